This design comes from an exercise in tuning for small area, a short achievable clock period and few clock cycles on the open sky130 flow, not from production work. At most, simulation tests tie the RTL to the original design; equivalence was not proved. Order is by start time. A run may have started before the one above it ended, and the first run may already hold edits. Not every run is shown, and edits may drop behaviour that the tests do not exercise. Function not checked in runs 1, 2, 7 to 9, 11, 15 to 17, 20, 25 and 26: the RTL went through the layout flow alone. Power is estimated from default activity; no workload was simulated.

`flow/run.sh`:
```
#!/bin/bash
# synth_recipe.tcl (not shown) runs the flow's synth.tcl, then flattens the netlist and writes it again
# the make line also repeats each setting of config.mk as NAME=value (left out here)
make -C /OpenROAD-flow-scripts/flow DESIGN_CONFIG=/design/flow/config.mk WORK_HOME=/design/flow/orfs CLKGATE_MAP_FILE= SYNTH_SCRIPT=/design/flow/synth_recipe.tcl finish
```
`flow/config.mk`:
```
export PLATFORM = sky130hd
export DESIGN_NAME = CPU
export DESIGN_NICKNAME = CPU
export VERILOG_FILES = /design/flow/design.v
export SDC_FILE = /design/flow/constraint.sdc
export NUM_CORES = 4
export LEC_CHECK = 0
export CAP_MARGIN = 20
export CORE_MARGIN = 2
export CORE_UTILIZATION = 40
export SLEW_MARGIN = 20
```
`flow/constraint.sdc`:
```
create_clock -name core_clock -period 8.0 [get_ports {clk}]
set_input_delay 1.6000 -clock core_clock [delete_from_list [all_inputs] [get_ports {clk}]]
set_output_delay 1.6000 -clock core_clock [all_outputs]
set_load 0.01 [all_outputs]
```
`flow/design.v`:
```
module CPU(clk, rst, data_out, data_in, address, memwt, reg0);
input clk;
input rst;
input [15:0] data_in;
output [15:0] data_out;
output [11:0] address;
output [15:0] reg0;
output memwt;
reg [15:0] regbank [7:0];
reg [11:0] addr;       
reg [11:0] pc;         
reg        zeroflag;
reg [15:0] opa, opb;   
reg [15:0] sdata;      
reg ex_alu, ex_ldi, ex_ld, ex_st, ex_mem;
reg [7:0] ex_we;       
reg [2:0] ex_rd;
reg s_sum, s_and, s_or, s_xor, cin;
assign memwt = ex_st;
assign data_out = sdata;
assign address = addr;
assign reg0 = regbank[0];
wire [15:0] g = opa & opb;
wire [15:0] p = opa ^ opb;
wire [15:0] o = opa | opb;
wire [15:0] g0 = {g[15:1], g[0] | (p[0] & cin)};
wire [15:0] p0 = p;
wire [15:0] g1, p1, g2, p2, g3, p3, g4, p4;
genvar i;
generate
    for (i = 0; i < 16; i = i + 1) begin : pfx
        if (i & 1) begin
            assign g1[i] = g0[i] | (p0[i] & g0[i - 1]);
            assign p1[i] = p0[i] & p0[i - 1];
        end else begin
            assign g1[i] = g0[i];
            assign p1[i] = p0[i];
        end
        if (i & 2) begin
            assign g2[i] = g1[i] | (p1[i] & g1[(i & ~3) + 1]);
            assign p2[i] = p1[i] & p1[(i & ~3) + 1];
        end else begin
            assign g2[i] = g1[i];
            assign p2[i] = p1[i];
        end
        if (i & 4) begin
            assign g3[i] = g2[i] | (p2[i] & g2[(i & ~7) + 3]);
            assign p3[i] = p2[i] & p2[(i & ~7) + 3];
        end else begin
            assign g3[i] = g2[i];
            assign p3[i] = p2[i];
        end
        if (i & 8) begin
            assign g4[i] = g3[i] | (p3[i] & g3[7]);
            assign p4[i] = p3[i] & p3[7];
        end else begin
            assign g4[i] = g3[i];
            assign p4[i] = p3[i];
        end
    end
endgenerate
wire [15:0] carry = {g4[14:0], cin};      
wire [15:0] sum = p ^ carry;
wire [15:0] result = ({16{s_sum}} & sum) | ({16{s_and}} & g) |
                     ({16{s_or}} & o) | ({16{s_xor}} & p);
wire z_sum = ~|(p ^ {o[14:0], cin});
wire z_next = (s_sum & z_sum) | (s_and & ~|g) | (s_or & ~|o) | (s_xor & ~|p) |
              ~(s_sum | s_and | s_or | s_xor);
wire [3:0] op = data_in[15:12];
wire [2:0] f = data_in[11:9];
wire [2:0] u = data_in[8:6];
wire [2:0] sa = data_in[8:6];
wire [2:0] sb = data_in[5:3];
wire fetch = ~ex_mem;
wire [11:0] seq = addr + 12'd1;
wire [15:0] ra = (ex_alu && ex_rd == sa) ? result : regbank[sa];
wire [15:0] rb = (ex_alu && ex_rd == sb) ? result : regbank[sb];
wire is_alu = (op == 4'h7);
wire un = is_alu & (f == 3'h7);                  
wire zf_now = ex_alu ? z_next : zeroflag;
wire take = (op == 4'h5) | ((op == 4'h4) & zf_now);
always @(posedge clk) begin
    opa <= un ? {16{u == 3'h3}} : ra;
    opb <= rb ^ {16{is_alu & ((f == 3'h1) | (un & (u == 3'h1)))}};
    sdata <= ra;
    cin <= (f == 3'h1) | (un & (u == 3'h2));
    s_sum <= (f == 3'h0) | (f == 3'h1) | (un & ~u[2]);
    s_and <= (f == 3'h2);
    s_or  <= (f == 3'h3);
    s_xor <= (f == 3'h4);
    ex_rd <= data_in[2:0];
    if (ex_alu)
        regbank[ex_rd] <= result;
    else if (ex_ldi | ex_ld)
        regbank[ex_rd] <= data_in;
    if (fetch)
        pc <= seq;
    if (rst) begin
        addr <= 12'd0;
        zeroflag <= 1'b0;
        {ex_alu, ex_ldi, ex_ld, ex_st, ex_mem} <= 5'b0;
    end else begin
        zeroflag <= zf_now;
        if (fetch) begin
            ex_alu <= is_alu;
            ex_ldi <= (op == 4'h1);
            ex_ld  <= (op == 4'h2);
            ex_st  <= (op == 4'h3);
            ex_mem <= (op == 4'h1) | (op == 4'h2) | (op == 4'h3);
            if ((op == 4'h2) | (op == 4'h3))
                addr <= rb[11:0];
            else if (take)
                addr <= seq + data_in[11:0];
            else
                addr <= seq;
        end else begin
            {ex_alu, ex_ldi, ex_ld, ex_st, ex_mem} <= 5'b0;
            addr <= ex_ldi ? seq : pc;
        end
    end
end
endmodule
```
==> results of run 1 <==
[power by group]
| group | leakage, uW | internal, uW | switching (uW) |
|---|---|---|---|
| registers | 0.00192 | 1250 | 32.9 |
| logic | 0.00263 | 214 | 304 |
| clock network | 0.000438 | 752 | 459 |
| total | 0.00499 | 2220 | 796 |
[per-stage QoR]
step           std cells  worst slack (ns)  utilization [%]
3_3_place_gp        1345             3.460            43.78
3_5_place_dp        1345             3.436            43.78
6_report            1389             3.773            46.90
5_1_grt             1389             3.588            46.90
4_1_cts             1389             3.904            46.90
2_1_floorplan        941             4.212                -
[cell usage in the layout, fill, tap and decap left out, types with 5 or more instances in the layout]
cell	netlist	final
mux4_2	64	64
a31oi_1	8	8
dfxtp_1	74	74
a32o_1	10	10
nor3b_1	5	5
mux2i_1	41	41
clkdlybuf4s50_1	0	58
a31o_2	5	5
mux2_2	15	15
nor3_1	10	8
a22oi_1	6	6
xnor2_1	46	46
nand4_1	11	11
ha_1	44	44
clkbuf_16	0	28
xor2_1	16	16
nor4_1	11	11
o22ai_1	6	6
a21o_1	6	6
nand2b_1	5	5
a211oi_1	7	7
a21oi_1	45	45
edfxtp_1	140	140
inv_1	50	50
a21bo_2	7	7
nand3_1	14	14
or2_2	5	5
o21ai_0	42	42
nor2_1	65	65
fa_1	6	6
buf_4	0	20
nand2_1	66	66
[flip-flops by register name (all words and copies together), names as in the netlist, 3 cells and up]
| name | cells |
|---|---|
| opa | 16 |
| pc | 12 |
| addr | 12 |
| regbank | 128 |
| sdata | 16 |
| opb | 16 |
| ex_rd | 3 |
[cell families (layout without fill, tap and decap cells)]
logic type | count (synthesis) | count (layout) | synth area share (%)
compound gates | 174 | 174 | 10.11
buf+inv | 113 | 177 | 3.893
xor+xnor | 62 | 62 | 4.720
simple gates | 208 | 208 | 8.461
mux | 120 | 120 | 17.56
fa+ha+maj | 50 | 50 | 5.829
flops | 214 | 214 | 49.42
[layer usage]
layer	vias to the layer above	track usage (%)
li1	3609	-
met1	3992	29.16
met2	260	34.57
met3	43	2.675
met4	0	6.583
met5	-	0
[area by class of cell]
| cell class | count | share of cell area (%) |
|---|---|---|
| clock buffers | 33 | 5.551 |
| clock inverters | 11 | 1.103 |
| inverters | 51 | 1.430 |
| multi-input cells | 614 | 40.25 |
| flip-flops and latches | 214 | 42.47 |
| well taps | 384 | 3.589 |
| repair buffers | 82 | 5.607 |
[final timing paths]
kind,startpoint,end,slack [ns],cells past startpoint
setup / recovery,opa[0],addr[8],3.77,14
hold reg to reg,zeroflag,zeroflag,0.54,2
hold / removal,zeroflag,zeroflag,0.54,2
setup reg to reg,opa[0],addr[8],3.77,14
[worst register-to-register path, stage by stage (launching register included)]
cell and delay [ns]:
dfxtp_1 0.34, inv_1 0.08, fa_1 0.44, fa_1 0.44, nand3b_1 0.21, a211oi_1 0.55, nor3_1 0.12, fa_1 0.50
inv_1 0.04, a22oi_1 0.23, nand2_1 0.15, o21ai_0 0.61, a21oi_1 0.18, o21ai_0 0.12, o21ai_0 0.10
==> summary.md, run 1 <==
| Metric | Value |
|---|---|
| Initial drt markers | `747` |
| CTS clk-pin slew, worst paths | `roughly 0.06 ns` |
| Vias in the first global route | `between 7000 and 8000` |
| DRT met1 WL | `~14000 um` |
| Clk buf depth | `3` |
| Power Total | `~3000 uW` |
| Max VDD drop | `roughly 0.16 mV` |
| Worst stage delay on the critical path | `just over 0.6 ns` |
| Crit Path Class | `flop to flop` |
| Period utilization | `approximately 53%` |
| DR WL met3 | `approximately 1900 um` |
| Grt total ovfl | `0` |
| Vias per inst | `about 5.7` |
| Min-Delay Path Class | `flop to flop` |
| Synth top cells by count | `edfxtp_1, dfxtp_1, nand2_1` |
| Placed instance area | `roughly 12000 um^2` |
| Hold_ws | `~0.54 ns` |
| Die X | `between 150 and 200 um` |
| Area contributors post-synth | `edfxtp_1, dfxtp_1, mux4_2` |
| Gpl congestion | `0.9331` |
| Clock Skews | `between 0.015 and 0.02 ns` |
| Top layer in use | `met4` |
| Mapped cell area | `11500 um^2` |
| Count of input and output buffers | `62` |
| Insertion delay to the later sink of the worst-skew pair | `~0.53 ns` |
| CTS Sinks | `approximately 210` |
| Yosys cell types | `60` |
| Die Span Y | `173.6 um` |
| Total track usage | `21.01%` |
| Cell chain of the critical path | `inv_1 -> fa_1 -> fa_1 -> nand3b_1 -> a211oi_1 -> nor3_1 -> fa_1 -> inv_1 -> a22oi_1 -> nand2_1 -> o21ai_0 -> a21oi_1 -> o21ai_0 -> o21ai_0` |
| Wirelength per Cell | `22.83 um` |
| Slew headroom | `36.41%` |
| CP Buf/Inv Count | `2` |
| Syn Area/Cell | `~12 um^2` |
| Status | `timing/DRC/antenna clean` |
| Post-synthesis cell count | `941` |
| Hold_buf cts | `0` |
| Leak | `about 0.005 uW` |
| Multi-input logic area | `5389 um^2` |
| First-pass GRT wire length | `between 40000 and 50000 um` |
| Setup Fix Bufs, Post-CTS | `0` |
| Routed wire length | `~32000 um` |
| Num CTS Buffers | `24` |
| Seq/Total Area, Yosys | `49.42%` |
| Fill count | `approximately 2600` |
| Synth Flop Type | `edfxtp_1` |
| CP max FO | `4` |
| Post-synth EDFFs | `140` |
| Io pins | `63` |
| Async set or reset register ratio after synthesis | `0%` |
| Root buffer cell | `clkbuf_16` |
| Most frequent cell after synthesis | `edfxtp_1` |
| Max Cap Viol | `0` |
| Yosys warns | `1` |
| Drt first pass iters | `5` |
| Startpoint Class | `flop` |
| H-tree Lvls | `1` |
| Core Region | `28550 um^2` |
| F_max | `between 200 and 250 MHz` |
| Final nets | `between 1000 and 1500` |
| PD cells | `approximately 230 nW/um^2` |
| Slew Viols, Final | `0` |
| P&R area growth vs syn | `16.37%` |
| Least-Margin Pin Slew | `between 0.9 and 1 ns` |
| PostCTS Resize Cnt | `0` |
| Initial antenna violation count | `1` |
| Setup TNS | `0 ns` |
| Largest net degree at the start of global routing | `between 40 and 50` |
| Final setup fails | `0` |
| Post-route antenna net violation count | `0` |
| Share of final-layout standard cells stronger than drive strength 1 | `17.11%` |
| Vias post-DR | `between 7000 and 8000` |
| CTS tree | `built` |
| Min cycle time layout | `~4.2 ns` |
| WP data required | `8.40 ns` |
| Sequential cell area | `around 5700 um^2` |
| Met2 routed WL | `15050 um` |
| # rows | `between 60 and 70` |
| Largest delay share family, worst path | `compound AO/OA/AOI/OAI gates` |
| Initial Utilization | `around 40%` |
| Remaining DRCs | `0` |
| Synth Net Count | `1009` |
| Area leader, netlist | `edfxtp_1` |
| Final Hold Viols | `0` |
| RSZ-0062 raised after global routing | `no` |
| Worst setup EP type | `flop` |
| Dpl hpwl | `22480 um` |
| Yosys top cell area share | `~37%` |
| Diodes inserted | `0` |
| Crit path DAT | `4.63 ns` |
| Synthesized flop and latch total | `~210` |
| Die ar. | `about 30000 um^2` |
| Design Area, Final | `around 13000 um^2` |
| Critical path's slowest cell | `o21ai_0` |
==> run 2: changes to the inputs <==
--- a/flow/config.mk
+++ b/flow/config.mk
@@ -5,7 +5,9 @@
 export SDC_FILE = /design/flow/constraint.sdc
 export NUM_CORES = 4
 export LEC_CHECK = 0
+export ABC_CLOCK_PERIOD_IN_PS = 3000
 export CAP_MARGIN = 20
 export CORE_MARGIN = 2
 export CORE_UTILIZATION = 40
+export SETUP_SLACK_MARGIN = 5.0
 export SLEW_MARGIN = 20
==> summary.md, run 2 <==
| Metric | Value |
|---|---|
| Min cycle time layout | `3.319 ns (was 4.228 ns)` |
| Clock Skews | `0.02197 ns (was 0.01931 ns)` |
| Seq/Total Area, Yosys | `49.42% (unchanged)` |
| Pint | `2270 uW (was 2218 uW)` |
| F_max | `301.3 MHz (was 236.5 MHz)` |
| Die ar. | `30140 um^2 (unchanged)` |
| Seq pwr share | `41.0% (was 42.6%)` |
| Root buffer cell | `clkbuf_16 (unchanged)` |
| Largest net degree at the start of global routing | `48 (unchanged)` |
| Switch Pwr | `867.8 uW (was 796.2 uW)` |
| Leak | `0.005622 uW (was 0.004990 uW)` |
| Crit path DAT | `3.74 ns (was 4.63 ns)` |
| Worst R2R Setup Slack | `4.68 ns (was 3.77 ns)` |
| Die Span Y | `173.6 um (unchanged)` |
| Max VDD drop | `0.1332 mV (was 0.1556 mV)` |
| Dpl hpwl | `22270 um (was 22480 um)` |
| Startpoint Class | `flop (unchanged)` |
| Clk buf depth | `3 (unchanged)` |
| RSZ-0062 raised after global routing | `yes (was no)` |
| Most frequent cell after synthesis | `edfxtp_1 (unchanged)` |
| Routed wire length | `34300 um (was 31710 um)` |
| Most flops, register | `regbank (unchanged)` |
| CP max FO | `4 (unchanged)` |
| Syn Area/Cell | `12.23 um^2 (unchanged)` |
| Place WS | `3.704 ns (was 3.436 ns)` |
| Synthesized flop and latch total | `214 (unchanged)` |
| Synth Flop Type | `edfxtp_1 (unchanged)` |
| Initial drt markers | `741 (was 747)` |
| Min-Delay Path Class | `flop to flop (unchanged)` |
| Wirelength per Cell | `23.58 um (was 22.83 um)` |
| Yosys top cell area share | `36.54% (unchanged)` |
| Slew headroom | `38.73% (was 36.41%)` |
| Insertion delay to the later sink of the worst-skew pair | `0.54 ns (was 0.53 ns)` |
| Gpl congestion | `0.9096 (was 0.9331)` |
| Slew Viols, Final | `0 (unchanged)` |
| Crit Path Class | `flop to flop (unchanged)` |
| Remaining DRCs | `0 (unchanged)` |
| Placed instance area | `12560 um^2 (was 12500 um^2)` |
| Design Area, Final | `14720 um^2 (was 13390 um^2)` |
| PD cells | `213.2 nW/um^2 (was 225.2 nW/um^2)` |
| Grt total ovfl | `0 (unchanged)` |
| Total track usage | `22.40% (was 21.01%)` |
| H-tree Lvls | `1 (unchanged)` |
| CTS clk-pin slew, worst paths | `0.06 ns (about the same)` |
| Setup TNS | `0 ns (unchanged)` |
| Least-Margin Pin Slew | `0.9178 ns (was 0.9495 ns)` |
| Reg2reg start | `opb[0] (was opa[0])` |
| Clock Power Share | `37.7% (was 40.2%)` |
| Final setup fails | `0 (unchanged)` |
| P&R area growth vs syn | `27.93% (was 16.37%)` |
| Die X | `173.6 um (unchanged)` |
| Yosys cell types | `60 (unchanged)` |
| Worst setup margin | `4.681 ns (was 3.773 ns)` |
| Vias post-DR | `8342 (was 7904)` |
| Diodes inserted | `0 (unchanged)` |
| Async set or reset register ratio after synthesis | `0% (unchanged)` |
| WP data required | `8.42 ns (was 8.40 ns)` |
| Fill count | `2489 (was 2645)` |
| Area contributors post-synth | `edfxtp_1, dfxtp_1, mux4_2 (unchanged)` |
| Drt first pass iters | `5 (unchanged)` |
| Synth Net Count | `1009 (unchanged)` |
| Initial Utilization | `40.30% (unchanged)` |
| Initial antenna violation count | `1 (unchanged)` |
| Final Hold Viols | `0 (unchanged)` |
| Commonest non-fill, non-tap cell in the layout | `edfxtp_1 (unchanged)` |
| Vias in the first global route | `8344 (was 7941)` |
| Min-Delay Startpoint | `pc[8] (was zeroflag)` |
| Final nets | `1119 (was 1055)` |
| Most frequent cells in the layout | `edfxtp_1, dfxtp_1, mux4_2 (was edfxtp_1, dfxtp_1, nand2_1)` |
| # rows | `62 (unchanged)` |
| First-pass GRT wire length | `51160 um (was 48630 um)` |
| Mapped cell area | `11500 um^2 (unchanged)` |
| Max reg flops | `128 (unchanged)` |
| Area leader, netlist | `edfxtp_1 (unchanged)` |
| Status | `timing/DRC/antenna clean (unchanged)` |
| Max Cap Viol | `0 (unchanged)` |
| Worst setup EP type | `flop (unchanged)` |
| Count of input and output buffers | `62 (unchanged)` |
| Sw frac | `27.65% (was 26.41%)` |
| Yosys warns | `1 (unchanged)` |
| Synth top cells by count | `edfxtp_1, dfxtp_1, nand2_1 (unchanged)` |
| CTS Sinks | `214 (unchanged)` |
| Critical path startpoint | `opb[0] (was opa[0])` |
| Post-route antenna net violation count | `0 (unchanged)` |
| Io pins | `63 (unchanged)` |
| Share of final-layout standard cells stronger than drive strength 1 | `30.91% (was 17.11%)` |
| Num CTS Buffers | `26 (was 24)` |
| Period utilization | `41.48% (was 52.84%)` |
| Post-synth EDFFs | `140 (unchanged)` |
| Post-synthesis cell count | `941 (unchanged)` |
| Vias per inst | `5.733 (was 5.690)` |
| Hold_buf cts | `0 (unchanged)` |
| Core Region | `28550 um^2 (unchanged)` |
| Combinational share of power | `21.3% (was 17.2%)` |
| Power Total | `3138 uW (was 3015 uW)` |
| CTS tree | `built (unchanged)` |
-- run 2: cell counts after synthesis --
Identical to the previous run, type by type.
-- run 2: cell families after synthesis --
family	count (synthesis)	share of synthesized area [%]
DFF	214	49.42
xor gates and xnor gates	62	4.720
muxes	120	17.56
AOI/OAI and AO/OA	174	10.11
and+or+nand+nor	208	8.461
adders and majority gates	50	5.829
buffers and inverters	113	3.893
-- run 2: critical path: stages (launching register included) --
cell and delay (ns):
dfxtp_2 0.34, inv_2 0.05, fa_2 0.39, fa_2 0.36
nand3b_1 0.24, a211oi_4 0.34, buf_4 0.17, nor2_2 0.05
a21oi_2 0.20, xor2_2 0.11, a221oi_4 0.35, o21ai_1 0.23
a221o_1 0.38
-- run 2: layer usage --
layer	wire length, um	vias up	track usage [%]	part of all wire, %
li1	-	3756	-	-
met4	1519	0	8.999	4.4
met2	16470	291	37.23	48
met3	2113	89	3.246	6.2
met5	0	-	0	0
met1	14200	4206	29.66	41
-- run 2: path summary, 6_finish.rpt --
kind,end,cells past startpoint
max,addr[10],12
max reg2reg,addr[10],12
min,addr[8],2
min reg2reg,addr[8],2
-- run 2: layout make-up --
cell class	instances	area (um^2)	area share, %
inverter	51	193.9	1.318
sequential	214	5693	38.68
multi-input combinational	615	6015	40.87
clock inverter	15	157.7	1.071
tap	384	480.5	3.264
timing repair buffer	143	1480	10.06
clock buffer	33	698.2	4.744
-- run 2: through the flow --
stage	cells	util (%)	hold WS, ns
2_1_floorplan	941	-	0.4816
3_3_place_gp	1344	43.98	0.5092
3_5_place_dp	1344	43.98	0.5139
4_1_cts	1438	50.26	0.5252
5_1_grt	1455	51.56	0.5586
6_report	1455	51.56	0.5268
-- run 2: power by group through the flow --
stage | clock (uW) | sequential, uW | combinational, uW
finish | 1180 | 1290 | 669
global route | 1230 | 1290 | 720
CTS | 1190 | 1280 | 619
detailed placement | 0 | 1310 | 524
global placement | 0 | 1310 | 522
floorplan | 0 | 1300 | 366
-- run 2: timing repair --
action / CTS / global route
setup buffers: 42 / 16
pin swaps: 41 / 37
setup endpoints to repair: 177 / 150
gates resized for setup: 163 / 65
hold endpoints to repair: 0 / 0
cloned: 4 / 1
==> run 3: changes to the inputs <==
--- a/flow/design.v
+++ b/flow/design.v
@@ -8,16 +8,15 @@
 output memwt;
 reg [15:0] regbank [7:0];
 reg [11:0] addr;       
-reg [11:0] pc;         
 reg        zeroflag;
-reg [15:0] opa, opb;   
-reg [15:0] sdata;      
+reg [15:0] opa;        
+reg [15:0] opb;        
 reg ex_alu, ex_ldi, ex_ld, ex_st, ex_mem;
 reg [7:0] ex_we;       
 reg [2:0] ex_rd;
 reg s_sum, s_and, s_or, s_xor, cin;
 assign memwt = ex_st;
-assign data_out = sdata;
+assign data_out = opa;
 assign address = addr;
 assign reg0 = regbank[0];
 wire [15:0] g = opa & opb;
@@ -78,11 +77,12 @@
 wire is_alu = (op == 4'h7);
 wire un = is_alu & (f == 3'h7);                  
 wire zf_now = ex_alu ? z_next : zeroflag;
+wire ldst = (op == 4'h2) | (op == 4'h3);
+wire hazard = ex_alu & (ex_rd == sb);
 wire take = (op == 4'h5) | ((op == 4'h4) & zf_now);
 always @(posedge clk) begin
     opa <= un ? {16{u == 3'h3}} : ra;
-    opb <= rb ^ {16{is_alu & ((f == 3'h1) | (un & (u == 3'h1)))}};
-    sdata <= ra;
+    opb <= ldst ? {4'h0, seq} : rb ^ {16{is_alu & ((f == 3'h1) | (un & (u == 3'h1)))}};
     cin <= (f == 3'h1) | (un & (u == 3'h2));
     s_sum <= (f == 3'h0) | (f == 3'h1) | (un & ~u[2]);
     s_and <= (f == 3'h2);
@@ -93,29 +93,29 @@
         regbank[ex_rd] <= result;
     else if (ex_ldi | ex_ld)
         regbank[ex_rd] <= data_in;
-    if (fetch)
-        pc <= seq;
     if (rst) begin
         addr <= 12'd0;
         zeroflag <= 1'b0;
         {ex_alu, ex_ldi, ex_ld, ex_st, ex_mem} <= 5'b0;
     end else begin
         zeroflag <= zf_now;
-        if (fetch) begin
+        if (fetch & ldst & hazard) begin
+            {ex_alu, ex_ldi, ex_ld, ex_st, ex_mem} <= 5'b0;
+        end else if (fetch) begin
             ex_alu <= is_alu;
             ex_ldi <= (op == 4'h1);
             ex_ld  <= (op == 4'h2);
             ex_st  <= (op == 4'h3);
-            ex_mem <= (op == 4'h1) | (op == 4'h2) | (op == 4'h3);
-            if ((op == 4'h2) | (op == 4'h3))
-                addr <= rb[11:0];
+            ex_mem <= (op == 4'h1) | ldst;
+            if (ldst)
+                addr <= regbank[sb][11:0];
             else if (take)
                 addr <= seq + data_in[11:0];
             else
                 addr <= seq;
         end else begin
             {ex_alu, ex_ldi, ex_ld, ex_st, ex_mem} <= 5'b0;
-            addr <= ex_ldi ? seq : pc;
+            addr <= ex_ldi ? seq : opb[11:0];
         end
     end
 end
==> flow/config.mk (replaced) <==
export PLATFORM = sky130hd
export DESIGN_NAME = CPU
export DESIGN_NICKNAME = CPU
export VERILOG_FILES = /design/flow/design.v
export SDC_FILE = /design/flow/constraint.sdc
export NUM_CORES = 4
export LEC_CHECK = 0
export ABC_CLOCK_PERIOD_IN_PS = 2000
export CAP_MARGIN = 20
export CORE_MARGIN = 2
export CORE_UTILIZATION = 60
export SETUP_SLACK_MARGIN = 5.0
export SLEW_MARGIN = 20
==> summary.md, run 3 <==
| Metric | Value |
|---|---|
| Die X | `139.5 um (was 173.6 um)` |
| Regs by FF count | `regbank (128), opa (16), opb (16)` |
| Remaining DRCs | `0 (unchanged)` |
| Io pins | `63 (unchanged)` |
| Routing usage on met1 | `51.21% (was 29.66%)` |
| Placed instance area | `11960 um^2 (was 12560 um^2)` |
| Final Hold Viols | `0 (unchanged)` |
| Wirelength per Cell | `30.04 um (was 23.58 um)` |
| Yosys top cell area share | `34.92% (was 36.54%)` |
| Min cycle time layout | `3.351 ns (was 3.319 ns)` |
| Worst stage delay on the critical path | `0.63 ns (was 0.39 ns)` |
| Commonest non-fill, non-tap cell in the layout | `edfxtp_1 (unchanged)` |
| Synth Net Count | `1015 (was 1009)` |
| H-tree Lvls | `4 (was 1)` |
| Worst reg2reg endpoint | `regbank[7][7] (was addr[10])` |
| Critical path startpoint | `opa[0] (was opb[0])` |
| Dpl hpwl | `23600 um (was 22270 um)` |
| FF-to-FF path depth | `10 (was 12)` |
| Yosys cell types | `68 (was 60)` |
| Drt first pass iters | `9 (was 5)` |
| Diodes inserted | `0 (unchanged)` |
| CTS clk-pin slew, worst paths | `0.07 ns (was 0.06 ns)` |
| Synth Flop Type | `edfxtp_1 (unchanged)` |
| Die Span Y | `139.5 um (was 173.6 um)` |
| Startpoint Class | `flop (unchanged)` |
| Routed wire length | `39170 um (was 34300 um)` |
| Worst setup EP type | `flop (unchanged)` |
| Insertion delay to the later sink of the worst-skew pair | `0.45 ns (was 0.54 ns)` |
| Most frequent cell after synthesis | `edfxtp_1 (unchanged)` |
| # rows | `49 (was 62)` |
| Setup TNS | `0 ns (unchanged)` |
| Period utilization | `41.89% (was 41.48%)` |
| Status | `timing/DRC/antenna clean (unchanged)` |
| Crit Path Class | `flop to flop (unchanged)` |
| Max reg flops | `128 (unchanged)` |
| Count of input and output buffers | `62 (unchanged)` |
| F_max | `298.4 MHz (was 301.3 MHz)` |
| Core Region | `17960 um^2 (was 28550 um^2)` |
| CP max FO | `8 (was 4)` |
| Design Area, Final | `14240 um^2 (was 14720 um^2)` |
| First-pass GRT wire length | `56840 um (was 51160 um)` |
| Max VDD drop | `0.1927 mV (was 0.1332 mV)` |
| Min-Delay Endpoint | `opb[0] (was addr[8])` |
| M3 GR Usage | `9.257% (was 3.246%)` |
| Largest delay share family, worst path | `compound AO/OA/AOI/OAI gates (unchanged)` |
| Min-Delay Startpoint | `addr[0] (was pc[8])` |
| Post-route antenna net violation count | `0 (unchanged)` |
| Final nets | `1131 (was 1119)` |
| CTS tree | `built (unchanged)` |
| Area contributors post-synth | `edfxtp_1, mux4_2, dfxtp_1 (was edfxtp_1, dfxtp_1, mux4_2)` |
| Critical path's slowest cell | `a221oi_2 (was fa_2)` |
| Grt met2 use | `62.31% (was 37.23%)` |
| Num CTS Buffers | `17 (was 26)` |
| Worst Hold Depth | `1 (was 2)` |
| Fill count | `996 (was 2489)` |
| WP data required | `8.07 ns (was 8.42 ns)` |
| CP Buf/Inv Count | `2 (unchanged)` |
| Root buffer cell | `clkbuf_16 (unchanged)` |
| Slew headroom | `32.04% (was 38.73%)` |
| Power Total | `2749 uW (was 3138 uW)` |
| Post-synth EDFFs | `128 (was 140)` |
| Total track usage | `39.25% (was 22.40%)` |
| Initial drt markers | `1434 (was 741)` |
| Die ar. | `19450 um^2 (was 30140 um^2)` |
| Synthesized flop and latch total | `186 (was 214)` |
| Clock Skews | `0.02335 ns (was 0.02197 ns)` |
| Largest net degree at the start of global routing | `39 (was 48)` |
| Sequential cell area | `5049 um^2 (was 5693 um^2)` |
| Reg2reg start | `opa[0] (was opb[0])` |
| Max Cap Viol | `0 (unchanged)` |
| Vias post-DR | `9390 (was 8342)` |
| Leak | `0.005387 uW (was 0.005622 uW)` |
| CTS Sinks | `186 (was 214)` |
| Async set or reset register ratio after synthesis | `0% (unchanged)` |
| Most flops, register | `regbank (unchanged)` |
| P&R area growth vs syn | `29.35% (was 27.93%)` |
| Slew Viols, Final | `0 (unchanged)` |
| Clk buf depth | `2 (was 3)` |
| Multi-input logic area | `6495 um^2 (was 6015 um^2)` |
| Post-synthesis cell count | `947 (was 941)` |
| Vias in the first global route | `9052 (was 8344)` |
| Yosys warns | `1 (unchanged)` |
| Worst R2R Setup Slack | `4.65 ns (was 4.68 ns)` |
| Area leader, netlist | `edfxtp_1 (unchanged)` |
| Gpl congestion | `0.9331 (was 0.9096)` |
| Most used cell, CP | `fa_2 (unchanged)` |
| Crit path DAT | `3.43 ns (was 3.74 ns)` |
| RSZ-0062 raised after global routing | `yes (unchanged)` |
| Grt total ovfl | `0 (unchanged)` |
| Syn Area/Cell | `11.62 um^2 (was 12.23 um^2)` |
| Least-Margin Pin Slew | `1.018 ns (was 0.9178 ns)` |
| Seq/Total Area, Yosys | `45.46% (was 49.42%)` |
| Most frequent cells in the layout | `edfxtp_1, mux4_2, buf_4 (was edfxtp_1, dfxtp_1, mux4_2)` |
| Mapped cell area | `11010 um^2 (was 11500 um^2)` |
| Synth top cells by count | `edfxtp_1, nor2_1, mux4_2, nand2_1, dfxtp_1 (was edfxtp_1, dfxtp_1, nand2_1)` |
| Cell chain of the critical path | `inv_4 -> fa_2 -> fa_2 -> nor2b_4 -> o31a_1 -> buf_4 -> o21ai_0 -> xnor2_1 -> a221oi_2 -> a21oi_1 (was inv_2 -> fa_2 -> fa_2 -> nand3b_1 -> a211oi_4 -> buf_4 -> nor2_2 -> a21oi_2 -> xor2_2 -> a221oi_4 -> o21ai_1 -> a221o_1)` |
| Vias per inst | `7.201 (was 5.733)` |
| Initial Utilization | `61.28% (was 40.30%)` |
| Min-Delay Path Class | `flop to flop (unchanged)` |
| PD cells | `193.1 nW/um^2 (was 213.2 nW/um^2)` |
| Final setup fails | `0 (unchanged)` |
| Share of final-layout standard cells stronger than drive strength 1 | `34.79% (was 30.91%)` |
| Busiest layer in global routing | `met2 (unchanged)` |
| Initial antenna violation count | `0 (was 1)` |
==> run 3: logic make-up after synthesis <==
kind of cell	count (synthesis)	share of synthesized area (%)
DFF	186	45.46
buffers and inverters	104	3.853
adders and majority gates	50	6.092
xor gates and xnor gates	58	4.615
and+or+nand+nor	225	9.877
muxes	117	18.10
AOI/OAI and AO/OA	207	12.00
==> run 3: routing by layer <==
| layer | routed length [um] | share of wire [%] | vias up |
|---|---|---|---|
| met4 | 2471 | 6.3 | 0 |
| met5 | 0 | 0 | - |
| met1 | 13790 | 35 | 4600 |
| li1 | - | - | 3826 |
| met3 | 4394 | 11 | 192 |
| met2 | 18520 | 47 | 772 |
==> run 3: layout make-up <==
class	instances	area share, %
Tap cell	229	2.012
Multi-Input combinational cell	659	45.61
Timing Repair Buffer	154	11.44
Sequential cell	186	35.46
Clock buffer	17	2.988
Inverter	45	1.230
Clock inverter	14	1.257
==> run 3: worst max-delay path by stage <==
stage,slack [ns],depth (start not counted),end
finish,4.65,10,regbank[7][7]
global route,4.57,15,opb[9]
CTS,4.67,15,opb[9]
detailed placement,3.53,7,opb[13]
global placement,3.63,7,opb[7]
floorplan,4.69,9,addr[6]
==> run 3: power by group <==
group | internal [uW] | switching [uW] | leakage [uW]
Sequential | 1090 | 47.7 | 0.00166
Combinational | 320 | 404 | 0.00344
Clock | 474 | 413 | 0.000293
Total | 1880 | 865 | 0.00539
==> run 3: per-stage QoR <==
step,setup slack [ns],hold WS [ns],instances,utilization [%]
6_report,4.649,0.5878,1304,79.26
5_1_grt,4.574,0.5812,1304,79.26
4_1_cts,4.667,0.5684,1280,76.14
3_5_place_dp,3.532,0.5949,1195,66.60
3_3_place_gp,3.631,0.5869,1195,66.60
2_1_floorplan,4.687,0.5370,947,-
==> run 3: timing repair <==
| action | CTS | global route |
|---|---|---|
| hold buffers | 0 | 0 |
| gates resized for setup | 184 | 104 |
| buffers inserted | 47 | 23 |
| pin swaps | 35 | 49 |
| cloned | 7 | 1 |
| endpoints found under the setup margin | 186 | 139 |
| endpoints found under the hold margin | 0 | 0 |
Testbench counts for the RTL of run 3, summed over its fixed seeds: cycles 36,768.
==> run 4: changes to the inputs <==
==> flow/flow/run.sh (new file) <==
#!/bin/bash
# The standard layout, except that synthesis leaves adders to abc instead of
# mapping them to the library's full and half adder cells first.
set -euo pipefail
bash standard.sh ADDER_MAP_FILE= finish > standard.log 2>&1
==> flow/standard.sh (new file) <==
#!/bin/bash
# synth_recipe.tcl (not shown) runs the flow's synth.tcl, then flattens the netlist and writes it again
# the make line also repeats each setting of config.mk as NAME=value (left out here)
make -C /OpenROAD-flow-scripts/flow DESIGN_CONFIG=/design/flow/config.mk WORK_HOME=/design/flow/orfs CLKGATE_MAP_FILE= SYNTH_SCRIPT=/design/flow/synth_recipe.tcl "${@:-finish}"
==> flow/config.mk (replaced) <==
export PLATFORM = sky130hd
export DESIGN_NAME = CPU
export DESIGN_NICKNAME = CPU
export VERILOG_FILES = /design/flow/design.v
export SDC_FILE = /design/flow/constraint.sdc
export NUM_CORES = 4
export LEC_CHECK = 0
export ABC_CLOCK_PERIOD_IN_PS = 3000
export CAP_MARGIN = 20
export CORE_MARGIN = 2
export CORE_UTILIZATION = 40
export SETUP_SLACK_MARGIN = 5.0
export SLEW_MARGIN = 20
removed: flow/run.sh
==> summary.md, run 4 <==
| Metric | Value |
|---|---|
| Status | `timing/DRC/antenna clean (unchanged)` |
| # rows | `61 (was 49)` |
| Setup TNS | `0 ns (unchanged)` |
| Vias in the first global route | `8388 (was 9052)` |
| WP data required | `8.31 ns (was 8.07 ns)` |
| Yosys warns | `1 (unchanged)` |
| Die ar. | `29260 um^2 (was 19450 um^2)` |
| Max reg flops | `128 (unchanged)` |
| Final setup fails | `0 (unchanged)` |
| CP max FO | `5 (was 8)` |
| Max Cap Viol | `0 (unchanged)` |
| Largest net degree at the start of global routing | `47 (was 39)` |
| Startpoint Class | `input port (was flop)` |
| Die Span Y | `171.0 um (was 139.5 um)` |
| Total track usage | `23.18% (was 39.25%)` |
| Most frequent cells in the layout | `edfxtp_1, nor2_1, a21oi_1 (was edfxtp_1, mux4_2, buf_4)` |
| Gpl congestion | `0.9394 (was 0.9331)` |
| Post-synthesis mux area share | `17.55% (was 18.10%)` |
| P&R area growth vs syn | `26.24% (was 29.35%)` |
| Most frequent cell after synthesis | `edfxtp_1 (unchanged)` |
| Critical path's slowest cell | `or4_4 (was a221oi_2)` |
| Max VDD drop | `0.1317 mV (was 0.1927 mV)` |
| Root buffer cell | `clkbuf_16 (unchanged)` |
| CTS tree | `built (unchanged)` |
| CTS clk-pin slew, worst paths | `0.08 ns (was 0.07 ns)` |
| Clk buf depth | `2 (unchanged)` |
| Post-synthesis cell count | `1023 (was 947)` |
| Remaining DRCs | `0 (unchanged)` |
| Most flops, register | `regbank (unchanged)` |
| Initial Utilization | `40.40% (was 61.28%)` |
| Period utilization | `45.33% (was 41.89%)` |
| Hold_ws | `0.5432 ns (was 0.5878 ns)` |
| Crit Path Class | `input port to flop (was flop to flop)` |
| Compound-cell area share of the yosys netlist | `14.53% (was 12.00%)` |
| Insertion delay to the later sink of the worst-skew pair | `0.43 ns (was 0.45 ns)` |
| Initial antenna violation count | `1 (was 0)` |
| Regs by FF count | `regbank (128), opa (16), opb (16) (unchanged)` |
| Synth Net Count | `1041 (was 1015)` |
| Io pins | `63 (unchanged)` |
| Slew headroom | `44.69% (was 32.04%)` |
| Area leader, netlist | `edfxtp_1 (unchanged)` |
| Least-Margin Pin Slew | `0.8285 ns (was 1.018 ns)` |
| Routed wire length | `34570 um (was 39170 um)` |
| Yosys top cell area share | `34.44% (was 34.92%)` |
| Vias post-DR | `8922 (was 9390)` |
| Dpl hpwl | `22170 um (was 23600 um)` |
| Synth Flop Type | `edfxtp_1 (unchanged)` |
| Min-Delay Path Class | `flop to flop (unchanged)` |
| F_max | `275.8 MHz (was 298.4 MHz)` |
| CTS Sinks | `186 (unchanged)` |
| H-tree Lvls | `4 (unchanged)` |
| Worst setup EP type | `flop (unchanged)` |
| Final nets | `1115 (was 1131)` |
| Min cycle time layout | `3.626 ns (was 3.351 ns)` |
| Adder-Cell Fraction of Synth Area | `0.7847% (was 6.092%)` |
| Area contributors post-synth | `edfxtp_1, mux4_2, dfxtp_1 (unchanged)` |
| Slew Viols, Final | `0 (unchanged)` |
| Core Region | `27630 um^2 (was 17960 um^2)` |
| Wirelength per Cell | `23.26 um (was 30.04 um)` |
| PD cells | `189.9 nW/um^2 (was 193.1 nW/um^2)` |
| Post-synthesis simple-gate area fraction | `11.21% (was 9.877%)` |
| Fill count | `2460 (was 996)` |
| Count of input and output buffers | `62 (unchanged)` |
| Worst stage delay on the critical path | `0.60 ns (was 0.63 ns)` |
| Vias per inst | `6.004 (was 7.201)` |
| Share of final-layout standard cells stronger than drive strength 1 | `33.48% (was 34.79%)` |
| RSZ-0062 raised after global routing | `yes (unchanged)` |
| Num CTS Buffers | `17 (unchanged)` |
| First-pass GRT wire length | `50340 um (was 56840 um)` |
| Cell chain of the critical path | `buf_12 -> a21oi_4 -> a211oi_4 -> a31oi_1 -> or4_4 -> a31oi_4 -> o2111ai_2 -> o211ai_1 -> xnor2_1 -> or3_1 -> a21oi_2 -> o22ai_1 (was inv_4 -> fa_2 -> fa_2 -> nor2b_4 -> o31a_1 -> buf_4 -> o21ai_0 -> xnor2_1 -> a221oi_2 -> a21oi_1)` |
| Yosys cell types | `76 (was 68)` |
| Async set or reset register ratio after synthesis | `0% (unchanged)` |
| Synthesized flop and latch total | `186 (unchanged)` |
| Diodes inserted | `0 (unchanged)` |
| Main combinational cell family by area after synthesis | `multiplexers (unchanged)` |
| Grt total ovfl | `0 (unchanged)` |
| Drt first pass iters | `6 (was 9)` |
| Synth top cells by count | `edfxtp_1, a21oi_1, nor2_1 (was edfxtp_1, nor2_1, mux4_2, nand2_1, dfxtp_1)` |
| Syn Area/Cell | `10.91 um^2 (was 11.62 um^2)` |
| Die X | `171.0 um (was 139.5 um)` |
| Commonest non-fill, non-tap cell in the layout | `edfxtp_1 (unchanged)` |
| Clock Skews | `0.01626 ns (was 0.02335 ns)` |
| Seq/Total Area, Yosys | `44.84% (was 45.46%)` |
| Hold_buf cts | `0 (unchanged)` |
| Synth Area in XOR/XNOR | `6.401% (was 4.615%)` |
| Leak | `0.005021 uW (was 0.005387 uW)` |
| Mapped cell area | `11160 um^2 (was 11010 um^2)` |
| Crit path DAT | `3.94 ns (was 3.43 ns)` |
| Final Hold Viols | `0 (unchanged)` |
| Post-synth EDFFs | `128 (unchanged)` |
| Initial drt markers | `928 (was 1434)` |
| Post-route antenna net violation count | `0 (unchanged)` |
## run 4: final cells by class
type,instances,area (um^2),area share (%)
Timing Repair Buffer,152,1590,11.29
Multi-Input combinational cell,729,6280,44.57
Sequential cell,186,5117,36.32
Inverter,11,45.04,0.3197
Clock inverter,13,160.2,1.137
Clock buffer,17,425.4,3.019
Tap cell,378,473.0,3.356
## run 4: report_power, final
part	switching [uW]	internal, uW
Combinational	350	291
Sequential	79.9	1100
Clock	388	468
Total	818	1860
## run 4: metal layers
metal	wire length (um)	global-route usage, %	share of wire (%)
met2	16750	37.85	48
met3	2397	3.794	6.9
met4	1142	9.727	3.3
met1	14270	30.66	41
met5	0	0	0
## run 4: through the flow
step | utilization [%] | instances | setup slack [ns] | power [uW] | area [um^2]
after floorplan | - | 1023 | 4.199 | 1550 | 11380
after global placement | 43.30 | 1386 | 3.250 | 1694 | 11960
after detailed placement | 43.30 | 1386 | 3.143 | 1696 | 11960
after CTS | 48.65 | 1452 | 4.406 | 2622 | 13440
after global routing | 51.00 | 1486 | 4.255 | 2778 | 14090
final | 51.00 | 1486 | 4.374 | 2676 | 14090
## run 4: critical path, delay by kind of cell
family / cells / cell delay, ns
AND/OR/NAND/NOR: 2 / 0.92
buffers and inverters: 1 / 0.09
XOR/XNOR: 1 / 0.09
AO/OA/AOI/OAI: 8 / 1.24
## run 4: timing repair
| item | CTS | global route |
|---|---|---|
| cloned | 3 | 3 |
| buffers inserted | 33 | 31 |
| setup endpoints to repair | 148 | 136 |
| pin swaps | 28 | 40 |
| gates resized for setup | 211 | 85 |
## run 4: cell families after synthesis
logic type | after synthesis
muxes | 113
and+or+nand+nor | 269
AOI/OAI and AO/OA | 260
buffers and inverters | 108
DFF | 186
adders and majority gates | 8
xor gates and xnor gates | 79
## run 4: path summary, 6_finish.rpt
| path | start | cells past startpoint | endpoint | slack [ns] |
|---|---|---|---|---|
| worst max-delay path | data_in[2] | 12 | addr[8] | 4.37 |
| worst min-delay path | addr[2] | 2 | addr[2] | 0.54 |
| worst max register to register | opa[0] | 12 | opb[14] | 4.81 |
| worst min register to register | addr[2] | 2 | addr[2] | 0.54 |
==> run 5: changes to the inputs <==
==> flow/run.sh (new file) <==
#!/bin/bash
# synth_recipe.tcl (not shown) runs the flow's synth.tcl, then flattens the netlist and writes it again
# the make line also repeats each setting of config.mk as NAME=value (left out here)
make -C /OpenROAD-flow-scripts/flow DESIGN_CONFIG=/design/flow/config.mk WORK_HOME=/design/flow/orfs CLKGATE_MAP_FILE= SYNTH_SCRIPT=/design/flow/synth_recipe.tcl finish
removed: flow/flow/run.sh
removed: flow/standard.sh
==> summary.md, run 5 <==
| Metric | Value |
|---|---|
| Remaining DRCs | `0 (unchanged)` |
| Regs by FF count | `regbank (128), opa (16), opb (16) (unchanged)` |
| Drt first pass iters | `6 (unchanged)` |
| Leak | `0.005514 uW (was 0.005021 uW)` |
| Insertion delay to the later sink of the worst-skew pair | `0.44 ns (was 0.43 ns)` |
| Worst reg2reg endpoint | `regbank[6][7] (was opb[14])` |
| Compound-cell area share of the yosys netlist | `12.00% (was 14.53%)` |
| Worst R2R Setup Slack | `4.74 ns (was 4.81 ns)` |
| First-pass GRT wire length | `51410 um (was 50340 um)` |
| Power Total | `2718 uW (was 2676 uW)` |
| Post-synthesis simple-gate area fraction | `9.877% (was 11.21%)` |
| Initial drt markers | `922 (was 928)` |
| Syn Area/Cell | `11.62 um^2 (was 10.91 um^2)` |
| Vias per inst | `6.036 (was 6.004)` |
| Seq pwr share | `41.8% (was 44.0%)` |
| Yosys top cell area share | `34.92% (was 34.44%)` |
| Startpoint Class | `flop (was input port)` |
| Initial Utilization | `40.84% (was 40.40%)` |
| Diodes inserted | `0 (unchanged)` |
| Die X | `169.9 um (was 171.0 um)` |
| Synthesized flop and latch total | `186 (unchanged)` |
| Max Cap Viol | `0 (unchanged)` |
| Least-Margin Pin Slew | `1.090 ns (was 0.8285 ns)` |
| PD cells | `187.3 nW/um^2 (was 189.9 nW/um^2)` |
| Period utilization | `40.75% (was 45.33%)` |
| Worst setup EP type | `flop (unchanged)` |
| Most frequent cells in the layout | `edfxtp_1, buf_4, mux4_2 (was edfxtp_1, nor2_1, a21oi_1)` |
| Hold_buf cts | `0 (unchanged)` |
| WP data required | `8.10 ns (was 8.31 ns)` |
| Clock Power Share | `32.0% (about the same)` |
| # rows | `60 (was 61)` |
| Yosys warns | `1 (unchanged)` |
| Final Hold Viols | `0 (unchanged)` |
| Status | `timing/DRC/antenna clean (unchanged)` |
| Io pins | `63 (unchanged)` |
| Min-Delay Endpoint | `opb[0] (was addr[2])` |
| Share of final-layout standard cells stronger than drive strength 1 | `35.45% (was 33.48%)` |
| Adder-Cell Fraction of Synth Area | `6.092% (was 0.7847%)` |
| Vias in the first global route | `8308 (was 8388)` |
| Switch Pwr | `850.5 uW (was 818.1 uW)` |
| Vias post-DR | `8613 (was 8922)` |
| Most flops, register | `regbank (unchanged)` |
| Grt total ovfl | `0 (unchanged)` |
| Synth top cells by count | `edfxtp_1, nor2_1, mux4_2, nand2_1, dfxtp_1 (was edfxtp_1, a21oi_1, nor2_1)` |
| Post-route antenna net violation count | `0 (unchanged)` |
| Final setup fails | `0 (unchanged)` |
| Area contributors post-synth | `edfxtp_1, mux4_2, dfxtp_1 (unchanged)` |
| F_max | `306.8 MHz (was 275.8 MHz)` |
| Pint | `1868 uW (was 1857 uW)` |
| Synth Area in XOR/XNOR | `4.615% (was 6.401%)` |
| Wirelength per Cell | `24.97 um (was 23.26 um)` |
| Root buffer cell | `clkbuf_16 (unchanged)` |
| Crit Path Class | `flop to flop (was input port to flop)` |
| Core Region | `26950 um^2 (was 27630 um^2)` |
| P&R area growth vs syn | `31.85% (was 26.24%)` |
| Worst Hold Depth | `1 (was 2)` |
| CTS clk-pin slew, worst paths | `0.08 ns (about the same)` |
| Num CTS Buffers | `17 (unchanged)` |
| Crit path DAT | `3.36 ns (was 3.94 ns)` |
| Clock Skews | `0.01839 ns (was 0.01626 ns)` |
| Synth Flop Type | `edfxtp_1 (unchanged)` |
| Count of input and output buffers | `62 (unchanged)` |
| Max VDD drop | `0.1268 mV (was 0.1317 mV)` |
| Async set or reset register ratio after synthesis | `0% (unchanged)` |
| Die Span Y | `169.9 um (was 171.0 um)` |
| Commonest non-fill, non-tap cell in the layout | `edfxtp_1 (unchanged)` |
| Placed instance area | `12120 um^2 (was 11960 um^2)` |
| Mapped cell area | `11010 um^2 (was 11160 um^2)` |
| Gpl congestion | `0.8899 (was 0.9394)` |
| Combinational share of power | `26.2% (was 24.0%)` |
| H-tree Lvls | `4 (unchanged)` |
| Post-synth EDFFs | `128 (unchanged)` |
| Clk buf depth | `2 (unchanged)` |
| Min-Delay Startpoint | `addr[0] (was addr[2])` |
| Dpl hpwl | `22680 um (was 22170 um)` |
| Area leader, netlist | `edfxtp_1 (unchanged)` |
| Initial antenna violation count | `0 (was 1)` |
| RSZ-0062 raised after global routing | `yes (unchanged)` |
| Sw frac | `31.29% (was 30.58%)` |
| CP max FO | `8 (was 5)` |
| Reg2reg start | `cin (was opa[0])` |
| Design Area, Final | `14510 um^2 (was 14090 um^2)` |
| Post-synthesis cell count | `947 (was 1023)` |
| Slew headroom | `27.25% (was 44.69%)` |
| Die ar. | `28860 um^2 (was 29260 um^2)` |
| Total track usage | `24.14% (was 23.18%)` |
| FF-to-FF path depth | `10 (was 12)` |
| Min cycle time layout | `3.260 ns (was 3.626 ns)` |
| Slew Viols, Final | `0 (unchanged)` |
| Largest net degree at the start of global routing | `39 (was 47)` |
| Max reg flops | `128 (unchanged)` |
| CTS tree | `built (unchanged)` |
| Seq/Total Area, Yosys | `45.46% (was 44.84%)` |
| Routed wire length | `35630 um (was 34570 um)` |
| Setup TNS | `0 ns (unchanged)` |
| Main combinational cell family by area after synthesis | `multiplexers (unchanged)` |
| Hold_ws | `0.5241 ns (was 0.5432 ns)` |
| Yosys cell types | `68 (was 76)` |
| Synth Net Count | `1015 (was 1041)` |
| Post-synthesis mux area share | `18.10% (was 17.55%)` |
| CTS Sinks | `186 (unchanged)` |
| Final nets | `1141 (was 1115)` |
| Min-Delay Path Class | `flop to flop (unchanged)` |
| Most frequent cell after synthesis | `edfxtp_1 (unchanged)` |
==> run 5: cell types whose count changed after synthesis, sizes merged, moves of 15 or more <==
| cell | before | now |
|---|---|---|
| xor2 | 34 | 17 |
| ha | 0 | 44 |
| a21oi | 111 | 53 |
| buf | 45 | 22 |
| o21ai | 52 | 70 |
| inv | 11 | 45 |
| clkbuf | 52 | 37 |
| nor2 | 101 | 68 |
==> run 5: how the worst max path moves through the flow <==
| stage | startpoint | end | slack [ns] |
|---|---|---|---|
| 2_1_floorplan | data_in[0] | addr[6] | 4.69 |
| 3_3_place_gp | data_in[12] | opb[13] | 3.68 |
| 3_5_place_dp | data_in[12] | opb[13] | 3.61 |
| 4_1_cts | cin | opb[9] | 4.69 |
| 5_1_grt | cin | regbank[6][7] | 4.65 |
| 6_report | cin | regbank[6][7] | 4.74 |
==> run 5: power by group through the flow <==
stage               combinational, uW  sequential [uW]  clock (uW)
floorplan                         385             1140           0
global placement                  545             1150           0
detailed placement                548             1150           0
CTS                               643             1130         879
global route                      761             1140         911
finish                            712             1140         869
==> run 5: stage by stage <==
| step | instances | utilization [%] | worst slack, ns |
|---|---|---|---|
| 2_1_floorplan | 947 | - | 4.687 |
| 3_3_place_gp | 1309 | 44.99 | 3.685 |
| 4_1_cts | 1389 | 51.22 | 4.692 |
| 5_1_grt | 1427 | 53.85 | 4.646 |
| 3_5_place_dp | 1309 | 44.99 | 3.613 |
| 6_report | 1427 | 53.85 | 4.740 |
==> run 5: cell families after synthesis <==
logic type | after synthesis
adder cells (fa/ha/maj) | 50
buffers and inverters | 104
AO/OA/AOI/OAI | 207
AND/OR/NAND/NOR | 225
multiplexers | 117
flip-flops | 186
XOR/XNOR | 58
==> run 5: what timing repair did <==
| action | in CTS | in global routing |
|---|---|---|
| pin swaps | 31 | 41 |
| gates cloned | 6 | 2 |
| endpoints found under the setup margin | 183 | 157 |
| hold endpoints to repair | 0 | 0 |
| resized for setup | 177 | 99 |
| buffers inserted | 42 | 36 |
==> run 5: worst max-delay path, stage by stage, from the launching register on <==
cell      delay, ns
dfxtp_2        0.33
inv_2          0.04
fa_2           0.39
fa_2           0.41
nor2b_4        0.13
o31a_1         0.25
buf_4          0.16
o21ai_0        0.14
xnor2_1        0.17
a221oi_2       0.56
a21oi_1        0.35
==> run 5: layout make-up <==
class,count,area (um^2)
fillers,2214,12440
flip-flops and latches,186,5052
clock buffers,17,425.4
well taps,341,426.7
multi-input cells,658,6466
clock inverters,15,180.2
repair buffers,165,1790
inverters,45,172.7
==> run 5: routing by layer <==
metal	part of all wire (%)	GRT usage (%)	routed length, um
met1	42	33.06	14810
met4	3.3	9.588	1174
met5	0	0	0
met3	7.1	3.349	2526
met2	48	38.97	17120
==> run 6: changes to the inputs <==
--- a/flow/config.mk
+++ b/flow/config.mk
@@ -9,5 +9,8 @@
 export CAP_MARGIN = 20
 export CORE_MARGIN = 2
 export CORE_UTILIZATION = 40
+export CTS_BUF_LIST = sky130_fd_sc_hd__clkbuf_8
+export CTS_CLUSTER_DIAMETER = 120
+export CTS_CLUSTER_SIZE = 40
 export SETUP_SLACK_MARGIN = 5.0
 export SLEW_MARGIN = 20
==> summary.md, run 6 <==
| Metric | Value |
|---|---|
| Crit path DAT | `3.52 ns (was 3.36 ns)` |
| Final nets | `1137 (was 1141)` |
| Critical path's slowest cell | `fa_2 (was a221oi_2)` |
| Worst setup EP type | `flop (unchanged)` |
| Area contributors post-synth | `edfxtp_1, mux4_2, dfxtp_1 (unchanged)` |
| FF-to-FF path depth | `13 (was 10)` |
| Worst reg2reg endpoint | `regbank[5][9] (was regbank[6][7])` |
| Seq/Total Area, Yosys | `45.46% (unchanged)` |
| Main combinational cell family by area after synthesis | `multiplexers (unchanged)` |
| Post-synthesis simple-gate area fraction | `9.877% (unchanged)` |
| Adder-Cell Fraction of Synth Area | `6.092% (unchanged)` |
| Post-route antenna net violation count | `0 (unchanged)` |
| Regs by FF count | `regbank (128), opa (16), opb (16) (unchanged)` |
| Io pins | `63 (unchanged)` |
| Most flops, register | `regbank (unchanged)` |
| Startpoint Class | `flop (unchanged)` |
| Reg2reg start | `opa[0] (was cin)` |
| Max VDD drop | `0.09004 mV (was 0.1268 mV)` |
| Yosys top cell area share | `34.92% (unchanged)` |
| Vias in the first global route | `8220 (was 8308)` |
| CP max FO | `8 (unchanged)` |
| Cell chain of the critical path | `inv_4 -> fa_2 -> fa_2 -> nor2b_4 -> o31a_1 -> o211a_1 -> nor2_2 -> fa_2 -> xnor2_2 -> a221oi_4 -> buf_6 -> buf_4 -> a21oi_4 (was inv_2 -> fa_2 -> fa_2 -> nor2b_4 -> o31a_1 -> buf_4 -> o21ai_0 -> xnor2_1 -> a221oi_2 -> a21oi_1)` |
| CTS clk-pin slew, worst paths | `0.12 ns (was 0.08 ns)` |
| PD cells | `176.8 nW/um^2 (was 187.3 nW/um^2)` |
| Insertion delay to the later sink of the worst-skew pair | `0.48 ns (was 0.44 ns)` |
| Status | `timing/DRC/antenna clean (unchanged)` |
| Min-Delay Path Class | `flop to flop (unchanged)` |
| Max Cap Viol | `0 (unchanged)` |
| Compound-cell area share of the yosys netlist | `12.00% (unchanged)` |
| Share of final-layout standard cells stronger than drive strength 1 | `34.94% (was 35.45%)` |
| Commonest non-fill, non-tap cell in the layout | `edfxtp_1 (unchanged)` |
| Initial drt markers | `845 (was 922)` |
| Period utilization | `40.50% (was 40.75%)` |
| Mapped cell area | `11010 um^2 (unchanged)` |
| Slew Viols, Final | `0 (unchanged)` |
| Dpl hpwl | `22680 um (unchanged)` |
| Crit Path Class | `flop to flop (unchanged)` |
| Remaining DRCs | `0 (unchanged)` |
| Synth Area in XOR/XNOR | `4.615% (unchanged)` |
| Worst stage delay on the critical path | `0.41 ns (was 0.56 ns)` |
| Slew headroom | `22.52% (was 27.25%)` |
| CTS tree | `built (unchanged)` |
| RSZ-0062 raised after global routing | `yes (unchanged)` |
| Initial antenna violation count | `0 (unchanged)` |
| Die X | `169.9 um (unchanged)` |
| Post-synthesis mux area share | `18.10% (unchanged)` |
| Placed instance area | `12120 um^2 (unchanged)` |
| Leak | `0.005301 uW (was 0.005514 uW)` |
| Grt total ovfl | `0 (unchanged)` |
| Drt first pass iters | `5 (was 6)` |
| Least-Margin Pin Slew | `1.161 ns (was 1.090 ns)` |
| Most frequent cells in the layout | `edfxtp_1, buf_4, mux4_2 (unchanged)` |
| Final Hold Viols | `0 (unchanged)` |
| Root buffer cell | `clkbuf_8 (was clkbuf_16)` |
| Most used cell, CP | `fa_2 (unchanged)` |
| Min cycle time layout | `3.240 ns (was 3.260 ns)` |
| Critical path startpoint | `opa[0] (was cin)` |
| Yosys cell types | `68 (unchanged)` |
| Hold_ws | `0.5094 ns (was 0.5241 ns)` |
| Synth top cells by count | `edfxtp_1, nor2_1, mux4_2, nand2_1, dfxtp_1 (unchanged)` |
| Area leader, netlist | `edfxtp_1 (unchanged)` |
| Synth Net Count | `1015 (unchanged)` |
| Wirelength per Cell | `24.41 um (was 24.97 um)` |
| H-tree Lvls | `4 (unchanged)` |
| Synthesized flop and latch total | `186 (unchanged)` |
| Routed wire length | `34740 um (was 35630 um)` |
| First-pass GRT wire length | `50400 um (was 51410 um)` |
| Clk buf depth | `2 (unchanged)` |
| Final setup fails | `0 (unchanged)` |
| WP data required | `8.28 ns (was 8.10 ns)` |
| Core Region | `26950 um^2 (unchanged)` |
| Syn Area/Cell | `11.62 um^2 (unchanged)` |
| Gpl congestion | `0.8899 (unchanged)` |
| Num CTS Buffers | `17 (unchanged)` |
| Min-Delay Startpoint | `addr[0] (unchanged)` |
| Largest net degree at the start of global routing | `39 (unchanged)` |
| Clock Skews | `0.02699 ns (was 0.01839 ns)` |
| Max reg flops | `128 (unchanged)` |
| Vias post-DR | `8481 (was 8613)` |
| Worst R2R Setup Slack | `4.76 ns (was 4.74 ns)` |
| Synth Flop Type | `edfxtp_1 (unchanged)` |
| Final Util | `52.43% (was 53.85%)` |
| Design Area, Final | `14130 um^2 (was 14510 um^2)` |
| Die ar. | `28860 um^2 (unchanged)` |
| Die Span Y | `169.9 um (unchanged)` |
| Count of input and output buffers | `62 (unchanged)` |
| P&R area growth vs syn | `28.36% (was 31.85%)` |
| Total track usage | `23.68% (was 24.14%)` |
| Setup TNS | `0 ns (unchanged)` |
| Async set or reset register ratio after synthesis | `0% (unchanged)` |
| Yosys warns | `1 (unchanged)` |
| Vias per inst | `5.960 (was 6.036)` |
| Most frequent cell after synthesis | `edfxtp_1 (unchanged)` |
| Post-synthesis cell count | `947 (unchanged)` |
| Worst Hold Depth | `1 (unchanged)` |
| Initial Utilization | `40.84% (unchanged)` |
| Post-synth EDFFs | `128 (unchanged)` |
| CTS Sinks | `186 (unchanged)` |
| F_max | `308.6 MHz (was 306.8 MHz)` |
| Min-Delay Endpoint | `opb[0] (unchanged)` |
| Diodes inserted | `0 (unchanged)` |
| # rows | `60 (unchanged)` |
| Hold_buf cts | `0 (unchanged)` |
## run 6: changes by cell type in the layout (fill, tap and decap cells not counted), sizes merged
cell,delta
buf,-5
bufbuf,-1
clkbuf,-1
clkdlybuf4s15,+3
clkdlybuf4s50,-18
dlygate4sd2,+30
dlymetal6s2s,-12
## run 6: what timing repair did
item,CTS,global route
gates resized for setup,188,96
setup buffers,51,25
pin swaps,27,35
endpoints found under the setup margin,197,154
cloned,5,1
## run 6: worst max-delay path: cells and delay by family, from the launching register on
kind | cells | cell delay, ns
AND/OR/NAND/NOR | 2 | 0.18
adder cells (fa/ha/maj) | 3 | 1.15
AO/OA/AOI/OAI | 4 | 0.74
XOR/XNOR | 1 | 0.21
flip-flops | 1 | 0.38
buffers and inverters | 3 | 0.38
## run 6: logic make-up (layout without fill, tap and decap cells)
group | after synthesis | after routing
adder cells (fa/ha/maj) | 50 | 50
flip-flops | 186 | 186
AND/OR/NAND/NOR | 225 | 226
AO/OA/AOI/OAI | 207 | 207
multiplexers | 117 | 117
buffers and inverters | 104 | 238
XOR/XNOR | 58 | 58
## run 6: cell type report
| type | instances | area, um^2 |
|---|---|---|
| clock inverter | 15 | 180.2 |
| fill | 2289 | 12820 |
| inverter | 45 | 175.2 |
| sequential | 186 | 5060 |
| tap | 341 | 426.7 |
| multi-input combinational | 658 | 6470 |
| clock buffer | 17 | 234.0 |
| timing repair buffer | 161 | 1584 |
## run 6: through the flow
step                      std cells  power [uW]  setup WS [ns]
after global routing           1423        2597          4.653
after detailed placement       1309        1701          3.613
final                          1423        2498          4.760
after global placement         1309        1698          3.685
after floorplan                 947        1522          4.687
after CTS                      1397        2429          4.696
## run 6: worst max path at each step
stage                    end  slack, ns  depth (start not counted)
6_report       regbank[5][9]       4.76                         13
5_1_grt               opb[9]       4.65                         15
2_1_floorplan        addr[6]       4.69                          9
4_1_cts               opb[9]       4.70                         15
3_5_place_dp         opb[13]       3.61                          7
3_3_place_gp         opb[13]       3.68                          7
## run 6: routing by layer
layer	up-vias	routed length (um)	track usage, %
met1	4282	14750	32.58
met3	64	2215	3.581
met2	300	16630	38.21
met4	0	1135	8.584
li1	3835	-	-
met5	-	0	0
## run 6: power breakdown
| group | switching (uW) | leakage, uW | internal, uW |
|---|---|---|---|
| registers | 45.9 | 0.00166 | 1090 |
| logic | 383 | 0.00344 | 319 |
| clock network | 394 | 0.000202 | 265 |
==> run 7: changes to the inputs <==
--- a/flow/design.v
+++ b/flow/design.v
@@ -8,13 +8,13 @@
 output memwt;
 reg [15:0] regbank [7:0];
 reg [11:0] addr;       
+reg [11:0] pc;         
 reg        zeroflag;
 reg [15:0] opa;        
 reg [15:0] opb;        
 reg ex_alu, ex_ldi, ex_ld, ex_st, ex_mem;
-reg [7:0] ex_we;       
 reg [2:0] ex_rd;
-reg s_sum, s_and, s_or, s_xor, cin;
+reg s_sum, s_and, s_or, s_xor, s_inv;
 assign memwt = ex_st;
 assign data_out = opa;
 assign address = addr;
@@ -22,18 +22,16 @@
 wire [15:0] g = opa & opb;
 wire [15:0] p = opa ^ opb;
 wire [15:0] o = opa | opb;
-wire [15:0] g0 = {g[15:1], g[0] | (p[0] & cin)};
-wire [15:0] p0 = p;
-wire [15:0] g1, p1, g2, p2, g3, p3, g4, p4;
+wire [15:0] g1, p1, g2, p2, g3, p3, g4;
 genvar i;
 generate
     for (i = 0; i < 16; i = i + 1) begin : pfx
         if (i & 1) begin
-            assign g1[i] = g0[i] | (p0[i] & g0[i - 1]);
-            assign p1[i] = p0[i] & p0[i - 1];
+            assign g1[i] = g[i] | (p[i] & g[i - 1]);
+            assign p1[i] = p[i] & p[i - 1];
         end else begin
-            assign g1[i] = g0[i];
-            assign p1[i] = p0[i];
+            assign g1[i] = g[i];
+            assign p1[i] = p[i];
         end
         if (i & 2) begin
             assign g2[i] = g1[i] | (p1[i] & g1[(i & ~3) + 1]);
@@ -49,20 +47,18 @@
             assign g3[i] = g2[i];
             assign p3[i] = p2[i];
         end
-        if (i & 8) begin
+        if (i & 8)
             assign g4[i] = g3[i] | (p3[i] & g3[7]);
-            assign p4[i] = p3[i] & p3[7];
-        end else begin
+        else
             assign g4[i] = g3[i];
-            assign p4[i] = p3[i];
-        end
     end
 endgenerate
-wire [15:0] carry = {g4[14:0], cin};      
-wire [15:0] sum = p ^ carry;
+wire [15:0] carry = {g4[14:0], 1'b0};     
+wire [15:0] sum = (p ^ {16{s_inv}}) ^ carry;
 wire [15:0] result = ({16{s_sum}} & sum) | ({16{s_and}} & g) |
                      ({16{s_or}} & o) | ({16{s_xor}} & p);
-wire z_sum = ~|(p ^ {o[14:0], cin});
+wire z_add = ~|(p ^ {o[14:0], 1'b0});
+wire z_sum = s_inv ? &p : z_add;
 wire z_next = (s_sum & z_sum) | (s_and & ~|g) | (s_or & ~|o) | (s_xor & ~|p) |
               ~(s_sum | s_and | s_or | s_xor);
 wire [3:0] op = data_in[15:12];
@@ -76,14 +72,15 @@
 wire [15:0] rb = (ex_alu && ex_rd == sb) ? result : regbank[sb];
 wire is_alu = (op == 4'h7);
 wire un = is_alu & (f == 3'h7);                  
+wire sub = is_alu & (f == 3'h1);
 wire zf_now = ex_alu ? z_next : zeroflag;
 wire ldst = (op == 4'h2) | (op == 4'h3);
 wire hazard = ex_alu & (ex_rd == sb);
 wire take = (op == 4'h5) | ((op == 4'h4) & zf_now);
 always @(posedge clk) begin
-    opa <= un ? {16{u == 3'h3}} : ra;
-    opb <= ldst ? {4'h0, seq} : rb ^ {16{is_alu & ((f == 3'h1) | (un & (u == 3'h1)))}};
-    cin <= (f == 3'h1) | (un & (u == 3'h2));
+    opa <= un ? {{15{u == 3'h3}}, (u == 3'h2) | (u == 3'h3)} : ra ^ {16{sub}};
+    opb <= rb ^ {16{un & (u == 3'h1)}};
+    s_inv <= (f == 3'h1);
     s_sum <= (f == 3'h0) | (f == 3'h1) | (un & ~u[2]);
     s_and <= (f == 3'h2);
     s_or  <= (f == 3'h3);
@@ -93,6 +90,8 @@
         regbank[ex_rd] <= result;
     else if (ex_ldi | ex_ld)
         regbank[ex_rd] <= data_in;
+    if (fetch)
+        pc <= seq;
     if (rst) begin
         addr <= 12'd0;
         zeroflag <= 1'b0;
@@ -115,7 +114,7 @@
                 addr <= seq;
         end else begin
             {ex_alu, ex_ldi, ex_ld, ex_st, ex_mem} <= 5'b0;
-            addr <= ex_ldi ? seq : opb[11:0];
+            addr <= ex_ldi ? seq : pc;
         end
     end
 end
--- a/flow/config.mk
+++ b/flow/config.mk
@@ -10,7 +10,7 @@
 export CORE_MARGIN = 2
 export CORE_UTILIZATION = 40
 export CTS_BUF_LIST = sky130_fd_sc_hd__clkbuf_8
-export CTS_CLUSTER_DIAMETER = 120
-export CTS_CLUSTER_SIZE = 40
+export CTS_CLUSTER_DIAMETER = 100
+export CTS_CLUSTER_SIZE = 30
 export SETUP_SLACK_MARGIN = 5.0
 export SLEW_MARGIN = 20
==> summary.md, run 7 <==
| Metric | Value |
|---|---|
| Core Region | `28630 um^2 (was 26950 um^2)` |
| Period utilization | `41.83% (was 40.50%)` |
| Worst setup EP type | `flop (unchanged)` |
| Insertion delay to the later sink of the worst-skew pair | `0.48 ns (about the same)` |
| H-tree Lvls | `4 (unchanged)` |
| Slew headroom | `28.31% (was 22.52%)` |
| Diodes inserted | `0 (unchanged)` |
| Final setup fails | `0 (unchanged)` |
| Status | `timing/DRC/antenna clean (unchanged)` |
| Crit path DAT | `3.74 ns (was 3.52 ns)` |
| Count of input and output buffers | `62 (unchanged)` |
| F_max | `298.8 MHz (was 308.6 MHz)` |
| Total track usage | `22.40% (was 23.68%)` |
| Die Span Y | `174.3 um (was 169.9 um)` |
| Synth top cells by count | `edfxtp_1, nand2_1, mux4_2 (was edfxtp_1, nor2_1, mux4_2, nand2_1, dfxtp_1)` |
| First-pass GRT wire length | `51820 um (was 50400 um)` |
| Max VDD drop | `0.08786 mV (was 0.09004 mV)` |
| Min-Delay Path Class | `flop to flop (unchanged)` |
| Gpl congestion | `0.8891 (was 0.8899)` |
| Worst setup margin | `4.653 ns (was 4.760 ns)` |
| Die X | `174.3 um (was 169.9 um)` |
| Synth Flop Type | `edfxtp_1 (unchanged)` |
| Startpoint Class | `input port (was flop)` |
| Die ar. | `30370 um^2 (was 28860 um^2)` |
| Fill count | `2487 (was 2289)` |
| Worst Hold Depth | `2 (was 1)` |
| Routed wire length | `34950 um (was 34740 um)` |
| Regs by FF count | `regbank (128), opa (16), opb (16) (unchanged)` |
| Hold_buf cts | `0 (unchanged)` |
| Crit Path Class | `input port to flop (was flop to flop)` |
| Post-synth EDFFs | `140 (was 128)` |
| Clock Skews | `0.02395 ns (was 0.02699 ns)` |
| Most flops, register | `regbank (unchanged)` |
| Initial Utilization | `40.51% (was 40.84%)` |
| Yosys cell types | `66 (was 68)` |
| WP data required | `8.39 ns (was 8.28 ns)` |
| CP max FO | `3 (was 8)` |
| FF-to-FF path depth | `14 (was 13)` |
| Yosys warns | `1 (unchanged)` |
| Io pins | `63 (unchanged)` |
| Setup TNS | `0 ns (unchanged)` |
| Share of final-layout standard cells stronger than drive strength 1 | `30.74% (was 34.94%)` |
| Commonest non-fill, non-tap cell in the layout | `edfxtp_1 (unchanged)` |
| Largest net degree at the start of global routing | `40 (was 39)` |
| Post-synthesis cell count | `1014 (was 947)` |
| Dpl hpwl | `22870 um (was 22680 um)` |
| Max Cap Viol | `0 (unchanged)` |
| Vias in the first global route | `8465 (was 8220)` |
| Synth Net Count | `1077 (was 1015)` |
| Initial drt markers | `914 (was 845)` |
| Least-Margin Pin Slew | `1.075 ns (was 1.161 ns)` |
| Post-route antenna net violation count | `0 (unchanged)` |
| Place WS | `3.380 ns (was 3.613 ns)` |
| Num CTS Buffers | `17 (unchanged)` |
| Initial antenna violation count | `0 (unchanged)` |
| Synthesized flop and latch total | `198 (was 186)` |
| Slew Viols, Final | `0 (unchanged)` |
| Seq/Total Area, Yosys | `46.27% (was 45.46%)` |
| RSZ-0062 raised after global routing | `yes (unchanged)` |
| Worst R2R Setup Slack | `5.00 ns (was 4.76 ns)` |
| Final Hold Viols | `0 (unchanged)` |
| Most frequent cell after synthesis | `edfxtp_1 (unchanged)` |
| Leak | `0.005571 uW (was 0.005301 uW)` |
| Yosys top cell area share | `36.25% (was 34.92%)` |
| CTS clk-pin slew, worst paths | `0.12 ns (about the same)` |
| Grt total ovfl | `0 (unchanged)` |
| Mapped cell area | `11600 um^2 (was 11010 um^2)` |
| Reg2reg start | `addr[0] (was opa[0])` |
| Final nets | `1182 (was 1137)` |
| Wirelength per Cell | `23.05 um (was 24.41 um)` |
| Syn Area/Cell | `11.44 um^2 (was 11.62 um^2)` |
| Remaining DRCs | `0 (unchanged)` |
| Cell chain of the critical path | `buf_8 -> ha_4 -> fa_2 -> a21o_1 -> a21oi_2 -> o21bai_2 -> a2111oi_4 -> o21ai_1 -> and3b_1 -> o21a_1 -> o221a_2 (was inv_4 -> fa_2 -> fa_2 -> nor2b_4 -> o31a_1 -> o211a_1 -> nor2_2 -> fa_2 -> xnor2_2 -> a221oi_4 -> buf_6 -> buf_4 -> a21oi_4)` |
| Clk buf depth | `2 (unchanged)` |
| Vias per inst | `5.833 (was 5.960)` |
| Root buffer cell | `clkbuf_8 (unchanged)` |
| Worst reg2reg endpoint | `addr[11] (was regbank[5][9])` |
| PD cells | `172.4 nW/um^2 (was 176.8 nW/um^2)` |
| Worst stage delay on the critical path | `0.39 ns (was 0.41 ns)` |
| Drt first pass iters | `6 (was 5)` |
| Min cycle time layout | `3.347 ns (was 3.240 ns)` |
| CTS tree | `built (unchanged)` |
| # rows | `62 (was 60)` |
| Most frequent cells in the layout | `edfxtp_1, nand2_1, buf_4 (was edfxtp_1, buf_4, mux4_2)` |
| Area contributors post-synth | `edfxtp_1, mux4_2, dfxtp_1 (unchanged)` |
| Min-Delay Endpoint | `zeroflag (was opb[0])` |
| Area leader, netlist | `edfxtp_1 (unchanged)` |
| CTS Sinks | `198 (was 186)` |
| Async set or reset register ratio after synthesis | `0% (unchanged)` |
| Vias post-DR | `8843 (was 8481)` |
| Min-Delay Startpoint | `zeroflag (was addr[0])` |
| Max reg flops | `128 (unchanged)` |
| P&R area growth vs syn | `25.16% (was 28.36%)` |
| Critical path's slowest cell | `a2111oi_4 (was fa_2)` |
## run 7: cell types whose count changed in the layout (fill, tap and decap cells not counted), moves of 13 or more
cell     change
nand2_1     +27
xnor2_1     +13
xor2_1      +30
nand3_1     +13
## run 7: per-layer routing
layer	track usage, %	share of wire, %
met1	31.40	43
met2	36.61	48
met3	2.953	6.1
met4	6.197	2.5
met5	0	0
## run 7: power breakdown
part	total, uW	switching [uW]	internal (uW)
Clock	625	395	230
Sequential	1200	32.5	1170
Combinational	680	376	304
Total	2500	803	1700
## run 7: kinds of logic after synthesis
kind of cell               after synthesis  share of synthesized area, %
buffers and inverters                  128                         4.586
adders and majority gates               45                         4.920
DFF                                    198                         46.27
muxes                                  101                         15.74
xor gates and xnor gates                93                         7.024
and+or+nand+nor                        276                         11.87
AOI/OAI and AO/OA                      173                         9.592
## run 7: worst max path at each step
stage               cells after the start        from       to  slack (ns)
detailed placement                      7  data_in[3]   opb[8]        3.38
finish                                 11  data_in[0]  addr[8]        4.65
floorplan                              10  data_in[0]  addr[8]        4.34
global route                           11  data_in[0]  addr[8]        4.60
global placement                        7  data_in[3]   opb[8]        3.45
CTS                                    11  data_in[0]  addr[8]        4.64
## run 7: area by class of cell
cell class | instances | area [um^2] | area share [%]
multi-input combinational | 689 | 6419 | 44.22
sequential | 198 | 5419 | 37.34
timing repair buffer | 159 | 1620 | 11.16
tap | 384 | 480.5 | 3.310
clock buffer | 17 | 234.0 | 1.612
inverter | 54 | 205.2 | 1.414
clock inverter | 15 | 136.4 | 0.9397
## run 7: critical path: cells and delay by family
| kind | cells | cell delay, ns |
|---|---|---|
| AND/OR/NAND/NOR | 1 | 0.16 |
| AO/OA/AOI/OAI | 7 | 1.37 |
| adder cells (fa/ha/maj) | 2 | 0.50 |
| buffers and inverters | 1 | 0.10 |
## run 7: per-stage QoR
step / hold slack (ns) / util [%] / instances / total power (uW) / area (um^2)
2_1_floorplan: 0.4559 / - / 1014 / 1599 / 11890
3_3_place_gp: 0.4795 / 44.14 / 1406 / 1756 / 12640
3_5_place_dp: 0.4829 / 44.14 / 1406 / 1759 / 12640
4_1_cts: 0.5035 / 47.87 / 1479 / 2420 / 13700
5_1_grt: 0.5611 / 50.70 / 1516 / 2606 / 14510
6_report: 0.5241 / 50.70 / 1516 / 2502 / 14510
## run 7: what timing repair did
action | in CTS | in global routing
pin swaps | 23 | 26
buffers inserted | 38 | 33
gates resized for setup | 172 | 102
cloned | 3 | 4
hold endpoints to repair | 0 | 0
setup endpoints to repair | 173 | 115
==> run 8: changes to the inputs <==
--- a/flow/config.mk
+++ b/flow/config.mk
@@ -8,7 +8,7 @@
 export ABC_CLOCK_PERIOD_IN_PS = 3000
 export CAP_MARGIN = 20
 export CORE_MARGIN = 2
-export CORE_UTILIZATION = 40
+export CORE_UTILIZATION = 50
 export CTS_BUF_LIST = sky130_fd_sc_hd__clkbuf_8
 export CTS_CLUSTER_DIAMETER = 100
 export CTS_CLUSTER_SIZE = 30
==> summary.md, run 8 <==
| Metric | Value |
|---|---|
| Status | `timing/DRC/antenna clean (unchanged)` |
| F_max | `298.4 MHz (was 298.8 MHz)` |
| Most flops, register | `regbank (unchanged)` |
| Max Cap Viol | `0 (unchanged)` |
| Largest net degree at the start of global routing | `40 (unchanged)` |
| Insertion delay to the later sink of the worst-skew pair | `0.49 ns (was 0.48 ns)` |
| FF-to-FF path depth | `12 (was 14)` |
| Yosys warns | `1 (unchanged)` |
| Startpoint Class | `input port (unchanged)` |
| CTS tree | `built (unchanged)` |
| CP Buf/Inv Count | `1 (unchanged)` |
| Worst setup EP type | `flop (unchanged)` |
| Slew headroom | `41.05% (was 28.31%)` |
| WP data required | `8.39 ns (about the same)` |
| DP Cell Count | `1309 (was 1406)` |
| Largest delay share family, worst path | `compound AO/OA/AOI/OAI gates (unchanged)` |
| Async set or reset register ratio after synthesis | `0% (unchanged)` |
| Dpl hpwl | `21830 um (was 22870 um)` |
| Least-Margin Pin Slew | `0.8843 ns (was 1.075 ns)` |
| Period utilization | `41.89% (was 41.83%)` |
| CTS clk-pin slew, worst paths | `0.11 ns (was 0.12 ns)` |
| Worst R2R Setup Slack | `5.06 ns (was 5.00 ns)` |
| Final nets | `1159 (was 1182)` |
| Post-route antenna net violation count | `0 (unchanged)` |
| Crit Path Class | `input port to flop (unchanged)` |
| Setup TNS | `0 ns (unchanged)` |
| Min cycle time layout | `3.351 ns (was 3.347 ns)` |
| Drt first pass iters | `7 (was 6)` |
| Remaining DRCs | `0 (unchanged)` |
| Slew Viols, Final | `0 (unchanged)` |
| Vias in the first global route | `8244 (was 8465)` |
| H-tree Lvls | `4 (unchanged)` |
| Die ar. | `24430 um^2 (was 30370 um^2)` |
| Synth Flop Type | `edfxtp_1 (unchanged)` |
| Mapped cell area | `11600 um^2 (unchanged)` |
| Routed wire length | `33090 um (was 34950 um)` |
| Synth top cells by count | `edfxtp_1, nand2_1, mux4_2 (unchanged)` |
| Initial antenna violation count | `0 (unchanged)` |
| Worst Hold Depth | `2 (unchanged)` |
| Die X | `156.3 um (was 174.3 um)` |
| Regs by FF count | `regbank (128), opa (16), opb (16) (unchanged)` |
| Total track usage | `27.25% (was 22.40%)` |
| Io pins | `63 (unchanged)` |
| Critical path's slowest cell | `fa_2 (was a2111oi_4)` |
| Root buffer cell | `clkbuf_8 (unchanged)` |
| P&R area growth vs syn | `20.90% (was 25.16%)` |
| Synthesized flop and latch total | `198 (unchanged)` |
| Placed instance area | `12530 um^2 (was 12640 um^2)` |
| Vias per inst | `6.194 (was 5.833)` |
| Crit path depth | `11 (unchanged)` |
| Synth Net Count | `1077 (unchanged)` |
| Vias post-DR | `8628 (was 8843)` |
| Yosys cell types | `66 (unchanged)` |
| Most frequent cell after synthesis | `edfxtp_1 (unchanged)` |
| # rows | `55 (was 62)` |
| Most frequent cells in the layout | `edfxtp_1, nand2_1, mux4_2 (was edfxtp_1, nand2_1, buf_4)` |
| Grt total ovfl | `0 (unchanged)` |
| Core Region | `22710 um^2 (was 28630 um^2)` |
| Yosys top cell area share | `36.25% (unchanged)` |
| Count of input and output buffers | `62 (unchanged)` |
| Clk buf depth | `2 (unchanged)` |
| Wirelength per Cell | `23.76 um (was 23.05 um)` |
| Crit path DAT | `3.74 ns (about the same)` |
| Max reg flops | `128 (unchanged)` |
| Share of final-layout standard cells stronger than drive strength 1 | `28.52% (was 30.74%)` |
| Worst stage delay on the critical path | `0.36 ns (was 0.39 ns)` |
| CP max FO | `2 (was 3)` |
| Post-synth EDFFs | `140 (unchanged)` |
| Cell chain of the critical path | `buf_8 -> ha_4 -> fa_2 -> a21o_1 -> a21oi_2 -> o21bai_2 -> a2111oi_4 -> o21ai_1 -> and3b_1 -> o21a_1 -> o221a_2 (unchanged)` |
| Gpl congestion | `0.8769 (was 0.8891)` |
| PD cells | `174.8 nW/um^2 (was 172.4 nW/um^2)` |
| Final Hold Viols | `0 (unchanged)` |
| Leak | `0.005394 uW (was 0.005571 uW)` |
| Post-synthesis cell count | `1014 (unchanged)` |
| RSZ-0062 raised after global routing | `yes (unchanged)` |
| Design Area, Final | `14020 um^2 (was 14510 um^2)` |
| Commonest non-fill, non-tap cell in the layout | `edfxtp_1 (unchanged)` |
| Seq/Total Area, Yosys | `46.27% (unchanged)` |
| Area leader, netlist | `edfxtp_1 (unchanged)` |
| Area contributors post-synth | `edfxtp_1, mux4_2, dfxtp_1 (unchanged)` |
| Max VDD drop | `0.1041 mV (was 0.08786 mV)` |
| Diodes inserted | `0 (unchanged)` |
| Min-Delay Path Class | `flop to flop (unchanged)` |
| Num CTS Buffers | `17 (unchanged)` |
| Initial Utilization | `51.06% (was 40.51%)` |
| First-pass GRT wire length | `49250 um (was 51820 um)` |
| Post-route insts no fill | `1393 (was 1516)` |
| CTS Sinks | `198 (unchanged)` |
| Die Span Y | `156.3 um (was 174.3 um)` |
| Initial drt markers | `861 (was 914)` |
| Clock Skews | `0.01514 ns (was 0.02395 ns)` |
| Final setup fails | `0 (unchanged)` |
| Syn Area/Cell | `11.44 um^2 (unchanged)` |
-- run 8: through the flow --
step           utilization (%)  power [uW]  hold WS (ns)  worst slack, ns
6_report                 61.74        2450        0.5234            4.649
5_1_grt                  61.74        2545        0.5626            4.596
4_1_cts                  59.92        2407        0.5042            4.665
3_5_place_dp             55.16        1755        0.4847            3.578
3_3_place_gp             55.16        1753        0.4798            3.609
2_1_floorplan                -        1599        0.4559            4.336
-- run 8: kinds of logic after synthesis --
family | Yosys count | synth area share [%]
AND/OR/NAND/NOR | 276 | 11.87
flip-flops | 198 | 46.27
AO/OA/AOI/OAI | 173 | 9.592
buffers and inverters | 128 | 4.586
multiplexers | 101 | 15.74
XOR/XNOR | 93 | 7.024
adder cells (fa/ha/maj) | 45 | 4.920
-- run 8: what timing repair did --
item                       CTS  global route
hold endpoints to repair     0             0
gates resized for setup    174            70
pin swaps                   26            19
setup endpoints to repair  173           101
hold buffers                 0             0
buffers inserted            34            14
cloned                       3             2
-- run 8: final timing paths --
check / end / from
setup / recovery: addr[8] / data_in[0]
hold / removal: addr[1] / addr[1]
setup reg to reg: addr[8] / addr[0]
hold reg to reg: addr[1] / addr[1]
-- run 8: routing by layer --
metal / track usage (%) / part of all wire (%) / up-vias
met3: 4.016 / 5.5 / 59
met4: 8.126 / 2.4 / 0
met5: 0 / 0 / -
met1: 39.38 / 45 / 4345
met2: 42.98 / 47 / 295
li1: - / - / 3929
-- run 8: worst reg2reg max path, delay by kind of cell, from the launching register on --
kind / cells / cell delay [ns]
XOR/XNOR: 1 / 0.27
buffers and inverters: 1 / 0.14
AND/OR/NAND/NOR: 1 / 0.17
AO/OA/AOI/OAI: 7 / 1.37
flip-flops: 1 / 0.37
adder cells (fa/ha/maj): 2 / 0.53
-- run 8: final cells by class --
type	instances	area (um^2)
fillers	1846	8690
multi-input cells	688	6275
flip-flops and latches	198	5403
repair buffers	137	1420
well taps	285	356.6
clock buffers	17	234.0
inverters	54	205.2
clock inverters	14	126.4
-- run 8: power breakdown --
group / internal (uW) / switching, uW
logic: 285 / 358
clock network: 223 / 389
registers: 1160 / 30.8
==> run 9: changes to the inputs <==
--- a/flow/design.v
+++ b/flow/design.v
@@ -54,9 +54,17 @@
     end
 endgenerate
 wire [15:0] carry = {g4[14:0], 1'b0};     
-wire [15:0] sum = (p ^ {16{s_inv}}) ^ carry;
-wire [15:0] result = ({16{s_sum}} & sum) | ({16{s_and}} & g) |
-                     ({16{s_or}} & o) | ({16{s_xor}} & p);
+wire s_zero = ~(s_sum | s_and | s_or | s_xor);
+function [15:0] res_x;
+    input en, m;
+    begin
+        res_x = ({16{en & s_sum}} & ((p ^ {16{s_inv ^ m}}) ^ carry)) |
+                ({16{en & s_and}} & (g ^ {16{m}})) |
+                ({16{en & s_or}} & (o ^ {16{m}})) |
+                ({16{en & s_xor}} & (p ^ {16{m}})) |
+                {16{en & s_zero & m}};
+    end
+endfunction
 wire z_add = ~|(p ^ {o[14:0], 1'b0});
 wire z_sum = s_inv ? &p : z_add;
 wire z_next = (s_sum & z_sum) | (s_and & ~|g) | (s_or & ~|o) | (s_xor & ~|p) |
@@ -68,8 +76,10 @@
 wire [2:0] sb = data_in[5:3];
 wire fetch = ~ex_mem;
 wire [11:0] seq = addr + 12'd1;
-wire [15:0] ra = (ex_alu && ex_rd == sa) ? result : regbank[sa];
-wire [15:0] rb = (ex_alu && ex_rd == sb) ? result : regbank[sb];
+wire [15:0] rb_bank = regbank[sb];
+wire [15:0] ra_bank = regbank[sa];
+wire fwd_a = ex_alu && ex_rd == sa;
+wire fwd_b = ex_alu && ex_rd == sb;
 wire is_alu = (op == 4'h7);
 wire un = is_alu & (f == 3'h7);                  
 wire sub = is_alu & (f == 3'h1);
@@ -77,23 +87,66 @@
 wire ldst = (op == 4'h2) | (op == 4'h3);
 wire hazard = ex_alu & (ex_rd == sb);
 wire take = (op == 4'h5) | ((op == 4'h4) & zf_now);
+wire [11:0] jx = seq;
+wire [11:0] jy = data_in[11:0];
+wire [11:0] jg = jx & jy;
+wire [11:0] jp = jx ^ jy;
+wire [11:0] jg1, jp1, jg2, jp2, jg3, jp3, jg4;
+generate
+    for (i = 0; i < 12; i = i + 1) begin : jpfx
+        if (i & 1) begin
+            assign jg1[i] = jg[i] | (jp[i] & jg[i - 1]);
+            assign jp1[i] = jp[i] & jp[i - 1];
+        end else begin
+            assign jg1[i] = jg[i];
+            assign jp1[i] = jp[i];
+        end
+        if (i & 2) begin
+            assign jg2[i] = jg1[i] | (jp1[i] & jg1[(i & ~3) + 1]);
+            assign jp2[i] = jp1[i] & jp1[(i & ~3) + 1];
+        end else begin
+            assign jg2[i] = jg1[i];
+            assign jp2[i] = jp1[i];
+        end
+        if (i & 4) begin
+            assign jg3[i] = jg2[i] | (jp2[i] & jg2[(i & ~7) + 3]);
+            assign jp3[i] = jp2[i] & jp2[(i & ~7) + 3];
+        end else begin
+            assign jg3[i] = jg2[i];
+            assign jp3[i] = jp2[i];
+        end
+        if (i & 8)
+            assign jg4[i] = jg3[i] | (jp3[i] & jg3[7]);
+        else
+            assign jg4[i] = jg3[i];
+    end
+endgenerate
+wire [11:0] target = jp ^ {jg4[10:0], 1'b0};
+wire n_rb   = ~rst & fetch & ldst & ~hazard;
+wire n_hold = ~rst & fetch & ldst & hazard;
+wire n_jmp  = ~rst & fetch & ~ldst & take;
+wire n_seq  = ~rst & ((fetch & ~ldst & ~take) | ex_ldi);
+wire n_pc   = ~rst & ~fetch & ~ex_ldi;
+wire [11:0] addr_next = ({12{n_rb}} & rb_bank[11:0]) | ({12{n_hold}} & addr) |
+                        ({12{n_jmp}} & target) | ({12{n_seq}} & seq) |
+                        ({12{n_pc}} & pc);
 always @(posedge clk) begin
-    opa <= un ? {{15{u == 3'h3}}, (u == 3'h2) | (u == 3'h3)} : ra ^ {16{sub}};
-    opb <= rb ^ {16{un & (u == 3'h1)}};
+    opa <= un ? {{15{u == 3'h3}}, (u == 3'h2) | (u == 3'h3)} :
+          res_x(fwd_a, sub) | ({16{~fwd_a}} & (ra_bank ^ {16{sub}}));
+    opb <= res_x(fwd_b, un & (u == 3'h1)) |
+          ({16{~fwd_b}} & (rb_bank ^ {16{un & (u == 3'h1)}}));
     s_inv <= (f == 3'h1);
     s_sum <= (f == 3'h0) | (f == 3'h1) | (un & ~u[2]);
     s_and <= (f == 3'h2);
     s_or  <= (f == 3'h3);
     s_xor <= (f == 3'h4);
     ex_rd <= data_in[2:0];
-    if (ex_alu)
-        regbank[ex_rd] <= result;
-    else if (ex_ldi | ex_ld)
-        regbank[ex_rd] <= data_in;
+    if (ex_alu | ex_ldi | ex_ld)
+        regbank[ex_rd] <= res_x(ex_alu, 1'b0) | ({16{~ex_alu}} & data_in);
     if (fetch)
         pc <= seq;
+    addr <= addr_next;
     if (rst) begin
-        addr <= 12'd0;
         zeroflag <= 1'b0;
         {ex_alu, ex_ldi, ex_ld, ex_st, ex_mem} <= 5'b0;
     end else begin
@@ -106,15 +159,8 @@
             ex_ld  <= (op == 4'h2);
             ex_st  <= (op == 4'h3);
             ex_mem <= (op == 4'h1) | ldst;
-            if (ldst)
-                addr <= regbank[sb][11:0];
-            else if (take)
-                addr <= seq + data_in[11:0];
-            else
-                addr <= seq;
         end else begin
             {ex_alu, ex_ldi, ex_ld, ex_st, ex_mem} <= 5'b0;
-            addr <= ex_ldi ? seq : pc;
         end
     end
 end
==> summary.md, run 9 <==
| Metric | Value |
|---|---|
| Most frequent cells in the layout | `edfxtp_1, buf_4, nand2_1 (was edfxtp_1, nand2_1, mux4_2)` |
| Worst setup EP type | `flop (unchanged)` |
| Wirelength per Cell | `28.62 um (was 23.76 um)` |
| Max reg flops | `128 (unchanged)` |
| Syn Area/Cell | `10.54 um^2 (was 11.44 um^2)` |
| H-tree Lvls | `4 (unchanged)` |
| Synthesized flop and latch total | `198 (unchanged)` |
| Worst setup margin | `4.705 ns (was 4.649 ns)` |
| Main combinational cell family by area after synthesis | `compound AO/OA/AOI/OAI gates (was multiplexers)` |
| Synth top cells by count | `edfxtp_1, nand2_1, xnor2_1 (was edfxtp_1, nand2_1, mux4_2)` |
| Io pins | `63 (unchanged)` |
| Remaining DRCs | `0 (unchanged)` |
| Grt total ovfl | `0 (unchanged)` |
| Root buffer cell | `clkbuf_8 (unchanged)` |
| Placed instance area | `13910 um^2 (was 12530 um^2)` |
| Vias in the first global route | `10680 (was 8244)` |
| Post-synthesis cell count | `1216 (was 1014)` |
| Design Area, Final | `17150 um^2 (was 14020 um^2)` |
| Setup TNS | `0 ns (unchanged)` |
| Share of final-layout standard cells stronger than drive strength 1 | `33.67% (was 28.52%)` |
| Status | `timing/DRC/antenna clean (unchanged)` |
| Most frequent cell after synthesis | `edfxtp_1 (unchanged)` |
| CTS tree | `built (unchanged)` |
| Max Cap Viol | `0 (unchanged)` |
| Async set or reset register ratio after synthesis | `0% (unchanged)` |
| Synth Net Count | `1281 (was 1077)` |
| F_max | `303.5 MHz (was 298.4 MHz)` |
| P&R area growth vs syn | `33.78% (was 20.90%)` |
| Mapped cell area | `12820 um^2 (was 11600 um^2)` |
| Die ar. | `26940 um^2 (was 24430 um^2)` |
| Post-synthesis mux area share | `13.83% (was 15.74%)` |
| CP max FO | `2 (unchanged)` |
| Dpl hpwl | `28590 um (was 21830 um)` |
| Most flops, register | `regbank (unchanged)` |
| Vias per inst | `6.742 (was 6.194)` |
| Largest net degree at the start of global routing | `34 (was 40)` |
| Final Hold Viols | `0 (unchanged)` |
| Area contributors post-synth | `edfxtp_1, mux4_2, dfxtp_1 (unchanged)` |
| # rows | `58 (was 55)` |
| Yosys cell types | `69 (was 66)` |
| Routed wire length | `48630 um (was 33090 um)` |
| Min-Delay Path Class | `flop to flop (unchanged)` |
| Final nets | `1422 (was 1159)` |
| Count of input and output buffers | `62 (unchanged)` |
| Period utilization | `41.18% (was 41.89%)` |
| Post-route antenna net violation count | `0 (unchanged)` |
| Num CTS Buffers | `17 (unchanged)` |
| Yosys top cell area share | `32.79% (was 36.25%)` |
| Total track usage | `35.52% (was 27.25%)` |
| Crit Path Class | `input port to flop (unchanged)` |
| Compound-cell area share of the yosys netlist | `15.24% (was 9.592%)` |
| Core Region | `25180 um^2 (was 22710 um^2)` |
| CTS clk-pin slew, worst paths | `0.12 ns (was 0.11 ns)` |
| Insertion delay to the later sink of the worst-skew pair | `0.49 ns (about the same)` |
| Hold_buf cts | `0 (unchanged)` |
| Initial antenna violation count | `0 (unchanged)` |
| Adder-Cell Fraction of Synth Area | `4.821% (was 4.920%)` |
| Crit path DAT | `3.68 ns (was 3.74 ns)` |
| Final setup fails | `0 (unchanged)` |
| Area leader, netlist | `edfxtp_1 (unchanged)` |
| WP data required | `8.39 ns (about the same)` |
| Post-synth EDFFs | `140 (unchanged)` |
| Leak | `0.006304 uW (was 0.005394 uW)` |
| Least-Margin Pin Slew | `0.8825 ns (was 0.8843 ns)` |
| Startpoint Class | `input port (unchanged)` |
| Max VDD drop | `0.1064 mV (was 0.1041 mV)` |
| Initial Utilization | `50.91% (was 51.06%)` |
| Post-synthesis simple-gate area fraction | `10.88% (was 11.87%)` |
| Die Span Y | `164.1 um (was 156.3 um)` |
| Regs by FF count | `regbank (128), opa (16), opb (16) (unchanged)` |
| CTS Sinks | `198 (unchanged)` |
| RSZ-0062 raised after global routing | `yes (unchanged)` |
| Place WS | `3.102 ns (was 3.578 ns)` |
| Yosys warns | `1 (unchanged)` |
| Clock Skews | `0.02493 ns (was 0.01514 ns)` |
| PD cells | `158.8 nW/um^2 (was 174.8 nW/um^2)` |
| First-pass GRT wire length | `69140 um (was 49250 um)` |
| Slew Viols, Final | `0 (unchanged)` |
| Synth Flop Type | `edfxtp_1 (unchanged)` |
| Min cycle time layout | `3.295 ns (was 3.351 ns)` |
| Gpl congestion | `0.9927 (was 0.8769)` |
| Clk buf depth | `2 (unchanged)` |
| Drt first pass iters | `11 (was 7)` |
| Die X | `164.1 um (was 156.3 um)` |
| Seq/Total Area, Yosys | `41.85% (was 46.27%)` |
| Commonest non-fill, non-tap cell in the layout | `edfxtp_1 (unchanged)` |
| Vias post-DR | `11450 (was 8628)` |
| Synth Area in XOR/XNOR | `8.334% (was 7.024%)` |
| Initial drt markers | `1676 (was 861)` |
| Slew headroom | `40.85% (was 41.05%)` |
| Diodes inserted | `0 (unchanged)` |
-- run 9: changes by cell type after synthesis, moves of 14 or more --
cell	change
a21oi_1	+19
a221o_1	+16
clkbuf_1	+17
nor2_1	+27
o21ai_0	+24
o22ai_1	+14
xnor2_1	+38
-- run 9: cells by family (layout without fill, tap and decap cells) --
kind of cell	Yosys count	count (layout)
fa+ha+maj	47	47
xor+xnor	122	122
flops	198	198
simple gates	299	299
buf+inv	161	314
mux	97	97
compound gates	292	292
-- run 9: final cells by class --
cell class                 instances  area (um^2)
timing repair buffer             218         2527
inverter                          65        246.5
clock buffer                      17        234.0
multi-input combinational        857         8162
tap                              330        412.9
clock inverter                    14        177.7
sequential                       198         5391
fill                            1868         8030
-- run 9: final timing paths --
check / startpoint / end / slack (ns) / cells after the start
min reg2reg: pc[4] / addr[4] / 0.57 / 3
min: pc[4] / addr[4] / 0.57 / 3
max reg2reg: addr[0] / addr[11] / 4.96 / 11
max: data_in[0] / addr[9] / 4.71 / 12
-- run 9: through the flow --
stage	power, uW	hold WS (ns)	utilization, %	std cells
final	2723	0.5667	68.11	1699
after global routing	2811	0.6164	68.11	1699
after floorplan	1656	0.5154	-	1216
after global placement	1839	0.5326	55.24	1541
after CTS	2636	0.5680	63.80	1650
after detailed placement	1840	0.5415	55.24	1541
-- run 9: worst max-delay path, cell delays in order --
cell	delay (ns)
buf_8	0.08
ha_4	0.12
inv_4	0.03
fa_2	0.38
nor2b_2	0.16
o2111ai_2	0.13
nand3_2	0.12
o41ai_4	0.08
buf_4	0.16
fa_1	0.38
xnor2_1	0.14
a221o_1	0.29
-- run 9: layer usage --
layer | global-route usage [%] | vias to the layer above | part of all wire, %
met4 | 18.26 | 0 | 6.4
met5 | 0 | - | 0
met3 | 6.364 | 199 | 11
met2 | 54.53 | 817 | 44
li1 | - | 4865 | -
met1 | 48.40 | 5573 | 38
-- run 9: repair_timing --
item,in CTS,in global routing
setup buffers,66,45
pin swaps,40,53
endpoints found under the setup margin,194,124
endpoints found under the hold margin,0,0
gates cloned,12,4
resized for setup,287,131
-- run 9: power breakdown --
part	switching [uW]	internal (uW)	leakage (uW)
clock network	432	268	0.000206
registers	29.1	1140	0.00178
logic	483	373	0.00432
total	944	1780	0.00630
==> run 10: changes to the inputs <==
--- a/flow/design.v
+++ b/flow/design.v
@@ -54,17 +54,9 @@
     end
 endgenerate
 wire [15:0] carry = {g4[14:0], 1'b0};     
-wire s_zero = ~(s_sum | s_and | s_or | s_xor);
-function [15:0] res_x;
-    input en, m;
-    begin
-        res_x = ({16{en & s_sum}} & ((p ^ {16{s_inv ^ m}}) ^ carry)) |
-                ({16{en & s_and}} & (g ^ {16{m}})) |
-                ({16{en & s_or}} & (o ^ {16{m}})) |
-                ({16{en & s_xor}} & (p ^ {16{m}})) |
-                {16{en & s_zero & m}};
-    end
-endfunction
+wire [15:0] sum = (p ^ {16{s_inv}}) ^ carry;
+wire [15:0] result = ({16{s_sum}} & sum) | ({16{s_and}} & g) |
+                     ({16{s_or}} & o) | ({16{s_xor}} & p);
 wire z_add = ~|(p ^ {o[14:0], 1'b0});
 wire z_sum = s_inv ? &p : z_add;
 wire z_next = (s_sum & z_sum) | (s_and & ~|g) | (s_or & ~|o) | (s_xor & ~|p) |
@@ -77,9 +69,8 @@
 wire fetch = ~ex_mem;
 wire [11:0] seq = addr + 12'd1;
 wire [15:0] rb_bank = regbank[sb];
-wire [15:0] ra_bank = regbank[sa];
-wire fwd_a = ex_alu && ex_rd == sa;
-wire fwd_b = ex_alu && ex_rd == sb;
+wire [15:0] ra = (ex_alu && ex_rd == sa) ? result : regbank[sa];
+wire [15:0] rb = (ex_alu && ex_rd == sb) ? result : rb_bank;
 wire is_alu = (op == 4'h7);
 wire un = is_alu & (f == 3'h7);                  
 wire sub = is_alu & (f == 3'h1);
@@ -131,18 +122,18 @@
                         ({12{n_jmp}} & target) | ({12{n_seq}} & seq) |
                         ({12{n_pc}} & pc);
 always @(posedge clk) begin
-    opa <= un ? {{15{u == 3'h3}}, (u == 3'h2) | (u == 3'h3)} :
-          res_x(fwd_a, sub) | ({16{~fwd_a}} & (ra_bank ^ {16{sub}}));
-    opb <= res_x(fwd_b, un & (u == 3'h1)) |
-          ({16{~fwd_b}} & (rb_bank ^ {16{un & (u == 3'h1)}}));
+    opa <= un ? {{15{u == 3'h3}}, (u == 3'h2) | (u == 3'h3)} : ra ^ {16{sub}};
+    opb <= rb ^ {16{un & (u == 3'h1)}};
     s_inv <= (f == 3'h1);
     s_sum <= (f == 3'h0) | (f == 3'h1) | (un & ~u[2]);
     s_and <= (f == 3'h2);
     s_or  <= (f == 3'h3);
     s_xor <= (f == 3'h4);
     ex_rd <= data_in[2:0];
-    if (ex_alu | ex_ldi | ex_ld)
-        regbank[ex_rd] <= res_x(ex_alu, 1'b0) | ({16{~ex_alu}} & data_in);
+    if (ex_alu)
+        regbank[ex_rd] <= result;
+    else if (ex_ldi | ex_ld)
+        regbank[ex_rd] <= data_in;
     if (fetch)
         pc <= seq;
     addr <= addr_next;
--- a/flow/config.mk
+++ b/flow/config.mk
@@ -8,7 +8,7 @@
 export ABC_CLOCK_PERIOD_IN_PS = 3000
 export CAP_MARGIN = 20
 export CORE_MARGIN = 2
-export CORE_UTILIZATION = 50
+export CORE_UTILIZATION = 40
 export CTS_BUF_LIST = sky130_fd_sc_hd__clkbuf_8
 export CTS_CLUSTER_DIAMETER = 100
 export CTS_CLUSTER_SIZE = 30
==> summary.md, run 10 <==
| Metric | Value |
|---|---|
| Status | `timing/DRC/antenna clean (unchanged)` |
| Crit Path Class | `input port to flop (unchanged)` |
| Slew headroom | `39.65% (was 40.85%)` |
| CP Buf/Inv Count | `4 (was 3)` |
| Slew Viols, Final | `0 (unchanged)` |
| Max reg flops | `128 (unchanged)` |
| Final setup fails | `0 (unchanged)` |
| Clock Skews | `0.02048 ns (was 0.02493 ns)` |
| Min cycle time layout | `3.044 ns (was 3.295 ns)` |
| DP Cell Count | `1384 (was 1541)` |
| PD cells | `179.9 nW/um^2 (was 158.8 nW/um^2)` |
| Post-synth EDFFs | `140 (unchanged)` |
| RSZ-0062 raised after global routing | `yes (unchanged)` |
| Die X | `173.3 um (was 164.1 um)` |
| Leak | `0.005344 uW (was 0.006304 uW)` |
| Mapped cell area | `11460 um^2 (was 12820 um^2)` |
| Final nets | `1147 (was 1422)` |
| Io pins | `63 (unchanged)` |
| Power Total | `2552 uW (was 2723 uW)` |
| Setup TNS | `0 ns (unchanged)` |
| F_max | `328.5 MHz (was 303.5 MHz)` |
| Post-route antenna net violation count | `0 (unchanged)` |
| Worst setup margin | `4.956 ns (was 4.705 ns)` |
| Initial Utilization | `40.92% (was 50.91%)` |
| Synth Flop Type | `edfxtp_1 (unchanged)` |
| Vias per inst | `5.971 (was 6.742)` |
| Yosys cell types | `74 (was 69)` |
| Vias post-DR | `8795 (was 11450)` |
| Worst setup EP type | `flop (unchanged)` |
| Area contributors post-synth | `edfxtp_1, mux4_2, dfxtp_1 (unchanged)` |
| Worst stage delay on the critical path | `0.50 ns (was 0.38 ns)` |
| Yosys warns | `1 (unchanged)` |
| Most flops, register | `regbank (unchanged)` |
| Min-Delay Path Class | `flop to flop (unchanged)` |
| Placed instance area | `12550 um^2 (was 13910 um^2)` |
| Core Region | `28010 um^2 (was 25180 um^2)` |
| Least-Margin Pin Slew | `0.9052 ns (was 0.8825 ns)` |
| Synth Net Count | `1058 (was 1281)` |
| Regs by FF count | `regbank (128), opa (16), opb (16) (unchanged)` |
| Async set or reset register ratio after synthesis | `0% (unchanged)` |
| Max Cap Viol | `0 (unchanged)` |
| Crit path DAT | `3.41 ns (was 3.68 ns)` |
| CP max FO | `6 (was 2)` |
| Period utilization | `38.05% (was 41.18%)` |
| Seq/Total Area, Yosys | `46.81% (was 41.85%)` |
| Most used cell, CP | `buf_12` |
| First-pass GRT wire length | `52130 um (was 69140 um)` |
| Max VDD drop | `0.09938 mV (was 0.1064 mV)` |
| Post-route insts no fill | `1473 (was 1699)` |
| Initial antenna violation count | `0 (unchanged)` |
| Total track usage | `22.94% (was 35.52%)` |
| Wirelength per Cell | `23.82 um (was 28.62 um)` |
| Share of final-layout standard cells stronger than drive strength 1 | `28.86% (was 33.67%)` |
| Place WS | `3.485 ns (was 3.102 ns)` |
| H-tree Lvls | `4 (unchanged)` |
| Largest delay share family, worst path | `multiplexers (was adder cells)` |
| Hold_buf cts | `0 (unchanged)` |
| Yosys top cell area share | `36.68% (was 32.79%)` |
| Vias in the first global route | `8385 (was 10680)` |
| Drt first pass iters | `5 (was 11)` |
| Startpoint Class | `input port (unchanged)` |
| Die Span Y | `173.3 um (was 164.1 um)` |
| Commonest non-fill, non-tap cell in the layout | `edfxtp_1 (unchanged)` |
| Insertion delay to the later sink of the worst-skew pair | `0.48 ns (was 0.49 ns)` |
| Largest net degree at the start of global routing | `41 (was 34)` |
| Critical path's slowest cell | `mux4_2 (was fa_2)` |
| Remaining DRCs | `0 (unchanged)` |
| Routed wire length | `35090 um (was 48630 um)` |
| Diodes inserted | `0 (unchanged)` |
| CTS Sinks | `198 (unchanged)` |
| Num CTS Buffers | `17 (unchanged)` |
| Most frequent cells in the layout | `edfxtp_1, nand2_1, mux4_2 (was edfxtp_1, buf_4, nand2_1)` |
| CTS tree | `built (unchanged)` |
| Gpl congestion | `0.8932 (was 0.9927)` |
| Area leader, netlist | `edfxtp_1 (unchanged)` |
| Count of input and output buffers | `62 (unchanged)` |
| Most frequent cell after synthesis | `edfxtp_1 (unchanged)` |
| Synth top cells by count | `edfxtp_1, nand2_1, mux4_2 (was edfxtp_1, nand2_1, xnor2_1)` |
| Fill count | `2437 (was 1868)` |
| Die ar. | `30030 um^2 (was 26940 um^2)` |
| Final Hold Viols | `0 (unchanged)` |
| Grt total ovfl | `0 (unchanged)` |
| Design Area, Final | `14180 um^2 (was 17150 um^2)` |
| Initial drt markers | `1243 (was 1676)` |
| Dpl hpwl | `23370 um (was 28590 um)` |
| Root buffer cell | `clkbuf_8 (unchanged)` |
| # rows | `61 (was 58)` |
| Cell chain of the critical path | `buf_8 -> buf_12 -> buf_12 -> buf_12 -> mux4_2 -> mux2i_1 -> nand2_1 -> o211ai_1 -> o2111ai_1 (was buf_8 -> ha_4 -> inv_4 -> fa_2 -> nor2b_2 -> o2111ai_2 -> nand3_2 -> o41ai_4 -> buf_4 -> fa_1 -> xnor2_1 -> a221o_1)` |
| P&R area growth vs syn | `23.75% (was 33.78%)` |
| Synthesized flop and latch total | `198 (unchanged)` |
| CTS clk-pin slew, worst paths | `0.11 ns (was 0.12 ns)` |
| Clk buf depth | `2 (unchanged)` |
| Post-synthesis cell count | `993 (was 1216)` |
| Syn Area/Cell | `11.54 um^2 (was 10.54 um^2)` |
| WP data required | `8.36 ns (was 8.39 ns)` |
run 10: cell type report:
class | instances | area, um^2 | share of cell area (%)
clock buffers | 17 | 234.0 | 1.649
clock inverters | 15 | 187.7 | 1.323
inverters | 53 | 201.4 | 1.420
multi-input cells | 675 | 6310 | 44.48
flip-flops and latches | 198 | 5404 | 38.10
well taps | 378 | 473.0 | 3.334
repair buffers | 137 | 1375 | 9.694
run 10: worst paths after layout:
| check | endpoint | slack, ns | cells after the start | start |
|---|---|---|---|---|
| worst max-delay path | addr[9] | 4.96 | 9 | data_in[3] |
| worst min-delay path | addr[8] | 0.48 | 2 | pc[8] |
| worst max register to register | regbank[4][14] | 5.09 | 10 | opb[9] |
| worst min register to register | addr[8] | 0.48 | 2 | pc[8] |
run 10: per-stage QoR:
stage | util, % | hold WS, ns
finish | 50.64 | 0.4766
global route | 50.64 | 0.4838
CTS | 48.99 | 0.4791
detailed placement | 44.81 | 0.4501
global placement | 44.81 | 0.4438
floorplan | - | 0.4334
run 10: worst register-to-register path, cell delays in order (launching register included):
cell and delay, ns:
dfxtp_1 0.41, inv_1 0.07, ha_2 0.35, and4_4 0.22, and2_0 0.13, a22o_1 0.23
o41a_1 0.42, and2_0 0.16, o31a_1 0.32, nor3_2 0.20, a21oi_4 0.13
run 10: layer usage:
metal / global-route usage, % / part of all wire, % / vias up
met3: 4.079 / 6.8 / 52
met1: 32.59 / 44 / 4427
met2: 35.40 / 47 / 405
met4: 8.157 / 2.9 / 0
met5: 0 / 0 / -
li1: - / - / 3911
run 10: cells by family after synthesis:
kind of cell	count (synthesis)	synth area share (%)
AO/OA/AOI/OAI	187	10.89
AND/OR/NAND/NOR	269	11.60
buffers and inverters	122	4.344
flip-flops	198	46.81
adder cells (fa/ha/maj)	47	5.392
XOR/XNOR	83	6.342
multiplexers	87	14.62
run 10: timing repair:
action | CTS | global route
endpoints found under the setup margin | 155 | 83
gates cloned | 5 | 4
setup buffers | 33 | 15
pin swaps | 26 | 16
endpoints found under the hold margin | 0 | 0
resized for setup | 174 | 54
run 10: report_power, final:
part           total (uW)  internal, uW  switching, uW
clock network         705           319            387
registers            1210          1170           37.8
logic                 637           267            370
Testbench counts for the RTL of run 10, summed over its fixed seeds: cycles 36,768.
==> run 11: changes to the inputs <==
--- a/flow/design.v
+++ b/flow/design.v
@@ -8,7 +8,6 @@
 output memwt;
 reg [15:0] regbank [7:0];
 reg [11:0] addr;       
-reg [11:0] pc;         
 reg        zeroflag;
 reg [15:0] opa;        
 reg [15:0] opb;        
@@ -120,10 +119,10 @@
 wire n_pc   = ~rst & ~fetch & ~ex_ldi;
 wire [11:0] addr_next = ({12{n_rb}} & rb_bank[11:0]) | ({12{n_hold}} & addr) |
                         ({12{n_jmp}} & target) | ({12{n_seq}} & seq) |
-                        ({12{n_pc}} & pc);
+                        ({12{n_pc}} & opb[11:0]);
 always @(posedge clk) begin
     opa <= un ? {{15{u == 3'h3}}, (u == 3'h2) | (u == 3'h3)} : ra ^ {16{sub}};
-    opb <= rb ^ {16{un & (u == 3'h1)}};
+    opb <= ldst ? {4'h0, seq} : rb ^ {16{un & (u == 3'h1)}};
     s_inv <= (f == 3'h1);
     s_sum <= (f == 3'h0) | (f == 3'h1) | (un & ~u[2]);
     s_and <= (f == 3'h2);
@@ -134,8 +133,6 @@
         regbank[ex_rd] <= result;
     else if (ex_ldi | ex_ld)
         regbank[ex_rd] <= data_in;
-    if (fetch)
-        pc <= seq;
     addr <= addr_next;
     if (rst) begin
         zeroflag <= 1'b0;
==> summary.md, run 11 <==
| Metric | Value |
|---|---|
| Yosys top cell area share | `33.77% (was 36.68%)` |
| Min-Delay Path Class | `flop to flop (unchanged)` |
| Post-route antenna net violation count | `0 (unchanged)` |
| Slew Viols, Final | `0 (unchanged)` |
| Insertion delay to the later sink of the worst-skew pair | `0.48 ns (about the same)` |
| F_max | `313.4 MHz (was 328.5 MHz)` |
| Largest net degree at the start of global routing | `40 (was 41)` |
| Dpl hpwl | `24130 um (was 23370 um)` |
| Setup TNS | `0 ns (unchanged)` |
| CTS clk-pin slew, worst paths | `0.12 ns (was 0.11 ns)` |
| Root buffer cell | `clkbuf_8 (unchanged)` |
| Commonest non-fill, non-tap cell in the layout | `edfxtp_1 (unchanged)` |
| Reg2reg start | `addr[0] (was opb[9])` |
| Min cycle time layout | `3.190 ns (was 3.044 ns)` |
| Initial antenna violation count | `1 (was 0)` |
| Final nets | `1180 (was 1147)` |
| Diodes inserted | `0 (unchanged)` |
| Crit path DAT | `3.54 ns (was 3.41 ns)` |
| Routed wire length | `36020 um (was 35090 um)` |
| Die Span Y | `172.7 um (was 173.3 um)` |
| Vias in the first global route | `8557 (was 8385)` |
| First-pass GRT wire length | `53050 um (was 52130 um)` |
| Area leader, netlist | `edfxtp_1 (unchanged)` |
| Worst R2R Setup Slack | `5.00 ns (was 5.09 ns)` |
| Max reg flops | `128 (unchanged)` |
| Die X | `172.7 um (was 173.3 um)` |
| Min-Delay Startpoint | `zeroflag (was pc[8])` |
| Worst reg2reg endpoint | `addr[11] (was regbank[4][14])` |
| P&R area growth vs syn | `23.99% (was 23.75%)` |
| Period utilization | `39.88% (was 38.05%)` |
| Vias per inst | `5.832 (was 5.971)` |
| Most frequent cells in the layout | `edfxtp_1, nand2_1, nor2_1 (was edfxtp_1, nand2_1, mux4_2)` |
| # rows | `61 (unchanged)` |
| Initial Utilization | `40.75% (was 40.92%)` |
| Count of input and output buffers | `62 (unchanged)` |
| Seq/Total Area, Yosys | `43.97% (was 46.81%)` |
| Post-route insts no fill | `1506 (was 1473)` |
| Yosys cell types | `77 (was 74)` |
| Leak | `0.005421 uW (was 0.005344 uW)` |
| Syn Area/Cell | `11.24 um^2 (was 11.54 um^2)` |
| Routing usage on met1 | `31.55% (was 32.59%)` |
| Num CTS Buffers | `17 (unchanged)` |
| Initial drt markers | `1010 (was 1243)` |
| Remaining DRCs | `0 (unchanged)` |
| Crit Path Class | `input port to flop (unchanged)` |
| Regs by FF count | `regbank (128), opa (16), opb (16) (unchanged)` |
| Critical path's slowest cell | `fa_2 (was mux4_2)` |
| Async set or reset register ratio after synthesis | `0% (unchanged)` |
| Die ar. | `29820 um^2 (was 30030 um^2)` |
| Cell chain of the critical path | `buf_8 -> ha_4 -> inv_2 -> fa_2 -> nor2b_4 -> o31ai_4 -> a211oi_2 -> o31ai_2 -> and3_1 -> o21a_1 -> xor2_1 -> o221ai_1 (was buf_8 -> buf_12 -> buf_12 -> buf_12 -> mux4_2 -> mux2i_1 -> nand2_1 -> o211ai_1 -> o2111ai_1)` |
| RSZ-0062 raised after global routing | `yes (unchanged)` |
| Core Region | `27930 um^2 (was 28010 um^2)` |
| Min-Delay Endpoint | `zeroflag (was addr[8])` |
| Worst stage delay on the critical path | `0.36 ns (was 0.50 ns)` |
| PD cells | `174.8 nW/um^2 (was 179.9 nW/um^2)` |
| Multi-input logic area | `6386 um^2 (was 6310 um^2)` |
| Worst setup EP type | `flop (unchanged)` |
| Drt first pass iters | `6 (was 5)` |
| Mapped cell area | `11380 um^2 (was 11460 um^2)` |
| Busiest layer in global routing | `met2 (unchanged)` |
| Clk buf depth | `2 (unchanged)` |
| Share of final-layout standard cells stronger than drive strength 1 | `29.96% (was 28.86%)` |
| Worst Hold Depth | `2 (unchanged)` |
| Synth Flop Type | `edfxtp_1 (unchanged)` |
| DP Cell Count | `1406 (was 1384)` |
| Most frequent cell after synthesis | `edfxtp_1 (unchanged)` |
| Post-synth EDFFs | `128 (was 140)` |
| Max VDD drop | `0.1019 mV (was 0.09938 mV)` |
| Gpl congestion | `0.9078 (was 0.8932)` |
| WP data required | `8.35 ns (was 8.36 ns)` |
| Vias post-DR | `8783 (was 8795)` |
| Final Hold Viols | `0 (unchanged)` |
| H-tree Lvls | `4 (unchanged)` |
| FF-to-FF path depth | `13 (was 10)` |
| Fill count | `2497 (was 2437)` |
| Final setup fails | `0 (unchanged)` |
| Wirelength per Cell | `23.92 um (was 23.82 um)` |
| Sequential cell area | `5044 um^2 (was 5404 um^2)` |
| Synth Net Count | `1078 (was 1058)` |
| Most flops, register | `regbank (unchanged)` |
| Least-Margin Pin Slew | `0.9912 ns (was 0.9052 ns)` |
| Max Cap Viol | `0 (unchanged)` |
| Status | `timing/DRC/antenna clean (unchanged)` |
| Grt met2 use | `38.47% (was 35.40%)` |
| CTS tree | `built (unchanged)` |
| Clock Skews | `0.01986 ns (was 0.02048 ns)` |
| Slew headroom | `33.92% (was 39.65%)` |
| CTS Sinks | `186 (was 198)` |
| Total track usage | `23.47% (was 22.94%)` |
| Synthesized flop and latch total | `186 (was 198)` |
| Grt total ovfl | `0 (unchanged)` |
| Yosys warns | `1 (unchanged)` |
| CP max FO | `3 (was 6)` |
| M3 GR Usage | `3.980% (was 4.079%)` |
| Synth top cells by count | `edfxtp_1, nand2_1, nor2_1 (was edfxtp_1, nand2_1, mux4_2)` |
| Area contributors post-synth | `edfxtp_1, mux4_2, dfxtp_1 (unchanged)` |
| Startpoint Class | `input port (unchanged)` |
| Io pins | `63 (unchanged)` |
| Post-synthesis cell count | `1013 (was 993)` |
run 11: changes by cell type in the layout (fill, tap and decap cells not counted), sizes merged, moves of 12 or more:
cell,previous run,this run
dlygate4sd2,49,36
xor2,43,29
a21oi,42,56
nand2,83,102
xnor2,40,54
nor2b,14,2
a211oi,16,4
nor2,59,79
edfxtp,140,128
mux2i,20,38
buf,76,93
run 11: how the worst max path moves through the flow:
| stage | startpoint | endpoint | depth (start not counted) | slack (ns) |
|---|---|---|---|---|
| global route | data_in[0] | addr[11] | 12 | 4.70 |
| global placement | data_in[5] | addr[6] | 8 | 3.26 |
| finish | data_in[0] | addr[11] | 12 | 4.81 |
| CTS | data_in[0] | addr[11] | 12 | 4.80 |
| detailed placement | data_in[5] | addr[7] | 8 | 3.20 |
| floorplan | data_in[0] | addr[9] | 10 | 4.52 |
run 11: logic make-up after synthesis:
| kind of cell | count (synthesis) | share of synthesized area [%] |
|---|---|---|
| multiplexers | 105 | 16.30 |
| XOR/XNOR | 83 | 6.386 |
| AO/OA/AOI/OAI | 172 | 10.35 |
| flip-flops | 186 | 43.97 |
| AND/OR/NAND/NOR | 306 | 13.13 |
| adder cells (fa/ha/maj) | 47 | 5.430 |
| buffers and inverters | 114 | 4.429 |
run 11: routing by layer:
layer,vias up,wire length [um]
met5,-,12
met2,361,17310
met1,4378,15490
met3,70,2153
li1,3972,-
met4,2,1044
run 11: report_power, final:
| part | internal, uW | total [uW] | switching, uW |
|---|---|---|---|
| Combinational | 285 | 683 | 397 |
| Sequential | 1090 | 1140 | 40.5 |
| Clock | 239 | 649 | 410 |
run 11: through the flow:
| step | hold slack, ns | setup WS, ns | area [um^2] | util, % | power, uW |
|---|---|---|---|---|---|
| 2_1_floorplan | 0.4559 | 4.523 | 11640 | - | 1562 |
| 3_3_place_gp | 0.4837 | 3.264 | 12400 | 44.37 | 1739 |
| 3_5_place_dp | 0.4849 | 3.198 | 12400 | 44.37 | 1743 |
| 4_1_cts | 0.5092 | 4.803 | 13550 | 48.50 | 2431 |
| 5_1_grt | 0.5816 | 4.702 | 14110 | 50.53 | 2558 |
| 6_report | 0.5179 | 4.810 | 14110 | 50.53 | 2467 |
run 11: cell type report:
type	instances	area share [%]
sequential	186	35.73
tap	378	3.351
inverter	45	1.214
multi-input combinational	713	45.24
clock inverter	15	1.170
timing repair buffer	152	11.63
clock buffer	17	1.658
run 11: critical path, delay by kind of cell:
family	cells	cell delay [ns]
adder cells (fa/ha/maj)	2	0.47
AO/OA/AOI/OAI	5	0.86
AND/OR/NAND/NOR	2	0.33
XOR/XNOR	1	0.15
buffers and inverters	2	0.12
run 11: what timing repair did:
item	4_1_cts	5_1_grt
setup endpoints to repair	162	84
resized for setup	183	65
pin swaps	18	22
hold buffers	0	0
buffers inserted	35	25
cloned	5	3
==> run 12: changes to the inputs <==
--- a/flow/design.v
+++ b/flow/design.v
@@ -8,6 +8,7 @@
 output memwt;
 reg [15:0] regbank [7:0];
 reg [11:0] addr;       
+reg [11:0] pc;         
 reg        zeroflag;
 reg [15:0] opa;        
 reg [15:0] opb;        
@@ -119,10 +120,10 @@
 wire n_pc   = ~rst & ~fetch & ~ex_ldi;
 wire [11:0] addr_next = ({12{n_rb}} & rb_bank[11:0]) | ({12{n_hold}} & addr) |
                         ({12{n_jmp}} & target) | ({12{n_seq}} & seq) |
-                        ({12{n_pc}} & opb[11:0]);
+                        ({12{n_pc}} & pc);
 always @(posedge clk) begin
     opa <= un ? {{15{u == 3'h3}}, (u == 3'h2) | (u == 3'h3)} : ra ^ {16{sub}};
-    opb <= ldst ? {4'h0, seq} : rb ^ {16{un & (u == 3'h1)}};
+    opb <= rb ^ {16{un & (u == 3'h1)}};
     s_inv <= (f == 3'h1);
     s_sum <= (f == 3'h0) | (f == 3'h1) | (un & ~u[2]);
     s_and <= (f == 3'h2);
@@ -133,6 +134,8 @@
         regbank[ex_rd] <= result;
     else if (ex_ldi | ex_ld)
         regbank[ex_rd] <= data_in;
+    if (fetch)
+        pc <= seq;
     addr <= addr_next;
     if (rst) begin
         zeroflag <= 1'b0;
==> flow/flow/run.sh (new file) <==
#!/bin/bash
# The standard layout (standard.sh), except that the port buffers are
# plain buf_1 cells (the default choice is a delay cell, slower and larger),
# and synthesis leaves the adders to abc instead of first mapping them to the
# library's full and half adder cells.
set -euo pipefail
bash standard.sh "BUFFER_PORTS_ARGS=-buffer_cell sky130_fd_sc_hd__buf_1" ADDER_MAP_FILE= finish > standard.log 2>&1
==> flow/standard.sh (new file) <==
#!/bin/bash
# synth_recipe.tcl (not shown) runs the flow's synth.tcl, then flattens the netlist and writes it again
# the make line also repeats each setting of config.mk as NAME=value (left out here)
make -C /OpenROAD-flow-scripts/flow DESIGN_CONFIG=/design/flow/config.mk WORK_HOME=/design/flow/orfs CLKGATE_MAP_FILE= SYNTH_SCRIPT=/design/flow/synth_recipe.tcl "${@:-finish}"
removed: flow/run.sh
==> summary.md, run 12 <==
| Metric | Value |
|---|---|
| Adder-Cell Fraction of Synth Area | `0.4773% (was 5.430%)` |
| PD cells | `191.2 nW/um^2 (was 174.8 nW/um^2)` |
| Least-Margin Pin Slew | `0.9136 ns (was 0.9912 ns)` |
| Critical path startpoint | `data_in[1] (was data_in[0])` |
| Max VDD drop | `0.1149 mV (was 0.1019 mV)` |
| Final Util | `47.87% (was 50.53%)` |
| F_max | `283.8 MHz (was 313.4 MHz)` |
| Insertion delay to the later sink of the worst-skew pair | `0.49 ns (was 0.48 ns)` |
| Yosys warns | `1 (unchanged)` |
| Max reg flops | `128 (unchanged)` |
| H-tree Lvls | `4 (unchanged)` |
| Reg2reg start | `addr[1] (was addr[0])` |
| Worst setup EP type | `flop (unchanged)` |
| Async set or reset register ratio after synthesis | `0% (unchanged)` |
| Post-synth EDFFs | `140 (was 128)` |
| Worst reg2reg endpoint | `addr[11] (unchanged)` |
| Die ar. | `30210 um^2 (was 29820 um^2)` |
| Power Total | `2613 uW (was 2467 uW)` |
| Worst stage delay on the critical path | `0.34 ns (was 0.36 ns)` |
| Status | `timing/DRC/antenna clean (unchanged)` |
| Count of input and output buffers | `62 (unchanged)` |
| Final Hold Viols | `0 (unchanged)` |
| Share of final-layout standard cells stronger than drive strength 1 | `28.21% (was 29.96%)` |
| Post-synthesis simple-gate area fraction | `10.96% (was 13.13%)` |
| Cell chain of the critical path | `buf_12 -> o22ai_4 -> a21boi_2 -> and4bb_2 -> o2bb2ai_4 -> a211o_1 -> a21o_1 -> a311oi_2 -> nor4_4 -> a211o_1 -> a41oi_2 -> a21boi_2 (was buf_8 -> ha_4 -> inv_2 -> fa_2 -> nor2b_4 -> o31ai_4 -> a211oi_2 -> o31ai_2 -> and3_1 -> o21a_1 -> xor2_1 -> o221ai_1)` |
| WP data required | `8.44 ns (was 8.35 ns)` |
| Io pins | `63 (unchanged)` |
| Initial antenna violation count | `0 (was 1)` |
| Gpl congestion | `0.9527 (was 0.9078)` |
| First-pass GRT wire length | `50450 um (was 53050 um)` |
| Syn Area/Cell | `11.14 um^2 (was 11.24 um^2)` |
| Remaining DRCs | `0 (unchanged)` |
| # rows | `62 (was 61)` |
| CTS clk-pin slew, worst paths | `0.12 ns (about the same)` |
| Min-Delay Path Class | `flop to flop (unchanged)` |
| Root buffer cell | `clkbuf_8 (unchanged)` |
| CTS tree | `built (unchanged)` |
| RSZ-0062 raised after global routing | `yes (unchanged)` |
| Drt first pass iters | `5 (was 6)` |
| Vias post-DR | `8929 (was 8783)` |
| Initial drt markers | `1049 (was 1010)` |
| Total track usage | `21.73% (was 23.47%)` |
| Commonest non-fill, non-tap cell in the layout | `edfxtp_1 (unchanged)` |
| Place WS | `3.158 ns (was 3.198 ns)` |
| Synth Area in XOR/XNOR | `8.797% (was 6.386%)` |
| Area leader, netlist | `edfxtp_1 (unchanged)` |
| Compound-cell area share of the yosys netlist | `14.12% (was 10.35%)` |
| Wirelength per Cell | `22.41 um (was 23.92 um)` |
| Slew headroom | `38.87% (was 33.92%)` |
| Crit Path Class | `input port to flop (unchanged)` |
| Post-route antenna net violation count | `0 (unchanged)` |
| Post-synthesis cell count | `1035 (was 1013)` |
| Synthesized flop and latch total | `198 (was 186)` |
| Seq/Total Area, Yosys | `46.51% (was 43.97%)` |
| Mapped cell area | `11530 um^2 (was 11380 um^2)` |
| Min-Delay Endpoint | `addr[0] (was zeroflag)` |
| Main combinational cell family by area after synthesis | `multiplexers (unchanged)` |
| Most flops, register | `regbank (unchanged)` |
| Num CTS Buffers | `17 (unchanged)` |
| P&R area growth vs syn | `18.48% (was 23.99%)` |
| Min cycle time layout | `3.524 ns (was 3.190 ns)` |
| Leak | `0.004632 uW (was 0.005421 uW)` |
| Most frequent cell after synthesis | `edfxtp_1 (unchanged)` |
| Die Span Y | `173.8 um (was 172.7 um)` |
| Most frequent cells in the layout | `edfxtp_1, a21oi_1, xnor2_1 (was edfxtp_1, nand2_1, nor2_1)` |
| Area contributors post-synth | `edfxtp_1, mux4_2, dfxtp_1 (unchanged)` |
| Initial Utilization | `40.41% (was 40.75%)` |
| Core Region | `28550 um^2 (was 27930 um^2)` |
| Vias in the first global route | `8328 (was 8557)` |
| Min-Delay Startpoint | `pc[0] (was zeroflag)` |
| Startpoint Class | `input port (unchanged)` |
| Fill count | `2646 (was 2497)` |
| Dpl hpwl | `22020 um (was 24130 um)` |
| Clock Skews | `0.02828 ns (was 0.01986 ns)` |
| Clk buf depth | `2 (unchanged)` |
| Die X | `173.8 um (was 172.7 um)` |
| Synth Flop Type | `edfxtp_1 (unchanged)` |
| CTS Sinks | `198 (was 186)` |
| Diodes inserted | `0 (unchanged)` |
| Yosys cell types | `71 (was 77)` |
| Critical path's slowest cell | `and4bb_2 (was fa_2)` |
| Crit path DAT | `3.96 ns (was 3.54 ns)` |
| Routed wire length | `33390 um (was 36020 um)` |
| Post-synthesis mux area share | `15.27% (was 16.30%)` |
| CP max FO | `5 (was 3)` |
| Hold_buf cts | `0 (unchanged)` |
| Worst R2R Setup Slack | `4.80 ns (was 5.00 ns)` |
| Period utilization | `44.05% (was 39.88%)` |
| Setup TNS | `0 ns (unchanged)` |
| Final nets | `1111 (was 1180)` |
| Slew Viols, Final | `0 (unchanged)` |
| Synth Net Count | `1053 (was 1078)` |
| Vias per inst | `5.993 (was 5.832)` |
| FF-to-FF path depth | `11 (was 13)` |
| Yosys top cell area share | `36.45% (was 33.77%)` |
| Largest net degree at the start of global routing | `43 (was 40)` |
| Max Cap Viol | `0 (unchanged)` |
| Grt total ovfl | `0 (unchanged)` |
| Worst Hold Depth | `2 (unchanged)` |
| Worst setup margin | `4.476 ns (was 4.810 ns)` |
| Synth top cells by count | `edfxtp_1, a21oi_1, xnor2_1 (was edfxtp_1, nand2_1, nor2_1)` |
| Final setup fails | `0 (unchanged)` |
| Regs by FF count | `regbank (128), opa (16), opb (16) (unchanged)` |
-- run 12: stage by stage --
stage	area (um^2)	hold WS [ns]	std cells
6_report	13670	0.4758	1490
4_1_cts	13160	0.4771	1467
3_3_place_gp	12180	0.4439	1407
3_5_place_dp	12180	0.4449	1407
5_1_grt	13670	0.5171	1490
2_1_floorplan	11860	0.4251	1035
-- run 12: how the worst max path moves through the flow --
stage	end	slack (ns)	cells past startpoint
after detailed placement	addr[11]	3.16	11
final	addr[11]	4.48	12
after global placement	addr[11]	3.25	11
after floorplan	addr[11]	4.37	11
after global routing	addr[11]	4.42	12
after CTS	addr[11]	4.56	12
-- run 12: kinds of logic after synthesis --
logic type,Yosys count
AO/OA/AOI/OAI,262
AND/OR/NAND/NOR,253
flip-flops,198
XOR/XNOR,115
buffers and inverters,108
multiplexers,94
adder cells (fa/ha/maj),5
-- run 12: worst max-delay path: cells and delay by family --
kind / cells / cell delay (ns)
AOI/OAI and AO/OA: 9 / 1.81
buffers and inverters: 1 / 0.11
and+or+nand+nor: 2 / 0.43
-- run 12: report_power, final --
group / switching [uW] / internal, uW / total, uW
registers: 91.6 / 1180 / 1280
clock network: 384 / 286 / 670
logic: 369 / 298 / 667
-- run 12: final cells by class --
class	count	area, um^2	area share, %
Clock buffer	17	234.0	1.712
Clock inverter	15	166.4	1.218
Tap cell	384	480.5	3.516
Timing Repair Buffer	134	1011	7.397
Sequential cell	198	5420	39.66
Inverter	11	41.29	0.3021
Multi-Input combinational cell	731	6314	46.20
-- run 12: metal layers --
metal	track usage, %	wire (um)	up-vias
met2	34.36	15850	362
met3	2.873	2071	56
met5	0	0	-
met1	30.82	14510	4475
met4	7.668	952	0
li1	-	-	4036
-- run 12: timing repair --
item	CTS	global route
pin swaps	27	21
endpoints found under the setup margin	118	105
gates resized for setup	90	66
buffers inserted	26	20
endpoints found under the hold margin	0	0
cloned	2	3
Testbench counts for the RTL of run 12, summed over its fixed seeds: cycles 36,768.
==> run 13: changes to the inputs <==
==> flow/flow/run.sh (replaced) <==
#!/bin/bash
# The standard layout (standard.sh), except that the port buffers are
# plain buf_1 cells: the default choice is a delay cell, slower and larger.
set -euo pipefail
bash standard.sh "BUFFER_PORTS_ARGS=-buffer_cell sky130_fd_sc_hd__buf_1" finish > standard.log 2>&1
==> summary.md, run 13 <==
| Metric | Value |
|---|---|
| Period utilization | `37.44% (was 44.05%)` |
| Final Hold Viols | `0 (unchanged)` |
| CTS Sinks | `198 (unchanged)` |
| Met2 routed WL | `16700 um (was 15850 um)` |
| Max VDD drop | `0.08608 mV (was 0.1149 mV)` |
| Insertion delay to the later sink of the worst-skew pair | `0.48 ns (was 0.49 ns)` |
| Setup TNS | `0 ns (unchanged)` |
| Most frequent cells in the layout | `edfxtp_1, nand2_1, mux4_2 (was edfxtp_1, a21oi_1, xnor2_1)` |
| Gpl congestion | `0.8863 (was 0.9527)` |
| Fill count | `2472 (was 2646)` |
| Initial antenna violation count | `0 (unchanged)` |
| Regs by FF count | `regbank (128), opa (16), opb (16) (unchanged)` |
| F_max | `333.8 MHz (was 283.8 MHz)` |
| DP Cell Count | `1384 (was 1407)` |
| Final setup fails | `0 (unchanged)` |
| Post-route insts no fill | `1466 (was 1490)` |
| CTS clk-pin slew, worst paths | `0.11 ns (was 0.12 ns)` |
| Final Util | `48.85% (was 47.87%)` |
| Synthesized flop and latch total | `198 (unchanged)` |
| Synth Net Count | `1058 (was 1053)` |
| WP data required | `8.36 ns (was 8.44 ns)` |
| Dpl hpwl | `22940 um (was 22020 um)` |
| Grt total ovfl | `0 (unchanged)` |
| First-pass GRT wire length | `51330 um (was 50450 um)` |
| Most frequent cell after synthesis | `edfxtp_1 (unchanged)` |
| Vias per inst | `5.993 (about the same)` |
| Slew Viols, Final | `0 (unchanged)` |
| Diodes inserted | `0 (unchanged)` |
| Placed instance area | `12200 um^2 (was 12180 um^2)` |
| Slew headroom | `30.96% (was 38.87%)` |
| Die Span Y | `173.3 um (was 173.8 um)` |
| Yosys cell types | `74 (was 71)` |
| PD cells | `181.4 nW/um^2 (was 191.2 nW/um^2)` |
| Max reg flops | `128 (unchanged)` |
| Synth top cells by count | `edfxtp_1, nand2_1, mux4_2 (was edfxtp_1, a21oi_1, xnor2_1)` |
| Vias in the first global route | `8376 (was 8328)` |
| Syn Area/Cell | `11.54 um^2 (was 11.14 um^2)` |
| Least-Margin Pin Slew | `1.030 ns (was 0.9136 ns)` |
| Synth Flop Type | `edfxtp_1 (unchanged)` |
| Clock Skews | `0.02480 ns (was 0.02828 ns)` |
| Mapped cell area | `11460 um^2 (was 11530 um^2)` |
| Largest net degree at the start of global routing | `41 (was 43)` |
| Most flops, register | `regbank (unchanged)` |
| Routed wire length | `35040 um (was 33390 um)` |
| CP max FO | `19 (was 5)` |
| Yosys top cell area share | `36.68% (was 36.45%)` |
| Remaining DRCs | `0 (unchanged)` |
| Design Area, Final | `13680 um^2 (was 13670 um^2)` |
| Vias post-DR | `8786 (was 8929)` |
| Crit path DAT | `3.36 ns (was 3.96 ns)` |
| Drt first pass iters | `5 (unchanged)` |
| Count of input and output buffers | `62 (unchanged)` |
| Critical path startpoint | `data_in[8] (was data_in[1])` |
| FF-to-FF path depth | `10 (was 11)` |
| Yosys warns | `1 (unchanged)` |
| Seq/Total Area, Yosys | `46.81% (was 46.51%)` |
| Reg2reg start | `opa[5] (was addr[1])` |
| Worst reg2reg endpoint | `regbank[6][14] (was addr[11])` |
| Die X | `173.3 um (was 173.8 um)` |
| Initial drt markers | `1253 (was 1049)` |
| Worst R2R Setup Slack | `5.06 ns (was 4.80 ns)` |
| Clk buf depth | `2 (unchanged)` |
| Commonest non-fill, non-tap cell in the layout | `edfxtp_1 (unchanged)` |
| Min cycle time layout | `2.995 ns (was 3.524 ns)` |
| Place WS | `3.509 ns (was 3.158 ns)` |
| DR WL met3 | `2714 um (was 2071 um)` |
| Area leader, netlist | `edfxtp_1 (unchanged)` |
| Top layer in use | `met4 (unchanged)` |
| Async set or reset register ratio after synthesis | `0% (unchanged)` |
| Status | `timing/DRC/antenna clean (unchanged)` |
| Worst setup margin | `5.005 ns (was 4.476 ns)` |
| Startpoint Class | `input port (unchanged)` |
| Crit Path Class | `input port to flop (unchanged)` |
| # rows | `61 (was 62)` |
| CTS tree | `built (unchanged)` |
| Die ar. | `30030 um^2 (was 30210 um^2)` |
| DRT met1 WL | `14840 um (was 14510 um)` |
| Initial Utilization | `40.92% (was 40.41%)` |
| Post-synth EDFFs | `140 (unchanged)` |
| Num CTS Buffers | `17 (unchanged)` |
| Io pins | `63 (unchanged)` |
| Max Cap Viol | `0 (unchanged)` |
| Area contributors post-synth | `edfxtp_1, mux4_2, dfxtp_1 (unchanged)` |
| H-tree Lvls | `4 (unchanged)` |
| Min-Delay Path Class | `flop to flop (unchanged)` |
| Critical Path Sink | `opa[15] (was addr[11])` |
| RSZ-0062 raised after global routing | `yes (unchanged)` |
| Core Region | `28010 um^2 (was 28550 um^2)` |
| Final nets | `1140 (was 1111)` |
| Total track usage | `22.61% (was 21.73%)` |
| Leak | `0.004972 uW (was 0.004632 uW)` |
| Worst setup EP type | `flop (unchanged)` |
| Post-synthesis cell count | `993 (was 1035)` |
| Wirelength per Cell | `23.90 um (was 22.41 um)` |
| Post-route antenna net violation count | `0 (unchanged)` |
| P&R area growth vs syn | `19.39% (was 18.48%)` |
| Root buffer cell | `clkbuf_8 (unchanged)` |
| Share of final-layout standard cells stronger than drive strength 1 | `26.47% (was 28.21%)` |
-- run 13: how the worst min path moves through the flow --
stage / start / to / slack (ns) / cells past startpoint
after floorplan: pc[8] / addr[8] / 0.43 / 2
after global placement: pc[1] / addr[1] / 0.44 / 2
after detailed placement: pc[7] / addr[7] / 0.47 / 2
after CTS: pc[0] / addr[0] / 0.48 / 2
after global routing: pc[8] / addr[8] / 0.53 / 2
final: pc[1] / addr[1] / 0.49 / 2
-- run 13: cell families (layout without fill, tap and decap cells) --
family | count (synthesis) | count (layout) | share of synthesized area (%)
DFF | 198 | 198 | 46.81
buffers and inverters | 122 | 216 | 4.344
xor gates and xnor gates | 83 | 83 | 6.342
and+or+nand+nor | 269 | 270 | 11.60
muxes | 87 | 87 | 14.62
adders and majority gates | 47 | 47 | 5.392
AOI/OAI and AO/OA | 187 | 187 | 10.89
-- run 13: what timing repair did --
item,in CTS,in global routing
endpoints found under the hold margin,0,0
resized for setup,78,51
pin swaps,14,12
gates cloned,4,5
setup buffers,14,27
hold buffers,0,0
endpoints found under the setup margin,121,68
-- run 13: per-layer routing --
layer  track usage [%]  vias up
li1                  -     3902
met1             31.71     4405
met2             35.95      428
met3             3.553       51
met4             7.627        0
met5                 0        -
-- run 13: per-stage QoR --
step	total power, uW	hold slack [ns]
floorplan	1596	0.4334
global route	2577	0.5254
global placement	1734	0.4401
finish	2483	0.4907
CTS	2435	0.4846
detailed placement	1740	0.4669
-- run 13: critical path: stages --
cell,delay (ns)
buf_1,0.07
buf_4,0.23
inv_2,0.49
mux2i_4,0.36
a21oi_1,0.09
a31oi_1,0.18
mux2i_1,0.23
nand2_1,0.07
-- run 13: power by group --
group	total (uW)	leakage [uW]	internal [uW]	switching [uW]
Clock	665	0.000204	265	400
Combinational	610	0.00298	248	362
Sequential	1210	0.00179	1170	37.8
-- run 13: final cells by class --
type                            count  area (um^2)  area share (%)
Clock buffer                       17        234.0           1.710
Inverter                           53        198.9           1.454
Multi-Input combinational cell    674         6198           45.30
Tap cell                          378        473.0           3.456
Timing Repair Buffer              131         1020           7.452
Clock inverter                     15        178.9           1.307
Sequential cell                   198         5381           39.33
==> run 14: changes to the inputs <==
--- a/flow/config.mk
+++ b/flow/config.mk
@@ -8,9 +8,9 @@
 export ABC_CLOCK_PERIOD_IN_PS = 3000
 export CAP_MARGIN = 20
 export CORE_MARGIN = 2
-export CORE_UTILIZATION = 40
+export CORE_UTILIZATION = 50
 export CTS_BUF_LIST = sky130_fd_sc_hd__clkbuf_8
 export CTS_CLUSTER_DIAMETER = 100
-export CTS_CLUSTER_SIZE = 30
+export CTS_CLUSTER_SIZE = 24
 export SETUP_SLACK_MARGIN = 5.0
 export SLEW_MARGIN = 20
==> summary.md, run 14 <==
| Metric | Value |
|---|---|
| Count of input and output buffers | `62 (unchanged)` |
| Regs by FF count | `regbank (128), opa (16), opb (16) (unchanged)` |
| Min-Delay Path Class | `flop to flop (unchanged)` |
| # rows | `55 (was 61)` |
| Startpoint Class | `input port (unchanged)` |
| Vias in the first global route | `8100 (was 8376)` |
| Vias per inst | `6.290 (was 5.993)` |
| Pint | `1681 uW (was 1682 uW)` |
| Worst stage delay on the critical path | `0.42 ns (was 0.49 ns)` |
| Critical path's slowest cell | `fa_1 (was inv_2)` |
| Synthesized flop and latch total | `198 (unchanged)` |
| Slew Viols, Final | `0 (unchanged)` |
| Initial Utilization | `50.78% (was 40.92%)` |
| Yosys warns | `1 (unchanged)` |
| Io pins | `63 (unchanged)` |
| Area leader, netlist | `edfxtp_1 (unchanged)` |
| Post-synthesis cell count | `993 (unchanged)` |
| CP max FO | `3 (was 19)` |
| CTS Sinks | `198 (unchanged)` |
| Routing usage on met1 | `39.46% (was 31.71%)` |
| Die X | `155.4 um (was 173.3 um)` |
| Most frequent cell after synthesis | `edfxtp_1 (unchanged)` |
| Die ar. | `24150 um^2 (was 30030 um^2)` |
| Root buffer cell | `clkbuf_8 (unchanged)` |
| Crit path DAT | `3.43 ns (was 3.36 ns)` |
| Least-Margin Pin Slew | `1.034 ns (was 1.030 ns)` |
| Most frequent cells in the layout | `edfxtp_1, nand2_1, mux4_2 (unchanged)` |
| First-pass GRT wire length | `49440 um (was 51330 um)` |
| Commonest non-fill, non-tap cell in the layout | `edfxtp_1 (unchanged)` |
| Period utilization | `38.09% (was 37.44%)` |
| CTS clk-pin slew, worst paths | `0.11 ns (about the same)` |
| RSZ-0062 raised after global routing | `yes (unchanged)` |
| Remaining DRCs | `0 (unchanged)` |
| Synth Flop Type | `edfxtp_1 (unchanged)` |
| Final Hold Viols | `0 (unchanged)` |
| F_max | `328.1 MHz (was 333.8 MHz)` |
| WP data required | `8.39 ns (was 8.36 ns)` |
| Core Region | `22570 um^2 (was 28010 um^2)` |
| Yosys cell types | `74 (unchanged)` |
| Initial antenna violation count | `0 (unchanged)` |
| Insertion delay to the later sink of the worst-skew pair | `0.49 ns (was 0.48 ns)` |
| Min-Delay Startpoint | `pc[7] (was pc[1])` |
| Grt met2 use | `43.91% (was 35.95%)` |
| Placed instance area | `12110 um^2 (was 12200 um^2)` |
| Dpl hpwl | `22390 um (was 22940 um)` |
| Max Cap Viol | `0 (unchanged)` |
| Wirelength per Cell | `24.81 um (was 23.90 um)` |
| Initial drt markers | `856 (was 1253)` |
| CP Buf/Inv Count | `6 (was 3)` |
| Async set or reset register ratio after synthesis | `0% (unchanged)` |
| Synth top cells by count | `edfxtp_1, nand2_1, mux4_2 (unchanged)` |
| Fill count | `1868 (was 2472)` |
| Worst setup EP type | `flop (unchanged)` |
| PD cells | `184.0 nW/um^2 (was 181.4 nW/um^2)` |
| Grt total ovfl | `0 (unchanged)` |
| Largest delay share family, worst path | `adder cells (was buffers and inverters)` |
| Drt first pass iters | `5 (unchanged)` |
| Crit Path Class | `input port to flop (unchanged)` |
| CTS tree | `built (unchanged)` |
| Diodes inserted | `0 (unchanged)` |
| H-tree Lvls | `4 (unchanged)` |
| Most flops, register | `regbank (unchanged)` |
| Num CTS Buffers | `17 (unchanged)` |
| Yosys top cell area share | `36.68% (unchanged)` |
| Max reg flops | `128 (unchanged)` |
| Leak | `0.004917 uW (was 0.004972 uW)` |
| Cell chain of the critical path | `buf_8 -> ha_4 -> inv_2 -> fa_2 -> inv_2 -> buf_4 -> buf_4 -> buf_4 -> fa_1 -> xor2_1 -> a221o_1 (was buf_1 -> buf_4 -> inv_2 -> mux2i_4 -> a21oi_1 -> a31oi_1 -> mux2i_1 -> nand2_1)` |
| Total track usage | `27.73% (was 22.61%)` |
| Design Area, Final | `13480 um^2 (was 13680 um^2)` |
| Critical path startpoint | `data_in[0] (was data_in[8])` |
| Die Span Y | `155.4 um (was 173.3 um)` |
| Reg2reg start | `opa[6] (was opa[5])` |
| Seq pwr share | `48.7% (about the same)` |
| Gpl congestion | `0.8857 (was 0.8863)` |
| Routed wire length | `33840 um (was 35040 um)` |
| Final nets | `1131 (was 1140)` |
| Clk buf depth | `2 (unchanged)` |
| Share of final-layout standard cells stronger than drive strength 1 | `25.67% (was 26.47%)` |
| DP Cell Count | `1294 (was 1384)` |
| Post-route insts no fill | `1364 (was 1466)` |
| Combinational share of power | `24.7% (was 24.6%)` |
| Mapped cell area | `11460 um^2 (unchanged)` |
| Syn Area/Cell | `11.54 um^2 (unchanged)` |
| Worst Hold Depth | `2 (unchanged)` |
| Seq/Total Area, Yosys | `46.81% (unchanged)` |
| Switch Pwr | `799.1 uW (was 800.5 uW)` |
| FF-to-FF path depth | `10 (unchanged)` |
| Busiest layer in global routing | `met2 (unchanged)` |
| Area contributors post-synth | `edfxtp_1, mux4_2, dfxtp_1 (unchanged)` |
| Slew headroom | `31.06% (was 30.96%)` |
| Synth Net Count | `1058 (unchanged)` |
| Crit path depth | `11 (was 8)` |
| P&R area growth vs syn | `17.62% (was 19.39%)` |
| Final setup fails | `0 (unchanged)` |
| Setup TNS | `0 ns (unchanged)` |
| Clock Power Share | `26.6% (was 26.8%)` |
| M3 GR Usage | `3.928% (was 3.553%)` |
| Min cycle time layout | `3.047 ns (was 2.995 ns)` |
| Post-route antenna net violation count | `0 (unchanged)` |
| Sw frac | `32.22% (was 32.24%)` |
| Post-synth EDFFs | `140 (unchanged)` |
| Hold_buf cts | `0 (unchanged)` |
| Most used cell, CP | `buf_4` |
| Vias post-DR | `8580 (was 8786)` |
| Clock Skews | `0.02069 ns (was 0.02480 ns)` |
| Max VDD drop | `0.1076 mV (was 0.08608 mV)` |
| Largest net degree at the start of global routing | `41 (unchanged)` |
| Status | `timing/DRC/antenna clean (unchanged)` |
[run 14: metal layers]
layer  share of wire [%]  wire length [um]
met1                  43             14510
met2                  47             15930
met3                 7.2              2453
met4                 2.8               949
met5                   0                 0
[run 14: timing repair]
| item | CTS | global route |
|---|---|---|
| setup buffers | 10 | 22 |
| cloned | 3 | 3 |
| setup endpoints to repair | 91 | 85 |
| resized for setup | 69 | 59 |
| pin swaps | 9 | 19 |
[run 14: cell families after synthesis]
family | count (synthesis) | synth area share, %
and+or+nand+nor | 269 | 11.60
xor gates and xnor gates | 83 | 6.342
AOI/OAI and AO/OA | 187 | 10.89
muxes | 87 | 14.62
buffers and inverters | 122 | 4.344
adders and majority gates | 47 | 5.392
DFF | 198 | 46.81
[run 14: cell type report]
cell class                 instances  area (um^2)  area share [%]
multi-input combinational        673         6203           46.01
clock buffer                      17        234.0           1.735
sequential                       198         5379           39.90
tap                              285        356.6           2.645
inverter                          53        201.4           1.494
clock inverter                    15        165.2           1.225
timing repair buffer             123        942.2           6.988
[run 14: path summary, 6_finish.rpt]
kind | endpoint | slack, ns
max reg2reg | opa[14] | 5.05
min | addr[7] | 0.49
max | addr[3] | 4.95
min reg2reg | addr[7] | 0.49
[run 14: power by group through the flow]
stage / Clock [uW] / Combinational (uW) / Sequential [uW]
finish: 661 / 612 / 1210
global route: 705 / 659 / 1210
CTS: 669 / 555 / 1210
detailed placement: 0 / 514 / 1230
global placement: 0 / 512 / 1230
floorplan: 0 / 377 / 1220
[run 14: tightest hold or removal path, cell delays in order, from the launching register on]
cell and delay, ns:
edfxtp_1 0.34, nand2_1 0.05, o2111ai_1 0.07
[run 14: per-stage QoR]
stage               hold WS (ns)  utilization, %  worst slack, ns  power, uW
global route              0.5149           59.73            4.944       2575
finish                    0.4881           59.73            4.953       2480
detailed placement        0.4649           53.65            3.601       1743
CTS                       0.4920           57.42            4.972       2430
floorplan                 0.4334               -            4.759       1596
global placement          0.4557           53.58            3.490       1739
==> run 15: changes to the inputs <==
--- a/flow/design.v
+++ b/flow/design.v
@@ -123,8 +123,8 @@
                         ({12{n_pc}} & pc);
 always @(posedge clk) begin
     opa <= un ? {{15{u == 3'h3}}, (u == 3'h2) | (u == 3'h3)} : ra ^ {16{sub}};
-    opb <= rb ^ {16{un & (u == 3'h1)}};
-    s_inv <= (f == 3'h1);
+    opb <= rb;
+    s_inv <= (f == 3'h1) | ((f == 3'h7) & (u == 3'h1));
     s_sum <= (f == 3'h0) | (f == 3'h1) | (un & ~u[2]);
     s_and <= (f == 3'h2);
     s_or  <= (f == 3'h3);
==> summary.md, run 15 <==
| Metric | Value |
|---|---|
| Status | `timing/DRC/antenna clean (unchanged)` |
| Synthesized flop and latch total | `198 (unchanged)` |
| Die Span Y | `154.7 um (was 155.4 um)` |
| Largest delay share family, worst path | `adder cells (unchanged)` |
| Crit Path Class | `input port to flop (unchanged)` |
| Synth top cells by count | `edfxtp_1, nand2_1, mux4_2 (unchanged)` |
| Diodes inserted | `0 (unchanged)` |
| Most frequent cell after synthesis | `edfxtp_1 (unchanged)` |
| Post-synth EDFFs | `140 (unchanged)` |
| Yosys warns | `1 (unchanged)` |
| Initial Utilization | `50.61% (was 50.78%)` |
| Final Hold Viols | `0 (unchanged)` |
| Clk buf depth | `2 (unchanged)` |
| Initial antenna violation count | `0 (unchanged)` |
| Grt total ovfl | `0 (unchanged)` |
| CTS clk-pin slew, worst paths | `0.11 ns (about the same)` |
| Slew Viols, Final | `0 (unchanged)` |
| Seq/Total Area, Yosys | `47.25% (was 46.81%)` |
| Root buffer cell | `clkbuf_8 (unchanged)` |
| Max Cap Viol | `0 (unchanged)` |
| CTS tree | `built (unchanged)` |
| P&R area growth vs syn | `15.45% (was 17.62%)` |
| Regs by FF count | `regbank (128), opa (16), opb (16) (unchanged)` |
| Commonest non-fill, non-tap cell in the layout | `edfxtp_1 (unchanged)` |
| Yosys cell types | `72 (was 74)` |
| Remaining DRCs | `0 (unchanged)` |
| Wirelength per Cell | `24.56 um (was 24.81 um)` |
| Die ar. | `23930 um^2 (was 24150 um^2)` |
| First-pass GRT wire length | `48620 um (was 49440 um)` |
| Clock Skews | `0.01666 ns (was 0.02069 ns)` |
| Share of final-layout standard cells stronger than drive strength 1 | `24.19% (was 25.67%)` |
| Vias post-DR | `8451 (was 8580)` |
| Place WS | `3.506 ns (was 3.601 ns)` |
| CP Buf/Inv Count | `3 (was 6)` |
| PD cells | `186.5 nW/um^2 (was 184.0 nW/um^2)` |
| Least-Margin Pin Slew | `1.205 ns (was 1.034 ns)` |
| F_max | `300.6 MHz (was 328.1 MHz)` |
| Gpl congestion | `0.9334 (was 0.8857)` |
| Drt first pass iters | `6 (was 5)` |
| Leak | `0.004795 uW (was 0.004917 uW)` |
| WP data required | `8.39 ns (about the same)` |
| Area leader, netlist | `edfxtp_1 (unchanged)` |
| Total track usage | `27.26% (was 27.73%)` |
| Critical path's slowest cell | `fa_2 (was fa_1)` |
| Multi-input logic area | `5921 um^2 (was 6203 um^2)` |
| Yosys top cell area share | `37.02% (was 36.68%)` |
| Most frequent cells in the layout | `edfxtp_1, nand2_1, mux4_2 (unchanged)` |
| Insertion delay to the later sink of the worst-skew pair | `0.49 ns (about the same)` |
| Hold_ws | `0.4964 ns (was 0.4881 ns)` |
| Sequential cell area | `5368 um^2 (was 5379 um^2)` |
| Most flops, register | `regbank (unchanged)` |
| Mapped cell area | `11350 um^2 (was 11460 um^2)` |
| CTS Sinks | `198 (unchanged)` |
| Core Region | `22430 um^2 (was 22570 um^2)` |
| Area contributors post-synth | `edfxtp_1, mux4_2, dfxtp_1 (unchanged)` |
| Largest net degree at the start of global routing | `38 (was 41)` |
| Crit path DAT | `3.72 ns (was 3.43 ns)` |
| Dpl hpwl | `21970 um (was 22390 um)` |
| Vias in the first global route | `7994 (was 8100)` |
| Final setup fails | `0 (unchanged)` |
| RSZ-0062 raised after global routing | `yes (unchanged)` |
| Die X | `154.7 um (was 155.4 um)` |
| Setup TNS | `0 ns (unchanged)` |
| Min-Delay Path Class | `flop to flop (unchanged)` |
| CP max FO | `3 (unchanged)` |
| Count of input and output buffers | `62 (unchanged)` |
| Synth Net Count | `1039 (was 1058)` |
| Worst setup EP type | `flop (unchanged)` |
| Startpoint Class | `input port (unchanged)` |
| Initial drt markers | `870 (was 856)` |
| Fill count | `1862 (was 1868)` |
| Final nets | `1102 (was 1131)` |
| Final Util | `58.43% (was 59.73%)` |
| Worst setup margin | `4.673 ns (was 4.953 ns)` |
| Max VDD drop | `0.09647 mV (was 0.1076 mV)` |
| Cell chain of the critical path | `buf_8 -> ha_4 -> inv_2 -> fa_2 -> nor2b_4 -> o31ai_4 -> a211oi_2 -> a21oi_2 -> fa_2 -> inv_2 -> a221o_1 (was buf_8 -> ha_4 -> inv_2 -> fa_2 -> inv_2 -> buf_4 -> buf_4 -> buf_4 -> fa_1 -> xor2_1 -> a221o_1)` |
| # rows | `55 (unchanged)` |
| Vias per inst | `6.330 (was 6.290)` |
| DP Cell Count | `1274 (was 1294)` |
| Post-synthesis cell count | `974 (was 993)` |
| Min cycle time layout | `3.327 ns (was 3.047 ns)` |
| Worst stage delay on the critical path | `0.55 ns (was 0.42 ns)` |
| Routed wire length | `32790 um (was 33840 um)` |
| Io pins | `63 (unchanged)` |
| Max reg flops | `128 (unchanged)` |
| Syn Area/Cell | `11.66 um^2 (was 11.54 um^2)` |
| Async set or reset register ratio after synthesis | `0% (unchanged)` |
| H-tree Lvls | `4 (unchanged)` |
| Post-route insts no fill | `1335 (was 1364)` |
| Period utilization | `41.58% (was 38.09%)` |
| Synth Flop Type | `edfxtp_1 (unchanged)` |
| Num CTS Buffers | `17 (unchanged)` |
| Post-route antenna net violation count | `0 (unchanged)` |
| Slew headroom | `19.68% (was 31.06%)` |
[run 15: layer usage]
| layer | GRT usage, % | vias up | wire length [um] |
|---|---|---|---|
| met5 | 0 | - | 0 |
| met4 | 8.510 | 0 | 835 |
| met3 | 4.847 | 58 | 2192 |
| met2 | 43.56 | 357 | 15660 |
| met1 | 38.26 | 4249 | 14100 |
| li1 | - | 3787 | - |
[run 15: logic make-up (layout without fill, tap and decap cells)]
family / count (synthesis) / count (layout) / share of synthesized area (%)
simple gates: 245 / 245 / 10.63
compound gates: 214 / 214 / 12.44
flops: 198 / 198 / 47.25
buf+inv: 121 / 197 / 4.716
mux: 80 / 80 / 14.13
xor+xnor: 69 / 69 / 5.388
fa+ha+maj: 47 / 47 / 5.444
[run 15: area by class of cell]
type | instances | area share, %
clock buffer | 17 | 1.785
sequential | 198 | 40.95
multi-input combinational | 655 | 45.17
inverter | 52 | 1.508
timing repair buffer | 113 | 6.624
tap | 285 | 2.720
clock inverter | 15 | 1.250
[run 15: worst paths after layout]
| path | cells past startpoint | endpoint | slack [ns] | startpoint |
|---|---|---|---|---|
| min | 1 | zeroflag | 0.50 | zeroflag |
| min reg2reg | 1 | zeroflag | 0.50 | zeroflag |
| max | 11 | addr[8] | 4.67 | data_in[0] |
| max reg2reg | 11 | addr[8] | 4.95 | addr[0] |
[run 15: worst reg2reg max path, delay by kind of cell (launching register included)]
kind	cells	cell delay (ns)
XOR/XNOR	1	0.40
AND/OR/NAND/NOR	1	0.10
AO/OA/AOI/OAI	5	0.97
buffers and inverters	1	0.03
flip-flops	1	0.47
adder cells (fa/ha/maj)	3	0.98
[run 15: timing repair]
| action | in CTS | in global routing |
|---|---|---|
| pin swaps | 12 | 7 |
| gates resized for setup | 71 | 43 |
| hold buffers | 0 | 0 |
| setup endpoints to repair | 107 | 119 |
| buffers inserted | 17 | 8 |
| cloned | 2 | 2 |
[run 15: through the flow]
| stage | total power, uW | area [um^2] |
|---|---|---|
| 2_1_floorplan | 1604 | 11590 |
| 6_report | 2445 | 13110 |
| 3_3_place_gp | 1734 | 11910 |
| 3_5_place_dp | 1739 | 11910 |
| 5_1_grt | 2546 | 13110 |
| 4_1_cts | 2416 | 12820 |
[run 15: report_power, final]
| group | switching [uW] | internal, uW |
|---|---|---|
| registers | 35.9 | 1170 |
| logic | 347 | 237 |
| clock network | 395 | 261 |
==> run 16: changes to the inputs <==
==> flow/flow/run.sh (replaced) <==
#!/bin/bash
# The standard layout (standard.sh), except that the port buffers are
# plain buf_1 cells (the default choice is a delay cell, slower and larger)
# and clock tree synthesis adds no dummy loads to balance its buffers.
set -euo pipefail
bash standard.sh "BUFFER_PORTS_ARGS=-buffer_cell sky130_fd_sc_hd__buf_1" \
  "CTS_ARGS=-sink_clustering_enable -repair_clock_nets -dont_use_dummy_load -buf_list sky130_fd_sc_hd__clkbuf_8 -sink_clustering_size 24 -sink_clustering_max_diameter 100" \
  finish > standard.log 2>&1
==> summary.md, run 16 <==
| Metric | Value |
|---|---|
| Vias in the first global route | `7958 (was 7994)` |
| WP data required | `8.36 ns (was 8.39 ns)` |
| Initial antenna violation count | `0 (unchanged)` |
| Reg2reg start | `addr[0] (unchanged)` |
| Clk buf depth | `2 (unchanged)` |
| Remaining DRCs | `0 (unchanged)` |
| H-tree Lvls | `4 (unchanged)` |
| Min-Delay Path Class | `flop to flop (unchanged)` |
| Startpoint Class | `input port (unchanged)` |
| Critical Path Sink | `addr[9] (was addr[8])` |
| F_max | `298.6 MHz (was 300.6 MHz)` |
| Most frequent cells in the layout | `edfxtp_1, nand2_1, mux4_2 (unchanged)` |
| Commonest non-fill, non-tap cell in the layout | `edfxtp_1 (unchanged)` |
| Final Hold Viols | `0 (unchanged)` |
| Io pins | `63 (unchanged)` |
| Max Cap Viol | `0 (unchanged)` |
| Status | `timing/DRC/antenna clean (unchanged)` |
| Area leader, netlist | `edfxtp_1 (unchanged)` |
| Post-synth EDFFs | `140 (unchanged)` |
| Share of final-layout standard cells stronger than drive strength 1 | `24.31% (was 24.19%)` |
| Synth Flop Type | `edfxtp_1 (unchanged)` |
| Crit Path Class | `input port to flop (unchanged)` |
| Die ar. | `23930 um^2 (unchanged)` |
| Yosys cell types | `72 (unchanged)` |
| Synth top cells by count | `edfxtp_1, nand2_1, mux4_2 (unchanged)` |
| Num CTS Buffers | `17 (unchanged)` |
| CTS tree | `built (unchanged)` |
| CTS clk-pin slew, worst paths | `0.11 ns (about the same)` |
| Dpl hpwl | `21970 um (unchanged)` |
| Fill count | `1832 (was 1862)` |
| Slew Viols, Final | `0 (unchanged)` |
| Die Span Y | `154.7 um (unchanged)` |
| Min cycle time layout | `3.349 ns (was 3.327 ns)` |
| Worst setup margin | `4.651 ns (was 4.673 ns)` |
| Post-synthesis simple-gate area fraction | `10.63% (unchanged)` |
| Adder-Cell Fraction of Synth Area | `5.444% (unchanged)` |
| Largest net degree at the start of global routing | `38 (unchanged)` |
| CTS Sinks | `198 (unchanged)` |
| Compound-cell area share of the yosys netlist | `12.44% (unchanged)` |
| Main combinational cell family by area after synthesis | `multiplexers (unchanged)` |
| Clock Skews | `0.03985 ns (was 0.01666 ns)` |
| Total track usage | `27.18% (was 27.26%)` |
| Most frequent cell after synthesis | `edfxtp_1 (unchanged)` |
| Most flops, register | `regbank (unchanged)` |
| Root buffer cell | `clkbuf_8 (unchanged)` |
| Worst reg2reg endpoint | `addr[9] (was addr[8])` |
| Initial drt markers | `1019 (was 870)` |
| Placed instance area | `11910 um^2 (unchanged)` |
| Multi-input logic area | `5987 um^2 (was 5921 um^2)` |
| Insertion delay to the later sink of the worst-skew pair | `0.46 ns (was 0.49 ns)` |
| Diodes inserted | `0 (unchanged)` |
| Final nets | `1116 (was 1102)` |
| Sequential cell area | `5368 um^2 (unchanged)` |
| Vias per inst | `6.362 (was 6.330)` |
| Critical path startpoint | `data_in[0] (unchanged)` |
| Wirelength per Cell | `25.20 um (was 24.56 um)` |
| Synth Net Count | `1039 (unchanged)` |
| Post-route antenna net violation count | `0 (unchanged)` |
| Mapped cell area | `11350 um^2 (unchanged)` |
| FF-to-FF path depth | `11 (unchanged)` |
| RSZ-0062 raised after global routing | `yes (unchanged)` |
| Regs by FF count | `regbank (128), opa (16), opb (16) (unchanged)` |
| Post-synthesis cell count | `974 (unchanged)` |
| Vias post-DR | `8487 (was 8451)` |
| Core Region | `22430 um^2 (unchanged)` |
| Gpl congestion | `0.9334 (unchanged)` |
| Die X | `154.7 um (unchanged)` |
| Leak | `0.004843 uW (was 0.004795 uW)` |
| Crit path DAT | `3.71 ns (was 3.72 ns)` |
| Grt total ovfl | `0 (unchanged)` |
| Yosys top cell area share | `37.02% (unchanged)` |
| Drt first pass iters | `5 (was 6)` |
| Period utilization | `41.86% (was 41.58%)` |
| Final setup fails | `0 (unchanged)` |
| Slew headroom | `24.63% (was 19.68%)` |
| CP max FO | `3 (unchanged)` |
| Async set or reset register ratio after synthesis | `0% (unchanged)` |
| Max reg flops | `128 (unchanged)` |
| Seq/Total Area, Yosys | `47.25% (unchanged)` |
| First-pass GRT wire length | `48450 um (was 48620 um)` |
| Design Area, Final | `13220 um^2 (was 13110 um^2)` |
| P&R area growth vs syn | `16.39% (was 15.45%)` |
| Post-synthesis mux area share | `14.13% (unchanged)` |
| Count of input and output buffers | `62 (unchanged)` |
| Synth Area in XOR/XNOR | `5.388% (unchanged)` |
| Synthesized flop and latch total | `198 (unchanged)` |
| Least-Margin Pin Slew | `1.131 ns (was 1.205 ns)` |
| Routed wire length | `33610 um (was 32790 um)` |
| Yosys warns | `1 (unchanged)` |
| Area contributors post-synth | `edfxtp_1, mux4_2, dfxtp_1 (unchanged)` |
| Place WS | `3.506 ns (unchanged)` |
| Setup TNS | `0 ns (unchanged)` |
| PD cells | `174.4 nW/um^2 (was 186.5 nW/um^2)` |
| Max VDD drop | `0.09788 mV (was 0.09647 mV)` |
| Syn Area/Cell | `11.66 um^2 (unchanged)` |
| Hold_buf cts | `0 (unchanged)` |
| Worst setup EP type | `flop (unchanged)` |
| Initial Utilization | `50.61% (unchanged)` |
| Worst R2R Setup Slack | `4.96 ns (was 4.95 ns)` |
| # rows | `55 (unchanged)` |
run 16: cell counts after synthesis:
No cell type changed its count.
run 16: critical path: stages:
cell,delay (ns)
buf_8,0.08
ha_4,0.12
inv_2,0.03
fa_2,0.36
nor2b_4,0.15
o31ai_4,0.10
a211oi_2,0.31
a21oi_2,0.10
fa_1,0.40
xnor2_1,0.15
a221o_1,0.29
run 16: power breakdown:
group	leakage (uW)	total (uW)	switching (uW)	internal, uW
logic	0.00294	604	355	250
registers	0.00179	1200	36.1	1170
clock network	0.000122	496	307	189
total	0.00484	2310	698	1610
run 16: cells by family after synthesis:
| kind of cell | after synthesis |
|---|---|
| buffers and inverters | 121 |
| and+or+nand+nor | 245 |
| DFF | 198 |
| muxes | 80 |
| AOI/OAI and AO/OA | 214 |
| adders and majority gates | 47 |
| xor gates and xnor gates | 69 |
run 16: worst min-delay path by stage:
stage / startpoint / to / slack, ns / depth (start not counted)
after floorplan: ex_mem / ex_alu / 0.44 / 1
after global placement: zeroflag / zeroflag / 0.46 / 1
after detailed placement: zeroflag / zeroflag / 0.47 / 1
after CTS: zeroflag / zeroflag / 0.49 / 1
after global routing: zeroflag / zeroflag / 0.51 / 1
final: zeroflag / zeroflag / 0.49 / 1
run 16: timing repair:
action,CTS,global route
setup buffers,19,16
cloned,3,5
pin swaps,11,17
endpoints found under the setup margin,101,116
gates resized for setup,70,58
run 16: routing by layer:
metal | wire (um) | global-route usage [%] | share of wire, %
met5 | 0 | 0 | 0
met4 | 723 | 8.686 | 2.2
met3 | 2748 | 4.763 | 8.2
met2 | 16270 | 43.62 | 48
met1 | 13870 | 37.96 | 41
run 16: cell type report:
| type | count | area share [%] |
|---|---|---|
| Multi-Input combinational cell | 655 | 45.30 |
| Sequential cell | 198 | 40.62 |
| Timing Repair Buffer | 127 | 8.114 |
| Tap cell | 285 | 2.698 |
| Clock buffer | 17 | 1.770 |
| Inverter | 52 | 1.496 |
run 16: per-stage QoR:
step / power [uW] / util, % / hold WS (ns) / cells
finish: 2305 / 58.91 / 0.4898 / 1334
global route: 2405 / 58.91 / 0.5113 / 1334
CTS: 2263 / 56.72 / 0.4896 / 1313
detailed placement: 1739 / 53.11 / 0.4741 / 1274
global placement: 1734 / 53.11 / 0.4634 / 1274
floorplan: 1604 / - / 0.4436 / 974
==> run 17: changes to the inputs <==
==> flow/flow/run.sh (replaced) <==
#!/bin/bash
# The standard layout (standard.sh), except that the port buffers are
# plain buf_1 cells: the default choice is a delay cell, slower and larger.
set -euo pipefail
bash standard.sh "BUFFER_PORTS_ARGS=-buffer_cell sky130_fd_sc_hd__buf_1" finish > standard.log 2>&1
--- a/flow/config.mk
+++ b/flow/config.mk
@@ -14,3 +14,4 @@
 export CTS_CLUSTER_SIZE = 24
 export SETUP_SLACK_MARGIN = 5.0
 export SLEW_MARGIN = 20
+export TNS_END_PERCENT = 0
==> summary.md, run 17 <==
| Metric | Value |
|---|---|
| Status | `timing/DRC/antenna clean (unchanged)` |
| PD cells | `187.8 nW/um^2 (was 174.4 nW/um^2)` |
| Sequential cell area | `5365 um^2 (was 5368 um^2)` |
| Hold_buf cts | `0 (unchanged)` |
| Slew headroom | `30.26% (was 24.63%)` |
| Dpl hpwl | `22590 um (was 21970 um)` |
| Adder-Cell Fraction of Synth Area | `5.444% (unchanged)` |
| Die ar. | `23930 um^2 (unchanged)` |
| Crit Path Class | `input port to flop (unchanged)` |
| Crit path depth | `9 (was 11)` |
| Remaining DRCs | `0 (unchanged)` |
| CTS tree | `built (unchanged)` |
| Yosys top cell area share | `37.02% (unchanged)` |
| Cell chain of the critical path | `clkbuf_8 -> buf_12 -> buf_12 -> xnor2_1 -> and4_1 -> buf_4 -> a211oi_2 -> o21ai_0 -> a221o_1 (was buf_8 -> ha_4 -> inv_2 -> fa_2 -> nor2b_4 -> o31ai_4 -> a211oi_2 -> a21oi_2 -> fa_1 -> xnor2_1 -> a221o_1)` |
| Async set or reset register ratio after synthesis | `0% (unchanged)` |
| Wirelength per Cell | `24.37 um (was 25.20 um)` |
| Yosys warns | `1 (unchanged)` |
| First-pass GRT wire length | `49050 um (was 48450 um)` |
| Num CTS Buffers | `17 (unchanged)` |
| Largest net degree at the start of global routing | `38 (unchanged)` |
| Count of input and output buffers | `62 (unchanged)` |
| Most flops, register | `regbank (unchanged)` |
| Post-synthesis mux area share | `14.13% (unchanged)` |
| Startpoint Class | `input port (unchanged)` |
| Post-route insts no fill | `1320 (was 1334)` |
| Multi-input logic area | `5619 um^2 (was 5987 um^2)` |
| Post-synthesis cell count | `974 (unchanged)` |
| Min-Delay Path Class | `flop to flop (unchanged)` |
| Worst setup margin | `4.663 ns (was 4.651 ns)` |
| Post-synthesis simple-gate area fraction | `10.63% (unchanged)` |
| Commonest non-fill, non-tap cell in the layout | `edfxtp_1 (unchanged)` |
| CP Buf/Inv Count | `4 (was 2)` |
| Io pins | `63 (unchanged)` |
| Met2 routed WL | `15190 um (was 16270 um)` |
| Max VDD drop | `0.1085 mV (was 0.09788 mV)` |
| Critical path's slowest cell | `and4_1 (was fa_1)` |
| Least-Margin Pin Slew | `1.046 ns (was 1.131 ns)` |
| Total track usage | `27.43% (was 27.18%)` |
| Die X | `154.7 um (unchanged)` |
| Yosys cell types | `72 (unchanged)` |
| Synthesized flop and latch total | `198 (unchanged)` |
| Routed wire length | `32170 um (was 33610 um)` |
| H-tree Lvls | `4 (unchanged)` |
| Slew Viols, Final | `0 (unchanged)` |
| Min cycle time layout | `3.337 ns (was 3.349 ns)` |
| F_max | `299.6 MHz (was 298.6 MHz)` |
| Post-route antenna net violation count | `0 (unchanged)` |
| Max reg flops | `128 (unchanged)` |
| Vias per inst | `6.320 (was 6.362)` |
| Top layer in use | `met4 (unchanged)` |
| Initial drt markers | `883 (was 1019)` |
| Synth Area in XOR/XNOR | `5.388% (unchanged)` |
| Worst Hold Depth | `1 (unchanged)` |
| Area contributors post-synth | `edfxtp_1, mux4_2, dfxtp_1 (unchanged)` |
| Place WS | `3.335 ns (was 3.506 ns)` |
| Synth Flop Type | `edfxtp_1 (unchanged)` |
| Main combinational cell family by area after synthesis | `multiplexers (unchanged)` |
| Area leader, netlist | `edfxtp_1 (unchanged)` |
| Syn Area/Cell | `11.66 um^2 (unchanged)` |
| Compound-cell area share of the yosys netlist | `12.44% (unchanged)` |
| Seq/Total Area, Yosys | `47.25% (unchanged)` |
| Worst setup EP type | `flop (unchanged)` |
| Die Span Y | `154.7 um (unchanged)` |
| Most frequent cells in the layout | `edfxtp_1, nand2_1, mux4_2 (unchanged)` |
| Most used cell, CP | `buf_12` |
| RSZ-0062 raised after global routing | `yes (unchanged)` |
| FF-to-FF path depth | `10 (was 11)` |
| Hold_ws | `0.4973 ns (was 0.4898 ns)` |
| Power Total | `2365 uW (was 2305 uW)` |
| Grt total ovfl | `0 (unchanged)` |
| WP data required | `8.35 ns (was 8.36 ns)` |
| Post-synth EDFFs | `140 (unchanged)` |
| Crit path DAT | `3.69 ns (was 3.71 ns)` |
| Final nets | `1087 (was 1116)` |
| Leak | `0.004624 uW (was 0.004843 uW)` |
| DRT met1 WL | `14050 um (was 13870 um)` |
| CTS Sinks | `198 (unchanged)` |
| # rows | `55 (unchanged)` |
| Share of final-layout standard cells stronger than drive strength 1 | `18.07% (was 24.31%)` |
| Gpl congestion | `0.9279 (was 0.9334)` |
| Largest delay share family, worst path | `compound AO/OA/AOI/OAI gates (was adder cells)` |
| Regs by FF count | `regbank (128), opa (16), opb (16) (unchanged)` |
| Final setup fails | `0 (unchanged)` |
| Initial antenna violation count | `0 (unchanged)` |
| Setup TNS | `0 ns (unchanged)` |
| P&R area growth vs syn | `10.92% (was 16.39%)` |
| Clock Skews | `0.02117 ns (was 0.03985 ns)` |
| Core Region | `22430 um^2 (unchanged)` |
| Synth top cells by count | `edfxtp_1, nand2_1, mux4_2 (unchanged)` |
| DP Cell Count | `1273 (was 1274)` |
| Initial Utilization | `50.61% (unchanged)` |
| Max Cap Viol | `0 (unchanged)` |
| Period utilization | `41.72% (was 41.86%)` |
| Worst stage delay on the critical path | `0.39 ns (was 0.40 ns)` |
| Synth Net Count | `1039 (unchanged)` |
| Vias post-DR | `8342 (was 8487)` |
| Most frequent cell after synthesis | `edfxtp_1 (unchanged)` |
| DR WL met3 | `2188 um (was 2748 um)` |
| CTS clk-pin slew, worst paths | `0.12 ns (was 0.11 ns)` |
| Clk buf depth | `2 (unchanged)` |
| Root buffer cell | `clkbuf_8 (unchanged)` |
| Vias in the first global route | `7990 (was 7958)` |
| Fill count | `1891 (was 1832)` |
| Final Hold Viols | `0 (unchanged)` |
| CP max FO | `22 (was 3)` |
| Mapped cell area | `11350 um^2 (unchanged)` |
| Diodes inserted | `0 (unchanged)` |
| Insertion delay to the later sink of the worst-skew pair | `0.48 ns (was 0.46 ns)` |
| Drt first pass iters | `5 (unchanged)` |
==> run 17: cell counts after synthesis <==
Identical to the previous run, type by type.
==> run 17: what timing repair did <==
item	in CTS	in global routing
buffers inserted	13	0
setup endpoints to repair	135	139
gates resized for setup	42	1
gates cloned	2	0
pin swaps	8	0
==> run 17: kinds of logic after synthesis <==
kind of cell | count (synthesis)
AO/OA/AOI/OAI | 214
XOR/XNOR | 69
adder cells (fa/ha/maj) | 47
buffers and inverters | 121
flip-flops | 198
multiplexers | 80
AND/OR/NAND/NOR | 245
==> run 17: final timing paths <==
| check | from | endpoint | slack [ns] |
|---|---|---|---|
| setup / recovery | data_in[4] | addr[4] | 4.66 |
| hold / removal | ex_mem | ex_alu | 0.50 |
| setup reg to reg | opa[7] | regbank[0][13] | 4.75 |
| hold reg to reg | ex_mem | ex_alu | 0.50 |
==> run 17: stage by stage <==
stage                     cell area, um^2  utilization [%]
after floorplan                     11400                -
after global placement              11840            52.77
after detailed placement            11840            52.77
after CTS                           12590            56.12
after global routing                12590            56.14
final                               12590            56.14
==> run 17: where the power goes <==
| part | total, uW | switching, uW | internal, uW |
|---|---|---|---|
| clock network | 617 | 389 | 228 |
| registers | 1200 | 34.0 | 1170 |
| logic | 545 | 332 | 213 |
| total | 2370 | 756 | 1610 |
==> run 17: area by class of cell <==
cell class                      instances  share of cell area [%]
Clock buffer                           17                   1.858
Sequential cell                       198                   42.60
Inverter                               52                   1.550
Timing Repair Buffer                   98                   5.494
Multi-Input combinational cell        655                   44.62
Tap cell                              285                   2.831
Clock inverter                         15                   1.053
==> run 17: per-layer routing <==
metal / GRT usage (%) / vias up
met5: 0 / -
met4: 7.055 / 0
met3: 3.811 / 53
met2: 44.45 / 365
met1: 39.29 / 4164
li1: - / 3760
==> run 18: changes to the inputs <==
--- a/flow/design.v
+++ b/flow/design.v
@@ -19,41 +19,58 @@
 assign data_out = opa;
 assign address = addr;
 assign reg0 = regbank[0];
+function [15:0] carries;
+    input [15:0] x, y;
+    reg [15:0] g, p, g1, p1, g2, p2, g3, p3, c;
+    integer k;
+    begin
+        g = x & y;
+        p = x ^ y;
+        for (k = 0; k < 16; k = k + 1) begin
+            if (k & 1) begin
+                g1[k] = g[k] | (p[k] & g[k - 1]);
+                p1[k] = p[k] & p[k - 1];
+            end else begin
+                g1[k] = g[k];
+                p1[k] = p[k];
+            end
+        end
+        g1[1] = g[1] | ((p[1] & x[0]) & y[0]);
+        for (k = 0; k < 16; k = k + 1) begin
+            if (k & 2) begin
+                g2[k] = g1[k] | (p1[k] & g1[(k & ~3) + 1]);
+                p2[k] = p1[k] & p1[(k & ~3) + 1];
+            end else begin
+                g2[k] = g1[k];
+                p2[k] = p1[k];
+            end
+        end
+        for (k = 0; k < 16; k = k + 1) begin
+            if (k & 4) begin
+                g3[k] = g2[k] | (p2[k] & g2[(k & ~7) + 3]);
+                p3[k] = p2[k] & p2[(k & ~7) + 3];
+            end else begin
+                g3[k] = g2[k];
+                p3[k] = p2[k];
+            end
+        end
+        c[0] = 1'b0;
+        for (k = 0; k < 15; k = k + 1) begin
+            if (k & 8)
+                c[k + 1] = g3[k] | (p3[k] & g3[7]);
+            else
+                c[k + 1] = g3[k];
+        end
+        c[3] = (g[2] | (p[2] & g[1])) | ((p[2] & p[1]) & g[0]);
+        c[5] = (g[4] | (p[4] & g[3])) | ((p[4] & p[3]) & c[3]);
+        c[9] = (g[8] | (p[8] & g[7])) | ((p[8] & p[7]) & g3[6]);
+        carries = c;
+    end
+endfunction
 wire [15:0] g = opa & opb;
 wire [15:0] p = opa ^ opb;
 wire [15:0] o = opa | opb;
-wire [15:0] g1, p1, g2, p2, g3, p3, g4;
-genvar i;
-generate
-    for (i = 0; i < 16; i = i + 1) begin : pfx
-        if (i & 1) begin
-            assign g1[i] = g[i] | (p[i] & g[i - 1]);
-            assign p1[i] = p[i] & p[i - 1];
-        end else begin
-            assign g1[i] = g[i];
-            assign p1[i] = p[i];
-        end
-        if (i & 2) begin
-            assign g2[i] = g1[i] | (p1[i] & g1[(i & ~3) + 1]);
-            assign p2[i] = p1[i] & p1[(i & ~3) + 1];
-        end else begin
-            assign g2[i] = g1[i];
-            assign p2[i] = p1[i];
-        end
-        if (i & 4) begin
-            assign g3[i] = g2[i] | (p2[i] & g2[(i & ~7) + 3]);
-            assign p3[i] = p2[i] & p2[(i & ~7) + 3];
-        end else begin
-            assign g3[i] = g2[i];
-            assign p3[i] = p2[i];
-        end
-        if (i & 8)
-            assign g4[i] = g3[i] | (p3[i] & g3[7]);
-        else
-            assign g4[i] = g3[i];
-    end
-endgenerate
-wire [15:0] carry = {g4[14:0], 1'b0};     
+wire [15:0] carry = carries(opa, opb);     
 wire [15:0] sum = (p ^ {16{s_inv}}) ^ carry;
 wire [15:0] result = ({16{s_sum}} & sum) | ({16{s_and}} & g) |
                      ({16{s_or}} & o) | ({16{s_xor}} & p);
@@ -78,41 +95,8 @@
 wire ldst = (op == 4'h2) | (op == 4'h3);
 wire hazard = ex_alu & (ex_rd == sb);
 wire take = (op == 4'h5) | ((op == 4'h4) & zf_now);
-wire [11:0] jx = seq;
-wire [11:0] jy = data_in[11:0];
-wire [11:0] jg = jx & jy;
-wire [11:0] jp = jx ^ jy;
-wire [11:0] jg1, jp1, jg2, jp2, jg3, jp3, jg4;
-generate
-    for (i = 0; i < 12; i = i + 1) begin : jpfx
-        if (i & 1) begin
-            assign jg1[i] = jg[i] | (jp[i] & jg[i - 1]);
-            assign jp1[i] = jp[i] & jp[i - 1];
-        end else begin
-            assign jg1[i] = jg[i];
-            assign jp1[i] = jp[i];
-        end
-        if (i & 2) begin
-            assign jg2[i] = jg1[i] | (jp1[i] & jg1[(i & ~3) + 1]);
-            assign jp2[i] = jp1[i] & jp1[(i & ~3) + 1];
-        end else begin
-            assign jg2[i] = jg1[i];
-            assign jp2[i] = jp1[i];
-        end
-        if (i & 4) begin
-            assign jg3[i] = jg2[i] | (jp2[i] & jg2[(i & ~7) + 3]);
-            assign jp3[i] = jp2[i] & jp2[(i & ~7) + 3];
-        end else begin
-            assign jg3[i] = jg2[i];
-            assign jp3[i] = jp2[i];
-        end
-        if (i & 8)
-            assign jg4[i] = jg3[i] | (jp3[i] & jg3[7]);
-        else
-            assign jg4[i] = jg3[i];
-    end
-endgenerate
-wire [11:0] target = jp ^ {jg4[10:0], 1'b0};
+wire [15:0] jc = carries({4'h0, seq}, {4'h0, data_in[11:0]});
+wire [11:0] target = seq ^ data_in[11:0] ^ jc[11:0];
 wire n_rb   = ~rst & fetch & ldst & ~hazard;
 wire n_hold = ~rst & fetch & ldst & hazard;
 wire n_jmp  = ~rst & fetch & ~ldst & take;
==> summary.md, run 18 <==
| Metric | Value |
|---|---|
| Final setup fails | `0 (unchanged)` |
| Main combinational cell family by area after synthesis | `multiplexers (unchanged)` |
| Routed wire length | `32140 um (was 32170 um)` |
| Yosys cell types | `68 (was 72)` |
| Die Span Y | `155.0 um (was 154.7 um)` |
| Slew Viols, Final | `0 (unchanged)` |
| Die X | `155.0 um (was 154.7 um)` |
| Remaining DRCs | `0 (unchanged)` |
| Post-synthesis mux area share | `15.53% (was 14.13%)` |
| Max Cap Viol | `0 (unchanged)` |
| Gpl congestion | `0.9088 (was 0.9279)` |
| Sequential cell area | `5365 um^2 (unchanged)` |
| F_max | `321.0 MHz (was 299.6 MHz)` |
| Startpoint Class | `input port (unchanged)` |
| Sw frac | `32.59% (was 31.95%)` |
| # rows | `55 (unchanged)` |
| Max reg flops | `128 (unchanged)` |
| Final Hold Viols | `0 (unchanged)` |
| Clk buf depth | `2 (unchanged)` |
| Synth Net Count | `1045 (was 1039)` |
| Yosys warns | `1 (unchanged)` |
| CP max FO | `37 (was 22)` |
| Clock Skews | `0.01911 ns (was 0.02117 ns)` |
| Async set or reset register ratio after synthesis | `0% (unchanged)` |
| Worst stage delay on the critical path | `0.44 ns (was 0.39 ns)` |
| Worst setup margin | `4.884 ns (was 4.663 ns)` |
| Post-synthesis cell count | `983 (was 974)` |
| Max VDD drop | `0.1048 mV (was 0.1085 mV)` |
| Setup TNS | `0 ns (unchanged)` |
| Seq/Total Area, Yosys | `47.07% (was 47.25%)` |
| Share of final-layout standard cells stronger than drive strength 1 | `19.16% (was 18.07%)` |
| Final Util | `56.55% (was 56.14%)` |
| Total track usage | `26.89% (was 27.43%)` |
| Cell chain of the critical path | `clkbuf_2 -> clkbuf_8 -> xnor2_2 -> and4_2 -> and4_1 -> o211ai_1 -> o311ai_1 -> mux2i_1 -> nand2_1 (was clkbuf_8 -> buf_12 -> buf_12 -> xnor2_1 -> and4_1 -> buf_4 -> a211oi_2 -> o21ai_0 -> a221o_1)` |
| Wirelength per Cell | `24.09 um (was 24.37 um)` |
| Combinational share of power | `24.7% (was 23.1%)` |
| Min-Delay Path Class | `flop to flop (unchanged)` |
| Synth top cells by count | `edfxtp_1, nor2_1, mux4_2 (was edfxtp_1, nand2_1, mux4_2)` |
| Drt first pass iters | `5 (unchanged)` |
| P&R area growth vs syn | `11.64% (was 10.92%)` |
| Count of input and output buffers | `62 (unchanged)` |
| Io pins | `63 (unchanged)` |
| Seq pwr share | `49.9% (was 50.8%)` |
| Insertion delay to the later sink of the worst-skew pair | `0.48 ns (about the same)` |
| Switch Pwr | `793.9 uW (was 755.5 uW)` |
| Initial antenna violation count | `0 (unchanged)` |
| Place WS | `3.385 ns (was 3.335 ns)` |
| Clock Power Share | `25.4% (was 26.1%)` |
| Slew headroom | `19.09% (was 30.26%)` |
| Diodes inserted | `0 (unchanged)` |
| Num CTS Buffers | `17 (unchanged)` |
| Worst setup EP type | `flop (unchanged)` |
| CTS tree | `built (unchanged)` |
| Most frequent cell after synthesis | `edfxtp_1 (unchanged)` |
| Final nets | `1098 (was 1087)` |
| Commonest non-fill, non-tap cell in the layout | `edfxtp_1 (unchanged)` |
| Hold_ws | `0.4868 ns (was 0.4973 ns)` |
| H-tree Lvls | `4 (unchanged)` |
| CTS clk-pin slew, worst paths | `0.10 ns (was 0.12 ns)` |
| Synth Flop Type | `edfxtp_1 (unchanged)` |
| Post-route antenna net violation count | `0 (unchanged)` |
| Status | `timing/DRC/antenna clean (unchanged)` |
| Vias post-DR | `8356 (was 8342)` |
| Initial Utilization | `50.65% (was 50.61%)` |
| Crit path DAT | `3.47 ns (was 3.69 ns)` |
| PD cells | `191.5 nW/um^2 (was 187.8 nW/um^2)` |
| Synthesized flop and latch total | `198 (unchanged)` |
| Syn Area/Cell | `11.60 um^2 (was 11.66 um^2)` |
| Die ar. | `24020 um^2 (was 23930 um^2)` |
| Grt total ovfl | `0 (unchanged)` |
| Vias per inst | `6.264 (was 6.320)` |
| Largest net degree at the start of global routing | `39 (was 38)` |
| Core Region | `22500 um^2 (was 22430 um^2)` |
| Crit Path Class | `input port to flop (unchanged)` |
| Vias in the first global route | `7989 (was 7990)` |
| Period utilization | `38.95% (was 41.72%)` |
| Post-synthesis simple-gate area fraction | `11.02% (was 10.63%)` |
| Leak | `0.004682 uW (was 0.004624 uW)` |
| Post-synth EDFFs | `140 (unchanged)` |
| Yosys top cell area share | `36.88% (was 37.02%)` |
| Root buffer cell | `clkbuf_8 (unchanged)` |
| Most flops, register | `regbank (unchanged)` |
| Area contributors post-synth | `edfxtp_1, mux4_2, dfxtp_1 (unchanged)` |
| CTS Sinks | `198 (unchanged)` |
| Dpl hpwl | `22350 um (was 22590 um)` |
| Initial drt markers | `736 (was 883)` |
| Most frequent cells in the layout | `edfxtp_1, nor2_1, mux4_2 (was edfxtp_1, nand2_1, mux4_2)` |
| Mapped cell area | `11400 um^2 (was 11350 um^2)` |
| First-pass GRT wire length | `48270 um (was 49050 um)` |
| Fill count | `1943 (was 1891)` |
| Least-Margin Pin Slew | `1.214 ns (was 1.046 ns)` |
| Min cycle time layout | `3.116 ns (was 3.337 ns)` |
| Compound-cell area share of the yosys netlist | `12.23% (was 12.44%)` |
| Adder-Cell Fraction of Synth Area | `4.830% (was 5.444%)` |
| WP data required | `8.35 ns (about the same)` |
| Regs by FF count | `regbank (128), opa (16), opb (16) (unchanged)` |
| Area leader, netlist | `edfxtp_1 (unchanged)` |
| Synth Area in XOR/XNOR | `4.995% (was 5.388%)` |
| Critical path's slowest cell | `and4_2 (was and4_1)` |
| Pint | `1642 uW (was 1610 uW)` |
| Multi-input logic area | `5804 um^2 (was 5619 um^2)` |
| Power Total | `2436 uW (was 2365 uW)` |
| RSZ-0062 raised after global routing | `yes (unchanged)` |
run 18: layer usage:
layer  GRT usage (%)  share of wire [%]  vias up
met4           8.818                2.2        0
li1                -                  -     3833
met1           38.66                 44     4211
met2           42.48                 48      273
met3           3.733                5.7       39
met5               0                  0        -
run 18: power groups by stage:
stage / Clock (uW) / Sequential (uW) / Combinational, uW
2_1_floorplan: 0 / 1230 / 410
3_3_place_gp: 0 / 1240 / 562
3_5_place_dp: 0 / 1240 / 565
4_1_cts: 630 / 1210 / 577
5_1_grt: 669 / 1220 / 653
6_report: 618 / 1220 / 603
run 18: worst max-delay path: cells and delay by family:
| kind | cells | cell delay [ns] |
|---|---|---|
| and+or+nand+nor | 3 | 0.74 |
| buffers and inverters | 2 | 0.34 |
| xor gates and xnor gates | 1 | 0.30 |
| AOI/OAI and AO/OA | 2 | 0.23 |
| muxes | 1 | 0.22 |
run 18: what timing repair did:
item | 4_1_cts | 5_1_grt
endpoints found under the setup margin | 123 | 116
setup buffers | 5 | 13
gates cloned | 1 | 0
pin swaps | 2 | 4
hold endpoints to repair | 0 | 0
hold buffers | 0 | 0
gates resized for setup | 23 | 26
run 18: through the flow:
step,area [um^2],cells
final,12720,1334
after global routing,12720,1334
after CTS,12500,1320
after detailed placement,11980,1282
after global placement,11980,1282
after floorplan,11560,983
run 18: cell families (layout without fill, tap and decap cells):
logic type,after synthesis,in the layout
flops,198,198
buf+inv,125,190
compound gates,208,208
fa+ha+maj,44,44
simple gates,247,248
mux,96,96
xor+xnor,65,65
run 18: area by class of cell:
cell class / count / share of cell area, %
Timing Repair Buffer: 101 / 4.798
Sequential cell: 198 / 42.16
Inverter: 57 / 1.681
Multi-Input combinational cell: 661 / 45.61
Clock inverter: 15 / 1.101
Tap cell: 285 / 2.802
Clock buffer: 17 / 1.839
run 18: path summary, 6_finish.rpt:
check                           startpoint             end  slack, ns  depth (start not counted)
worst max-delay path            data_in[7]         opa[11]       4.88                          9
worst min-delay path              zeroflag        zeroflag       0.49                          2
worst max register to register      opa[3]  regbank[4][10]       4.93                          8
worst min register to register    zeroflag        zeroflag       0.49                          2
Testbench counts for the RTL of run 18, summed over its fixed seeds: cycles 36,768.
==> run 19: changes to the inputs <==
--- a/flow/config.mk
+++ b/flow/config.mk
@@ -14,4 +14,3 @@
 export CTS_CLUSTER_SIZE = 24
 export SETUP_SLACK_MARGIN = 5.0
 export SLEW_MARGIN = 20
-export TNS_END_PERCENT = 0
==> summary.md, run 19 <==
| Metric | Value |
|---|---|
| Max Cap Viol | `0 (unchanged)` |
| Mapped cell area | `11400 um^2 (unchanged)` |
| Initial Utilization | `50.65% (unchanged)` |
| Largest net degree at the start of global routing | `38 (was 39)` |
| Final Hold Viols | `0 (unchanged)` |
| Synth top cells by count | `edfxtp_1, nor2_1, mux4_2 (unchanged)` |
| Place WS | `3.446 ns (was 3.385 ns)` |
| Share of final-layout standard cells stronger than drive strength 1 | `24.02% (was 19.16%)` |
| PD cells | `188.1 nW/um^2 (was 191.5 nW/um^2)` |
| Fill count | `1881 (was 1943)` |
| Compound-cell area share of the yosys netlist | `12.23% (unchanged)` |
| Adder-Cell Fraction of Synth Area | `4.830% (unchanged)` |
| Slew Viols, Final | `0 (unchanged)` |
| Vias post-DR | `8454 (was 8356)` |
| Yosys warns | `1 (unchanged)` |
| CTS clk-pin slew, worst paths | `0.11 ns (was 0.10 ns)` |
| Post-synth EDFFs | `140 (unchanged)` |
| Commonest non-fill, non-tap cell in the layout | `edfxtp_1 (unchanged)` |
| Worst setup EP type | `flop (unchanged)` |
| Multi-input logic area | `6033 um^2 (was 5804 um^2)` |
| Post-synthesis cell count | `983 (unchanged)` |
| Leak | `0.004868 uW (was 0.004682 uW)` |
| Wirelength per Cell | `24.29 um (was 24.09 um)` |
| Most flops, register | `regbank (unchanged)` |
| Final nets | `1115 (was 1098)` |
| Synth Net Count | `1045 (unchanged)` |
| Die X | `155.0 um (unchanged)` |
| Yosys cell types | `68 (unchanged)` |
| Insertion delay to the later sink of the worst-skew pair | `0.49 ns (was 0.48 ns)` |
| First-pass GRT wire length | `48760 um (was 48270 um)` |
| Vias in the first global route | `7979 (was 7989)` |
| Status | `timing/DRC/antenna clean (unchanged)` |
| Slew headroom | `19.02% (was 19.09%)` |
| Cell chain of the critical path | `inv_1 -> ha_4 -> nand4_1 -> buf_4 -> a221oi_4 -> nor4_1 -> or4_1 -> a21o_1 -> mux2_4 (was clkbuf_2 -> clkbuf_8 -> xnor2_2 -> and4_2 -> and4_1 -> o211ai_1 -> o311ai_1 -> mux2i_1 -> nand2_1)` |
| Largest delay share family, worst path | `simple AND/OR/NAND/NOR gates (unchanged)` |
| Routed wire length | `32820 um (was 32140 um)` |
| Reg2reg start | `opa[5] (was opa[3])` |
| Worst setup margin | `5.058 ns (was 4.884 ns)` |
| Initial drt markers | `816 (was 736)` |
| Drt first pass iters | `5 (unchanged)` |
| Max reg flops | `128 (unchanged)` |
| Post-synthesis simple-gate area fraction | `11.02% (unchanged)` |
| Least-Margin Pin Slew | `1.215 ns (was 1.214 ns)` |
| Worst stage delay on the critical path | `0.49 ns (was 0.44 ns)` |
| Critical path's slowest cell | `or4_1 (was and4_2)` |
| Syn Area/Cell | `11.60 um^2 (unchanged)` |
| Synth Flop Type | `edfxtp_1 (unchanged)` |
| Crit Path Class | `flop to flop (was input port to flop)` |
| Num CTS Buffers | `17 (unchanged)` |
| Regs by FF count | `regbank (128), opa (16), opb (16) (unchanged)` |
| Count of input and output buffers | `62 (unchanged)` |
| Async set or reset register ratio after synthesis | `0% (unchanged)` |
| Final setup fails | `0 (unchanged)` |
| Vias per inst | `6.258 (was 6.264)` |
| Gpl congestion | `0.9066 (was 0.9088)` |
| Clk buf depth | `2 (unchanged)` |
| CTS Sinks | `198 (unchanged)` |
| Min-Delay Endpoint | `addr[3] (was zeroflag)` |
| Die Span Y | `155.0 um (unchanged)` |
| Synth Area in XOR/XNOR | `4.995% (unchanged)` |
| CP max FO | `8 (was 37)` |
| Worst Hold Depth | `2 (unchanged)` |
| Critical path startpoint | `opa[5] (was data_in[7])` |
| Io pins | `63 (unchanged)` |
| Core Region | `22500 um^2 (unchanged)` |
| Crit path DAT | `3.17 ns (was 3.47 ns)` |
| Area leader, netlist | `edfxtp_1 (unchanged)` |
| Dpl hpwl | `22420 um (was 22350 um)` |
| WP data required | `8.23 ns (was 8.35 ns)` |
| Worst reg2reg endpoint | `regbank[4][10] (unchanged)` |
| Sequential cell area | `5371 um^2 (was 5365 um^2)` |
| Remaining DRCs | `0 (unchanged)` |
| Final Util | `58.68% (was 56.55%)` |
| Root buffer cell | `clkbuf_8 (unchanged)` |
| Worst R2R Setup Slack | `5.06 ns (was 4.93 ns)` |
| Most frequent cell after synthesis | `edfxtp_1 (unchanged)` |
| P&R area growth vs syn | `15.85% (was 11.64%)` |
| Initial antenna violation count | `0 (unchanged)` |
| Period utilization | `36.77% (was 38.95%)` |
| # rows | `55 (unchanged)` |
| Yosys top cell area share | `36.88% (unchanged)` |
| Post-synthesis mux area share | `15.53% (unchanged)` |
| Grt total ovfl | `0 (unchanged)` |
| CP Buf/Inv Count | `2 (unchanged)` |
| Min-Delay Startpoint | `pc[3] (was zeroflag)` |
| Die ar. | `24020 um^2 (unchanged)` |
| Clock Skews | `0.01484 ns (was 0.01911 ns)` |
| Min cycle time layout | `2.942 ns (was 3.116 ns)` |
| FF-to-FF path depth | `9 (was 8)` |
| Main combinational cell family by area after synthesis | `multiplexers (unchanged)` |
| F_max | `339.9 MHz (was 321.0 MHz)` |
| Startpoint Class | `flop (was input port)` |
| Synthesized flop and latch total | `198 (unchanged)` |
| H-tree Lvls | `4 (unchanged)` |
| Area contributors post-synth | `edfxtp_1, mux4_2, dfxtp_1 (unchanged)` |
| Max VDD drop | `0.09513 mV (was 0.1048 mV)` |
| Diodes inserted | `0 (unchanged)` |
| Total track usage | `27.32% (was 26.89%)` |
| Min-Delay Path Class | `flop to flop (unchanged)` |
| Most frequent cells in the layout | `edfxtp_1, nor2_1, mux4_2 (unchanged)` |
| RSZ-0062 raised after global routing | `yes (unchanged)` |
| Seq/Total Area, Yosys | `47.07% (unchanged)` |
| Post-route antenna net violation count | `0 (unchanged)` |
| Setup TNS | `0 ns (unchanged)` |
| CTS tree | `built (unchanged)` |
[run 19: cell count changes in the layout (fill, tap and decap cells not counted), moves of 4 or more]
| cell | change |
|---|---|
| dfxtp_2 | +5 |
| nor2b_4 | +5 |
| buf_4 | +11 |
| ha_1 | -8 |
| mux2_2 | -4 |
| dfxtp_1 | -5 |
| mux2_4 | +4 |
| ha_2 | +4 |
| a21oi_1 | -4 |
| ha_4 | +4 |
| nor2b_1 | -5 |
| buf_12 | +5 |
[run 19: through the flow]
stage / area (um^2) / power, uW / hold slack (ns) / std cells
2_1_floorplan: 11770 / 1649 / 0.4365 / 983
3_3_place_gp: 12110 / 1810 / 0.4529 / 1284
3_5_place_dp: 12110 / 1811 / 0.4503 / 1284
4_1_cts: 12870 / 2441 / 0.4746 / 1334
5_1_grt: 13210 / 2581 / 0.5019 / 1351
6_report: 13210 / 2484 / 0.4803 / 1351
[run 19: worst register-to-register path, cell delays in order, from the launching register on]
cell and delay (ns):
dfxtp_1 0.43, inv_1 0.10, ha_4 0.33, nand4_1 0.12
buf_4 0.17, a221oi_4 0.25, nor4_1 0.09, or4_1 0.49
a21o_1 0.33, mux2_4 0.37
[run 19: how the worst max path moves through the flow]
stage	end	slack [ns]	cells after the start
finish	regbank[4][10]	5.06	9
global route	addr[8]	4.99	10
CTS	regbank[4][14]	4.92	9
detailed placement	addr[11]	3.45	10
global placement	addr[11]	3.50	10
floorplan	addr[11]	4.85	9
[run 19: cell type report]
| cell class | instances | area share (%) |
|---|---|---|
| well taps | 285 | 2.700 |
| repair buffers | 119 | 6.614 |
| clock inverters | 15 | 0.9286 |
| clock buffers | 17 | 1.772 |
| multi-input cells | 660 | 45.69 |
| inverters | 57 | 1.620 |
| flip-flops and latches | 198 | 40.68 |
[run 19: where the power goes]
group	total, uW	internal (uW)	switching [uW]
Combinational	654	272	382
Sequential	1220	1180	39.6
Clock	614	223	392
Total	2480	1670	813
[run 19: layer usage]
metal	wire length [um]	up-vias	track usage, %
li1	-	3863	-
met1	14790	4212	39.74
met2	15090	334	41.33
met3	2156	45	4.819
met4	787	0	10.01
met5	0	-	0
[run 19: cell families after synthesis]
logic type      count (synthesis)
flops                         198
xor+xnor                       65
buf+inv                       125
simple gates                  247
compound gates                208
fa+ha+maj                      44
mux                            96
[run 19: repair_timing]
item | 4_1_cts | 5_1_grt
setup endpoints to repair | 127 | 121
gates cloned | 2 | 1
resized for setup | 47 | 44
pin swaps | 5 | 13
hold buffers | 0 | 0
setup buffers | 16 | 15
==> run 20: changes to the inputs <==
--- a/flow/design.v
+++ b/flow/design.v
@@ -8,7 +8,6 @@
 output memwt;
 reg [15:0] regbank [7:0];
 reg [11:0] addr;       
-reg [11:0] pc;         
 reg        zeroflag;
 reg [15:0] opa;        
 reg [15:0] opb;        
@@ -104,10 +103,10 @@
 wire n_pc   = ~rst & ~fetch & ~ex_ldi;
 wire [11:0] addr_next = ({12{n_rb}} & rb_bank[11:0]) | ({12{n_hold}} & addr) |
                         ({12{n_jmp}} & target) | ({12{n_seq}} & seq) |
-                        ({12{n_pc}} & pc);
+                        ({12{n_pc}} & opb[11:0]);
 always @(posedge clk) begin
     opa <= un ? {{15{u == 3'h3}}, (u == 3'h2) | (u == 3'h3)} : ra ^ {16{sub}};
-    opb <= rb;
+    opb <= ldst ? {4'h0, seq} : rb;
     s_inv <= (f == 3'h1) | ((f == 3'h7) & (u == 3'h1));
     s_sum <= (f == 3'h0) | (f == 3'h1) | (un & ~u[2]);
     s_and <= (f == 3'h2);
@@ -118,8 +117,6 @@
         regbank[ex_rd] <= result;
     else if (ex_ldi | ex_ld)
         regbank[ex_rd] <= data_in;
-    if (fetch)
-        pc <= seq;
     addr <= addr_next;
     if (rst) begin
         zeroflag <= 1'b0;
==> summary.md, run 20 <==
| Metric | Value |
|---|---|
| Status | `timing/DRC/antenna clean (unchanged)` |
| Count of input and output buffers | `62 (unchanged)` |
| Vias per inst | `6.417 (was 6.258)` |
| Most frequent cell after synthesis | `edfxtp_1 (unchanged)` |
| Die Span Y | `153.6 um (was 155.0 um)` |
| # rows | `54 (was 55)` |
| Cell chain of the critical path | `clkbuf_16 -> mux4_2 -> mux2i_1 -> nand2_1 -> o211ai_1 -> o21ai_1 -> a22o_1 -> a311o_1 (was inv_1 -> ha_4 -> nand4_1 -> buf_4 -> a221oi_4 -> nor4_1 -> or4_1 -> a21o_1 -> mux2_4)` |
| Design Area, Final | `13110 um^2 (was 13210 um^2)` |
| Initial Utilization | `51.12% (was 50.65%)` |
| Min-Delay Path Class | `flop to flop (unchanged)` |
| Syn Area/Cell | `11.63 um^2 (was 11.60 um^2)` |
| Yosys top cell area share | `34.35% (was 36.88%)` |
| Startpoint Class | `input port (was flop)` |
| Fill count | `1830 (was 1881)` |
| Post-synthesis cell count | `962 (was 983)` |
| CP Buf/Inv Count | `1 (was 2)` |
| Final Hold Viols | `0 (unchanged)` |
| PD cells | `181.8 nW/um^2 (was 188.1 nW/um^2)` |
| Total track usage | `28.12% (was 27.32%)` |
| Sequential cell area | `5015 um^2 (was 5371 um^2)` |
| Io pins | `63 (unchanged)` |
| Leak | `0.004793 uW (was 0.004868 uW)` |
| Setup TNS | `0 ns (unchanged)` |
| Post-route antenna net violation count | `0 (unchanged)` |
| Vias post-DR | `8592 (was 8454)` |
| Dpl hpwl | `23260 um (was 22420 um)` |
| Die ar. | `23590 um^2 (was 24020 um^2)` |
| Root buffer cell | `clkbuf_8 (unchanged)` |
| Worst setup EP type | `flop (unchanged)` |
| RSZ-0062 raised after global routing | `yes (unchanged)` |
| Initial antenna violation count | `0 (unchanged)` |
| Routed wire length | `33980 um (was 32820 um)` |
| Core Region | `21890 um^2 (was 22500 um^2)` |
| Area contributors post-synth | `edfxtp_1, mux4_2, dfxtp_1 (unchanged)` |
| P&R area growth vs syn | `17.17% (was 15.85%)` |
| Least-Margin Pin Slew | `0.9646 ns (was 1.215 ns)` |
| Post-synth EDFFs | `128 (was 140)` |
| Seq/Total Area, Yosys | `44.72% (was 47.07%)` |
| Regs by FF count | `regbank (128), opa (16), opb (16) (unchanged)` |
| Num CTS Buffers | `17 (unchanged)` |
| Most flops, register | `regbank (unchanged)` |
| Die X | `153.6 um (was 155.0 um)` |
| Grt total ovfl | `0 (unchanged)` |
| Final nets | `1110 (was 1115)` |
| Remaining DRCs | `0 (unchanged)` |
| CP max FO | `18 (was 8)` |
| DP Cell Count | `1264 (was 1284)` |
| Wirelength per Cell | `25.38 um (was 24.29 um)` |
| Period utilization | `37.43% (was 36.77%)` |
| Commonest non-fill, non-tap cell in the layout | `edfxtp_1 (unchanged)` |
| Slew Viols, Final | `0 (unchanged)` |
| Vias in the first global route | `8185 (was 7979)` |
| Max reg flops | `128 (unchanged)` |
| Insertion delay to the later sink of the worst-skew pair | `0.48 ns (was 0.49 ns)` |
| F_max | `334.0 MHz (was 339.9 MHz)` |
| Placed instance area | `11800 um^2 (was 12110 um^2)` |
| Drt first pass iters | `7 (was 5)` |
| Largest delay share family, worst path | `multiplexers (was simple AND/OR/NAND/NOR gates)` |
| Initial drt markers | `645 (was 816)` |
| WP data required | `8.37 ns (was 8.23 ns)` |
| CTS Sinks | `186 (was 198)` |
| Async set or reset register ratio after synthesis | `0% (unchanged)` |
| H-tree Lvls | `4 (unchanged)` |
| Slew headroom | `35.69% (was 19.02%)` |
| Area leader, netlist | `edfxtp_1 (unchanged)` |
| CTS tree | `built (unchanged)` |
| Min cycle time layout | `2.994 ns (was 2.942 ns)` |
| Yosys cell types | `77 (was 68)` |
| Crit path DAT | `3.37 ns (was 3.17 ns)` |
| Yosys warns | `1 (unchanged)` |
| Mapped cell area | `11190 um^2 (was 11400 um^2)` |
| First-pass GRT wire length | `49870 um (was 48760 um)` |
| Final setup fails | `0 (unchanged)` |
| Largest net degree at the start of global routing | `39 (was 38)` |
| Clk buf depth | `2 (unchanged)` |
| Critical path's slowest cell | `mux4_2 (was or4_1)` |
| Max Cap Viol | `0 (unchanged)` |
| Final Util | `59.90% (was 58.68%)` |
| Clock Skews | `0.01164 ns (was 0.01484 ns)` |
| Multi-input logic area | `6202 um^2 (was 6033 um^2)` |
| Crit Path Class | `input port to flop (was flop to flop)` |
| Share of final-layout standard cells stronger than drive strength 1 | `26.25% (was 24.02%)` |
| Hold_ws | `0.4944 ns (was 0.4803 ns)` |
| Synth Flop Type | `edfxtp_1 (unchanged)` |
| Worst stage delay on the critical path | `0.54 ns (was 0.49 ns)` |
| CTS clk-pin slew, worst paths | `0.10 ns (was 0.11 ns)` |
| Synth Net Count | `1024 (was 1045)` |
| Synthesized flop and latch total | `186 (was 198)` |
| Gpl congestion | `0.9326 (was 0.9066)` |
| Most frequent cells in the layout | `edfxtp_1, mux4_2, nand2_1 (was edfxtp_1, nor2_1, mux4_2)` |
| Synth top cells by count | `edfxtp_1, mux4_2, nand2_1 (was edfxtp_1, nor2_1, mux4_2)` |
| Max VDD drop | `0.1139 mV (was 0.09513 mV)` |
| Diodes inserted | `0 (unchanged)` |
| Post-route insts no fill | `1339 (was 1351)` |
-- run 20: cell types whose count changed after synthesis, sizes merged, moves of 10 or more --
| cell | delta |
|---|---|
| a22oi | +14 |
| nand2 | +10 |
| a21oi | -13 |
| nor2 | -18 |
| edfxtp | -12 |
| inv | -13 |
| o221ai | -12 |
| nor2b | -10 |
| o21ai | +17 |
-- run 20: repair_timing --
item	4_1_cts	5_1_grt
setup endpoints to repair	127	96
cloned	2	3
gates resized for setup	68	54
hold buffers	0	0
buffers inserted	18	22
pin swaps	11	19
-- run 20: final cells by class --
| class | count | share of cell area (%) |
|---|---|---|
| Clock buffer | 17 | 1.784 |
| Multi-Input combinational cell | 668 | 47.30 |
| Tap cell | 280 | 2.672 |
| Sequential cell | 186 | 38.24 |
| Inverter | 44 | 1.260 |
| Clock inverter | 13 | 0.8588 |
| Timing Repair Buffer | 131 | 7.882 |
-- run 20: final timing paths --
kind | from | endpoint | slack, ns | depth (start not counted)
max | data_in[6] | opa[15] | 5.01 | 8
max reg2reg | opa[5] | regbank[2][9] | 5.07 | 9
min | zeroflag | zeroflag | 0.49 | 2
min reg2reg | zeroflag | zeroflag | 0.49 | 2
-- run 20: through the flow --
step	total power, uW	setup WS [ns]
2_1_floorplan	1556	4.796
3_3_place_gp	1718	3.487
3_5_place_dp	1722	3.391
4_1_cts	2343	4.987
5_1_grt	2481	4.963
6_report	2384	5.006
-- run 20: kinds of logic after synthesis --
logic type      after synthesis  share of synthesized area, %
simple gates                232                         10.83
compound gates              218                         13.46
flops                       186                         44.72
buf+inv                     109                         4.092
mux                         103                         16.49
xor+xnor                     70                         5.479
fa+ha+maj                    44                         4.920
-- run 20: routing by layer --
layer / vias up / part of all wire [%] / wire length [um] / global-route usage [%]
met5: - / 0 / 0 / 0
met1: 4306 / 42 / 14440 / 39.51
met3: 65 / 6.5 / 2193 / 4.481
li1: 3850 / - / - / -
met4: 0 / 3.7 / 1266 / 10.09
met2: 371 / 47 / 16080 / 44.59
-- run 20: tightest hold or removal path, cell delays in order, from the launching register on --
cell,delay (ns)
dfxtp_1,0.32
nor2_1,0.08
nor3_1,0.05
-- run 20: power breakdown --
| group | switching (uW) | internal [uW] |
|---|---|---|
| Sequential | 46.5 | 1090 |
| Combinational | 381 | 278 |
| Clock | 367 | 220 |
| Total | 795 | 1590 |
==> run 21: changes to the inputs <==
--- a/flow/design.v
+++ b/flow/design.v
@@ -8,6 +8,7 @@
 output memwt;
 reg [15:0] regbank [7:0];
 reg [11:0] addr;       
+reg [11:0] pc;         
 reg        zeroflag;
 reg [15:0] opa;        
 reg [15:0] opb;        
@@ -103,10 +104,10 @@
 wire n_pc   = ~rst & ~fetch & ~ex_ldi;
 wire [11:0] addr_next = ({12{n_rb}} & rb_bank[11:0]) | ({12{n_hold}} & addr) |
                         ({12{n_jmp}} & target) | ({12{n_seq}} & seq) |
-                        ({12{n_pc}} & opb[11:0]);
+                        ({12{n_pc}} & pc);
 always @(posedge clk) begin
     opa <= un ? {{15{u == 3'h3}}, (u == 3'h2) | (u == 3'h3)} : ra ^ {16{sub}};
-    opb <= ldst ? {4'h0, seq} : rb;
+    opb <= rb;
     s_inv <= (f == 3'h1) | ((f == 3'h7) & (u == 3'h1));
     s_sum <= (f == 3'h0) | (f == 3'h1) | (un & ~u[2]);
     s_and <= (f == 3'h2);
@@ -117,6 +118,8 @@
         regbank[ex_rd] <= result;
     else if (ex_ldi | ex_ld)
         regbank[ex_rd] <= data_in;
+    if (fetch)
+        pc <= seq;
     addr <= addr_next;
     if (rst) begin
         zeroflag <= 1'b0;
--- a/flow/config.mk
+++ b/flow/config.mk
@@ -8,7 +8,7 @@
 export ABC_CLOCK_PERIOD_IN_PS = 3000
 export CAP_MARGIN = 20
 export CORE_MARGIN = 2
-export CORE_UTILIZATION = 50
+export CORE_UTILIZATION = 58
 export CTS_BUF_LIST = sky130_fd_sc_hd__clkbuf_8
 export CTS_CLUSTER_DIAMETER = 100
 export CTS_CLUSTER_SIZE = 24
==> summary.md, run 21 <==
| Metric | Value |
|---|---|
| Status | `timing/DRC/antenna clean (unchanged)` |
| P&R area growth vs syn | `18.38% (was 17.17%)` |
| Clock Skews | `0.01514 ns (was 0.01164 ns)` |
| Commonest non-fill, non-tap cell in the layout | `edfxtp_1 (unchanged)` |
| WP data required | `8.35 ns (was 8.37 ns)` |
| Dpl hpwl | `22780 um (was 23260 um)` |
| Clk buf depth | `2 (unchanged)` |
| Drt first pass iters | `5 (was 7)` |
| CP Buf/Inv Count | `2 (was 1)` |
| Final Hold Viols | `0 (unchanged)` |
| Final Util | `69.56% (was 59.90%)` |
| CTS clk-pin slew, worst paths | `0.11 ns (was 0.10 ns)` |
| Synthesized flop and latch total | `198 (was 186)` |
| Slew Viols, Final | `0 (unchanged)` |
| Gpl congestion | `0.9655 (was 0.9326)` |
| Crit path DAT | `3.34 ns (was 3.37 ns)` |
| Post-synth EDFFs | `140 (was 128)` |
| Reg2reg start | `opa[7] (was opa[5])` |
| Syn Area/Cell | `11.60 um^2 (was 11.63 um^2)` |
| Critical path startpoint | `data_in[8] (was data_in[6])` |
| Diodes inserted | `0 (unchanged)` |
| Design Area, Final | `13490 um^2 (was 13110 um^2)` |
| Synth Flop Type | `edfxtp_1 (unchanged)` |
| Yosys warns | `1 (unchanged)` |
| CTS Sinks | `198 (was 186)` |
| Vias in the first global route | `8506 (was 8185)` |
| CTS tree | `built (unchanged)` |
| Startpoint Class | `input port (unchanged)` |
| Largest delay share family, worst path | `simple AND/OR/NAND/NOR gates (was multiplexers)` |
| Vias per inst | `6.535 (was 6.417)` |
| Async set or reset register ratio after synthesis | `0% (unchanged)` |
| Min-Delay Startpoint | `pc[3] (was zeroflag)` |
| Final setup fails | `0 (unchanged)` |
| First-pass GRT wire length | `49780 um (was 49870 um)` |
| Wirelength per Cell | `25.06 um (was 25.38 um)` |
| Cell chain of the critical path | `clkbuf_2 -> buf_8 -> xnor2_2 -> and4_4 -> and4_1 -> o211ai_1 -> o311ai_2 -> mux2i_1 -> nand2_1 (was clkbuf_16 -> mux4_2 -> mux2i_1 -> nand2_1 -> o211ai_1 -> o21ai_1 -> a22o_1 -> a311o_1)` |
| Period utilization | `37.35% (was 37.43%)` |
| Min-Delay Endpoint | `addr[3] (was zeroflag)` |
| Area contributors post-synth | `edfxtp_1, mux4_2, dfxtp_1 (unchanged)` |
| PD cells | `190.3 nW/um^2 (was 181.8 nW/um^2)` |
| Hold_buf cts | `0 (unchanged)` |
| # rows | `51 (was 54)` |
| Area leader, netlist | `edfxtp_1 (unchanged)` |
| Placed instance area | `12080 um^2 (was 11800 um^2)` |
| CP max FO | `22 (was 18)` |
| Die ar. | `20790 um^2 (was 23590 um^2)` |
| Die Span Y | `144.2 um (was 153.6 um)` |
| Crit Path Class | `input port to flop (unchanged)` |
| Worst reg2reg endpoint | `regbank[4][11] (was regbank[2][9])` |
| H-tree Lvls | `4 (unchanged)` |
| Initial antenna violation count | `0 (unchanged)` |
| Worst setup EP type | `flop (unchanged)` |
| Max Cap Viol | `0 (unchanged)` |
| Max reg flops | `128 (unchanged)` |
| Initial Utilization | `58.76% (was 51.12%)` |
| Total track usage | `32.50% (was 28.12%)` |
| Remaining DRCs | `0 (unchanged)` |
| Most flops, register | `regbank (unchanged)` |
| Fill count | `1426 (was 1830)` |
| Post-route antenna net violation count | `0 (unchanged)` |
| Synth Net Count | `1045 (was 1024)` |
| Multi-input logic area | `6127 um^2 (was 6202 um^2)` |
| Regs by FF count | `regbank (128), opa (16), opb (16) (unchanged)` |
| Max VDD drop | `0.1463 mV (was 0.1139 mV)` |
| Seq/Total Area, Yosys | `47.07% (was 44.72%)` |
| Min-Delay Path Class | `flop to flop (unchanged)` |
| Final nets | `1127 (was 1110)` |
| Worst Hold Depth | `2 (unchanged)` |
| Sequential cell area | `5369 um^2 (was 5015 um^2)` |
| Post-synthesis cell count | `983 (was 962)` |
| Core Region | `19400 um^2 (was 21890 um^2)` |
| F_max | `334.7 MHz (was 334.0 MHz)` |
| Slew headroom | `28.06% (was 35.69%)` |
| Yosys top cell area share | `36.88% (was 34.35%)` |
| Min cycle time layout | `2.988 ns (was 2.994 ns)` |
| FF-to-FF path depth | `9 (unchanged)` |
| Count of input and output buffers | `62 (unchanged)` |
| Initial drt markers | `977 (was 645)` |
| Die X | `144.2 um (was 153.6 um)` |
| Least-Margin Pin Slew | `1.079 ns (was 0.9646 ns)` |
| Synth top cells by count | `edfxtp_1, nor2_1, mux4_2 (was edfxtp_1, mux4_2, nand2_1)` |
| Num CTS Buffers | `17 (unchanged)` |
| Vias post-DR | `8777 (was 8592)` |
| Leak | `0.005001 uW (was 0.004793 uW)` |
| Critical path's slowest cell | `and4_4 (was mux4_2)` |
| Yosys cell types | `68 (was 77)` |
| RSZ-0062 raised after global routing | `yes (unchanged)` |
| Root buffer cell | `clkbuf_8 (unchanged)` |
| Share of final-layout standard cells stronger than drive strength 1 | `25.70% (was 26.25%)` |
| Insertion delay to the later sink of the worst-skew pair | `0.47 ns (was 0.48 ns)` |
| Largest net degree at the start of global routing | `38 (was 39)` |
| Most frequent cells in the layout | `edfxtp_1, nor2_1, mux4_2 (was edfxtp_1, mux4_2, nand2_1)` |
| Io pins | `63 (unchanged)` |
| Mapped cell area | `11400 um^2 (was 11190 um^2)` |
| Grt total ovfl | `0 (unchanged)` |
| Worst stage delay on the critical path | `0.37 ns (was 0.54 ns)` |
| Worst R2R Setup Slack | `5.06 ns (was 5.07 ns)` |
| Routed wire length | `33650 um (was 33980 um)` |
| Most frequent cell after synthesis | `edfxtp_1 (unchanged)` |
| Setup TNS | `0 ns (unchanged)` |
## run 21: report_power, final
part | leakage, uW | internal, uW | switching (uW)
sequential | 0.00178 | 1180 | 41.4
combinational | 0.00300 | 283 | 394
clock | 0.000213 | 293 | 381
total | 0.00500 | 1750 | 816
## run 21: layout make-up
| class | count | area share, % |
|---|---|---|
| Tap cell | 265 | 2.457 |
| Multi-Input combinational cell | 661 | 45.41 |
| Sequential cell | 198 | 39.79 |
| Timing Repair Buffer | 130 | 7.660 |
| Clock inverter | 15 | 1.363 |
| Clock buffer | 17 | 1.734 |
| Inverter | 57 | 1.586 |
## run 21: kinds of logic after synthesis
family	Yosys count	share of synthesized area, %
fa+ha+maj	44	4.830
xor+xnor	65	4.995
buf+inv	125	4.325
flops	198	47.07
compound gates	208	12.23
simple gates	247	11.02
mux	96	15.53
## run 21: how the worst max path moves through the flow
stage                           to  slack (ns)  cells past startpoint
finish                     opa[11]        5.01                      9
CTS                  regbank[5][6]        4.99                      9
global placement           addr[8]        3.65                      9
floorplan                 addr[11]        4.85                      9
detailed placement          opa[8]        3.48                      7
global route        regbank[6][11]        4.92                      9
## run 21: per-stage QoR
stage / hold slack (ns) / total power (uW) / setup slack (ns) / instances
finish: 0.4861 / 2568 / 5.012 / 1343
global route: 0.5216 / 2664 / 4.921 / 1343
CTS: 0.4890 / 2507 / 4.987 / 1318
detailed placement: 0.4615 / 1812 / 3.477 / 1264
global placement: 0.4462 / 1797 / 3.651 / 1264
floorplan: 0.4365 / 1649 / 4.852 / 983
## run 21: worst min-delay path: cells and delay by family (launching register included)
family	cells	cell delay, ns
AOI/OAI and AO/OA	2	0.11
DFF	1	0.34
## run 21: per-layer routing
| layer | GRT usage, % | wire, um |
|---|---|---|
| met5 | 0 | 0 |
| met4 | 11.45 | 996 |
| met3 | 4.801 | 2588 |
| met2 | 52.43 | 16120 |
| met1 | 45.48 | 13950 |
## run 21: timing repair
action                     4_1_cts  5_1_grt
setup endpoints to repair      119      122
buffers inserted                17       23
cloned                           5        2
pin swaps                        8       29
resized for setup               49       68
Testbench counts for the RTL of run 21, summed over its fixed seeds: cycles 36,768.
==> run 22: changes to the inputs <==
--- a/flow/config.mk
+++ b/flow/config.mk
@@ -8,9 +8,10 @@
 export ABC_CLOCK_PERIOD_IN_PS = 3000
 export CAP_MARGIN = 20
 export CORE_MARGIN = 2
-export CORE_UTILIZATION = 58
+export CORE_UTILIZATION = 50
 export CTS_BUF_LIST = sky130_fd_sc_hd__clkbuf_8
 export CTS_CLUSTER_DIAMETER = 100
 export CTS_CLUSTER_SIZE = 24
+export PLACE_DENSITY = 0.8
 export SETUP_SLACK_MARGIN = 5.0
 export SLEW_MARGIN = 20
==> summary.md, run 22 <==
| Metric | Value |
|---|---|
| Status | `timing/DRC/antenna clean (unchanged)` |
| Num CTS Buffers | `17 (unchanged)` |
| Post-synthesis cell count | `983 (unchanged)` |
| # rows | `55 (was 51)` |
| Post-synthesis simple-gate area fraction | `11.02% (unchanged)` |
| Area leader, netlist | `edfxtp_1 (unchanged)` |
| Initial drt markers | `1380 (was 977)` |
| Critical Path Sink | `opa[0] (was opa[11])` |
| Remaining DRCs | `0 (unchanged)` |
| Die ar. | `24020 um^2 (was 20790 um^2)` |
| Max Cap Viol | `0 (unchanged)` |
| Initial antenna violation count | `0 (unchanged)` |
| Post-route antenna net violation count | `0 (unchanged)` |
| Most frequent cell after synthesis | `edfxtp_1 (unchanged)` |
| Worst R2R Setup Slack | `5.06 ns (about the same)` |
| Cell chain of the critical path | `buf_2 -> buf_12 -> mux4_2 -> mux2_2 -> a21oi_1 -> xor2_1 -> o21ai_0 (was clkbuf_2 -> buf_8 -> xnor2_2 -> and4_4 -> and4_1 -> o211ai_1 -> o311ai_2 -> mux2i_1 -> nand2_1)` |
| Worst stage delay on the critical path | `0.51 ns (was 0.37 ns)` |
| Synthesized flop and latch total | `198 (unchanged)` |
| Core Region | `22500 um^2 (was 19400 um^2)` |
| Commonest non-fill, non-tap cell in the layout | `edfxtp_1 (unchanged)` |
| Leak | `0.004865 uW (was 0.005001 uW)` |
| Async set or reset register ratio after synthesis | `0% (unchanged)` |
| Reg2reg start | `opa[5] (was opa[7])` |
| Regs by FF count | `regbank (128), opa (16), opb (16) (unchanged)` |
| Synth Flop Type | `edfxtp_1 (unchanged)` |
| Slew headroom | `41.21% (was 28.06%)` |
| Post-synthesis mux area share | `15.53% (unchanged)` |
| Place WS | `3.612 ns (was 3.477 ns)` |
| Syn Area/Cell | `11.60 um^2 (unchanged)` |
| RSZ-0062 raised after global routing | `no (was yes)` |
| Setup TNS | `0 ns (unchanged)` |
| Max VDD drop | `0.1360 mV (was 0.1463 mV)` |
| Drt first pass iters | `6 (was 5)` |
| Power Total | `2475 uW (was 2568 uW)` |
| Most flops, register | `regbank (unchanged)` |
| Period utilization | `37.59% (was 37.35%)` |
| Initial Utilization | `50.65% (was 58.76%)` |
| Final Util | `58.77% (was 69.56%)` |
| Startpoint Class | `input port (unchanged)` |
| First-pass GRT wire length | `49590 um (was 49780 um)` |
| Total track usage | `27.40% (was 32.50%)` |
| Die Span Y | `155.0 um (was 144.2 um)` |
| Dpl hpwl | `22020 um (was 22780 um)` |
| Min-Delay Path Class | `flop to flop (unchanged)` |
| Least-Margin Pin Slew | `0.8819 ns (was 1.079 ns)` |
| Io pins | `63 (unchanged)` |
| Yosys warns | `1 (unchanged)` |
| Most frequent cells in the layout | `edfxtp_1, nor2_1, mux4_2 (unchanged)` |
| Yosys top cell area share | `36.88% (unchanged)` |
| Clock Skews | `0.02000 ns (was 0.01514 ns)` |
| Final setup fails | `0 (unchanged)` |
| Max reg flops | `128 (unchanged)` |
| Min cycle time layout | `3.007 ns (was 2.988 ns)` |
| CTS Sinks | `198 (unchanged)` |
| Area contributors post-synth | `edfxtp_1, mux4_2, dfxtp_1 (unchanged)` |
| Compound-cell area share of the yosys netlist | `12.23% (unchanged)` |
| Final nets | `1109 (was 1127)` |
| Final Hold Viols | `0 (unchanged)` |
| Vias per inst | `6.664 (was 6.535)` |
| Vias post-DR | `8963 (was 8777)` |
| Count of input and output buffers | `62 (unchanged)` |
| Wirelength per Cell | `25.28 um (was 25.06 um)` |
| CTS clk-pin slew, worst paths | `0.11 ns (about the same)` |
| Die X | `155.0 um (was 144.2 um)` |
| Mapped cell area | `11400 um^2 (unchanged)` |
| Post-synth EDFFs | `140 (unchanged)` |
| CTS tree | `built (unchanged)` |
| Root buffer cell | `clkbuf_8 (unchanged)` |
| Critical path's slowest cell | `mux4_2 (was and4_4)` |
| Synth top cells by count | `edfxtp_1, nor2_1, mux4_2 (unchanged)` |
| PD cells | `187.2 nW/um^2 (was 190.3 nW/um^2)` |
| Insertion delay to the later sink of the worst-skew pair | `0.48 ns (was 0.47 ns)` |
| Share of final-layout standard cells stronger than drive strength 1 | `23.49% (was 25.70%)` |
| Routed wire length | `34000 um (was 33650 um)` |
| Gpl congestion | `0.9380 (was 0.9655)` |
| Worst reg2reg endpoint | `regbank[1][11] (was regbank[4][11])` |
| Seq/Total Area, Yosys | `47.07% (unchanged)` |
| H-tree Lvls | `4 (unchanged)` |
| Critical path startpoint | `data_in[6] (was data_in[8])` |
| Crit Path Class | `input port to flop (unchanged)` |
| Vias in the first global route | `8566 (was 8506)` |
| WP data required | `8.34 ns (was 8.35 ns)` |
| P&R area growth vs syn | `16.03% (was 18.38%)` |
| Worst setup margin | `4.993 ns (was 5.012 ns)` |
| Yosys cell types | `68 (unchanged)` |
| Clk buf depth | `2 (unchanged)` |
| Slew Viols, Final | `0 (unchanged)` |
| F_max | `332.5 MHz (was 334.7 MHz)` |
| Adder-Cell Fraction of Synth Area | `4.830% (unchanged)` |
| Synth Area in XOR/XNOR | `4.995% (unchanged)` |
| Largest net degree at the start of global routing | `39 (was 38)` |
| Grt total ovfl | `0 (unchanged)` |
| FF-to-FF path depth | `9 (unchanged)` |
| Crit path DAT | `3.35 ns (was 3.34 ns)` |
| Worst setup EP type | `flop (unchanged)` |
| Diodes inserted | `0 (unchanged)` |
| CP max FO | `10 (was 22)` |
| Synth Net Count | `1045 (unchanged)` |
| Main combinational cell family by area after synthesis | `multiplexers (unchanged)` |
run 22: stage by stage:
step | cell area [um^2] | hold WS, ns | cells
global route | 13230 | 0.4981 | 1345
floorplan | 11770 | 0.4365 | 983
finish | 13230 | 0.4784 | 1345
CTS | 12860 | 0.4735 | 1333
global placement | 12090 | 0.4424 | 1283
detailed placement | 12100 | 0.4557 | 1283
run 22: what timing repair did:
item | CTS | global route
buffers inserted | 14 | 10
gates cloned | 4 | 2
resized for setup | 44 | 51
hold buffers | 0 | 0
setup endpoints to repair | 111 | 105
pin swaps | 10 | 15
run 22: routing by layer:
layer,wire length [um],track usage (%),vias to the layer above
met4,1548,13.23,0
met2,16570,43.94,621
li1,-,-,3843
met5,0,0,-
met3,3264,5.348,114
met1,12610,36.01,4385
run 22: cell type report:
| cell class | count | area, um^2 |
|---|---|---|
| multi-input combinational | 661 | 6130 |
| sequential | 198 | 5366 |
| timing repair buffer | 112 | 807.0 |
| clock buffer | 17 | 234.0 |
| tap | 285 | 356.6 |
| inverter | 57 | 214.0 |
| fill | 1695 | 9278 |
| clock inverter | 15 | 117.6 |
run 22: how the worst min path moves through the flow:
stage,start,end,slack (ns),cells after the start
after floorplan,pc[4],addr[4],0.44,2
after global placement,pc[3],addr[3],0.44,2
after detailed placement,pc[8],addr[8],0.46,2
after CTS,pc[8],addr[8],0.47,2
after global routing,pc[8],addr[8],0.50,2
final,pc[8],addr[8],0.48,2
run 22: power breakdown:
part           internal (uW)  leakage [uW]  switching (uW)
combinational            272       0.00290             387
clock                    222      0.000178             379
sequential              1180       0.00178            40.4
run 22: cells by family (layout without fill, tap and decap cells):
family                   count (synthesis)  in the layout
multiplexers                            96             96
AND/OR/NAND/NOR                        247            248
AO/OA/AOI/OAI                          208            208
XOR/XNOR                                65             65
adder cells (fa/ha/maj)                 44             44
buffers and inverters                  125            201
flip-flops                             198            198
run 22: worst max-delay path: cells and delay by family:
| kind | cells | cell delay, ns |
|---|---|---|
| mux | 2 | 0.83 |
| buf+inv | 2 | 0.40 |
| compound gates | 2 | 0.34 |
| xor+xnor | 1 | 0.17 |
==> run 23: changes to the inputs <==
--- a/flow/config.mk
+++ b/flow/config.mk
@@ -12,6 +12,6 @@
 export CTS_BUF_LIST = sky130_fd_sc_hd__clkbuf_8
 export CTS_CLUSTER_DIAMETER = 100
 export CTS_CLUSTER_SIZE = 24
-export PLACE_DENSITY = 0.8
+export GPL_TIMING_DRIVEN = 0
 export SETUP_SLACK_MARGIN = 5.0
 export SLEW_MARGIN = 20
==> summary.md, run 23 <==
| Metric | Value |
|---|---|
| Reg2reg start | `ex_alu (was opa[5])` |
| Routed wire length | `33900 um (was 34000 um)` |
| Max reg flops | `128 (unchanged)` |
| Die Span Y | `155.0 um (unchanged)` |
| Multi-input logic area | `6131 um^2 (was 6130 um^2)` |
| Dpl hpwl | `25050 um (was 22020 um)` |
| Sequential cell area | `5374 um^2 (was 5366 um^2)` |
| FF-to-FF path depth | `5 (was 9)` |
| Most flops, register | `regbank (unchanged)` |
| H-tree Lvls | `4 (unchanged)` |
| Setup TNS | `0 ns (unchanged)` |
| Seq/Total Area, Yosys | `47.07% (unchanged)` |
| Gpl congestion | `0.9383 (was 0.9380)` |
| Worst reg2reg endpoint | `regbank[4][3] (was regbank[1][11])` |
| Crit path DAT | `3.32 ns (was 3.35 ns)` |
| Place WS | `3.643 ns (was 3.612 ns)` |
| Initial Utilization | `50.65% (unchanged)` |
| First-pass GRT wire length | `51740 um (was 49590 um)` |
| Wirelength per Cell | `24.32 um (was 25.28 um)` |
| Vias post-DR | `8568 (was 8963)` |
| Initial antenna violation count | `0 (unchanged)` |
| Die ar. | `24020 um^2 (unchanged)` |
| Most frequent cell after synthesis | `edfxtp_1 (unchanged)` |
| Least-Margin Pin Slew | `0.8414 ns (was 0.8819 ns)` |
| Grt total ovfl | `0 (unchanged)` |
| Worst setup EP type | `flop (unchanged)` |
| PD cells | `186.9 nW/um^2 (was 187.2 nW/um^2)` |
| Vias in the first global route | `8382 (was 8566)` |
| Num CTS Buffers | `17 (unchanged)` |
| CTS Sinks | `198 (unchanged)` |
| Async set or reset register ratio after synthesis | `0% (unchanged)` |
| CTS tree | `built (unchanged)` |
| Clk buf depth | `2 (unchanged)` |
| Leak | `0.005047 uW (was 0.004865 uW)` |
| Slew Viols, Final | `0 (unchanged)` |
| Initial drt markers | `733 (was 1380)` |
| # rows | `55 (unchanged)` |
| Mapped cell area | `11400 um^2 (unchanged)` |
| WP data required | `8.35 ns (was 8.34 ns)` |
| Remaining DRCs | `0 (unchanged)` |
| Post-synth EDFFs | `140 (unchanged)` |
| Io pins | `63 (unchanged)` |
| Synth Net Count | `1045 (unchanged)` |
| RSZ-0062 raised after global routing | `yes (was no)` |
| Share of final-layout standard cells stronger than drive strength 1 | `27.23% (was 23.49%)` |
| Slew headroom | `43.91% (was 41.21%)` |
| Root buffer cell | `clkbuf_8 (unchanged)` |
| Yosys cell types | `68 (unchanged)` |
| Min-Delay Endpoint | `addr[4] (was addr[8])` |
| Yosys top cell area share | `36.88% (unchanged)` |
| Count of input and output buffers | `61 (was 62)` |
| Min cycle time layout | `2.966 ns (was 3.007 ns)` |
| Core Region | `22500 um^2 (unchanged)` |
| Vias per inst | `6.146 (was 6.664)` |
| Synth top cells by count | `edfxtp_1, nor2_1, mux4_2 (unchanged)` |
| Post-synthesis cell count | `983 (unchanged)` |
| Syn Area/Cell | `11.60 um^2 (unchanged)` |
| Final setup fails | `0 (unchanged)` |
| Largest net degree at the start of global routing | `20 (was 39)` |
| Design Area, Final | `13590 um^2 (was 13230 um^2)` |
| Total track usage | `28.93% (was 27.40%)` |
| Max VDD drop | `0.1038 mV (was 0.1360 mV)` |
| Min-Delay Path Class | `flop to flop (unchanged)` |
| CTS clk-pin slew, worst paths | `0.12 ns (was 0.11 ns)` |
| Crit Path Class | `input port to flop (unchanged)` |
| Die X | `155.0 um (unchanged)` |
| Worst R2R Setup Slack | `5.07 ns (was 5.06 ns)` |
| Period utilization | `37.07% (was 37.59%)` |
| Area leader, netlist | `edfxtp_1 (unchanged)` |
| Final Hold Viols | `0 (unchanged)` |
| Area contributors post-synth | `edfxtp_1, mux4_2, dfxtp_1 (unchanged)` |
| Yosys warns | `1 (unchanged)` |
| Fill count | `1870 (was 1695)` |
| Startpoint Class | `input port (unchanged)` |
| Regs by FF count | `regbank (128), opa (16), opb (16) (unchanged)` |
| Worst Hold Depth | `2 (unchanged)` |
| Insertion delay to the later sink of the worst-skew pair | `0.49 ns (was 0.48 ns)` |
| Max Cap Viol | `0 (unchanged)` |
| Worst setup margin | `5.034 ns (was 4.993 ns)` |
| Min-Delay Startpoint | `pc[4] (was pc[8])` |
| Clock Skews | `0.02765 ns (was 0.02000 ns)` |
| Status | `timing/DRC/antenna clean (unchanged)` |
| Placed instance area | `12480 um^2 (was 12100 um^2)` |
| Commonest non-fill, non-tap cell in the layout | `edfxtp_1 (unchanged)` |
| Diodes inserted | `0 (unchanged)` |
| Final Util | `60.38% (was 58.77%)` |
| Final nets | `1158 (was 1109)` |
| Synthesized flop and latch total | `198 (unchanged)` |
| Drt first pass iters | `5 (was 6)` |
| CP max FO | `6 (was 10)` |
| Most frequent cells in the layout | `edfxtp_1, mux4_2, nor2_1 (was edfxtp_1, nor2_1, mux4_2)` |
| Post-route antenna net violation count | `0 (unchanged)` |
| Synth Flop Type | `edfxtp_1 (unchanged)` |
| Hold_buf cts | `0 (unchanged)` |
| P&R area growth vs syn | `19.21% (was 16.03%)` |
| F_max | `337.2 MHz (was 332.5 MHz)` |
-- run 23: cell count changes in the layout (fill, tap and decap cells not counted), sizes merged --
cell,change
clkinv,+3
nand4,-1
clkbuf,+36
inv,-1
bufinv,+1
clkinvlp,-3
bufbuf,-2
buf,+16
-- run 23: worst max path at each step --
stage,startpoint,end,slack [ns],depth (start not counted)
after global routing,ex_alu,regbank[4][3],4.91,5
after global placement,data_in[5],addr[10],3.67,7
after CTS,opa[5],regbank[4][13],4.96,11
after detailed placement,data_in[5],regbank[0][5],3.64,5
final,data_in[6],opa[1],5.03,8
after floorplan,data_in[2],addr[11],4.85,9
-- run 23: through the flow --
step	total power [uW]	std cells	hold WS (ns)
5_1_grt	2643	1394	0.4868
6_report	2539	1394	0.4723
2_1_floorplan	1649	983	0.4365
4_1_cts	2497	1382	0.4734
3_3_place_gp	1817	1329	0.4426
3_5_place_dp	1821	1337	0.4508
-- run 23: layout make-up --
cell class / count / area share [%]
multi-input combinational: 660 / 45.12
sequential: 198 / 39.55
timing repair buffer: 94 / 4.319
buffer: 68 / 3.913
tap: 285 / 2.624
clock buffer: 17 / 1.722
inverter: 57 / 1.575
clock inverter: 15 / 1.179
-- run 23: critical path, stage by stage --
cell and delay, ns:
buf_4 0.11, buf_12 0.13, buf_4 0.19, mux4_2 0.55
mux2_2 0.30, a21oi_1 0.21, xor2_1 0.15, o21ai_0 0.08
-- run 23: kinds of logic (layout without fill, tap and decap cells) --
group / count (synthesis) / count (layout) / share of synthesized area (%)
compound gates: 208 / 208 / 12.23
xor+xnor: 65 / 65 / 4.995
fa+ha+maj: 44 / 44 / 4.830
buf+inv: 125 / 251 / 4.325
flops: 198 / 198 / 47.07
mux: 96 / 96 / 15.53
simple gates: 247 / 247 / 11.02
-- run 23: power breakdown --
group	switching, uW	internal [uW]
sequential	32.8	1180
clock	397	260
combinational	395	278
-- run 23: metal layers --
| layer | part of all wire, % | up-vias | global-route usage (%) |
|---|---|---|---|
| met4 | 1.9 | 0 | 7.275 |
| li1 | - | 3947 | - |
| met5 | 0 | - | 0 |
| met2 | 47 | 284 | 45.74 |
| met1 | 45 | 4301 | 42.60 |
| met3 | 5.7 | 36 | 3.844 |
-- run 23: timing repair --
item	in CTS	in global routing
gates cloned	1	0
setup buffers	12	12
setup endpoints to repair	125	127
resized for setup	64	81
pin swaps	8	21
==> run 24: changes to the inputs <==
--- a/flow/config.mk
+++ b/flow/config.mk
@@ -6,12 +6,11 @@
 export NUM_CORES = 4
 export LEC_CHECK = 0
 export ABC_CLOCK_PERIOD_IN_PS = 3000
-export CAP_MARGIN = 20
+export CAP_MARGIN = 5
 export CORE_MARGIN = 2
 export CORE_UTILIZATION = 50
 export CTS_BUF_LIST = sky130_fd_sc_hd__clkbuf_8
 export CTS_CLUSTER_DIAMETER = 100
 export CTS_CLUSTER_SIZE = 24
-export GPL_TIMING_DRIVEN = 0
 export SETUP_SLACK_MARGIN = 5.0
-export SLEW_MARGIN = 20
+export SLEW_MARGIN = 5
==> summary.md, run 24 <==
| Metric | Value |
|---|---|
| Root buffer cell | `clkbuf_8 (unchanged)` |
| Insertion delay to the later sink of the worst-skew pair | `0.49 ns (about the same)` |
| P&R area growth vs syn | `15.66% (was 19.21%)` |
| Async set or reset register ratio after synthesis | `0% (unchanged)` |
| Final Util | `58.59% (was 60.38%)` |
| Vias per inst | `6.315 (was 6.146)` |
| Most flops, register | `regbank (unchanged)` |
| Routed wire length | `32890 um (was 33900 um)` |
| Clock Skews | `0.01921 ns (was 0.02765 ns)` |
| Post-synth EDFFs | `140 (unchanged)` |
| Crit Path Class | `flop to flop (was input port to flop)` |
| Synth Flop Type | `edfxtp_1 (unchanged)` |
| FF-to-FF path depth | `8 (was 5)` |
| Synth top cells by count | `edfxtp_1, nor2_1, mux4_2 (unchanged)` |
| Syn Area/Cell | `11.60 um^2 (unchanged)` |
| Remaining DRCs | `0 (unchanged)` |
| H-tree Lvls | `4 (unchanged)` |
| Most frequent cells in the layout | `edfxtp_1, nor2_1, mux4_2 (was edfxtp_1, mux4_2, nor2_1)` |
| WP data required | `8.21 ns (was 8.35 ns)` |
| Max reg flops | `128 (unchanged)` |
| Yosys cell types | `68 (unchanged)` |
| Worst stage delay on the critical path | `0.49 ns (was 0.55 ns)` |
| Dpl hpwl | `22420 um (was 25050 um)` |
| Io pins | `63 (unchanged)` |
| Power Total | `2482 uW (was 2539 uW)` |
| Most frequent cell after synthesis | `edfxtp_1 (unchanged)` |
| Yosys warns | `1 (unchanged)` |
| PD cells | `188.2 nW/um^2 (was 186.9 nW/um^2)` |
| Share of final-layout standard cells stronger than drive strength 1 | `24.08% (was 27.23%)` |
| Status | `timing/DRC/antenna clean (unchanged)` |
| Worst setup EP type | `flop (unchanged)` |
| RSZ-0062 raised after global routing | `yes (unchanged)` |
| Post-route antenna net violation count | `0 (unchanged)` |
| Hold_buf cts | `0 (unchanged)` |
| Worst reg2reg endpoint | `regbank[4][10] (was regbank[4][3])` |
| Slew headroom | `18.29% (was 43.91%)` |
| Max Cap Viol | `0 (unchanged)` |
| CTS tree | `built (unchanged)` |
| Period utilization | `37.04% (was 37.07%)` |
| # rows | `55 (unchanged)` |
| Initial antenna violation count | `0 (unchanged)` |
| Crit path DAT | `3.18 ns (was 3.32 ns)` |
| Count of input and output buffers | `62 (was 61)` |
| Post-synthesis cell count | `983 (unchanged)` |
| Total track usage | `27.32% (was 28.93%)` |
| Core Region | `22500 um^2 (unchanged)` |
| Area contributors post-synth | `edfxtp_1, mux4_2, dfxtp_1 (unchanged)` |
| Cell chain of the critical path | `inv_1 -> ha_4 -> nand4_1 -> a221oi_4 -> nor4_1 -> or4_1 -> a21o_1 -> mux2_2 (was buf_4 -> buf_12 -> buf_4 -> mux4_2 -> mux2_2 -> a21oi_1 -> xor2_1 -> o21ai_0)` |
| Synth Net Count | `1045 (unchanged)` |
| Leak | `0.004844 uW (was 0.005047 uW)` |
| Initial Utilization | `50.65% (unchanged)` |
| CTS Sinks | `198 (unchanged)` |
| Commonest non-fill, non-tap cell in the layout | `edfxtp_1 (unchanged)` |
| CP Buf/Inv Count | `1 (was 3)` |
| Mapped cell area | `11400 um^2 (unchanged)` |
| Initial drt markers | `742 (was 733)` |
| Final nets | `1112 (was 1158)` |
| Drt first pass iters | `5 (unchanged)` |
| Synthesized flop and latch total | `198 (unchanged)` |
| Min-Delay Path Class | `flop to flop (unchanged)` |
| Min-Delay Startpoint | `pc[3] (was pc[4])` |
| Slew Viols, Final | `0 (unchanged)` |
| Num CTS Buffers | `17 (unchanged)` |
| Worst Hold Depth | `2 (unchanged)` |
| First-pass GRT wire length | `48760 um (was 51740 um)` |
| Largest net degree at the start of global routing | `38 (was 20)` |
| F_max | `337.5 MHz (was 337.2 MHz)` |
| CTS clk-pin slew, worst paths | `0.11 ns (was 0.12 ns)` |
| Grt total ovfl | `0 (unchanged)` |
| Worst R2R Setup Slack | `5.04 ns (was 5.07 ns)` |
| CP max FO | `8 (was 6)` |
| Final setup fails | `0 (unchanged)` |
| Largest delay share family, worst path | `simple AND/OR/NAND/NOR gates (was multiplexers)` |
| Design Area, Final | `13180 um^2 (was 13590 um^2)` |
| Diodes inserted | `0 (unchanged)` |
| Sequential cell area | `5371 um^2 (was 5374 um^2)` |
| Final Hold Viols | `0 (unchanged)` |
| Wirelength per Cell | `24.40 um (was 24.32 um)` |
| Die Span Y | `155.0 um (unchanged)` |
| Fill count | `1898 (was 1870)` |
| Seq/Total Area, Yosys | `47.07% (unchanged)` |
| Vias in the first global route | `7979 (was 8382)` |
| Yosys top cell area share | `36.88% (unchanged)` |
| Startpoint Class | `flop (was input port)` |
| Die X | `155.0 um (unchanged)` |
| Clk buf depth | `2 (unchanged)` |
| Setup TNS | `0 ns (unchanged)` |
| Regs by FF count | `regbank (128), opa (16), opb (16) (unchanged)` |
| Post-route insts no fill | `1348 (was 1394)` |
| Gpl congestion | `0.9066 (was 0.9383)` |
| DP Cell Count | `1284 (was 1337)` |
| Multi-input logic area | `6047 um^2 (was 6131 um^2)` |
| Max VDD drop | `0.09456 mV (was 0.1038 mV)` |
| Least-Margin Pin Slew | `1.226 ns (was 0.8414 ns)` |
| Die ar. | `24020 um^2 (unchanged)` |
| Reg2reg start | `opa[5] (was ex_alu)` |
| Min cycle time layout | `2.963 ns (was 2.966 ns)` |
| Vias post-DR | `8512 (was 8568)` |
| Critical path's slowest cell | `or4_1 (was mux4_2)` |
| Placed instance area | `12110 um^2 (was 12480 um^2)` |
| Min-Delay Endpoint | `addr[3] (was addr[4])` |
| Area leader, netlist | `edfxtp_1 (unchanged)` |
==> run 24: cell counts after synthesis <==
No cell type changed its count.
==> run 24: final cells by class <==
cell class,instances,share of cell area (%)
tap,285,2.705
clock inverter,15,0.9301
timing repair buffer,116,6.359
clock buffer,17,1.775
inverter,57,1.623
sequential,198,40.74
multi-input combinational,660,45.87
==> run 24: report_power, final <==
group	internal (uW)	leakage [uW]	switching (uW)
Sequential	1180	0.00178	39.3
Clock	223	0.000180	389
Combinational	271	0.00288	384
Total	1670	0.00484	812
==> run 24: timing repair <==
action | in CTS | in global routing
endpoints found under the setup margin | 127 | 121
resized for setup | 47 | 48
cloned | 2 | 1
pin swaps | 5 | 12
buffers inserted | 16 | 13
==> run 24: metal layers <==
layer | track usage (%) | vias to the layer above | share of wire [%]
li1 | - | 3856 | -
met1 | 39.74 | 4252 | 45
met2 | 41.33 | 356 | 46
met3 | 4.819 | 48 | 6.5
met4 | 10.01 | 0 | 2.5
met5 | 0 | - | 0
==> run 24: cell families after synthesis <==
family	count (synthesis)	synth area share, %
xor+xnor	65	4.995
compound gates	208	12.23
mux	96	15.53
fa+ha+maj	44	4.830
flops	198	47.07
simple gates	247	11.02
buf+inv	125	4.325
==> run 24: worst max path at each step <==
stage	from	endpoint	cells after the start
final	opa[5]	regbank[4][10]	8
after global routing	opa[4]	regbank[4][10]	8
after detailed placement	data_in[3]	addr[11]	10
after floorplan	data_in[2]	addr[11]	9
after CTS	opa[1]	regbank[4][14]	9
after global placement	data_in[3]	addr[11]	10
==> run 24: tightest hold or removal path: stages (launching register included) <==
cell      delay (ns)
edfxtp_1        0.34
a21oi_1         0.06
o221ai_1        0.06
==> run 24: stage by stage <==
step	hold slack, ns	worst slack [ns]
finish	0.4779	5.037
floorplan	0.4365	4.852
global route	0.5019	4.976
detailed placement	0.4503	3.446
CTS	0.4746	4.916
global placement	0.4529	3.504
==> run 25: changes to the inputs <==
--- a/flow/design.v
+++ b/flow/design.v
@@ -71,9 +71,11 @@
 wire [15:0] p = opa ^ opb;
 wire [15:0] o = opa | opb;
 wire [15:0] carry = carries(opa, opb);     
-wire [15:0] sum = (p ^ {16{s_inv}}) ^ carry;
-wire [15:0] result = ({16{s_sum}} & sum) | ({16{s_and}} & g) |
-                     ({16{s_or}} & o) | ({16{s_xor}} & p);
+wire [15:0] logic_res = ({16{s_and}} & g) | ({16{s_or}} & o) | ({16{s_xor}} & p);
+wire [15:0] sum0 = p ^ {16{s_inv}};
+wire [15:0] res1 = s_sum ? ~sum0 : logic_res;
+wire [15:0] res0 = s_sum ? sum0 : logic_res;
+wire [15:0] result = (carry & res1) | (~carry & res0);
 wire z_add = ~|(p ^ {o[14:0], 1'b0});
 wire z_sum = s_inv ? &p : z_add;
 wire z_next = (s_sum & z_sum) | (s_and & ~|g) | (s_or & ~|o) | (s_xor & ~|p) |
==> summary.md, run 25 <==
| Metric | Value |
|---|---|
| Routed wire length | `32420 um (was 32890 um)` |
| Io pins | `63 (unchanged)` |
| Status | `timing/DRC/antenna clean (unchanged)` |
| FF-to-FF path depth | `12 (was 8)` |
| Insertion delay to the later sink of the worst-skew pair | `0.49 ns (about the same)` |
| Setup TNS | `0 ns (unchanged)` |
| Power Total | `2432 uW (was 2482 uW)` |
| Total track usage | `27.05% (was 27.32%)` |
| CTS Sinks | `198 (unchanged)` |
| WP data required | `8.37 ns (was 8.21 ns)` |
| Met2 routed WL | `15250 um (was 15220 um)` |
| Remaining DRCs | `0 (unchanged)` |
| # rows | `55 (unchanged)` |
| Reg2reg start | `addr[0] (was opa[5])` |
| Mapped cell area | `11450 um^2 (was 11400 um^2)` |
| Initial drt markers | `629 (was 742)` |
| Leak | `0.004754 uW (was 0.004844 uW)` |
| Clock Skews | `0.02102 ns (was 0.01921 ns)` |
| Die ar. | `24120 um^2 (was 24020 um^2)` |
| Least-Margin Pin Slew | `1.121 ns (was 1.226 ns)` |
| Worst reg2reg endpoint | `addr[11] (was regbank[4][10])` |
| Yosys warns | `1 (unchanged)` |
| Seq/Total Area, Yosys | `46.87% (was 47.07%)` |
| Vias per inst | `6.245 (was 6.315)` |
| First-pass GRT wire length | `48820 um (was 48760 um)` |
| Pint | `1654 uW (was 1669 uW)` |
| DP Cell Count | `1288 (was 1284)` |
| Clock Power Share | `24.9% (was 24.7%)` |
| Share of final-layout standard cells stronger than drive strength 1 | `24.95% (was 24.08%)` |
| Final Hold Viols | `0 (unchanged)` |
| Yosys top cell area share | `36.73% (was 36.88%)` |
| Seq pwr share | `49.3% (was 49.0%)` |
| Post-route insts no fill | `1355 (was 1348)` |
| Yosys cell types | `69 (was 68)` |
| Initial antenna violation count | `0 (unchanged)` |
| Post-synthesis mux area share | `14.89% (was 15.53%)` |
| Post-synthesis simple-gate area fraction | `10.92% (was 11.02%)` |
| CTS clk-pin slew, worst paths | `0.10 ns (was 0.11 ns)` |
| Period utilization | `39.51% (was 37.04%)` |
| Final nets | `1121 (was 1112)` |
| Final setup fails | `0 (unchanged)` |
| Async set or reset register ratio after synthesis | `0% (unchanged)` |
| Post-route antenna net violation count | `0 (unchanged)` |
| Regs by FF count | `regbank (128), opa (16), opb (16) (unchanged)` |
| Critical path startpoint | `data_in[3] (was opa[5])` |
| Post-synth EDFFs | `140 (unchanged)` |
| Grt total ovfl | `0 (unchanged)` |
| CTS tree | `built (unchanged)` |
| Place WS | `3.581 ns (was 3.446 ns)` |
| Post-synthesis cell count | `987 (was 983)` |
| Most flops, register | `regbank (unchanged)` |
| Most frequent cells in the layout | `edfxtp_1, nand2_1, mux4_2 (was edfxtp_1, nor2_1, mux4_2)` |
| Critical Path Sink | `addr[11] (was regbank[4][10])` |
| Hold_buf cts | `0 (unchanged)` |
| Diodes inserted | `0 (unchanged)` |
| DR WL met3 | `1996 um (was 2153 um)` |
| Area contributors post-synth | `edfxtp_1, mux4_2, dfxtp_1 (unchanged)` |
| Crit Path Class | `input port to flop (was flop to flop)` |
| Sequential cell area | `5374 um^2 (was 5371 um^2)` |
| Drt first pass iters | `6 (was 5)` |
| Most frequent cell after synthesis | `edfxtp_1 (unchanged)` |
| Switch Pwr | `778.2 uW (was 812.3 uW)` |
| CP max FO | `3 (was 8)` |
| F_max | `316.4 MHz (was 337.5 MHz)` |
| Synth top cells by count | `edfxtp_1, nand2_1, mux4_2 (was edfxtp_1, nor2_1, mux4_2)` |
| Main combinational cell family by area after synthesis | `multiplexers (unchanged)` |
| Worst setup EP type | `flop (unchanged)` |
| Gpl congestion | `0.9276 (was 0.9066)` |
| Compound-cell area share of the yosys netlist | `12.75% (was 12.23%)` |
| Synthesized flop and latch total | `198 (unchanged)` |
| Final Util | `59.12% (was 58.59%)` |
| Sw frac | `31.99% (was 32.73%)` |
| Synth Flop Type | `edfxtp_1 (unchanged)` |
| Num CTS Buffers | `17 (unchanged)` |
| Max reg flops | `128 (unchanged)` |
| PD cells | `182.3 nW/um^2 (was 188.2 nW/um^2)` |
| Area leader, netlist | `edfxtp_1 (unchanged)` |
| Slew headroom | `24.51% (was 18.29%)` |
| Root buffer cell | `clkbuf_8 (unchanged)` |
| Dpl hpwl | `22340 um (was 22420 um)` |
| Syn Area/Cell | `11.60 um^2 (about the same)` |
| Min cycle time layout | `3.161 ns (was 2.963 ns)` |
| Vias in the first global route | `8271 (was 7979)` |
| Initial Utilization | `50.71% (was 50.65%)` |
| Fill count | `1848 (was 1898)` |
| Die X | `155.3 um (was 155.0 um)` |
| Die Span Y | `155.3 um (was 155.0 um)` |
| Multi-input logic area | `6201 um^2 (was 6047 um^2)` |
| Wirelength per Cell | `23.92 um (was 24.40 um)` |
| Synth Area in XOR/XNOR | `5.586% (was 4.995%)` |
| Max VDD drop | `0.09327 mV (was 0.09456 mV)` |
| Adder-Cell Fraction of Synth Area | `4.810% (was 4.830%)` |
| P&R area growth vs syn | `16.58% (was 15.66%)` |
| Synth Net Count | `1049 (was 1045)` |
| Vias post-DR | `8462 (was 8512)` |
| Commonest non-fill, non-tap cell in the layout | `edfxtp_1 (unchanged)` |
| Worst R2R Setup Slack | `5.00 ns (was 5.04 ns)` |
| Core Region | `22570 um^2 (was 22500 um^2)` |
| Clk buf depth | `2 (unchanged)` |
| Startpoint Class | `input port (was flop)` |
| Crit path DAT | `3.53 ns (was 3.18 ns)` |
| DRT met1 WL | `14440 um (was 14690 um)` |
| Combinational share of power | `25.9% (was 26.4%)` |
| H-tree Lvls | `4 (unchanged)` |
| Largest net degree at the start of global routing | `39 (was 38)` |
| RSZ-0062 raised after global routing | `yes (unchanged)` |
| Count of input and output buffers | `62 (unchanged)` |
| Slew Viols, Final | `0 (unchanged)` |
| Min-Delay Path Class | `flop to flop (unchanged)` |
| Max Cap Viol | `0 (unchanged)` |
| Top layer in use | `met4 (unchanged)` |
| Worst setup margin | `4.839 ns (was 5.037 ns)` |
-- run 25: area by class of cell --
| cell class | count | area share (%) |
|---|---|---|
| timing repair buffer | 120 | 6.629 |
| sequential | 198 | 40.27 |
| inverter | 46 | 1.303 |
| clock inverter | 13 | 0.9001 |
| multi-input combinational | 676 | 46.47 |
| tap | 285 | 2.672 |
| clock buffer | 17 | 1.753 |
-- run 25: worst min-delay path by stage --
stage / startpoint / end / depth (start not counted)
after floorplan: ex_mem / ex_alu / 1
after global placement: zeroflag / zeroflag / 2
after detailed placement: ex_mem / ex_alu / 1
after CTS: ex_mem / ex_alu / 1
after global routing: ex_mem / ex_alu / 1
final: zeroflag / zeroflag / 2
-- run 25: worst max-delay path, stage by stage --
cell and delay (ns):
clkbuf_16 0.12, buf_12 0.12, ha_4 0.26, nor2_2 0.03, a211oi_2 0.20, a41oi_2 0.17, a211o_1 0.31, o21bai_1 0.19
a21oi_1 0.11, xnor2_1 0.13, a221o_1 0.29
-- run 25: what timing repair did --
action | in CTS | in global routing
pin swaps | 18 | 16
setup endpoints to repair | 149 | 110
resized for setup | 88 | 40
buffers inserted | 19 | 16
cloned | 1 | 1
-- run 25: logic make-up (layout without fill, tap and decap cells) --
family	count (synthesis)	in the layout
and+or+nand+nor	250	250
xor gates and xnor gates	73	73
muxes	89	89
buffers and inverters	113	196
AOI/OAI and AO/OA	220	220
adders and majority gates	44	44
DFF	198	198
-- run 25: routing by layer --
metal	up-vias	track usage (%)
met4	0	7.907
met1	4248	37.87
met3	52	4.401
met5	-	0
li1	3881	-
met2	281	43.94
-- run 25: power by group through the flow --
stage | clock network, uW | logic, uW | registers, uW
after global routing | 650 | 679 | 1200
after global placement | 0 | 531 | 1220
after CTS | 610 | 595 | 1200
after floorplan | 0 | 397 | 1210
final | 605 | 629 | 1200
after detailed placement | 0 | 533 | 1220
-- run 25: metrics by stage --
stage	hold slack (ns)	instance area (um^2)
after floorplan	0.4441	11760
after global placement	0.4671	12070
after detailed placement	0.4719	12070
after CTS	0.4929	13040
after global routing	0.5092	13340
final	0.4946	13340
==> run 26: changes to the inputs <==
--- a/flow/design.v
+++ b/flow/design.v
@@ -8,7 +8,6 @@
 output memwt;
 reg [15:0] regbank [7:0];
 reg [11:0] addr;       
-reg [11:0] pc;         
 reg        zeroflag;
 reg [15:0] opa;        
 reg [15:0] opb;        
@@ -71,11 +70,9 @@
 wire [15:0] p = opa ^ opb;
 wire [15:0] o = opa | opb;
 wire [15:0] carry = carries(opa, opb);     
-wire [15:0] logic_res = ({16{s_and}} & g) | ({16{s_or}} & o) | ({16{s_xor}} & p);
-wire [15:0] sum0 = p ^ {16{s_inv}};
-wire [15:0] res1 = s_sum ? ~sum0 : logic_res;
-wire [15:0] res0 = s_sum ? sum0 : logic_res;
-wire [15:0] result = (carry & res1) | (~carry & res0);
+wire [15:0] sum = (p ^ {16{s_inv}}) ^ carry;
+wire [15:0] result = ({16{s_sum}} & sum) | ({16{s_and}} & g) |
+                     ({16{s_or}} & o) | ({16{s_xor}} & p);
 wire z_add = ~|(p ^ {o[14:0], 1'b0});
 wire z_sum = s_inv ? &p : z_add;
 wire z_next = (s_sum & z_sum) | (s_and & ~|g) | (s_or & ~|o) | (s_xor & ~|p) |
@@ -106,10 +103,10 @@
 wire n_pc   = ~rst & ~fetch & ~ex_ldi;
 wire [11:0] addr_next = ({12{n_rb}} & rb_bank[11:0]) | ({12{n_hold}} & addr) |
                         ({12{n_jmp}} & target) | ({12{n_seq}} & seq) |
-                        ({12{n_pc}} & pc);
+                        ({12{n_pc}} & opb[11:0]);
 always @(posedge clk) begin
     opa <= un ? {{15{u == 3'h3}}, (u == 3'h2) | (u == 3'h3)} : ra ^ {16{sub}};
-    opb <= rb;
+    opb <= ldst ? {4'h0, seq} : rb;
     s_inv <= (f == 3'h1) | ((f == 3'h7) & (u == 3'h1));
     s_sum <= (f == 3'h0) | (f == 3'h1) | (un & ~u[2]);
     s_and <= (f == 3'h2);
@@ -120,8 +117,6 @@
         regbank[ex_rd] <= result;
     else if (ex_ldi | ex_ld)
         regbank[ex_rd] <= data_in;
-    if (fetch)
-        pc <= seq;
     addr <= addr_next;
     if (rst) begin
         zeroflag <= 1'b0;
==> summary.md, run 26 <==
| Metric | Value |
|---|---|
| First-pass GRT wire length | `49870 um (was 48820 um)` |
| Drt first pass iters | `7 (was 6)` |
| Vias per inst | `6.417 (was 6.245)` |
| Post-synthesis simple-gate area fraction | `10.83% (was 10.92%)` |
| Worst setup EP type | `flop (unchanged)` |
| Final setup fails | `0 (unchanged)` |
| Synthesized flop and latch total | `186 (was 198)` |
| Count of input and output buffers | `62 (unchanged)` |
| Area leader, netlist | `edfxtp_1 (unchanged)` |
| Most frequent cell after synthesis | `edfxtp_1 (unchanged)` |
| Min-Delay Endpoint | `zeroflag (unchanged)` |
| Remaining DRCs | `0 (unchanged)` |
| Io pins | `63 (unchanged)` |
| Startpoint Class | `input port (unchanged)` |
| Dpl hpwl | `23260 um (was 22340 um)` |
| Switch Pwr | `794.8 uW (was 778.2 uW)` |
| Compound-cell area share of the yosys netlist | `13.46% (was 12.75%)` |
| Regs by FF count | `regbank (128), opa (16), opb (16) (unchanged)` |
| Seq/Total Area, Yosys | `44.72% (was 46.87%)` |
| Min-Delay Path Class | `flop to flop (unchanged)` |
| Post-synthesis mux area share | `16.49% (was 14.89%)` |
| Reg2reg start | `opa[5] (was addr[0])` |
| Async set or reset register ratio after synthesis | `0% (unchanged)` |
| Adder-Cell Fraction of Synth Area | `4.919% (was 4.810%)` |
| H-tree Lvls | `4 (unchanged)` |
| Mapped cell area | `11190 um^2 (was 11450 um^2)` |
| # rows | `54 (was 55)` |
| Yosys cell types | `77 (was 69)` |
| FF-to-FF path depth | `9 (was 12)` |
| Post-synth EDFFs | `128 (was 140)` |
| Post-synthesis cell count | `962 (was 987)` |
| Worst Hold Depth | `2 (unchanged)` |
| Initial drt markers | `645 (was 629)` |
| Wirelength per Cell | `25.38 um (was 23.92 um)` |
| CTS tree | `built (unchanged)` |
| CP max FO | `18 (was 3)` |
| Largest net degree at the start of global routing | `39 (unchanged)` |
| WP data required | `8.37 ns (about the same)` |
| Post-route antenna net violation count | `0 (unchanged)` |
| Most flops, register | `regbank (unchanged)` |
| CTS clk-pin slew, worst paths | `0.10 ns (about the same)` |
| Final Util | `59.90% (was 59.12%)` |
| Die X | `153.6 um (was 155.3 um)` |
| Min-Delay Startpoint | `zeroflag (unchanged)` |
| Clock Skews | `0.01164 ns (was 0.02102 ns)` |
| Design Area, Final | `13110 um^2 (was 13340 um^2)` |
| Commonest non-fill, non-tap cell in the layout | `edfxtp_1 (unchanged)` |
| Fill count | `1830 (was 1848)` |
| Diodes inserted | `0 (unchanged)` |
| Area contributors post-synth | `edfxtp_1, mux4_2, dfxtp_1 (unchanged)` |
| Post-route insts no fill | `1339 (was 1355)` |
| Min cycle time layout | `2.994 ns (was 3.161 ns)` |
| Synth top cells by count | `edfxtp_1, mux4_2, nand2_1 (was edfxtp_1, nand2_1, mux4_2)` |
| Leak | `0.004793 uW (was 0.004754 uW)` |
| Synth Net Count | `1024 (was 1049)` |
| Placed instance area | `11800 um^2 (was 12070 um^2)` |
| F_max | `334.0 MHz (was 316.4 MHz)` |
| CTS Sinks | `186 (was 198)` |
| Most frequent cells in the layout | `edfxtp_1, mux4_2, nand2_1 (was edfxtp_1, nand2_1, mux4_2)` |
| Synth Area in XOR/XNOR | `5.479% (was 5.586%)` |
| Main combinational cell family by area after synthesis | `multiplexers (unchanged)` |
| Gpl congestion | `0.9326 (was 0.9276)` |
| PD cells | `181.8 nW/um^2 (was 182.3 nW/um^2)` |
| P&R area growth vs syn | `17.17% (was 16.58%)` |
| Hold_buf cts | `0 (unchanged)` |
| Syn Area/Cell | `11.63 um^2 (was 11.60 um^2)` |
| Vias in the first global route | `8185 (was 8271)` |
| Slew headroom | `35.69% (was 24.51%)` |
| Insertion delay to the later sink of the worst-skew pair | `0.48 ns (was 0.49 ns)` |
| Hold_ws | `0.4944 ns (was 0.4946 ns)` |
| Total track usage | `28.12% (was 27.05%)` |
| Slew Viols, Final | `0 (unchanged)` |
| Max VDD drop | `0.1139 mV (was 0.09327 mV)` |
| Final Hold Viols | `0 (unchanged)` |
| Seq pwr share | `47.7% (was 49.3%)` |
| Root buffer cell | `clkbuf_8 (unchanged)` |
| Core Region | `21890 um^2 (was 22570 um^2)` |
| Die ar. | `23590 um^2 (was 24120 um^2)` |
| Least-Margin Pin Slew | `0.9646 ns (was 1.121 ns)` |
| Initial Utilization | `51.12% (was 50.71%)` |
| Worst reg2reg endpoint | `regbank[2][9] (was addr[11])` |
| Pint | `1589 uW (was 1654 uW)` |
| Max reg flops | `128 (unchanged)` |
| Period utilization | `37.43% (was 39.51%)` |
| Die Span Y | `153.6 um (was 155.3 um)` |
| Max Cap Viol | `0 (unchanged)` |
| Combinational share of power | `27.6% (was 25.9%)` |
| DP Cell Count | `1264 (was 1288)` |
| Initial antenna violation count | `0 (unchanged)` |
| Grt total ovfl | `0 (unchanged)` |
| Setup TNS | `0 ns (unchanged)` |
| Final nets | `1110 (was 1121)` |
| RSZ-0062 raised after global routing | `yes (unchanged)` |
| Share of final-layout standard cells stronger than drive strength 1 | `26.25% (was 24.95%)` |
| Num CTS Buffers | `17 (unchanged)` |
| Clk buf depth | `2 (unchanged)` |
| Worst R2R Setup Slack | `5.07 ns (was 5.00 ns)` |
| Status | `timing/DRC/antenna clean (unchanged)` |
| Sw frac | `33.33% (was 31.99%)` |
| Crit Path Class | `input port to flop (unchanged)` |
| Yosys top cell area share | `34.35% (was 36.73%)` |
| Routed wire length | `33980 um (was 32420 um)` |
| Crit path DAT | `3.37 ns (was 3.53 ns)` |
| Clock Power Share | `24.6% (was 24.9%)` |
| Vias post-DR | `8592 (was 8462)` |
| Synth Flop Type | `edfxtp_1 (unchanged)` |
| Yosys warns | `1 (unchanged)` |
-- run 26: cell count changes after synthesis, sizes merged, moves of 9 or more --
cell	previous run	this run
mux2i	15	28
edfxtp	140	128
nor2b	16	7
nand2	78	62
o21ai	69	58
a22oi	4	19
-- run 26: layout make-up --
cell class / instances / area (um^2) / share of cell area, %
flip-flops and latches: 186 / 5015 / 38.24
repair buffers: 131 / 1033 / 7.882
clock inverters: 13 / 112.6 / 0.8588
clock buffers: 17 / 234.0 / 1.784
inverters: 44 / 165.2 / 1.260
multi-input cells: 668 / 6202 / 47.30
well taps: 280 / 350.3 / 2.672
-- run 26: cells by family (layout without fill, tap and decap cells) --
logic type,Yosys count,in the layout
buf+inv,109,205
flops,186,186
xor+xnor,70,70
compound gates,218,218
mux,103,103
simple gates,232,233
fa+ha+maj,44,44
-- run 26: how the worst max path moves through the flow --
stage | startpoint | end | slack [ns] | cells after the start
2_1_floorplan | data_in[7] | opa[14] | 4.80 | 7
3_3_place_gp | data_in[3] | addr[0] | 3.49 | 9
3_5_place_dp | data_in[3] | addr[4] | 3.39 | 8
4_1_cts | opa[7] | regbank[4][11] | 4.99 | 9
5_1_grt | data_in[6] | opa[15] | 4.96 | 8
6_report | data_in[6] | opa[15] | 5.01 | 8
-- run 26: worst max-delay path: stages --
cell,delay [ns]
clkbuf_16,0.20
mux4_2,0.54
mux2i_1,0.24
nand2_1,0.12
o211ai_1,0.10
o21ai_1,0.09
a22o_1,0.19
a311o_1,0.26
-- run 26: per-stage QoR --
| step | total power (uW) | setup WS [ns] |
|---|---|---|
| after floorplan | 1556 | 4.796 |
| after global placement | 1718 | 3.487 |
| after detailed placement | 1722 | 3.391 |
| after CTS | 2343 | 4.987 |
| after global routing | 2481 | 4.963 |
| final | 2384 | 5.006 |
-- run 26: what timing repair did --
item,CTS,global route
endpoints found under the setup margin,127,96
pin swaps,11,19
gates cloned,2,3
buffers inserted,18,22
gates resized for setup,68,54
-- run 26: power groups by stage --
stage / logic [uW] / registers (uW) / clock network [uW]
final: 659 / 1140 / 587
after global routing: 710 / 1140 / 631
after CTS: 613 / 1140 / 595
after detailed placement: 565 / 1160 / 0
after global placement: 560 / 1160 / 0
after floorplan: 416 / 1140 / 0
-- run 26: layer usage --
metal	global-route usage, %	vias up	share of wire, %
li1	-	3850	-
met1	39.51	4306	42
met5	0	-	0
met4	10.09	0	3.7
met3	4.481	65	6.5
met2	44.59	371	47

## separate check: timing with driven ports
How much do the figures lean on ideal ports? The routed layouts below were timed once more, with nothing changed but the port constraints.
Step 1: set_driving_cell puts a clkbuf_16 on clk and a buf_2 on each other input, an assumption about the parent block.
Step 2 adds t to the input delays and takes it off the output delays; t is the mean of the earliest and latest rising clock arrival at the registers after step 1. Input paths then give back, and output paths get back, about the clock's delay inside the block.
Slacks: ideal / step 1 / step 2; pairs: ideal / step 1.
run | t, ns | setup slack, ns | worst setup path at the end | worst slew at a driven data input, ns | pins driven straight from the clock port
run 1 | 0.567 | 3.773 / 3.773 / 3.361 | input to register | 0.03 | 1
run 2 | 0.577 | 4.681 / 4.681 / 4.164 | input to register | 0.05 | 1
run 3 | 0.485 | 4.649 / 4.649 / 4.285 | input to register | 0.06 | 1
run 4 | 0.478 | 4.374 / 4.363 / 3.885 | input to register | 0.18 | 1
run 5 | 0.481 | 4.740 / 4.740 / 4.364 | input to register | 0.08 | 1
run 6 | 0.510 | 4.760 / 4.760 / 4.350 | input to register | 0.09 | 1
run 7 | 0.518 | 4.653 / 4.650 / 4.132 | input to register | 0.08 | 1
run 8 | 0.525 | 4.649 / 4.651 / 4.126 | input to register | 0.08 | 1
run 9 | 0.526 | 4.705 / 4.702 / 4.176 | input to register | 0.08 | 1
run 10 | 0.515 | 4.956 / 4.946 / 4.431 | input to register | 0.05 | 1
run 11 | 0.514 | 4.810 / 4.806 / 4.292 | input to register | 0.06 | 1
run 12 | 0.523 | 4.476 / 4.470 / 3.947 | input to register | 0.07 | 1
run 13 | 0.514 | 5.005 / 5.031 / 4.517 | input to register | 0.05 | 1
run 14 | 0.522 | 4.953 / 4.961 / 4.439 | input to register | 0.06 | 1
run 15 | 0.524 | 4.673 / 4.661 / 4.136 | input to register | 0.07 | 1
run 16 | 0.488 | 4.651 / 4.637 / 4.149 | input to register | 0.07 | 1
run 17 | 0.511 | 4.663 / 4.645 / 4.134 | input to register | 0.06 | 1
run 18 | 0.514 | 4.884 / 4.902 / 4.387 | input to register | 0.06 | 1
run 19 | 0.524 | 5.058 / 5.058 / 4.537 | input to register | 0.06 | 1
run 20 | 0.515 | 5.006 / 4.992 / 4.477 | input to register | 0.06 | 1
run 21 | 0.499 | 5.012 / 5.015 / 4.516 | input to register | 0.06 | 1
run 22 | 0.516 | 4.993 / 5.014 / 4.498 | input to register | 0.05 | 1
run 23 | 0.522 | 5.034 / 5.045 / 4.523 | input to register | 0.06 | 1
run 24 | 0.520 | 5.037 / 5.037 / 4.536 | input to register | 0.06 | 1
run 25 | 0.518 | 4.839 / 4.845 / 4.326 | input to register | 0.05 | 1
run 26 | 0.515 | 5.006 / 4.992 / 4.477 | input to register | 0.06 | 1
After both steps setup and hold are still met in every run listed. The setup slack of run 15, which loses most, moves by -0.012 ns with the drivers and by -0.537 ns with both steps.
